Context: an optimization exercise on an open-source flow, tuned for small area. The choices shown serve that exercise and are no tape-out recipe.
RTL that was checked went through simulation tests only; none was proved equivalent to the original.
Order is by start time. A run may have started before the one above it ended, and the first run may already hold edits.
Not every run is shown, and edits may drop behaviour that the tests do not exercise.
Only the layout flow was run in runs 1 to 5; the RTL was not checked for function there.
The clock port is modelled as an ideal driver; clocking choices that lean on that would not hold on a real chip.
Power is estimated from default activity; no workload was simulated.

## design/flow/run.sh

```bash
#!/bin/bash
# synth_recipe.tcl (not shown) runs the flow's synth.tcl, then flattens the netlist and writes it again
# the make line also repeats each setting of config.mk as NAME=value (left out here)
make -C /OpenROAD-flow-scripts/flow DESIGN_CONFIG=/design/flow/config.mk WORK_HOME=/design/flow/orfs CLKGATE_MAP_FILE= SYNTH_SCRIPT=/design/flow/synth_recipe.tcl finish
```

## design/flow/config.mk

```make
export PLATFORM = sky130hd
export DESIGN_NAME = Top_PWM_Light
export DESIGN_NICKNAME = Top_PWM_Light
export VERILOG_FILES = /design/flow/design.v
export SDC_FILE = /design/flow/constraint.sdc
export NUM_CORES = 4
export LEC_CHECK = 0
export CAP_MARGIN = 20
export CORE_MARGIN = 2
export CORE_UTILIZATION = 40
export SLEW_MARGIN = 20
```

## design/flow/constraint.sdc

```tcl
create_clock -name core_clock -period 10.0 [get_ports {i_clk}]
set_input_delay 2.0000 -clock core_clock [delete_from_list [all_inputs] [get_ports {i_clk}]]
set_output_delay 2.0000 -clock core_clock [all_outputs]
set_load 0.01 [all_outputs]
```

## design/flow/design.v

```verilog
`timescale 1ns / 1ps
module Clock_Divider(
    input i_clk,
    input i_reset,
    output o_tick
    );
    reg [6:0] r_phase;
    wire w_fb = ~(r_phase[6] ^ r_phase[0]);
    wire w_wrap = (r_phase == 7'd7);
    assign o_tick = (r_phase == 7'd73);
    always @(posedge i_clk) begin
        r_phase <= (i_reset | w_wrap) ? 7'd0 : {r_phase[5:0], w_fb};
    end
endmodule
`timescale 1ns / 1ps
module Counter(
    input i_clk,
    input i_en,
    input i_reset,
    output [9:0] o_counter
    );
    reg [9:0] r_counter;
    assign o_counter = r_counter;
    always @(posedge i_clk) begin
        if (i_reset)
            r_counter <= 10'd0;
        else if (i_en)
            r_counter <= (r_counter == 10'd999) ? 10'd0 : r_counter + 10'd1;
    end
endmodule
`timescale 1ns / 1ps
module comparater(
    input [9:0] i_counter,
    output o_light_0, o_light_1, o_light_2, o_light_3
    );
    assign o_light_0 = (i_counter == 0);
    assign o_light_1 = (i_counter < 300);
    assign o_light_2 = (i_counter < 400);
    assign o_light_3 = (i_counter < 600);
endmodule
`timescale 1ns / 1ps
module Button_Controller(
    input i_clk,
    input i_button,
    input i_reset,
    output o_button
    );
    reg r_state;             
    reg r_event;             
    reg [18:0] r_count;
    wire w_diff = i_button ^ r_state;
    wire w_term = (r_count == 19'd207217);
    wire w_en   = w_diff & ~w_term & ~i_reset;
    wire w_fb   = ~(r_count[18] ^ r_count[5]);
    assign o_button = r_event;
    always @(posedge i_clk) begin
        r_count <= w_en ? {r_count[17:0], w_fb} : 19'd0;
        r_state <= ~i_reset & (r_state ^ (w_diff & w_term));
        r_event <= ~i_reset & w_diff & w_term & r_state;
    end
endmodule
`timescale 1ns / 1ps
module FSM(
    input i_clk,
    input i_reset,
    input [2:0] i_button,
    output [2:0] o_lightState
    );
    reg [2:0] r_level;
    reg [2:0] w_next;
    assign o_lightState = r_level;
    always @(*) begin
        w_next = r_level;
        if (i_button[0]) begin
            if (r_level != 3'd4) w_next = r_level + 3'd1;
        end else if (r_level != 3'd0) begin
            if (i_button[1])      w_next = r_level - 3'd1;
            else if (i_button[2]) w_next = 3'd0;
        end
    end
    always @(posedge i_clk) begin
        r_level <= i_reset ? 3'd0 : w_next;
    end
endmodule
`timescale 1ns / 1ps
module MUX(
    input [3:0] i_x,
    input [2:0] sel,
    input i_reset,
    output o_y
    );
    reg r_y;
    always @(*) begin
        case (sel)
            3'd1: r_y = i_x[0];
            3'd2: r_y = i_x[1];
            3'd3: r_y = i_x[2];
            3'd4: r_y = i_x[3];
            default: r_y = 1'b0;
        endcase
    end
    assign o_y = r_y & ~i_reset;
endmodule
`timescale 1ns / 1ps
module Top_PWM_Light(
    input i_clk,
    input i_reset,
    input [2:0] i_button,
    output o_y
    );
    wire w_tick;
    Clock_Divider Clock_divider(.i_clk(i_clk), .i_reset(i_reset), .o_tick(w_tick));
    wire [9:0] w_counter;
    Counter counter(.i_clk(i_clk), .i_en(w_tick), .i_reset(i_reset), .o_counter(w_counter));
    wire [3:0] w_light;
    comparater comp(.i_counter(w_counter), .o_light_0(w_light[0]), .o_light_1(w_light[1]),
                    .o_light_2(w_light[2]), .o_light_3(w_light[3]));
    wire [2:0] w_button;
    Button_Controller Bt0(.i_clk(i_clk), .i_button(i_button[0]), .i_reset(i_reset), .o_button(w_button[0]));
    Button_Controller Bt1(.i_clk(i_clk), .i_button(i_button[1]), .i_reset(i_reset), .o_button(w_button[1]));
    Button_Controller Bt2(.i_clk(i_clk), .i_button(i_button[2]), .i_reset(i_reset), .o_button(w_button[2]));
    wire [2:0] w_lightState;
    FSM fsm(.i_clk(i_clk), .i_reset(i_reset), .i_button(w_button), .o_lightState(w_lightState));
    MUX mux(.i_x(w_light), .sel(w_lightState), .i_reset(i_reset), .o_y(o_y));
endmodule
```

==> run_results.csv, run 1 <==
group,metric,value,unit
run_status,status,"timing/DRC/antenna clean",
clock_network,numCtsBuffers,9,
clock_network,cts.sinks,83,
clock_network,post_cts_resized,0,
final_layout,diodes,0,
power_and_ir_drop,p_leak,0.00134,uW
yosys,synth-seq-cells,83,
yosys,ys.flop_type,"dfxtp_1",
global_route,grt_pass1_wl,9.28,mm
yosys,synthArstFlopShare,0,%
placed_design,dpl.hpwl,3.45,mm
drt,ant_nets,0,
yosys,syn_avg_cell_area,10.4,um^2
worst_setup_path,crit_fanout,23,
yosys,synth-seq-area-share,52.3,%
power_and_ir_drop,pwr_density_cell,169,nW/um^2
timing,fin_hold_ws,448,ps
power_and_ir_drop,sw_frac_of_total,22.8,%
drt,viasPerCell,4.89,
yosys,synth_top_cell_area_share,52.3,%
flow_run,drv_cap,0,
timing,drv_slew,0,
clock_network,cts.reportedPaths.clkPinSlew,80,ps
global_route,overflow,0,
clock_network,postCtsHoldBufs,0,
floorplan,die_x,93.1,um
timing,finalCritPeriodShare,55.9,%
power_and_ir_drop,power.share.sequential,56.3,%
power_and_ir_drop,p_switching,135,uW
timing,worstMarginPinSlew,786,ps
global_route,antenna_found_initial,0,
floorplan,core_region_area,7730,um^2
final_layout,stdcell_count,420,
timing,setup_viol,0,
yosys,synth_edf_count,0,
floorplan,dieArea,8660,um^2
yosys,yosysTopAreaCell,"dfxtp_1",
final_layout,layout_commonest_cell,"dfxtp_1",
global_route,grt_max_degree,24,
timing,hold_violations,0,
final_layout,fillers,769,
clock_network,worst_skew_pair.late_latency,350,ps
placed_design,placedCellCount,404,
placed_design,port_buffers,5,
timing,post-route-min-period,5590,ps
final_layout,layout_common_cells,"dfxtp_1 (83), and2_1 (60), nor2_1 (19), inv_1 (12), a21oi_1 (12)",
worst_setup_path,critical_path_class,"input port to primary output",
clock_network,cts-htree-levels,3,
final_layout,syn_to_final_growth,10.1,%
final_layout,fin_nets,326,
power_and_ir_drop,fin_total_pwr,592,uW
drt,dr_wl_met3,148,um
drt,met2_length,2.21,mm
power_and_ir_drop,combPwrFrac,2.0,%
timing,max_freq,179,MHz
placed_design,place.gp.congestion,0.790,
floorplan,initial_core_util,41.1,%
timing,rsz0062_at_grt,"no",
floorplan,die_y,93.1,um
yosys,synthTopCellsByArea,"dfxtp_1 (52%), and2_1 (12%), ha_1 (3.2%), nor4bb_1 (3.2%), nor2_1 (2.2%)",
drt,drt-met1-wl,2.65,mm
drt,top_layer_used,"met4",
timing,relSlewSlack,47.5,%
worst_setup_path,crit_path_start_kind,"input port",
floorplan,pin_count,6,
drt,routed_wirelength,5.10,mm
power_and_ir_drop,internal-power,457,uW
yosys,syn-num-nets,319,
clock_network,cts_tree,"done",
clock_network,cts_setup_buffers,0,
worst_setup_path,cp_data_arrival_time,3590,ps
timing,clock_skew,15.0,ps
power_and_ir_drop,clkPwrFrac,41.7,%
worst_setup_path,critical_path_required,8000,ps
global_route,grt_pass1_vias,1997,
floorplan,num_rows,32,
hold_path,hold_path_class,"flop to flop",
worst_setup_path,critPathCaptureType,"primary output",
yosys,syn_area,3170,um^2
final_layout,drive_gt1_share,8.81,%
drt,drt_iter0_drc,75,
drt,vias,2053,
yosys,yosys_warnings,5,
drt,wl_per_cell,12.1,um
clock_network,cts_buffer_depth,2,
drt,first_pass_iters,4,
drt,drc,0,
yosys,ys_types,47,
clock_network,root_buffer,"clkbuf_8",
power_and_ir_drop,ir_drop,0.108,mV
yosys,synth_cells,306,
global_route,grt_util_all_layers,13.6,%
timing,tns,0,ps
final_layout,fin_util,45.2,%
==> cells by family after synthesis <==
| group | Yosys count | share of synthesized area (%) |
|---|---|---|
| AOI/OAI and AO/OA | 36 | 7.84 |
| xor gates and xnor gates | 14 | 3.86 |
| buffers and inverters | 22 | 3.67 |
| DFF | 83 | 52.3 |
| and+or+nand+nor | 143 | 29.1 |
| adders and majority gates | 8 | 3.15 |
==> path summary, 6_finish.rpt <==
check,depth (start not counted),slack (ps),end,startpoint
setup / recovery,5,4410,o_y,i_reset
hold / removal,1,450,Bt1.r_count[9]$_SDFF_PN0_,Bt1.r_count[8]$_SDFF_PN0_
setup reg to reg,4,8320,Bt2.r_count[5]$_SDFF_PN0_,Bt2.r_state$_DFF_P_
hold reg to reg,1,450,Bt1.r_count[9]$_SDFF_PN0_,Bt1.r_count[8]$_SDFF_PN0_
==> final cells by class <==
type / instances / area, um^2 / share of cell area, %
Clock inverter: 7 / 83.8 / 2.40
Timing Repair Buffer: 6 / 57.6 / 1.65
Inverter: 12 / 45.0 / 1.29
Multi-Input combinational cell: 201 / 1400 / 39.9
Clock buffer: 9 / 124 / 3.54
Tap cell: 102 / 128 / 3.65
Sequential cell: 83 / 1660 / 47.5
==> stage by stage <==
| step | area (um^2) | setup slack [ps] |
|---|---|---|
| 6_report | 3500 | 4410 |
| 5_1_grt | 3500 | 4240 |
| 4_1_cts | 3500 | 4410 |
| 3_5_place_dp | 3290 | 4430 |
| 3_3_place_gp | 3290 | 4420 |
| 2_1_floorplan | 3170 | 5280 |
==> synth_stat cells (4+ instances only) <==
cell type and count:
a21oi_1 12, and2_1 60, and4_1 6, clkbuf_1 4, dfxtp_1 83, ha_1 8
inv_1 12, nand2_1 7, nand3_1 6, nand4_1 6, nor2_1 19, nor2b_1 4
nor4b_1 6, nor4bb_1 10, o21ai_0 6, xnor2_1 7, xor2_1 7
==> sequential cells by signal (all words and copies together) (netlist names) <==
| register | count |
|---|---|
| Bt0.r_count | 19 |
| Bt0.r_event | 1 |
| Bt0.r_state | 1 |
| Bt1.r_count | 19 |
| Bt1.r_event | 1 |
| Bt1.r_state | 1 |
| Bt2.r_count | 19 |
| Bt2.r_event | 1 |
| Bt2.r_state | 1 |
| Clock_divider.r_phase | 7 |
| counter.r_counter | 10 |
| fsm.r_level | 3 |
==> layer usage <==
| metal | global-route usage (%) | vias to the layer above |
|---|---|---|
| met2 | 20.5 | 26 |
| li1 | - | 1062 |
| met5 | 0 | - |
| met4 | 5.51 | 0 |
| met1 | 17.9 | 957 |
| met3 | 4.35 | 8 |
==> critical path, cell delays in order <==
cell and delay, ps:
clkdlybuf4s50_1 410, buf_4 220, a21oi_1 130, nor4b_1 240, clkdlybuf4s50_1 580
==> power by group through the flow <==
stage                     clock [uW]  sequential [uW]  combinational, uW
final                            247              333               12.0
after global routing             271              334               13.8
after CTS                        257              333               12.4
after detailed placement           0              341               12.3
after global placement             0              341               12.3
after floorplan                    0              341               8.24
==> run 2, diff against run 1 <==
--- a/design/flow/design.v
+++ b/design/flow/design.v
@@ -6,8 +6,13 @@
     );
+    localparam [6:0] POL  = 7'h2a;
+    localparam [6:0] SEED = 7'h72;
+    localparam [6:0] TICK = 7'h46;
+    localparam [6:0] TERM = 7'h2a;
     reg [6:0] r_phase;
-    wire w_fb = ~(r_phase[6] ^ r_phase[0]);
-    wire w_wrap = (r_phase == 7'd7);
-    assign o_tick = (r_phase == 7'd73);
+    wire [6:0] w_phase = r_phase ^ POL;
+    wire w_fb = ~(w_phase[6] ^ w_phase[0]);
+    wire w_wrap = (w_phase == TERM);
+    assign o_tick = (w_phase == TICK);
     always @(posedge i_clk) begin
-        r_phase <= (i_reset | w_wrap) ? 7'd0 : {r_phase[5:0], w_fb};
+        r_phase <= ((i_reset | w_wrap) ? SEED : {w_phase[5:0], w_fb}) ^ POL;
     end
@@ -47,2 +52,5 @@
     );
+    localparam [18:0] POL  = 19'h2aaaa;
+    localparam [18:0] SEED = 19'h71c3e;
+    localparam [18:0] TERM = 19'h2aaaa;
     reg r_state;             
@@ -50,9 +58,11 @@
     reg [18:0] r_count;
+    wire [18:0] w_count = r_count ^ POL;
     wire w_diff = i_button ^ r_state;
-    wire w_term = (r_count == 19'd207217);
+    wire w_term = (w_count == TERM);
     wire w_en   = w_diff & ~w_term & ~i_reset;
-    wire w_fb   = ~(r_count[18] ^ r_count[5]);
+    wire w_fb   = ~(w_count[18] ^ w_count[5]);
+    wire [18:0] w_next = w_en ? {w_count[17:0], w_fb} : SEED;
     assign o_button = r_event;
     always @(posedge i_clk) begin
-        r_count <= w_en ? {r_count[17:0], w_fb} : 19'd0;
+        r_count <= w_next ^ POL;
         r_state <= ~i_reset & (r_state ^ (w_diff & w_term));
==> run 2 against run 1 <==
Against the previous run: still clean on timing, DRC and antenna; synthesized cell count increased by 2.9%; total power increased by 1.3%; sequential power increased by 3%; sequential share of layout area increased by 2.4 points; global-route usage increased by 0.62 points; via count increased by 3.5%; maximum frequency decreased by 3.2%; largest power group unchanged.
==> run_results.csv, run 2 <==
group,metric,value,unit
run_status,status,"timing/DRC/antenna clean",
final_layout,fin_nets,339,
worst_setup_path,critical_path_class,"input port to primary output",
worst_setup_path,crit_path_frequent_cell,"clkdlybuf4s50_1",
power_and_ir_drop,combPwrFrac,2.9,%
worst_setup_path,cpPeakStageDelay,870,ps
drt,first_pass_iters,4,
hold_path,hold-path-endpoint,"Bt2.r_count[12]$_SDFF_PN1_",
global_route,grt_pass1_vias,2065,
floorplan,die_x,90.4,um
drt,vias,2124,
floorplan,initial_core_util,41.2,%
placed_design,dpl.hpwl,3.70,mm
drt,drt_iter0_drc,103,
final_layout,fin_util,45.9,%
placed_design,place_ws,4190,ps
yosys,synthAdderAreaFrac,3.35,%
worst_setup_path,reg2reg_to,"counter.r_counter[0]$_SDFFE_PP0N_",
timing,finalCritPeriodShare,57.7,%
timing,hold_violations,0,
yosys,synth-seq-cells,83,
flow_run,drv_cap,0,
yosys,netlist_top_cells_count,"dfxtp_1 (83), nand2_1 (45), nor2_1 (45)",
worst_setup_path,critical_path_required,8000,ps
yosys,synthTopCellsByArea,"dfxtp_1 (56%), nand2_1 (5.7%), nor2_1 (5.7%), ha_1 (3.4%), xnor2_1 (3.2%)",
global_route,grt_pass1_wl,9.38,mm
floorplan,core_region_area,7250,um^2
final_layout,largest_registers,"Bt0.r_count (19), Bt1.r_count (19), Bt2.r_count (19)",
final_layout,drive_gt1_share,8.16,%
placed_design,placedCellCount,414,
timing,tns,0,ps
yosys,synth-xor-area-share,3.81,%
yosys,syn_avg_cell_area,9.48,um^2
final_layout,fillers,744,
drt,viasPerCell,4.94,
timing,max_freq,173,MHz
yosys,synthMuxAreaShare,0,%
worst_setup_path,timing.rr.start,"Clock_divider.r_phase[0]$_SDFF_PP0_",
yosys,synth_top_family_by_area,"simple AND/OR/NAND/NOR gates",
yosys,synth-seq-area-share,55.7,%
yosys,synth_simple_gate_area_share,25.1,%
power_and_ir_drop,pwr_density_cell,180,nW/um^2
drt,ant_nets,0,
global_route,overflow,0,
clock_network,cts.sinks,83,
worst_setup_path,worst-r2r-setup-slack,8390,ps
timing,setup_ws,4230,ps
worst_setup_path,critPathCaptureType,"primary output",
yosys,ys_types,47,
timing,clock_skew,10.5,ps
timing,rsz0062_at_grt,"no",
final_layout,stdcell_count,430,
hold_path,min_path_cells,1,
power_and_ir_drop,clkPwrFrac,39.9,%
floorplan,die_y,90.4,um
floorplan,dieArea,8170,um^2
worst_setup_path,worstPathCellList,"clkdlybuf4s50_1 -> inv_1 -> o211a_1 -> clkdlybuf4s50_1",
timing,worstMarginPinSlew,632,ps
drt,routed_wirelength,5.26,mm
yosys,yosys_warnings,5,
clock_network,cts-htree-levels,3,
power_and_ir_drop,ir_drop,0.106,mV
hold_path,min_from,"Bt2.r_count[11]$_DFF_P_",
worst_setup_path,cp_data_arrival_time,3770,ps
placed_design,port_buffers,5,
worst_setup_path,r2r_cells,4,
yosys,ys.flop_type,"dfxtp_1",
power_and_ir_drop,p_leak,0.00125,uW
worst_setup_path,crit_path_start_kind,"input port",
global_route,grt_util_all_layers,14.2,%
yosys,yosysMostFrequentCell,"dfxtp_1",
power_and_ir_drop,sw_frac_of_total,23.0,%
yosys,syn-num-nets,328,
clock_network,worst_skew_pair.late_latency,340,ps
drt,wl_per_cell,12.2,um
final_layout,syn_to_final_growth,11.5,%
yosys,syn_area,2990,um^2
yosys,synth_compound_area_share,9.72,%
global_route,antenna_found_initial,0,
floorplan,num_rows,31,
timing,relSlewSlack,57.7,%
yosys,synth_edf_count,0,
clock_network,cts_buffer_depth,2,
power_and_ir_drop,p_switching,138,uW
floorplan,pin_count,6,
timing,setup_viol,0,
worst_setup_path,critPathSlowestCell,"clkdlybuf4s50_1",
clock_network,cts_tree,"done",
clock_network,post_cts_resized,0,
yosys,synthArstFlopShare,0,%
clock_network,cts_setup_buffers,0,
placed_design,place.gp.congestion,0.848,
worst_setup_path,crit_fanout,17,
clock_network,postCtsHoldBufs,0,
yosys,synth_cells,315,
yosys,yosysTopAreaCell,"dfxtp_1",
power_and_ir_drop,power.share.sequential,57.2,%
clock_network,root_buffer,"clkbuf_8",
clock_network,cts.reportedPaths.clkPinSlew,80,ps
final_layout,layout_common_cells,"dfxtp_1 (83), nand2_1 (45), nor2_1 (45), a21oi_1 (13), nor4_1 (12)",
clock_network,numCtsBuffers,9,
power_and_ir_drop,internal-power,462,uW
final_layout,diodes,0,
timing,drv_slew,0,
yosys,synth_top_cell_area_share,55.7,%
final_layout,layout_commonest_cell,"dfxtp_1",
drt,drc,0,
hold_path,hold_path_class,"flop to flop",
global_route,grt_max_degree,18,
timing,post-route-min-period,5770,ps
## run 2: cell types whose count changed after synthesis, moves of 4 or more
cell      before  now
nor4bb_1      10    0
xnor2_1        7   11
nor4_1         1   12
and2_1        60    3
nor4b_1        6    0
nor3_1         1    9
nand2_1        7   45
xor2_1         7    2
o21ai_0        6   10
and4_1         6    2
nor2_1        19   45
## run 2: worst max path at each step
stage / start / endpoint / slack [ps] / cells after the start
after floorplan: i_reset / o_y / 5480 / 3
after detailed placement: i_reset / o_y / 4190 / 4
after CTS: i_reset / o_y / 4180 / 4
after global routing: i_reset / o_y / 4060 / 4
final: i_reset / o_y / 4230 / 4
after global placement: i_reset / o_y / 4240 / 4
## run 2: logic make-up (layout without fill, tap and decap cells)
group           Yosys count  count (layout)
compound gates           44              44
fa+ha+maj                 8               8
xor+xnor                 13              13
simple gates            151             151
buf+inv                  16              32
flops                    83              83
## run 2: power groups by stage
stage | sequential, uW | clock, uW | combinational [uW]
finish | 343 | 239 | 17.3
global route | 345 | 263 | 19.7
CTS | 343 | 245 | 17.5
detailed placement | 351 | 0 | 17.3
global placement | 351 | 0 | 17.2
floorplan | 350 | 0 | 12.7
## run 2: area by class of cell
| type | count | area [um^2] | share of cell area, % |
|---|---|---|---|
| clock buffer | 9 | 124 | 3.72 |
| clock inverter | 7 | 75.1 | 2.25 |
| inverter | 11 | 41.3 | 1.24 |
| multi-input combinational | 216 | 1250 | 37.7 |
| sequential | 83 | 1660 | 49.9 |
| tap | 99 | 124 | 3.72 |
| timing repair buffer | 5 | 50.0 | 1.50 |
## run 2: metrics by stage
| stage | area, um^2 | total power, uW | hold WS [ps] |
|---|---|---|---|
| finish | 3330 | 600 | 376 |
| CTS | 3330 | 606 | 382 |
| floorplan | 2990 | 363 | 358 |
| global route | 3330 | 627 | 402 |
| global placement | 3130 | 368 | 364 |
| detailed placement | 3130 | 368 | 366 |
## run 2: metal layers
| layer | global-route usage [%] | up-vias | wire length (um) |
|---|---|---|---|
| met5 | 0 | - | 0 |
| li1 | - | 1104 | - |
| met3 | 4.34 | 4 | 217 |
| met1 | 20.2 | 983 | 2720 |
| met4 | 4.74 | 0 | 36 |
| met2 | 20.4 | 33 | 2280 |
## run 2: worst max-delay path, delay by kind of cell
family,cells,cell delay [ps]
AOI/OAI and AO/OA,1,170
buffers and inverters,3,1590
==> run 3, diff against run 2 <==
--- a/design/flow/design.v
+++ b/design/flow/design.v
@@ -53,18 +53,16 @@
     localparam [18:0] POL  = 19'h2aaaa;
-    localparam [18:0] SEED = 19'h71c3e;
-    localparam [18:0] TERM = 19'h2aaaa;
+    localparam [18:0] SEED = 19'h2b0b7;
+    localparam [18:0] PEND = 19'h6b0b7;
     reg r_state;             
-    reg r_event;             
     reg [18:0] r_count;
     wire [18:0] w_count = r_count ^ POL;
-    wire w_diff = i_button ^ r_state;
-    wire w_term = (w_count == TERM);
-    wire w_en   = w_diff & ~w_term & ~i_reset;
-    wire w_fb   = ~(w_count[18] ^ w_count[5]);
+    wire w_pend  = (w_count == PEND);
+    wire w_state = r_state ^ w_pend;
+    wire w_en    = (i_button ^ w_state) & ~i_reset;
+    wire w_fb    = ~(w_count[18] ^ w_count[5]) ^ w_pend;
     wire [18:0] w_next = w_en ? {w_count[17:0], w_fb} : SEED;
-    assign o_button = r_event;
+    assign o_button = w_pend & r_state;
     always @(posedge i_clk) begin
         r_count <= w_next ^ POL;
-        r_state <= ~i_reset & (r_state ^ (w_diff & w_term));
-        r_event <= ~i_reset & w_diff & w_term & r_state;
+        r_state <= ~i_reset & w_state;
     end
--- a/design/flow/config.mk
+++ b/design/flow/config.mk
@@ -10,2 +10,5 @@
 export CORE_UTILIZATION = 40
+export CTS_BUF_LIST = sky130_fd_sc_hd__clkbuf_4
+export CTS_CLUSTER_DIAMETER = 200
+export CTS_CLUSTER_SIZE = 40
 export SLEW_MARGIN = 20
==> run 3 against run 2 <==
Against the previous run: largest power group unchanged; total power shrank 4.8%; clock-buffer cell count is the same; final cell count shrank 3.0%; design area shrank 2.1%; core utilization shrank 1.2 points; worst hold slack gained 11 ps.
==> run_results.csv, run 3 <==
group,metric,value,unit
global_route,grt_max_degree,27,
drt,first_pass_iters,4,
timing,drv_slew,0,
timing,max_freq,176,MHz
clock_network,cts.reportedPaths.clkPinSlew,130,ps
floorplan,dieArea,8250,um^2
floorplan,pin_count,6,
run_status,status,"timing/DRC/antenna clean",
power_and_ir_drop,p_leak,0.00126,uW
power_and_ir_drop,ir_drop,0.0892,mV
worst_setup_path,r2r_cells,10,
power_and_ir_drop,pwr_density_cell,175,nW/um^2
yosys,synth-seq-area-share,53.1,%
power_and_ir_drop,p_switching,144,uW
clock_network,root_buffer,"clkbuf_4",
floorplan,initial_core_util,41.3,%
power_and_ir_drop,combPwrFrac,7.1,%
placed_design,dpl.hpwl,3.49,mm
clock_network,cts_buffer_depth,2,
worst_setup_path,critPathSlowestCell,"clkdlybuf4s50_1",
final_layout,layout_common_cells,"dfxtp_1 (80), nor2_1 (56), nand2_1 (28), inv_1 (11), ha_1 (10)",
yosys,synthTopCellsByArea,"dfxtp_1 (53%), nor2_1 (7.0%), ha_1 (4.2%), nand2_1 (3.5%), xor2_1 (2.6%)",
worst_setup_path,crit_path_frequent_cell,"clkdlybuf4s50_1",
clock_network,numCtsBuffers,9,
clock_network,postCtsHoldBufs,0,
yosys,yosysMostFrequentCell,"dfxtp_1",
clock_network,worst_skew_pair.late_latency,420,ps
yosys,yosys_warnings,5,
hold_path,hold_path_class,"flop to flop",
clock_network,cts_tree,"done",
floorplan,die_x,90.8,um
final_layout,fin_util,44.7,%
global_route,antenna_found_initial,0,
worst_setup_path,cp_data_arrival_time,3680,ps
global_route,grt_util_all_layers,13.7,%
drt,routed_wirelength,5.00,mm
yosys,synth_top_cell_area_share,53.1,%
yosys,synth_edf_count,0,
yosys,syn_area,3010,um^2
drt,vias,2038,
yosys,netlist_top_cells_count,"dfxtp_1 (80), nor2_1 (56), nand2_1 (28)",
timing,relSlewSlack,50.3,%
worst_setup_path,endpoint,"o_y",
final_layout,drive_gt1_share,8.49,%
worst_setup_path,timing.rr.start,"Bt0.r_count[5]$_DFF_P_",
yosys,ys_types,60,
timing,tns,0,ps
worst_setup_path,reg2reg_to,"fsm.r_level[2]$_SDFFE_PP0P_",
timing,setup_viol,0,
yosys,ys.flop_type,"dfxtp_1",
clock_network,cts-htree-levels,3,
worst_setup_path,worstPathCellList,"clkdlybuf4s50_1 -> buf_4 -> a2111oi_0 -> clkdlybuf4s50_1",
yosys,yosysTopAreaCell,"dfxtp_1",
timing,rsz0062_at_grt,"no",
clock_network,post_cts_resized,0,
final_layout,layout_commonest_cell,"dfxtp_1",
worst_setup_path,critical_path_required,8000,ps
worst_setup_path,worst-r2r-setup-slack,7560,ps
global_route,grt_pass1_wl,9.05,mm
drt,viasPerCell,4.89,
final_layout,largest_registers,"Bt0.r_count (19), Bt1.r_count (19), Bt2.r_count (19)",
drt,wl_per_cell,12.0,um
timing,finalCritPeriodShare,56.8,%
clock_network,cts_setup_buffers,0,
global_route,overflow,0,
yosys,synth-seq-cells,80,
final_layout,fin_nets,328,
timing,post-route-min-period,5680,ps
drt,ant_nets,0,
floorplan,die_y,90.8,um
timing,worstMarginPinSlew,742,ps
timing,hold_violations,0,
floorplan,num_rows,31,
timing,clock_skew,10.2,ps
global_route,grt_pass1_vias,2048,
flow_run,drv_cap,0,
placed_design,place.gp.congestion,0.788,
worst_setup_path,crit_path_start,"i_reset",
clock_network,cts.sinks,80,
drt,drc,0,
worst_setup_path,critical_path_class,"input port to primary output",
floorplan,core_region_area,7290,um^2
power_and_ir_drop,internal-power,427,uW
worst_setup_path,critPathCaptureType,"primary output",
final_layout,diodes,0,
yosys,syn_avg_cell_area,9.82,um^2
power_and_ir_drop,sw_frac_of_total,25.2,%
power_and_ir_drop,clkPwrFrac,32.9,%
yosys,syn-num-nets,322,
worst_setup_path,cpPeakStageDelay,630,ps
yosys,synthArstFlopShare,0,%
power_and_ir_drop,power.share.sequential,60.1,%
worst_setup_path,crit_path_start_kind,"input port",
worst_setup_path,crit_fanout,26,
final_layout,syn_to_final_growth,8.14,%
drt,drt_iter0_drc,73,
yosys,synth_cells,307,
placed_design,port_buffers,5,
-- run 3: cell count changes after synthesis, moves of 5 or more --
cell	before	now
nor4_1	12	4
xnor2_1	11	5
o21ai_0	10	5
nor4b_1	0	5
nor2_1	45	56
a21oi_1	13	7
nand2_1	45	28
xor2_1	2	9
-- run 3: area by class of cell --
class,count,area (um^2)
sequential,80,1600
fill,737,4030
timing repair buffer,6,57.6
inverter,11,41.3
clock inverter,7,71.3
multi-input combinational,205,1300
tap,99,124
clock buffer,9,67.6
-- run 3: worst max-delay path, delay by kind of cell --
| family | cells | cell delay, ps |
|---|---|---|
| buffers and inverters | 3 | 1240 |
| AOI/OAI and AO/OA | 1 | 430 |
-- run 3: worst min path at each step --
stage / start / endpoint / depth (start not counted)
2_1_floorplan: Bt2.r_count[11]$_DFF_P_ / Bt2.r_count[12]$_SDFF_PN1_ / 1
3_3_place_gp: Bt0.r_count[2]$_SDFF_PN1_ / Bt0.r_count[3]$_DFF_P_ / 1
3_5_place_dp: Bt1.r_count[3]$_DFF_P_ / Bt1.r_count[4]$_SDFF_PN1_ / 1
4_1_cts: Bt1.r_count[3]$_DFF_P_ / Bt1.r_count[4]$_SDFF_PN1_ / 1
5_1_grt: Bt2.r_count[11]$_DFF_P_ / Bt2.r_count[12]$_SDFF_PN1_ / 1
6_report: Bt1.r_count[3]$_DFF_P_ / Bt1.r_count[4]$_SDFF_PN1_ / 1
-- run 3: logic make-up after synthesis --
kind of cell             Yosys count  share of synthesized area, %
buffers and inverters             22                          3.86
XOR/XNOR                          14                          4.07
adder cells (fa/ha/maj)           10                          4.15
AO/OA/AOI/OAI                     33                          8.47
multiplexers                       1                         0.332
flip-flops                        80                          53.1
AND/OR/NAND/NOR                  147                          26.0
-- run 3: metrics by stage --
step	worst slack, ps	area, um^2	hold WS [ps]	cells	power [uW]
6_report	4320	3260	387	417	571
5_1_grt	4210	3260	390	417	600
4_1_cts	4320	3260	384	417	580
3_5_place_dp	4320	3120	364	401	391
3_3_place_gp	4380	3120	359	401	390
2_1_floorplan	4970	3010	353	307	381
-- run 3: power groups by stage --
stage | clock, uW | sequential (uW) | combinational, uW
after floorplan | 0 | 348 | 33.2
final | 188 | 343 | 40.3
after global routing | 208 | 345 | 46.4
after CTS | 195 | 343 | 41.1
after global placement | 0 | 350 | 39.9
after detailed placement | 0 | 350 | 40.7
-- run 3: metal layers --
| layer | routed length [um] | share of wire, % | GRT usage (%) | vias to the layer above |
|---|---|---|---|---|
| li1 | - | - | - | 1060 |
| met1 | 2500 | 50 | 16.5 | 950 |
| met2 | 2250 | 45 | 21.9 | 21 |
| met3 | 173 | 3.5 | 5.51 | 7 |
| met4 | 78 | 1.6 | 5.30 | 0 |
| met5 | 0 | 0 | 0 | - |
==> run 4, diff against run 3 <==
==> design/flow/design.v (replaced) <==
`timescale 1ns / 1ps
module Clock_Divider(
    input i_clk,
    input i_reset,
    output o_tick,
    output o_first
    );
    localparam [13:0] POL  = 14'h2aaa;
    localparam [13:0] SEED = 14'h0;
    localparam [13:0] R99  = 14'h225a;
    localparam [13:0] R9999 = 14'h3933;
    localparam [13:0] R49  = 14'h354f;
    reg [13:0] r_r;
    reg r_first;
    wire [13:0] w_r = r_r ^ POL;
    wire w_fb = ~(w_r[13] ^ w_r[0]);
    wire w_wrap = (w_r == R49);
    assign o_tick = (w_r == R9999);
    assign o_first = r_first;
    always @(posedge i_clk) begin
        r_r <= ((i_reset | w_wrap) ? SEED : {w_r[12:0], w_fb}) ^ POL;
        r_first <= i_reset | o_tick | (r_first & ~(w_r == R99));
    end
endmodule
`timescale 1ns / 1ps
module Counter(
    input i_clk,
    input i_en,
    input i_reset,
    output [3:0] o_counter
    );
    reg [3:0] r_counter;
    assign o_counter = r_counter;
    wire w_wrap = i_en & r_counter[3] & r_counter[0];
    always @(posedge i_clk) begin
        if (i_reset | w_wrap)
            r_counter <= 4'd0;
        else
            r_counter <= r_counter + {3'd0, i_en};
    end
endmodule
`timescale 1ns / 1ps
module comparater(
    input [3:0] i_counter,
    input i_first,
    output o_light_0, o_light_1, o_light_2, o_light_3
    );
    assign o_light_0 = i_first & (i_counter == 4'd0);
    assign o_light_1 = (i_counter < 4'd3);
    assign o_light_2 = (i_counter < 4'd4);
    assign o_light_3 = (i_counter < 4'd6);
endmodule
`timescale 1ns / 1ps
module Button_Controller(
    input i_clk,
    input i_button,
    input i_reset,
    output o_button
    );
    localparam [18:0] POL  = 19'h2aaaa;
    localparam [18:0] SEED = 19'h2b0b7;
    localparam [18:0] PEND = 19'h6b0b7;
    reg r_state;             
    reg [18:0] r_count;
    wire [18:0] w_count = r_count ^ POL;
    wire w_pend  = (w_count == PEND);
    wire w_state = r_state ^ w_pend;
    wire w_en    = (i_button ^ w_state) & ~i_reset;
    wire w_fb    = w_pend ? 1'b0 : ~(w_count[18] ^ w_count[5]);
    wire [18:0] w_next = w_en ? {w_count[17:0], w_fb} : SEED;
    assign o_button = w_pend & r_state;
    always @(posedge i_clk) begin
        r_count <= w_next ^ POL;
        r_state <= ~i_reset & w_state;
    end
endmodule
`timescale 1ns / 1ps
module FSM(
    input i_clk,
    input i_reset,
    input [2:0] i_button,
    output [3:0] o_lightState
    );
    reg [3:0] r_level;
    assign o_lightState = r_level;
    always @(posedge i_clk) begin
        if (i_reset)          r_level <= 4'b0000;
        else if (i_button[0] & ~r_level[3]) r_level <= {r_level[2:0], 1'b1};   
        else if (i_button[1]) r_level <= {1'b0, r_level[3:1]};
        else if (i_button[2]) r_level <= 4'b0000;
    end
endmodule
`timescale 1ns / 1ps
module MUX(
    input [3:0] i_x,
    input [3:0] sel,
    input i_reset,
    output o_y
    );
    assign o_y = ~i_reset & |(i_x & sel);
endmodule
`timescale 1ns / 1ps
module Top_PWM_Light(
    input i_clk,
    input i_reset,
    input [2:0] i_button,
    output o_y
    );
    wire w_tick, w_first;
    Clock_Divider Clock_divider(.i_clk(i_clk), .i_reset(i_reset), .o_tick(w_tick), .o_first(w_first));
    wire [3:0] w_counter;
    Counter counter(.i_clk(i_clk), .i_en(w_tick), .i_reset(i_reset), .o_counter(w_counter));
    wire [3:0] w_light;
    comparater comp(.i_counter(w_counter), .i_first(w_first), .o_light_0(w_light[0]), .o_light_1(w_light[1]),
                    .o_light_2(w_light[2]), .o_light_3(w_light[3]));
    wire [2:0] w_button;
    Button_Controller Bt0(.i_clk(i_clk), .i_button(i_button[0]), .i_reset(i_reset), .o_button(w_button[0]));
    Button_Controller Bt1(.i_clk(i_clk), .i_button(i_button[1]), .i_reset(i_reset), .o_button(w_button[1]));
    Button_Controller Bt2(.i_clk(i_clk), .i_button(i_button[2]), .i_reset(i_reset), .o_button(w_button[2]));
    wire [3:0] w_lightState;
    FSM fsm(.i_clk(i_clk), .i_reset(i_reset), .i_button(w_button), .o_lightState(w_lightState));
    MUX mux(.i_x(w_light), .sel(w_lightState), .i_reset(i_reset), .o_y(o_y));
endmodule
==> design/flow/flow/run.sh (new file) <==
#!/bin/bash
# Own flow: the standard layout (standard.sh), with three changes:
#  - synthesis maps with an area-oriented ABC script (flow/area.abc) instead of
#    ORFS's speed script; everything else in synthesis is the standard flow's synth_recipe.tcl
#    and ORFS's synth.tcl unchanged (same registers and names);
#  - ports are buffered with buf_1 cells;
#  - CTS uses clkbuf_8 and inserts no dummy loads.
set -euo pipefail
W=$(pwd)
F=$W/flow
sed 's#^\( *\)log_cmd abc {\*}\$abc_args#\1log_cmd abc -script '"$F"'/area.abc {*}$lib_args {*}$lib_dont_use_args#' \
  "$FLOW_HOME/scripts/synth.tcl" > "$W/synth_core.tcl"
grep -q "$F/area.abc" "$W/synth_core.tcl"
sed "s#\$::env(SCRIPTS_DIR)/synth.tcl#$W/synth_core.tcl#" synth_recipe.tcl > "$W/synth_area.tcl"
grep -q synth_core.tcl "$W/synth_area.tcl"
export BUFFER_PORTS_ARGS="-buffer_cell sky130_fd_sc_hd__buf_1"
export CTS_ARGS="-sink_clustering_enable -repair_clock_nets -dont_use_dummy_load -buf_list sky130_fd_sc_hd__clkbuf_8"
bash standard.sh SYNTH_SCRIPT="$W/synth_area.tcl" finish > "$W/standard.log" 2>&1
==> design/flow/flow/area.abc (new file) <==
strash
&get -n
&st
&syn2
&dch -f
&nf -R 1000
&put
topo
==> design/flow/standard.sh (new file) <==
#!/bin/bash
# synth_recipe.tcl (not shown) runs the flow's synth.tcl, then flattens the netlist and writes it again
# the make line also repeats each setting of config.mk as NAME=value (left out here)
make -C /OpenROAD-flow-scripts/flow DESIGN_CONFIG=/design/flow/config.mk WORK_HOME=/design/flow/orfs CLKGATE_MAP_FILE= SYNTH_SCRIPT=/design/flow/synth_recipe.tcl "${@:-finish}"
--- a/design/flow/config.mk
+++ b/design/flow/config.mk
@@ -10,5 +10,2 @@
 export CORE_UTILIZATION = 40
-export CTS_BUF_LIST = sky130_fd_sc_hd__clkbuf_4
-export CTS_CLUSTER_DIAMETER = 200
-export CTS_CLUSTER_SIZE = 40
 export SLEW_MARGIN = 20
removed: design/flow/run.sh
==> run 4 against run 3 <==
Against the previous run: sequential cell count rose by 3; via count fell by 20%; design area fell by 14%; worst hold slack got worse by 12 ps; critical endpoint unchanged; worst setup slack improved by 1000 ps; clock power fell by 6%; die area fell by 15%; critical path depth did not move; final cell count fell by 19%; still clean on timing, DRC and antenna; wire length fell by 25%; combinational power fell by 43%; sequential power rose by 3%.
==> run_results.csv, run 4 <==
group,metric,value,unit
run_status,status,"timing/DRC/antenna clean",
yosys,syn-num-nets,256,
global_route,grt_pass1_wl,6.71,mm
timing,clock_skew,15.1,ps
yosys,synth_top_cell_area_share,65.3,%
flow_run,drv_cap,0,
hold_path,hold_path_class,"flop to flop",
placed_design,place_ws,5350,ps
yosys,synth-seq-cells,83,
timing,setup_viol,0,
placed_design,place.gp.congestion,0.697,
floorplan,die_y,83.8,um
drt,wl_per_cell,11.1,um
worst_setup_path,crit_fanout,21,
worst_setup_path,crit_path_start_kind,"input port",
final_layout,stdcell_count,338,
timing,fin_hold_ws,375,ps
final_layout,fin_nets,273,
worst_setup_path,worstPathCellList,"buf_1 -> buf_4 -> nor3_1 -> buf_1",
floorplan,die_x,83.8,um
worst_setup_path,crit_path_frequent_cell,"buf_1",
yosys,synth-seq-area-share,65.3,%
worst_setup_path,critPathSlowestCell,"nor3_1",
clock_network,cts.reportedPaths.clkPinSlew,70,ps
drt,routed_wirelength,3.75,mm
yosys,ys_types,32,
global_route,grt_util_all_layers,12.1,%
worst_setup_path,worst-r2r-setup-slack,7700,ps
floorplan,dieArea,7020,um^2
clock_network,postCtsHoldBufs,0,
yosys,syn_area,2550,um^2
final_layout,largest_registers,"Bt0.r_count (19), Bt1.r_count (19), Bt2.r_count (19)",
worst_setup_path,critical_path_required,8000,ps
final_layout,drive_gt1_share,3.83,%
final_layout,diodes,0,
power_and_ir_drop,ir_drop,0.0882,mV
timing,rsz0062_at_grt,"no",
drt,drc,0,
global_route,antenna_found_initial,0,
yosys,synthArstFlopShare,0,%
worst_setup_path,cp_data_arrival_time,2640,ps
final_layout,fin_area,2790,um^2
yosys,yosysTopAreaCell,"dfxtp_1",
floorplan,pin_count,6,
clock_network,post_cts_resized,0,
worst_setup_path,critPathBufInv,3,
floorplan,num_rows,29,
timing,post-route-min-period,4640,ps
final_layout,layout_common_cells,"dfxtp_1 (83), nor2_1 (57), nand2_1 (30), clkbuf_8 (9), nor2b_1 (8)",
clock_network,cts-htree-levels,3,
drt,first_pass_iters,4,
worst_setup_path,critical_path_class,"input port to primary output",
power_and_ir_drop,p_leak,0.00112,uW
yosys,synth_edf_count,0,
clock_network,numCtsBuffers,9,
global_route,overflow,0,
global_route,grt_pass1_vias,1579,
placed_design,port_buffers,5,
placed_design,placedCellCount,329,
clock_network,cts_setup_buffers,0,
timing,finalCritPeriodShare,46.4,%
final_layout,layout_commonest_cell,"dfxtp_1",
yosys,ys.flop_type,"dfxtp_1",
drt,vias,1634,
timing,max_freq,216,MHz
yosys,syn_avg_cell_area,10.4,um^2
clock_network,cts_tree,"done",
timing,setup_ws,5360,ps
floorplan,core_region_area,6240,um^2
placed_design,dpl.hpwl,2.59,mm
yosys,yosys_warnings,4,
worst_setup_path,critPathCaptureType,"primary output",
clock_network,cts_buffer_depth,2,
drt,drt_iter0_drc,52,
yosys,synth_cells,246,
final_layout,syn_to_final_growth,9.68,%
floorplan,initial_core_util,40.8,%
clock_network,root_buffer,"clkbuf_8",
worst_setup_path,cpPeakStageDelay,200,ps
drt,viasPerCell,4.83,
yosys,synthTopCellsByArea,"dfxtp_1 (65%), nor2_1 (8.4%), nand2_1 (4.4%), ha_1 (2.5%), nor2b_1 (2.0%)",
placed_design,placed_cell_area,2670,um^2
drt,ant_nets,0,
timing,drv_slew,0,
timing,worstMarginPinSlew,636,ps
power_and_ir_drop,pwr_density_cell,197,nW/um^2
clock_network,cts.sinks,83,
timing,tns,0,ps
yosys,yosysMostFrequentCell,"dfxtp_1",
clock_network,worst_skew_pair.late_latency,340,ps
global_route,grt_max_degree,22,
worst_setup_path,critical-path-top-delay-family,"buffers and inverters",
timing,hold_violations,0,
yosys,netlist_top_cells_count,"dfxtp_1 (83), nor2_1 (57), nand2_1 (30)",
timing,relSlewSlack,57.2,%
## run 4: cell type report
cell class / count / area [um^2]
clock buffers: 9 / 124
fillers: 630 / 3450
inverters: 2 / 7.51
multi-input cells: 161 / 877
flip-flops and latches: 83 / 1660
well taps: 77 / 96.3
repair buffers: 6 / 26.3
## run 4: worst paths after layout
check | start | end | depth (start not counted)
max reg2reg | Bt0.r_count[5]$_DFF_P_ | Bt0.r_count[0]$_SDFF_PN1_ | 6
max | i_reset | o_y | 4
min | Bt1.r_count[11]$_DFF_P_ | Bt1.r_count[12]$_SDFF_PN1_ | 1
min reg2reg | Bt1.r_count[11]$_DFF_P_ | Bt1.r_count[12]$_SDFF_PN1_ | 1
## run 4: kinds of logic (layout without fill, tap and decap cells)
logic type,after synthesis,count (layout),synth area share [%]
buffers and inverters,2,17,0.295
AND/OR/NAND/NOR,130,130,24.5
adder cells (fa/ha/maj),5,5,2.46
flip-flops,83,83,65.3
XOR/XNOR,9,9,3.10
AO/OA/AOI/OAI,17,17,4.42
## run 4: worst reg2reg max path, delay by kind of cell, from the launching register on
kind / cells / cell delay, ps
compound gates: 1 / 160
fa+ha+maj: 1 / 300
flops: 1 / 330
xor+xnor: 1 / 190
simple gates: 3 / 1210
## run 4: where the power goes
| group | leakage, uW | switching [uW] | internal [uW] | total (uW) |
|---|---|---|---|---|
| Combinational | 0.000372 | 13.1 | 9.76 | 22.9 |
| Clock | 0.0000647 | 95.2 | 80.4 | 176 |
| Sequential | 0.000680 | 7.44 | 345 | 352 |
## run 4: per-layer routing
metal / vias up / GRT usage, % / part of all wire, %
met5: - / 0 / 0
met2: 21 / 17.8 / 43
li1: 856 / - / -
met1: 753 / 14.9 / 51
met4: 0 / 5.28 / 0.96
met3: 4 / 5.84 / 4.7
## run 4: through the flow
step	util, %	power, uW
final	44.7	551
after global routing	44.7	579
after floorplan	-	375
after CTS	44.7	561
after global placement	42.8	383
after detailed placement	42.8	383
==> run 5, diff against run 4 <==
--- a/design/flow/design.v
+++ b/design/flow/design.v
@@ -4,20 +4,15 @@
     input i_reset,
-    output o_tick,
-    output o_first
+    output o_tick
     );
-    localparam [13:0] POL  = 14'h2aaa;
-    localparam [13:0] SEED = 14'h0;
-    localparam [13:0] R99  = 14'h225a;
-    localparam [13:0] R9999 = 14'h3933;
-    localparam [13:0] R49  = 14'h354f;
-    reg [13:0] r_r;
-    reg r_first;
-    wire [13:0] w_r = r_r ^ POL;
-    wire w_fb = ~(w_r[13] ^ w_r[0]);
-    wire w_wrap = (w_r == R49);
-    assign o_tick = (w_r == R9999);
-    assign o_first = r_first;
+    localparam [6:0] POL  = 7'h2a;
+    localparam [6:0] SEED = 7'h0;
+    localparam [6:0] TICK = 7'h49;
+    localparam [6:0] TERM = 7'h7;
+    reg [6:0] r_phase;
+    wire [6:0] w_phase = r_phase ^ POL;
+    wire w_fb = ~(w_phase[6] ^ w_phase[0]);
+    wire w_wrap = (w_phase == TERM);
+    assign o_tick = (w_phase == TICK);
     always @(posedge i_clk) begin
-        r_r <= ((i_reset | w_wrap) ? SEED : {w_r[12:0], w_fb}) ^ POL;
-        r_first <= i_reset | o_tick | (r_first & ~(w_r == R99));
+        r_phase <= ((i_reset | w_wrap) ? SEED : {w_phase[5:0], w_fb}) ^ POL;
     end
@@ -29,12 +24,12 @@
     input i_reset,
-    output [3:0] o_counter
+    output [9:0] o_counter
     );
-    reg [3:0] r_counter;
+    reg [9:0] r_counter;
     assign o_counter = r_counter;
-    wire w_wrap = i_en & r_counter[3] & r_counter[0];
+    wire w_wrap = i_en & (r_counter[9:5] == 5'b11111) & (r_counter[2:0] == 3'b111);
     always @(posedge i_clk) begin
         if (i_reset | w_wrap)
-            r_counter <= 4'd0;
+            r_counter <= 10'd0;
         else
-            r_counter <= r_counter + {3'd0, i_en};
+            r_counter <= r_counter + {9'd0, i_en};
     end
@@ -43,10 +38,9 @@
 module comparater(
-    input [3:0] i_counter,
-    input i_first,
+    input [9:0] i_counter,
     output o_light_0, o_light_1, o_light_2, o_light_3
     );
-    assign o_light_0 = i_first & (i_counter == 4'd0);
-    assign o_light_1 = (i_counter < 4'd3);
-    assign o_light_2 = (i_counter < 4'd4);
-    assign o_light_3 = (i_counter < 4'd6);
+    assign o_light_0 = (i_counter == 10'd0);
+    assign o_light_1 = (i_counter < 10'd300);
+    assign o_light_2 = (i_counter < 10'd400);
+    assign o_light_3 = (i_counter < 10'd600);
 endmodule
@@ -108,8 +102,8 @@
     );
-    wire w_tick, w_first;
-    Clock_Divider Clock_divider(.i_clk(i_clk), .i_reset(i_reset), .o_tick(w_tick), .o_first(w_first));
-    wire [3:0] w_counter;
+    wire w_tick;
+    Clock_Divider Clock_divider(.i_clk(i_clk), .i_reset(i_reset), .o_tick(w_tick));
+    wire [9:0] w_counter;
     Counter counter(.i_clk(i_clk), .i_en(w_tick), .i_reset(i_reset), .o_counter(w_counter));
     wire [3:0] w_light;
-    comparater comp(.i_counter(w_counter), .i_first(w_first), .o_light_0(w_light[0]), .o_light_1(w_light[1]),
+    comparater comp(.i_counter(w_counter), .o_light_0(w_light[0]), .o_light_1(w_light[1]),
                     .o_light_2(w_light[2]), .o_light_3(w_light[3]));
==> run 5 against run 4 <==
Against the previous run: still clean on timing, DRC and antenna; maximum frequency is 0.83% higher; register-to-register slack hardly changed; clock-buffer cell count stayed put; first-iteration DRC count is 3.8% lower; largest power group unchanged.
==> run_results.csv, run 5 <==
group,metric,value,unit
clock_network,post_cts_resized,0,
drt,first_pass_iters,4,
timing,hold_violations,0,
worst_setup_path,cp_data_arrival_time,2600,ps
worst_setup_path,reg2reg_to,"Bt2.r_count[0]$_SDFF_PN1_",
clock_network,root_buffer,"clkbuf_8",
power_and_ir_drop,p_leak,0.00113,uW
drt,routed_wirelength,3.94,mm
clock_network,cts_buffer_depth,2,
global_route,grt_pass1_wl,6.97,mm
clock_network,cts.reportedPaths.clkPinSlew,70,ps
power_and_ir_drop,ir_drop,0.0816,mV
drt,drc,0,
worst_setup_path,worst-r2r-setup-slack,7710,ps
worst_setup_path,endpoint,"o_y",
yosys,synth_cells,260,
timing,post-route-min-period,4600,ps
worst_setup_path,cpPeakStageDelay,180,ps
global_route,overflow,0,
floorplan,dieArea,7140,um^2
yosys,yosysTopAreaCell,"dfxtp_1",
final_layout,stdcell_count,352,
final_layout,syn_to_final_growth,9.51,%
run_status,status,"timing/DRC/antenna clean",
timing,rsz0062_at_grt,"no",
worst_setup_path,crit_path_frequent_cell,"buf_1",
floorplan,pin_count,6,
yosys,synthArstFlopShare,0,%
placed_design,dpl.hpwl,2.83,mm
drt,drt_iter0_drc,50,
final_layout,multiInputGateArea,960,um^2
floorplan,die_y,84.5,um
timing,relSlewSlack,70.1,%
worst_setup_path,critical_path_class,"input port to primary output",
clock_network,cts_setup_buffers,0,
placed_design,port_buffers,5,
yosys,syn_area,2590,um^2
clock_network,cts.sinks,81,
timing,finalCritPeriodShare,46.0,%
final_layout,diodes,0,
drt,drt-met1-wl,2.02,mm
power_and_ir_drop,pwr_density_cell,191,nW/um^2
worst_setup_path,critPathCaptureType,"primary output",
yosys,synth_top_cell_area_share,62.5,%
final_layout,layout_commonest_cell,"dfxtp_1",
final_layout,final-seq-area,1620,um^2
global_route,grt_util_all_layers,12.2,%
drt,ant_nets,0,
timing,setup_viol,0,
drt,viasPerCell,4.84,
yosys,synth_edf_count,0,
final_layout,largest_registers,"Bt0.r_count (19), Bt1.r_count (19), Bt2.r_count (19)",
clock_network,numCtsBuffers,9,
worst_setup_path,timing.rr.start,"Bt2.r_count[5]$_DFF_P_",
floorplan,initial_core_util,41.1,%
timing,drv_slew,0,
timing,worstMarginPinSlew,448,ps
yosys,synthTopCellsByArea,"dfxtp_1 (63%), nor2_1 (9.7%), nand2_1 (3.9%), xor2_1 (2.7%), ha_1 (2.4%)",
worst_setup_path,crit_path_start,"i_reset",
timing,tns,0,ps
yosys,synth-seq-area-share,62.5,%
drt,top_layer_used,"met4",
yosys,yosysMostFrequentCell,"dfxtp_1",
worst_setup_path,critical_path_required,8000,ps
clock_network,cts_tree,"done",
floorplan,core_region_area,6310,um^2
worst_setup_path,crit_fanout,19,
final_layout,drive_gt1_share,3.64,%
worst_setup_path,critPathSlowestCell,"buf_4",
global_route,grt_max_degree,20,
yosys,synth-seq-cells,81,
yosys,ys.flop_type,"dfxtp_1",
drt,wl_per_cell,11.2,um
yosys,ys_types,31,
drt,vias,1704,
worst_setup_path,crit_path_start_kind,"input port",
worst_setup_path,worstPathCellList,"buf_1 -> buf_4 -> a31oi_1 -> buf_1",
worst_setup_path,r2r_cells,8,
floorplan,die_x,84.5,um
clock_network,cts-htree-levels,3,
global_route,grt_pass1_vias,1648,
drt,met2_length,1.72,mm
placed_design,place.gp.congestion,0.745,
global_route,antenna_found_initial,0,
drt,dr_wl_met3,107,um
clock_network,worst_skew_pair.late_latency,340,ps
final_layout,fillers,623,
flow_run,drv_cap,0,
yosys,syn-num-nets,270,
clock_network,postCtsHoldBufs,0,
placed_design,placedCellCount,343,
timing,max_freq,217,MHz
yosys,netlist_top_cells_count,"dfxtp_1 (81), nor2_1 (67), nand2_1 (27)",
yosys,yosys_warnings,4,
timing,clock_skew,20.6,ps
hold_path,hold_path_class,"flop to flop",
yosys,syn_avg_cell_area,9.97,um^2
floorplan,num_rows,29,
final_layout,layout_common_cells,"dfxtp_1 (81), nor2_1 (67), nand2_1 (27), nor2b_1 (10), clkbuf_8 (9)",
final_layout,fin_nets,287,
==> run 5: cells by family after synthesis <==
family          synth area share [%]
simple gates                    24.8
fa+ha+maj                       2.41
compound gates                  4.73
xor+xnor                        5.07
buf+inv                        0.434
flops                           62.5
==> run 5: layout make-up <==
cell class                 count  area share (%)
tap                           77            3.39
clock buffer                   9            4.36
timing repair buffer           6           0.926
inverter                       3           0.397
sequential                    81            57.1
multi-input combinational    176            33.8
==> run 5: critical path: cells and delay by family <==
kind,cells,cell delay (ps)
compound gates,1,170
buf+inv,3,420
==> run 5: layer usage <==
metal,vias up,track usage (%)
met5,-,0
met4,0,7.36
met3,8,3.24
met2,16,19.3
met1,778,14.9
li1,902,-
==> run 5: worst min path at each step <==
stage,start,to,slack (ps),depth (start not counted)
2_1_floorplan,Bt0.r_count[3]$_DFF_P_,Bt0.r_count[4]$_SDFF_PN1_,350,1
3_3_place_gp,Bt1.r_count[3]$_DFF_P_,Bt1.r_count[4]$_SDFF_PN1_,370,1
3_5_place_dp,Bt0.r_count[3]$_DFF_P_,Bt0.r_count[4]$_SDFF_PN1_,370,1
4_1_cts,Bt0.r_count[2]$_SDFF_PN1_,Bt0.r_count[3]$_DFF_P_,370,1
5_1_grt,Bt0.r_count[2]$_SDFF_PN1_,Bt0.r_count[3]$_DFF_P_,390,1
6_report,Bt0.r_count[2]$_SDFF_PN1_,Bt0.r_count[3]$_DFF_P_,370,1
==> run 5: through the flow <==
| stage | hold slack [ps] | utilization [%] | power [uW] | area [um^2] | worst slack [ps] |
|---|---|---|---|---|---|
| detailed placement | 368 | 43.0 | 376 | 2720 | 5370 |
| CTS | 373 | 45.0 | 551 | 2840 | 5370 |
| global route | 388 | 45.0 | 568 | 2840 | 5330 |
| floorplan | 353 | - | 368 | 2590 | 5770 |
| global placement | 365 | 43.0 | 376 | 2720 | 5370 |
| finish | 368 | 45.0 | 541 | 2840 | 5400 |
==> run 5: power breakdown <==
group          internal, uW  leakage, uW  total, uW  switching (uW)
logic                  10.4     0.000406       24.0            13.6
registers               337     0.000664        344            7.59
clock network          80.4    0.0000647        173            92.2
total                   427      0.00113        541             113
==> run 6, diff against run 5 <==
--- a/design/flow/design.v
+++ b/design/flow/design.v
@@ -4,15 +4,17 @@
     input i_reset,
-    output o_tick
+    output o_tick,
+    output o_r99
     );
-    localparam [6:0] POL  = 7'h2a;
-    localparam [6:0] SEED = 7'h0;
-    localparam [6:0] TICK = 7'h49;
-    localparam [6:0] TERM = 7'h7;
-    reg [6:0] r_phase;
-    wire [6:0] w_phase = r_phase ^ POL;
-    wire w_fb = ~(w_phase[6] ^ w_phase[0]);
-    wire w_wrap = (w_phase == TERM);
-    assign o_tick = (w_phase == TICK);
+    localparam [13:0] POL   = 14'h2aaa;
+    localparam [13:0] R0    = 14'h0;
+    localparam [13:0] R50   = 14'h4b4;
+    localparam [13:0] R99   = 14'h3435;
+    localparam [13:0] R9999 = 14'h354f;
+    reg [13:0] r_r;
+    wire [13:0] w_r = r_r ^ POL;
+    wire w_fb = ~(w_r[13] ^ w_r[0]);
+    assign o_tick = (w_r == R9999);
+    assign o_r99 = (w_r == R99);
     always @(posedge i_clk) begin
-        r_phase <= ((i_reset | w_wrap) ? SEED : {w_phase[5:0], w_fb}) ^ POL;
+        r_r <= (i_reset ? R50 : o_tick ? R0 : {w_r[12:0], w_fb}) ^ POL;
     end
@@ -23,13 +25,16 @@
     input i_en,
+    input i_r99,
     input i_reset,
-    output [9:0] o_counter
+    output [3:0] o_counter
     );
-    reg [9:0] r_counter;
+    reg [3:0] r_counter;
     assign o_counter = r_counter;
-    wire w_wrap = i_en & (r_counter[9:5] == 5'b11111) & (r_counter[2:0] == 3'b111);
+    wire w_zero = (r_counter == 4'd0);
+    wire w_inc = i_en | (i_r99 & w_zero);
+    wire w_wrap = i_en & r_counter[3] & r_counter[1];
     always @(posedge i_clk) begin
         if (i_reset | w_wrap)
-            r_counter <= 10'd0;
+            r_counter <= 4'd0;
         else
-            r_counter <= r_counter + {9'd0, i_en};
+            r_counter <= r_counter + {3'd0, w_inc};
     end
@@ -38,9 +43,9 @@
 module comparater(
-    input [9:0] i_counter,
+    input [3:0] i_counter,
     output o_light_0, o_light_1, o_light_2, o_light_3
     );
-    assign o_light_0 = (i_counter == 10'd0);
-    assign o_light_1 = (i_counter < 10'd300);
-    assign o_light_2 = (i_counter < 10'd400);
-    assign o_light_3 = (i_counter < 10'd600);
+    assign o_light_0 = (i_counter == 4'd0);    
+    assign o_light_1 = (i_counter < 4'd4);     
+    assign o_light_2 = (i_counter < 4'd5);     
+    assign o_light_3 = (i_counter < 4'd7);     
 endmodule
@@ -102,6 +107,6 @@
     );
-    wire w_tick;
-    Clock_Divider Clock_divider(.i_clk(i_clk), .i_reset(i_reset), .o_tick(w_tick));
-    wire [9:0] w_counter;
-    Counter counter(.i_clk(i_clk), .i_en(w_tick), .i_reset(i_reset), .o_counter(w_counter));
+    wire w_tick, w_r99;
+    Clock_Divider Clock_divider(.i_clk(i_clk), .i_reset(i_reset), .o_tick(w_tick), .o_r99(w_r99));
+    wire [3:0] w_counter;
+    Counter counter(.i_clk(i_clk), .i_en(w_tick), .i_r99(w_r99), .i_reset(i_reset), .o_counter(w_counter));
     wire [3:0] w_light;
==> design/flow/flow/area.abc (replaced) <==
strash
&get -n
&st
&deepsyn -T 60
&synch2
&nf -R 1000
&put
topo
==> run 6 against run 5 <==
Against the previous run: clock skew grew 0.70 ps; clock power about the same; synthesized cell count fell by 10%; synthesized area decreased by 4.1%; largest power group unchanged; via count is 7.3% lower; combinational power about the same; register-to-register slack got worse by 40 ps; sequential share of layout area rose by 2.7 points; critical path depth stayed put; total power increased by 1.5%; worst hold slack got worse by 0.57 ps; sequential power grew 2%.
==> run_results.csv, run 6 <==
group,metric,value,unit
floorplan,initial_core_util,41.8,%
drt,met2_length,1.59,mm
power_and_ir_drop,ir_drop,0.0832,mV
clock_network,cts.reportedPaths.clkPinSlew,70,ps
yosys,syn-num-nets,243,
placed_design,place.gp.congestion,0.777,
final_layout,multiInputGateArea,838,um^2
drt,wl_per_cell,11.6,um
worst_setup_path,r2r_cells,8,
timing,hold_violations,0,
placed_design,placedCellCount,316,
yosys,ys.flop_type,"dfxtp_1",
floorplan,die_x,82.9,um
yosys,yosys_warnings,4,
timing,clock_skew,21.3,ps
yosys,synthArstFlopShare,0,%
timing,drv_slew,0,
final_layout,diodes,0,
clock_network,cts-htree-levels,3,
drt,top_layer_used,"met4",
floorplan,core_region_area,5960,um^2
drt,first_pass_iters,4,
global_route,antenna_found_initial,0,
final_layout,fin_util,46.1,%
hold_path,min_from,"Bt1.r_count[2]$_SDFF_PN1_",
yosys,synthTopCellsByArea,"dfxtp_1 (66%), nor2_1 (7.4%), nand2_1 (4.1%), nor4bb_1 (2.8%), ha_1 (2.5%)",
worst_setup_path,crit_fanout,20,
timing,fin_hold_ws,367,ps
timing,worstMarginPinSlew,802,ps
timing,finalCritPeriodShare,49.5,%
worst_setup_path,critPathCaptureType,"primary output",
drt,ant_nets,0,
clock_network,numCtsBuffers,9,
final_layout,layout_common_cells,"dfxtp_1 (82), nor2_1 (49), nand2_1 (27), clkbuf_8 (9)",
timing,setup_viol,0,
floorplan,dieArea,6860,um^2
timing,post-route-min-period,4950,ps
power_and_ir_drop,fin_total_pwr,549,uW
worst_setup_path,crit_path_start_kind,"input port",
power_and_ir_drop,clkPwrFrac,31.8,%
power_and_ir_drop,power.share.sequential,63.9,%
final_layout,stdcell_count,325,
timing,max_freq,202,MHz
final_layout,final-seq-area,1640,um^2
worst_setup_path,critical_path_required,8000,ps
global_route,grt_pass1_wl,6.60,mm
yosys,synth_top_cell_area_share,66.0,%
timing,tns,0,ps
drt,dr_wl_met3,139,um
global_route,grt_pass1_vias,1536,
power_and_ir_drop,pwr_density_cell,200,nW/um^2
yosys,synth-seq-area-share,66.0,%
worst_setup_path,timing.rr.start,"Clock_divider.r_r[13]$_DFF_P_",
worst_setup_path,critical_path_class,"input port to primary output",
run_status,status,"timing/DRC/antenna clean",
timing,relSlewSlack,46.6,%
yosys,netlist_top_cells_count,"dfxtp_1 (82), nor2_1 (49), nand2_1 (27)",
clock_network,post_cts_resized,0,
worst_setup_path,worst-r2r-setup-slack,7670,ps
clock_network,cts_buffer_depth,2,
drt,drt_iter0_drc,45,
placed_design,dpl.hpwl,2.65,mm
final_layout,fin_nets,262,
floorplan,pin_count,6,
hold_path,min_path_cells,1,
power_and_ir_drop,p_switching,116,uW
power_and_ir_drop,internal-power,433,uW
final_layout,fillers,574,
clock_network,cts_tree,"done",
clock_network,postCtsHoldBufs,0,
global_route,grt_util_all_layers,12.2,%
final_layout,layout_commonest_cell,"dfxtp_1",
yosys,yosysTopAreaCell,"dfxtp_1",
placed_design,port_buffers,5,
power_and_ir_drop,sw_frac_of_total,21.1,%
yosys,ys_types,30,
yosys,yosysMostFrequentCell,"dfxtp_1",
power_and_ir_drop,p_leak,0.00111,uW
global_route,grt_max_degree,21,
worst_setup_path,cp_data_arrival_time,2950,ps
yosys,synth_cells,233,
global_route,overflow,0,
drt,drc,0,
worst_setup_path,reg2reg_to,"counter.r_counter[1]$_SDFF_PP0_",
power_and_ir_drop,combPwrFrac,4.3,%
clock_network,cts_setup_buffers,0,
final_layout,drive_gt1_share,4.80,%
clock_network,cts.sinks,82,
floorplan,die_y,82.9,um
timing,rsz0062_at_grt,"no",
final_layout,syn_to_final_growth,10.4,%
yosys,synth_edf_count,0,
yosys,syn_area,2490,um^2
hold_path,hold_path_class,"flop to flop",
drt,viasPerCell,4.86,
drt,drt-met1-wl,1.93,mm
yosys,syn_avg_cell_area,10.7,um^2
clock_network,root_buffer,"clkbuf_8",
flow_run,drv_cap,0,
clock_network,worst_skew_pair.late_latency,350,ps
floorplan,num_rows,28,
drt,vias,1580,
drt,routed_wirelength,3.77,mm
hold_path,hold-path-endpoint,"Bt1.r_count[3]$_DFF_P_",
yosys,synth-seq-cells,82,
final_layout,largest_registers,"Bt0.r_count (19), Bt1.r_count (19), Bt2.r_count (19)",
==> run 6: cell types whose count changed in the layout (fill, tap and decap cells not counted), sizes merged, moves of 3 or more <==
cell / before / now
nor2: 67 / 49
nor4bb: 0 / 7
xor2: 8 / 1
a21oi: 3 / 7
nor2b: 10 / 6
o21a: 0 / 4
nand3: 6 / 3
o21ai: 3 / 6
==> run 6: logic make-up (layout without fill, tap and decap cells) <==
logic type               Yosys count  after routing  share of synthesized area (%)
AO/OA/AOI/OAI                     27             27                           7.19
XOR/XNOR                           6              6                           2.11
adder cells (fa/ha/maj)            5              5                           2.52
buffers and inverters              2             19                          0.302
flip-flops                        82             82                           66.0
AND/OR/NAND/NOR                  111            111                           21.9
==> run 6: worst max-delay path, cell delays in order <==
cell,delay (ps)
buf_1,330
a311oi_1,310
o21a_1,160
buf_1,140
==> run 6: final cells by class <==
class | count | area share, %
Clock buffer | 9 | 4.51
Tap cell | 75 | 3.42
Multi-Input combinational cell | 149 | 30.5
Timing Repair Buffer | 8 | 1.50
Inverter | 2 | 0.273
Sequential cell | 82 | 59.8
==> run 6: routing by layer <==
metal | global-route usage, % | vias up
met4 | 7.15 | 0
li1 | - | 827
met1 | 14.8 | 728
met3 | 5.37 | 12
met5 | 0 | -
met2 | 17.7 | 13
==> run 6: stage by stage <==
stage          worst slack, ps  cell area [um^2]
2_1_floorplan             5630              2490
3_3_place_gp              5040              2620
3_5_place_dp              5020              2620
4_1_cts                   5020              2750
5_1_grt                   4890              2750
6_report                  5050              2750
==> run 6: power groups by stage <==
stage	registers, uW	logic, uW	clock network [uW]
2_1_floorplan	356	17.4	0
3_3_place_gp	358	23.8	0
3_5_place_dp	358	24.3	0
4_1_cts	351	24.3	183
5_1_grt	353	27.5	196
6_report	351	23.7	174
==> run 6: worst max-delay path by stage <==
| stage | end | startpoint |
|---|---|---|
| floorplan | o_y | i_reset |
| global placement | o_y | i_reset |
| detailed placement | o_y | i_reset |
| CTS | o_y | i_reset |
| global route | o_y | i_reset |
| finish | o_y | i_reset |
==> run 7, diff against run 6 <==
--- a/design/flow/flow/run.sh
+++ b/design/flow/flow/run.sh
@@ -6,3 +6,5 @@
 #  - ports are buffered with buf_1 cells;
-#  - CTS uses clkbuf_8 and inserts no dummy loads.
+#  - the clock is buffered by flow/clock_buffers.tcl (run before CTS): the
+#    clock sinks are split into three groups by position, each driven by one
+#    clkbuf_16 at its centroid; CTS then finds no net left to buffer.
 set -euo pipefail
@@ -16,3 +18,4 @@
 export BUFFER_PORTS_ARGS="-buffer_cell sky130_fd_sc_hd__buf_1"
-export CTS_ARGS="-sink_clustering_enable -repair_clock_nets -dont_use_dummy_load -buf_list sky130_fd_sc_hd__clkbuf_8"
+export PRE_CTS_TCL="$F/clock_buffers.tcl"
+export CTS_ARGS="-sink_clustering_enable -repair_clock_nets -dont_use_dummy_load -buf_list sky130_fd_sc_hd__clkbuf_16"
 bash standard.sh SYNTH_SCRIPT="$W/synth_area.tcl" finish > "$W/standard.log" 2>&1
==> design/flow/flow/clock_buffers.tcl (new file) <==
# manual clock buffering: split the clock sinks into K groups by position (k-means)
# and drive each group with one buffer of type CELL placed at the group's centroid
proc my_clock_buffers {K CELL} {
  set block [ord::get_db_block]
  set dbu [$block getDbUnitsPerMicron]
  set net [$block findNet i_clk]
  set pins {}
  foreach it [$net getITerms] {
    set inst [$it getInst]
    set bb [$inst getBBox]
    lappend pins [list [$inst getName]/[[$it getMTerm] getName] [expr ([$bb xMin]+[$bb xMax])/2.0/$dbu] [expr ([$bb yMin]+[$bb yMax])/2.0/$dbu]]
  }
  set n [llength $pins]
  # init centroids: spread along sorted x
  set sorted [lsort -real -index 1 $pins]
  set cs {}
  for {set k 0} {$k < $K} {incr k} {
    set p [lindex $sorted [expr int(($k + 0.5) * $n / $K)]]
    lappend cs [list [lindex $p 1] [lindex $p 2]]
  }
  for {set iter 0} {$iter < 50} {incr iter} {
    set groups {}
    for {set k 0} {$k < $K} {incr k} { lappend groups {} }
    foreach p $pins {
      set best 0; set bd 1e18
      for {set k 0} {$k < $K} {incr k} {
        set c [lindex $cs $k]
        set d [expr abs([lindex $p 1]-[lindex $c 0]) + abs([lindex $p 2]-[lindex $c 1])]
        if {$d < $bd} { set bd $d; set best $k }
      }
      lset groups $best [concat [lindex $groups $best] [list $p]]
    }
    set cs {}
    foreach g $groups {
      set sx 0; set sy 0
      foreach p $g { set sx [expr $sx + [lindex $p 1]]; set sy [expr $sy + [lindex $p 2]] }
      set m [llength $g]; if {$m == 0} { set m 1 }
      lappend cs [list [expr $sx / $m] [expr $sy / $m]]
    }
  }
  set k 0
  foreach g $groups c $cs {
    if {[llength $g] == 0} continue
    set loads {}
    foreach p $g { lappend loads [get_pins [lindex $p 0]] }
    puts "clock group $k: [llength $g] sinks at $c"
    insert_buffer -buffer_cell $CELL -net i_clk -load_pins $loads -location $c -buffer_name clkbuf_my_$k -net_name clknet_my_$k
    incr k
  }
}

# PRE_CTS hook: drive the clock sinks from three clkbuf_16, one per group;
# the clock port drives only these three buffers.
my_clock_buffers 3 sky130_fd_sc_hd__clkbuf_16
==> run 7 against run 6 <==
Against the previous run: still clean; clock power decreased by 25%; wire length shrank 2.4%; sequential cell count stayed put; critical endpoint unchanged.
==> run_results.csv, run 7 <==
group,metric,value,unit
run_status,status,"timing/DRC/antenna clean",
timing,setup_viol,0,
timing,post-route-min-period,4960,ps
worst_setup_path,critical_path_class,"input port to primary output",
floorplan,dieArea,6860,um^2
timing,worstMarginPinSlew,817,ps
yosys,synth_cells,233,
power_and_ir_drop,ir_drop,0.142,mV
drt,viasPerCell,4.88,
worst_setup_path,crit_path_start_kind,"input port",
global_route,overflow,0,
yosys,syn-num-nets,243,
power_and_ir_drop,power.share.sequential,69.4,%
final_layout,multiInputGateArea,838,um^2
timing,clock_skew,14.1,ps
placed_design,place_ws,5020,ps
timing,hold_violations,0,
floorplan,core_region_area,5960,um^2
floorplan,pin_count,6,
power_and_ir_drop,p_leak,0.00108,uW
final_layout,drive_gt1_share,2.46,%
yosys,yosysTopAreaCell,"dfxtp_1",
global_route,grt_util_all_layers,10.4,%
hold_path,hold_path_class,"flop to flop",
placed_design,port_buffers,5,
floorplan,die_x,82.9,um
timing,rsz0062_at_grt,"no",
final_layout,layout_commonest_cell,"dfxtp_1",
drt,wl_per_cell,11.5,um
worst_setup_path,cp_data_arrival_time,2960,ps
final_layout,largest_registers,"Bt0.r_count (19), Bt1.r_count (19), Bt2.r_count (19)",
yosys,ys.flop_type,"dfxtp_1",
drt,vias,1557,
global_route,grt_pass1_wl,6.38,mm
yosys,synth_top_cell_area_share,66.0,%
timing,finalCritPeriodShare,49.6,%
timing,setup_ws,5040,ps
yosys,synthArstFlopShare,0,%
yosys,synth-seq-area-share,66.0,%
final_layout,fillers,580,
drt,drc,0,
power_and_ir_drop,internal-power,408,uW
power_and_ir_drop,p_switching,97.4,uW
drt,routed_wirelength,3.68,mm
timing,relSlewSlack,45.5,%
floorplan,die_y,82.9,um
final_layout,fin_nets,256,
drt,first_pass_iters,4,
worst_setup_path,critical_path_required,8000,ps
yosys,synthTopCellsByArea,"dfxtp_1 (66%), nor2_1 (7.4%), nand2_1 (4.1%), nor4bb_1 (2.8%), ha_1 (2.5%)",
worst_setup_path,critPathCaptureType,"primary output",
final_layout,syn_to_final_growth,8.45,%
power_and_ir_drop,combPwrFrac,4.7,%
final_layout,diodes,0,
clock_network,cts_setup_buffers,0,
power_and_ir_drop,pwr_density_cell,187,nW/um^2
placed_design,dpl.hpwl,2.65,mm
yosys,yosysMostFrequentCell,"dfxtp_1",
worst_setup_path,crit_fanout,20,
global_route,grt_pass1_vias,1477,
power_and_ir_drop,sw_frac_of_total,19.3,%
yosys,netlist_top_cells_count,"dfxtp_1 (82), nor2_1 (49), nand2_1 (27)",
clock_network,worst_skew_pair.late_latency,160,ps
drt,ant_nets,0,
yosys,syn_area,2490,um^2
yosys,synth_edf_count,0,
global_route,grt_max_degree,31,
flow_run,drv_cap,0,
placed_design,place.gp.congestion,0.777,
yosys,syn_avg_cell_area,10.7,um^2
yosys,yosys_warnings,4,
clock_network,postCtsHoldBufs,0,
power_and_ir_drop,clkPwrFrac,25.9,%
final_layout,layout_common_cells,"dfxtp_1 (82), nor2_1 (49), nand2_1 (27), a21oi_1 (7), nor4bb_1 (7)",
global_route,antenna_found_initial,0,
final_layout,final-seq-area,1640,um^2
clock_network,cts.reportedPaths.clkPinSlew,100,ps
drt,drt_iter0_drc,52,
floorplan,num_rows,28,
yosys,synth-seq-cells,82,
floorplan,initial_core_util,41.8,%
timing,drv_slew,0,
clock_network,post_cts_resized,0,
timing,tns,0,ps
timing,max_freq,202,MHz
yosys,ys_types,30,
run 7: cell counts after synthesis:
Identical to the previous run, type by type.
run 7: per-layer routing:
layer | wire length, um | vias up | global-route usage [%] | share of wire, %
li1 | - | 817 | - | -
met1 | 1950 | 729 | 15.0 | 53
met2 | 1590 | 6 | 17.3 | 43
met3 | 77 | 5 | 0.895 | 2.1
met4 | 62 | 0 | 1.49 | 1.7
met5 | 0 | - | 0 | 0
run 7: final cells by class, without the clock buffers:
type,instances,share of cell area [%]
Inverter,2,0.278
Multi-Input combinational cell,149,31.1
Sequential cell,82,60.9
Tap cell,75,3.48
Timing Repair Buffer,8,1.53
run 7: critical path, cell delays in order:
cell and delay, ps:
buf_1 330, a311oi_1 320, o21a_1 160, buf_1 140
run 7: cell families after synthesis:
logic type               after synthesis  share of synthesized area, %
AND/OR/NAND/NOR                      111                          21.9
flip-flops                            82                          66.0
AO/OA/AOI/OAI                         27                          7.19
XOR/XNOR                               6                          2.11
adder cells (fa/ha/maj)                5                          2.52
buffers and inverters                  2                         0.302
run 7: power groups by stage:
stage	Clock (uW)	Sequential, uW	Combinational (uW)
3_3_place_gp	0	358	23.8
5_1_grt	146	353	27.5
4_1_cts	104	359	24.3
6_report	131	351	23.8
3_5_place_dp	0	358	24.3
2_1_floorplan	0	356	17.4
run 7: per-stage QoR:
step / cells / utilization, % / hold WS (ps) / area, um^2 / power [uW]
global route: 319 / 45.3 / 397 / 2700 / 527
detailed placement: 316 / 44.0 / 366 / 2620 / 383
global placement: 316 / 44.0 / 363 / 2620 / 382
floorplan: 233 / - / 353 / 2490 / 373
finish: 319 / 45.3 / 389 / 2700 / 506
CTS: 319 / 45.3 / 366 / 2700 / 487
run 7: worst paths after layout:
path | startpoint | end | slack (ps) | depth (start not counted)
max | i_reset | o_y | 5040 | 4
min | Bt2.r_count[11]$_DFF_P_ | Bt2.r_count[12]$_SDFF_PN1_ | 390 | 1
max reg2reg | Clock_divider.r_r[13]$_DFF_P_ | counter.r_counter[1]$_SDFF_PP0_ | 7680 | 8
min reg2reg | Bt2.r_count[11]$_DFF_P_ | Bt2.r_count[12]$_SDFF_PN1_ | 390 | 1
==> run 8, diff against run 7 <==
==> design/flow/flow/area.abc (replaced) <==
strash
&get -n
&st
&deepsyn -T 120
&synch2
&nf -R 1000
&put
topo
--- a/design/flow/config.mk
+++ b/design/flow/config.mk
@@ -10,2 +10,3 @@
 export CORE_UTILIZATION = 40
+export GPL_TIMING_DRIVEN = 0
 export SLEW_MARGIN = 20
==> run 8 against run 7 <==
Against the previous run: sequential share of layout area increased by 0.51 points; clock power about the same; first-iteration DRC count increased by 12%; worst setup slack got worse by 28 ps; critical path depth unchanged; die area unchanged; sequential cell count unchanged; wire length decreased by 3.0%; worst hold slack got worse by 5.3 ps; still clean; total power decreased by 0.25%; critical path type unchanged; design area decreased by 0.83%.
==> run_results.csv, run 8 <==
group,metric,value,unit
timing,hold_violations,0,
floorplan,dieArea,6860,um^2
worst_setup_path,r2r_cells,8,
worst_setup_path,path_depth,4,
timing,relSlewSlack,43.1,%
timing,finalCritPeriodShare,49.9,%
global_route,grt_util_all_layers,10.3,%
placed_design,place_ws,4980,ps
yosys,syn-num-nets,243,
drt,drt_iter0_drc,58,
yosys,synth-seq-cells,82,
worst_setup_path,reg2reg_to,"counter.r_counter[1]$_SDFF_PP0_",
power_and_ir_drop,pwr_density_cell,189,nW/um^2
yosys,yosys_warnings,4,
drt,wl_per_cell,11.3,um
global_route,grt_pass1_wl,6.33,mm
yosys,yosysTopAreaCell,"dfxtp_1",
timing,post-route-min-period,4990,ps
yosys,synthArstFlopShare,0,%
power_and_ir_drop,fin_total_pwr,504,uW
power_and_ir_drop,ir_drop,0.156,mV
clock_network,worst_skew_pair.late_latency,170,ps
worst_setup_path,crit_fanout,20,
final_layout,fin_nets,253,
yosys,synth-seq-area-share,66.0,%
worst_setup_path,critical_path_class,"input port to primary output",
timing,setup_viol,0,
timing,setup_ws,5010,ps
drt,vias,1521,
floorplan,die_x,82.9,um
floorplan,die_y,82.9,um
global_route,antenna_found_initial,0,
worst_setup_path,worstPathCellList,"buf_1 -> a311oi_1 -> o21a_1 -> buf_1",
floorplan,core_region_area,5960,um^2
clock_network,postCtsHoldBufs,0,
drt,viasPerCell,4.81,
final_layout,diodes,0,
final_layout,syn_to_final_growth,7.55,%
hold_path,hold_path_class,"flop to flop",
yosys,ys.flop_type,"dfxtp_1",
yosys,ys_types,30,
timing,max_freq,201,MHz
worst_setup_path,endpoint,"o_y",
yosys,synth_cells,233,
global_route,grt_pass1_vias,1465,
worst_setup_path,critical_path_required,8000,ps
yosys,synthTopCellsByArea,"dfxtp_1 (66%), nor2_1 (7.4%), nand2_1 (4.1%), nor4bb_1 (2.8%), ha_1 (2.5%)",
worst_setup_path,worst-r2r-setup-slack,7620,ps
clock_network,cts_setup_buffers,0,
final_layout,layout_common_cells,"dfxtp_1 (82), nor2_1 (49), nand2_1 (27), a21oi_1 (7), nor4bb_1 (7)",
timing,fin_hold_ws,383,ps
timing,clock_skew,22.0,ps
drt,routed_wirelength,3.57,mm
worst_setup_path,crit_path_frequent_cell,"buf_1",
yosys,syn_area,2490,um^2
drt,ant_nets,0,
clock_network,post_cts_resized,0,
worst_setup_path,cpPeakStageDelay,330,ps
final_layout,layout_commonest_cell,"dfxtp_1",
power_and_ir_drop,p_leak,0.00107,uW
timing,rsz0062_at_grt,"no",
worst_setup_path,timing.rr.start,"Clock_divider.r_r[13]$_DFF_P_",
clock_network,cts.reportedPaths.clkPinSlew,90,ps
yosys,syn_avg_cell_area,10.7,um^2
drt,drc,0,
global_route,grt_max_degree,34,
worst_setup_path,crit_path_start,"i_reset",
worst_setup_path,crit_path_start_kind,"input port",
timing,tns,0,ps
timing,worstMarginPinSlew,848,ps
worst_setup_path,critPathBufInv,2,
final_layout,largest_registers,"Bt0.r_count (19), Bt1.r_count (19), Bt2.r_count (19)",
placed_design,place.gp.congestion,0.720,
worst_setup_path,cp_data_arrival_time,2990,ps
floorplan,initial_core_util,41.8,%
worst_setup_path,critPathSlowestCell,"buf_1",
floorplan,pin_count,6,
yosys,netlist_top_cells_count,"dfxtp_1 (82), nor2_1 (49), nand2_1 (27)",
worst_setup_path,critPathCaptureType,"primary output",
placed_design,port_buffers,5,
floorplan,num_rows,28,
drt,first_pass_iters,4,
timing,drv_slew,0,
run_status,status,"timing/DRC/antenna clean",
global_route,overflow,0,
worst_setup_path,critical-path-top-delay-family,"compound AO/OA/AOI/OAI gates",
flow_run,drv_cap,0,
yosys,synth_edf_count,0,
placed_design,dpl.hpwl,2.55,mm
yosys,synth_top_cell_area_share,66.0,%
final_layout,drive_gt1_share,1.24,%
yosys,yosysMostFrequentCell,"dfxtp_1",
==> run 8: cell counts after synthesis <==
Identical to the previous run, type by type.
==> run 8: power by group <==
part	internal, uW	switching (uW)
clock	55.2	75.7
sequential	342	8.34
combinational	10.1	12.8
==> run 8: logic make-up (layout without fill, tap and decap cells) <==
group / Yosys count / in the layout / synth area share (%)
buf+inv: 2 / 10 / 0.302
simple gates: 111 / 111 / 21.9
fa+ha+maj: 5 / 5 / 2.52
compound gates: 27 / 27 / 7.19
xor+xnor: 6 / 6 / 2.11
flops: 82 / 82 / 66.0
==> run 8: per-layer routing <==
| metal | vias up | wire [um] | GRT usage (%) |
|---|---|---|---|
| li1 | 816 | - | - |
| met1 | 695 | 1920 | 14.6 |
| met5 | - | 0 | 0 |
| met2 | 6 | 1530 | 17.7 |
| met4 | 0 | 46 | 1.04 |
| met3 | 4 | 83 | 0.994 |
==> run 8: metrics by stage <==
stage	instances	utilization, %	area (um^2)
after floorplan	233	-	2490
after global placement	313	43.7	2600
after detailed placement	313	43.7	2600
after CTS	316	44.9	2680
after global routing	316	44.9	2680
final	316	44.9	2680
==> run 8: how the worst min path moves through the flow <==
stage / startpoint / end / cells past startpoint
after floorplan: Bt0.r_count[11]$_DFF_P_ / Bt0.r_count[12]$_SDFF_PN1_ / 1
after global placement: Bt0.r_count[3]$_DFF_P_ / Bt0.r_count[4]$_SDFF_PN1_ / 1
after detailed placement: Bt0.r_count[3]$_DFF_P_ / Bt0.r_count[4]$_SDFF_PN1_ / 1
after CTS: Bt0.r_count[3]$_DFF_P_ / Bt0.r_count[4]$_SDFF_PN1_ / 1
after global routing: Bt2.r_count[3]$_DFF_P_ / Bt2.r_count[4]$_SDFF_PN1_ / 1
final: Bt2.r_count[10]$_SDFF_PN0_ / Bt2.r_count[11]$_DFF_P_ / 1
==> run 8: area by class of cell, without the clock buffers <==
class / count / area [um^2]
fill: 566 / 3280
sequential: 82 / 1640
multi-input combinational: 149 / 838
tap: 75 / 93.8
timing repair buffer: 5 / 18.8
inverter: 2 / 7.51
==> run 8: worst reg2reg max path: stages (launching register included) <==
cell and delay [ps]:
dfxtp_1 340, nand4b_1 170, nor2_1 180, nor4b_1 650, clkinv_1 210, o41ai_1 120
ha_1 240, ha_1 220, nor2b_1 130
==> run 9, diff against run 8 <==
--- a/design/flow/config.mk
+++ b/design/flow/config.mk
@@ -9,3 +9,3 @@
 export CORE_MARGIN = 2
-export CORE_UTILIZATION = 40
+export CORE_UTILIZATION = 55
 export GPL_TIMING_DRIVEN = 0
==> run 9 against run 8 <==
Against the previous run: combinational power about the same; register-to-register slack got worse by 30 ps; design area fell by 1.1%; worst hold slack improved by 4.3 ps; maximum frequency decreased by 0.27%; first-iteration DRC count rose by 22%; critical path depth did not move; sequential power about the same.
==> run_results.csv, run 9 <==
group,metric,value,unit
run_status,status,"timing/DRC/antenna clean",
yosys,ys_types,30,
global_route,grt_pass1_vias,1487,
power_and_ir_drop,p_leak,0.00107,uW
yosys,synth_compound_area_share,7.19,%
timing,rsz0062_at_grt,"no",
worst_setup_path,reg2reg_to,"counter.r_counter[2]$_SDFF_PP0_",
floorplan,pin_count,6,
floorplan,die_y,71.3,um
global_route,grt_use_met2,27.6,%
timing,worstMarginPinSlew,833,ps
final_layout,layout_common_cells,"dfxtp_1 (82), nor2_1 (49), nand2_1 (27), a21oi_1 (7), nor4bb_1 (7)",
timing,relSlewSlack,44.4,%
worst_setup_path,critical_path_class,"input port to primary output",
yosys,synth-xor-area-share,2.11,%
final_layout,fin_nets,253,
drt,ant_nets,0,
drt,vias,1566,
global_route,grt_max_degree,32,
worst_setup_path,critPathCaptureType,"primary output",
yosys,synth_edf_count,0,
final_layout,layout_commonest_cell,"dfxtp_1",
yosys,netlist_top_cells_count,"dfxtp_1 (82), nor2_1 (49), nand2_1 (27)",
timing,finalCritPeriodShare,50.0,%
yosys,syn_avg_cell_area,10.7,um^2
yosys,synth-seq-cells,82,
yosys,yosysMostFrequentCell,"dfxtp_1",
yosys,synth_top_family_by_area,"simple AND/OR/NAND/NOR gates",
floorplan,dieArea,5080,um^2
yosys,syn-num-nets,243,
clock_network,cts_setup_buffers,0,
clock_network,postCtsHoldBufs,0,
yosys,synth_cells,233,
global_route,grt_util_all_layers,15.2,%
yosys,synthArstFlopShare,0,%
drt,drc,0,
worst_setup_path,worst-r2r-setup-slack,7590,ps
yosys,synthMuxAreaShare,0,%
worst_setup_path,crit_path_start_kind,"input port",
floorplan,core_region_area,4350,um^2
yosys,synth_simple_gate_area_share,21.9,%
final_layout,largest_registers,"Bt0.r_count (19), Bt1.r_count (19), Bt2.r_count (19)",
floorplan,num_rows,24,
placed_design,place_ws,5000,ps
final_layout,syn_to_final_growth,6.39,%
yosys,yosys_warnings,4,
flow_run,drv_cap,0,
yosys,yosysTopAreaCell,"dfxtp_1",
drt,wl_per_cell,12.7,um
timing,clock_skew,21.1,ps
final_layout,drive_gt1_share,1.24,%
hold_path,hold_path_class,"flop to flop",
placed_design,port_buffers,5,
global_route,grt_pass1_wl,6.56,mm
floorplan,initial_core_util,57.1,%
hold_path,min_from,"Bt1.r_count[11]$_DFF_P_",
power_and_ir_drop,ir_drop,0.105,mV
floorplan,die_x,71.3,um
global_route,met3_usage,0.985,%
global_route,overflow,0,
clock_network,cts.reportedPaths.clkPinSlew,80,ps
yosys,synth-seq-area-share,66.0,%
clock_network,post_cts_resized,0,
placed_design,place.gp.congestion,0.786,
worst_setup_path,timing.rr.start,"Clock_divider.r_r[13]$_DFF_P_",
timing,drv_slew,0,
drt,drt_iter0_drc,71,
yosys,synthTopCellsByArea,"dfxtp_1 (66%), nor2_1 (7.4%), nand2_1 (4.1%), nor4bb_1 (2.8%), ha_1 (2.5%)",
global_route,antenna_found_initial,0,
drt,routed_wirelength,3.72,mm
timing,tns,0,ps
worst_setup_path,cp_data_arrival_time,3000,ps
yosys,syn_area,2490,um^2
power_and_ir_drop,pwr_density_cell,190,nW/um^2
worst_setup_path,critical_path_required,8000,ps
yosys,ys.flop_type,"dfxtp_1",
placed_design,dpl.hpwl,2.77,mm
hold_path,hold-path-endpoint,"Bt1.r_count[12]$_SDFF_PN1_",
timing,setup_viol,0,
final_layout,diodes,0,
yosys,synthAdderAreaFrac,2.52,%
drt,viasPerCell,5.34,
worst_setup_path,r2r_cells,9,
global_route,grtUsageMet1,21.0,%
global_route,busiest_layer,"met2",
timing,max_freq,200,MHz
timing,setup_ws,5000,ps
timing,post-route-min-period,5000,ps
hold_path,min_path_cells,1,
clock_network,worst_skew_pair.late_latency,160,ps
drt,first_pass_iters,4,
worst_setup_path,crit_fanout,20,
yosys,synth_top_cell_area_share,66.0,%
timing,hold_violations,0,
-- run 9: cell counts after synthesis --
No cell type changed its count.
-- run 9: worst max-delay path by stage --
stage,startpoint,to,slack (ps),cells past startpoint
global route,i_reset,o_y,4880,4
finish,i_reset,o_y,5000,4
global placement,i_reset,o_y,5000,4
CTS,i_reset,o_y,4990,4
detailed placement,i_reset,o_y,5000,4
floorplan,i_reset,o_y,5630,2
-- run 9: report_power, final --
part	switching [uW]	internal, uW
Clock	73.1	55.1
Combinational	12.8	10.1
Sequential	8.90	342
Total	94.8	407
-- run 9: cell type report, without the clock buffers --
cell class	count	area, um^2
Fill cell	360	1710
Inverter	2	7.51
Multi-Input combinational cell	149	838
Sequential cell	82	1640
Tap cell	52	65.1
Timing Repair Buffer	5	18.8
-- run 9: kinds of logic after synthesis --
group / count (synthesis)
flip-flops: 82
AO/OA/AOI/OAI: 27
AND/OR/NAND/NOR: 111
buffers and inverters: 2
adder cells (fa/ha/maj): 5
XOR/XNOR: 6
-- run 9: stage by stage --
stage | cell area, um^2 | utilization (%) | instances | hold slack [ps] | total power (uW)
after floorplan | 2490 | - | 233 | 353 | 373
after global placement | 2570 | 59.1 | 290 | 360 | 380
after detailed placement | 2570 | 59.1 | 290 | 369 | 382
after CTS | 2650 | 60.8 | 293 | 369 | 486
after global routing | 2650 | 60.8 | 293 | 401 | 524
final | 2650 | 60.8 | 293 | 388 | 502
-- run 9: metal layers --
layer	up-vias	share of wire, %	wire length (um)
met3	2	2.8	103
met5	-	0	0
met2	18	50	1860
met4	0	0.67	25
met1	732	46	1730
li1	814	-	-
-- run 9: worst max-delay path: stages --
cell and delay, ps:
buf_1 340, a311oi_1 340, o21a_1 170, buf_1 150
==> run 10, diff against run 9 <==
--- a/design/flow/design.v
+++ b/design/flow/design.v
@@ -8,11 +8,13 @@
     localparam [13:0] POL   = 14'h2aaa;
-    localparam [13:0] R0    = 14'h0;
-    localparam [13:0] R50   = 14'h4b4;
-    localparam [13:0] R99   = 14'h3435;
-    localparam [13:0] R9999 = 14'h354f;
+    localparam [13:0] R0    = 14'h3781;
+    localparam [13:0] R50   = 14'h37c1;
+    localparam [13:0] R99   = 14'h1be8;
+    localparam [13:0] R9999 = 14'h2f5;
     reg [13:0] r_r;
     wire [13:0] w_r = r_r ^ POL;
-    wire w_fb = ~(w_r[13] ^ w_r[0]);
-    assign o_tick = (w_r == R9999);
-    assign o_r99 = (w_r == R99);
+    wire w_fb = ~(w_r[13] ^ w_r[12]);
+    localparam [13:0] M9999 = 14'h16ff;
+    localparam [13:0] M99   = 14'h17fb;
+    assign o_tick = ((w_r & M9999) == (R9999 & M9999));
+    assign o_r99 = ((w_r & M99) == (R99 & M99));
     always @(posedge i_clk) begin
@@ -59,4 +61,4 @@
     localparam [18:0] POL  = 19'h2aaaa;
-    localparam [18:0] SEED = 19'h2b0b7;
-    localparam [18:0] PEND = 19'h6b0b7;
+    localparam [18:0] SEED = 19'h3d7d5;
+    localparam [18:0] PEND = 19'h7d7d5;
     reg r_state;             
@@ -64,6 +66,7 @@
     wire [18:0] w_count = r_count ^ POL;
-    wire w_pend  = (w_count == PEND);
+    localparam [18:0] MASK = 19'h7fff7;
+    wire w_pend  = ((w_count & MASK) == (PEND & MASK));    
     wire w_state = r_state ^ w_pend;
     wire w_en    = (i_button ^ w_state) & ~i_reset;
-    wire w_fb    = w_pend ? 1'b0 : ~(w_count[18] ^ w_count[5]);
+    wire w_fb    = w_pend ? 1'b1 : ~(w_count[18] ^ w_count[11]);
     wire [18:0] w_next = w_en ? {w_count[17:0], w_fb} : SEED;
==> design/flow/flow/area.abc (replaced) <==
strash
&get -n
&st
&deepsyn -T 120
&synch2
&nf -R 1000
&put
mfs3 -ae
mfs3 -am
topo
==> run 10 against run 9 <==
Against the previous run: still clean; sequential power increased by 2%; maximum frequency hardly changed; first-iteration DRC count down 49%; highest routed layer unchanged.
==> run_results.csv, run 10 <==
group,metric,value,unit
run_status,status,"timing/DRC/antenna clean",
final_layout,diodes,0,
final_layout,largest_registers,"Bt0.r_count (19), Bt1.r_count (19), Bt2.r_count (19)",
final_layout,fin_nets,254,
yosys,syn_avg_cell_area,10.5,um^2
yosys,synth_top_cell_area_share,66.7,%
timing,finalCritPeriodShare,50.0,%
power_and_ir_drop,p_leak,0.00104,uW
yosys,synth_cells,234,
drt,wl_per_cell,12.6,um
yosys,yosysMostFrequentCell,"dfxtp_1",
global_route,grt_max_degree,34,
final_layout,syn_to_final_growth,6.46,%
timing,post-route-min-period,5000,ps
yosys,synthArstFlopShare,0,%
floorplan,die_x,70.9,um
power_and_ir_drop,pwr_density_cell,198,nW/um^2
final_layout,fin_area,2620,um^2
global_route,grt_pass1_vias,1571,
yosys,syn_area,2460,um^2
timing,tns,0,ps
drt,drc,0,
final_layout,layout_commonest_cell,"dfxtp_1",
worst_setup_path,critical_path_required,8000,ps
worst_setup_path,critical_path_class,"input port to primary output",
clock_network,postCtsHoldBufs,0,
yosys,yosys_warnings,4,
timing,rsz0062_at_grt,"no",
yosys,ys.flop_type,"dfxtp_1",
final_layout,drive_gt1_share,1.24,%
placed_design,placed_cell_area,2540,um^2
hold_path,hold_path_class,"flop to flop",
drt,ant_nets,0,
yosys,yosysTopAreaCell,"dfxtp_1",
placed_design,place.gp.congestion,0.745,
clock_network,cts.reportedPaths.clkPinSlew,100,ps
global_route,overflow,0,
yosys,synthTopCellsByArea,"dfxtp_1 (67%), nand2_1 (7.6%), nor2_1 (4.7%), ha_1 (2.5%), nand4b_1 (2.1%)",
timing,hold_violations,0,
worst_setup_path,reg2reg_to,"Bt1.r_count[12]$_SDFF_PN1_",
worst_setup_path,critPathCaptureType,"primary output",
clock_network,worst_skew_pair.late_latency,170,ps
floorplan,core_region_area,4320,um^2
global_route,grt_pass1_wl,6.71,mm
global_route,grt_util_all_layers,15.7,%
worst_setup_path,critical-path-top-delay-family,"buffers and inverters",
timing,max_freq,200,MHz
timing,relSlewSlack,37.7,%
final_layout,layout_common_cells,"dfxtp_1 (82), nand2_1 (50), nor2_1 (31), nand4_1 (6), nand4b_1 (6)",
floorplan,pin_count,6,
worst_setup_path,crit_path_start_kind,"input port",
drt,drt_iter0_drc,36,
final_layout,fillers,382,
yosys,ys_types,27,
yosys,syn-num-nets,244,
worst_setup_path,worst-r2r-setup-slack,7410,ps
worst_setup_path,r2r_cells,7,
floorplan,dieArea,5020,um^2
floorplan,die_y,70.9,um
drt,first_pass_iters,4,
floorplan,num_rows,24,
yosys,synth_edf_count,0,
clock_network,cts_setup_buffers,0,
timing,setup_ws,5000,ps
timing,setup_viol,0,
floorplan,initial_core_util,56.9,%
clock_network,post_cts_resized,0,
worst_setup_path,crit_path_frequent_cell,"buf_1",
power_and_ir_drop,ir_drop,0.182,mV
timing,drv_slew,0,
drt,viasPerCell,5.26,
timing,clock_skew,23.7,ps
timing,worstMarginPinSlew,934,ps
hold_path,min_path_cells,1,
worst_setup_path,worstPathCellList,"buf_1 -> nor4_1 -> buf_1",
worst_setup_path,cpPeakStageDelay,680,ps
hold_path,hold-path-endpoint,"Bt0.r_count[4]$_SDFF_PN1_",
yosys,synth-seq-cells,82,
worst_setup_path,crit_fanout,23,
worst_setup_path,timing.rr.start,"Bt1.r_count[12]$_SDFF_PN1_",
worst_setup_path,critPathBufInv,2,
placed_design,dpl.hpwl,2.71,mm
global_route,antenna_found_initial,0,
drt,vias,1546,
final_layout,fin_util,60.6,%
worst_setup_path,cp_data_arrival_time,3000,ps
placed_design,port_buffers,5,
drt,routed_wirelength,3.71,mm
yosys,synth-seq-area-share,66.7,%
yosys,netlist_top_cells_count,"dfxtp_1 (82), nand2_1 (50), nor2_1 (31)",
hold_path,min_from,"Bt0.r_count[3]$_DFF_P_",
worst_setup_path,critPathSlowestCell,"buf_1",
placed_design,place_ws,5000,ps
flow_run,drv_cap,0,
## run 10: kinds of logic (layout without fill, tap and decap cells)
| logic type | Yosys count | after routing | synth area share (%) |
|---|---|---|---|
| buf+inv | 0 | 8 | 0 |
| compound gates | 13 | 13 | 3.51 |
| xor+xnor | 9 | 9 | 3.20 |
| fa+ha+maj | 5 | 5 | 2.54 |
| simple gates | 125 | 125 | 24.0 |
| flops | 82 | 82 | 66.7 |
## run 10: metrics by stage
stage | instances | hold slack (ps) | total power, uW
after floorplan | 234 | 343 | 386
after global placement | 291 | 350 | 395
after detailed placement | 291 | 357 | 397
after CTS | 294 | 357 | 501
after global routing | 294 | 397 | 542
final | 294 | 375 | 519
## run 10: metal layers
layer | global-route usage (%) | wire [um] | vias to the layer above
li1 | - | - | 801
met1 | 20.4 | 1770 | 727
met2 | 29.2 | 1800 | 11
met3 | 0.997 | 73 | 7
met4 | 2.52 | 74 | 0
met5 | 0 | 0 | -
## run 10: how the worst max path moves through the flow
stage               depth (start not counted)    start   to  slack, ps
global route                                3  i_reset  o_y       4840
CTS                                         3  i_reset  o_y       5000
global placement                            3  i_reset  o_y       5030
detailed placement                          3  i_reset  o_y       5000
finish                                      3  i_reset  o_y       5000
floorplan                                   1  i_reset  o_y       5570
## run 10: cell type report, without the clock buffers
cell class	instances	area (um^2)	share of cell area, %
Multi-Input combinational cell	152	818	31.2
Timing Repair Buffer	5	18.8	0.717
Sequential cell	82	1640	62.7
Tap cell	52	65.1	2.48
## run 10: where the power goes
part / total (uW) / switching (uW) / internal, uW
registers: 357 / 10.9 / 346
logic: 31.4 / 17.8 / 13.6
clock network: 130 / 74.6 / 55.2
## run 10: worst register-to-register path, stage by stage (launching register included)
cell and delay (ps):
dfxtp_1 360, nand4_1 100, or3_1 380, nor4_1 410, ha_1 330, xnor2_1 140
nor2_1 590, nand2_1 140
==> run 11, diff against run 10 <==
--- a/design/flow/flow/run.sh
+++ b/design/flow/flow/run.sh
@@ -3,4 +3,5 @@
 #  - synthesis maps with an area-oriented ABC script (flow/area.abc) instead of
-#    ORFS's speed script; everything else in synthesis is the standard flow's synth_recipe.tcl
-#    and ORFS's synth.tcl unchanged (same registers and names);
+#    ORFS's speed script, and leaves adders to ABC (no half/full-adder cell
+#    mapping); everything else in synthesis is the standard flow's synth_recipe.tcl and
+#    ORFS's synth.tcl unchanged (same registers and names);
 #  - ports are buffered with buf_1 cells;
@@ -20,2 +21,2 @@
 export CTS_ARGS="-sink_clustering_enable -repair_clock_nets -dont_use_dummy_load -buf_list sky130_fd_sc_hd__clkbuf_16"
-bash standard.sh SYNTH_SCRIPT="$W/synth_area.tcl" finish > "$W/standard.log" 2>&1
+bash standard.sh SYNTH_SCRIPT="$W/synth_area.tcl" ADDER_MAP_FILE= finish > "$W/standard.log" 2>&1
==> run 11 against run 10 <==
Against the previous run: synthesized area down 1.0%; wire length up 0.65%; maximum frequency down 2.9%; core utilization about the same; sequential cell count unchanged; still clean on timing, DRC and antenna; die area down 0.96%; sequential power up 1%; final cell count up 1.7%; critical endpoint unchanged.
==> run_results.csv, run 11 <==
group,metric,value,unit
run_status,status,"timing/DRC/antenna clean",
yosys,synth_top_cell_area_share,67.4,%
timing,max_freq,194,MHz
final_layout,largest_registers,"Bt0.r_count (19), Bt1.r_count (19), Bt2.r_count (19)",
timing,post-route-min-period,5150,ps
placed_design,place.gp.congestion,0.727,
global_route,grtUsageMet1,20.7,%
drt,first_pass_iters,4,
yosys,synth-seq-area-share,67.4,%
drt,wl_per_cell,12.5,um
timing,rsz0062_at_grt,"no",
timing,relSlewSlack,37.1,%
global_route,grt_util_all_layers,15.5,%
worst_setup_path,critical-path-top-delay-family,"buffers and inverters",
final_layout,fin_area,2600,um^2
global_route,grt_pass1_wl,6.70,mm
yosys,syn_area,2430,um^2
final_layout,final-seq-area,1640,um^2
flow_run,drv_cap,0,
timing,clock_skew,23.2,ps
global_route,busiest_layer,"met2",
placed_design,port_buffers,5,
drt,ant_nets,0,
drt,vias,1558,
yosys,synth-seq-cells,82,
placed_design,placed_cell_area,2520,um^2
clock_network,postCtsHoldBufs,0,
hold_path,hold_path_class,"flop to flop",
global_route,grt_pass1_vias,1581,
worst_setup_path,cp_data_arrival_time,3150,ps
floorplan,dieArea,4980,um^2
global_route,met3_usage,1.28,%
worst_setup_path,critPathBufInv,2,
yosys,syn_avg_cell_area,10.2,um^2
yosys,ys_types,26,
worst_setup_path,worstPathCellList,"buf_1 -> a311oi_1 -> and2_0 -> buf_1",
final_layout,drive_gt1_share,1.62,%
worst_setup_path,critPathSlowestCell,"buf_1",
timing,drv_slew,0,
clock_network,worst_skew_pair.late_latency,170,ps
floorplan,core_region_area,4290,um^2
floorplan,initial_core_util,56.7,%
final_layout,multiInputGateArea,796,um^2
global_route,antenna_found_initial,0,
drt,viasPerCell,5.21,
global_route,overflow,0,
final_layout,syn_to_final_growth,6.78,%
drt,routed_wirelength,3.74,mm
yosys,synthArstFlopShare,0,%
timing,setup_viol,0,
final_layout,layout_common_cells,"dfxtp_1 (82), nand2_1 (57), nor2_1 (34), nor3_1 (7), nand3_1 (7)",
yosys,syn-num-nets,244,
final_layout,diodes,0,
final_layout,fillers,359,
final_layout,fin_nets,254,
yosys,synthTopCellsByArea,"dfxtp_1 (67%), nand2_1 (8.8%), nor2_1 (5.2%), nand4b_1 (2.2%), xor2_1 (2.2%)",
clock_network,cts_setup_buffers,0,
yosys,yosysMostFrequentCell,"dfxtp_1",
floorplan,pin_count,6,
floorplan,num_rows,24,
yosys,synth_cells,239,
clock_network,post_cts_resized,0,
worst_setup_path,crit_fanout,23,
final_layout,fin_util,60.5,%
global_route,grt_use_met2,28.8,%
worst_setup_path,crit_path_start_kind,"input port",
yosys,synth_edf_count,0,
yosys,yosys_warnings,4,
yosys,ys.flop_type,"dfxtp_1",
floorplan,die_x,70.5,um
worst_setup_path,critical_path_required,8000,ps
clock_network,cts.reportedPaths.clkPinSlew,90,ps
timing,finalCritPeriodShare,51.5,%
power_and_ir_drop,pwr_density_cell,203,nW/um^2
yosys,netlist_top_cells_count,"dfxtp_1 (82), nand2_1 (57), nor2_1 (34)",
timing,hold_violations,0,
worst_setup_path,critical_path_class,"input port to primary output",
floorplan,die_y,70.5,um
worst_setup_path,critPathCaptureType,"primary output",
worst_setup_path,crit_path_frequent_cell,"buf_1",
yosys,yosysTopAreaCell,"dfxtp_1",
worst_setup_path,cpPeakStageDelay,680,ps
timing,tns,0,ps
drt,drc,0,
global_route,grt_max_degree,33,
placed_design,dpl.hpwl,2.74,mm
timing,worstMarginPinSlew,944,ps
power_and_ir_drop,p_leak,0.000993,uW
final_layout,layout_commonest_cell,"dfxtp_1",
power_and_ir_drop,ir_drop,0.129,mV
drt,drt_iter0_drc,65,
-- run 11: cells by family after synthesis --
kind of cell    synth area share, %
simple gates                   24.5
flops                          67.4
compound gates                 4.32
xor+xnor                       3.60
buf+inv                       0.154
-- run 11: worst reg2reg max path: stages, from the launching register on --
cell and delay [ps]:
dfxtp_1 320, nor4b_1 480, nand2_1 140, nor4b_2 660
a31oi_1 210, nand2_1 130, o21a_1 150, nor2b_1 180
o21a_1 120
-- run 11: final cells by class, without the clock buffers --
type | count | area share, %
timing repair buffer | 5 | 0.722
multi-input combinational | 156 | 30.6
tap | 52 | 2.50
sequential | 82 | 63.1
inverter | 1 | 0.144
-- run 11: metal layers --
| layer | part of all wire (%) | vias up |
|---|---|---|
| met1 | 47 | 736 |
| met3 | 2.5 | 4 |
| met4 | 0.99 | 0 |
| met2 | 49 | 10 |
| met5 | 0 | - |
| li1 | - | 808 |
-- run 11: worst paths after layout --
path              depth (start not counted)  slack, ps                           from                                to
setup / recovery                          4       4850                        i_reset                               o_y
hold / removal                            1        370  Clock_divider.r_r[11]$_DFF_P_  Clock_divider.r_r[12]$_SDFF_PP1_
setup reg to reg                          8       7580   Clock_divider.r_r[7]$_DFF_P_   counter.r_counter[3]$_SDFF_PP0_
hold reg to reg                           1        370  Clock_divider.r_r[11]$_DFF_P_  Clock_divider.r_r[12]$_SDFF_PP1_
-- run 11: power by group --
group / internal, uW / total [uW] / switching [uW]
registers: 349 / 361 / 12.5
clock network: 55.2 / 130 / 75.1
logic: 15.3 / 35.1 / 19.8
total: 419 / 527 / 107
-- run 11: per-stage QoR --
step	hold WS, ps	setup WS, ps	power (uW)	cells
after floorplan	343	5550	393	239
after global placement	344	4870	402	296
after detailed placement	349	4840	404	296
after CTS	349	4830	509	299
after global routing	395	4720	548	299
final	369	4850	527	299
==> run 12, diff against run 11 <==
--- a/design/flow/config.mk
+++ b/design/flow/config.mk
@@ -11,2 +11,3 @@
 export GPL_TIMING_DRIVEN = 0
+export PLACE_DENSITY = 0.75
 export SLEW_MARGIN = 20
==> run 12 against run 11 <==
Against the previous run: total power down 0.15%; global-route usage down 1.1 points; synthesized area unchanged; sequential power about the same; register-to-register slack about the same; worst setup slack better by 40 ps; design area unchanged; critical endpoint unchanged; largest power group unchanged; critical path depth unchanged; clock skew down 10 ps; wire length down 7.0%; combinational power about the same; largest cell class unchanged; still clean.
==> run_results.csv, run 12 <==
group,metric,value,unit
drt,drt_iter0_drc,85,
worst_setup_path,crit_fanout,23,
yosys,syn_avg_cell_area,10.2,um^2
flow_run,drv_cap,0,
worst_setup_path,r2r_cells,8,
placed_design,place.gp.congestion,0.759,
drt,drc,0,
drt,wl_per_cell,11.6,um
yosys,ys_types,26,
timing,finalCritPeriodShare,51.1,%
floorplan,core_region_area,4290,um^2
yosys,synth_top_cell_area_share,67.4,%
worst_setup_path,timing.rr.start,"Clock_divider.r_r[7]$_DFF_P_",
final_layout,stdcell_count,299,
timing,setup_viol,0,
clock_network,cts_setup_buffers,0,
drt,routed_wirelength,3.48,mm
floorplan,die_x,70.5,um
placed_design,port_buffers,5,
final_layout,largest_registers,"Bt0.r_count (19), Bt1.r_count (19), Bt2.r_count (19)",
floorplan,die_y,70.5,um
timing,post-route-min-period,5110,ps
worst_setup_path,crit_path_start,"i_reset",
worst_setup_path,critPathCaptureType,"primary output",
worst_setup_path,reg2reg_to,"counter.r_counter[3]$_SDFF_PP0_",
worst_setup_path,crit_path_start_kind,"input port",
yosys,netlist_top_cells_count,"dfxtp_1 (82), nand2_1 (57), nor2_1 (34)",
global_route,grt_pass1_wl,6.25,mm
final_layout,fin_nets,254,
timing,worstMarginPinSlew,897,ps
yosys,syn_area,2430,um^2
final_layout,layout_common_cells,"dfxtp_1 (82), nand2_1 (57), nor2_1 (34), nor3_1 (7), nand3_1 (7)",
drt,vias,1527,
floorplan,pin_count,6,
timing,clock_skew,12.8,ps
timing,hold_violations,0,
yosys,yosysTopAreaCell,"dfxtp_1",
timing,relSlewSlack,40.2,%
yosys,synthArstFlopShare,0,%
worst_setup_path,cp_data_arrival_time,3110,ps
final_layout,fillers,381,
yosys,synth_edf_count,0,
yosys,yosysMostFrequentCell,"dfxtp_1",
worst_setup_path,worst-r2r-setup-slack,7590,ps
drt,viasPerCell,5.11,
power_and_ir_drop,pwr_density_cell,202,nW/um^2
clock_network,cts.reportedPaths.clkPinSlew,100,ps
final_layout,syn_to_final_growth,6.78,%
global_route,grt_max_degree,30,
placed_design,placedCellCount,296,
final_layout,diodes,0,
clock_network,post_cts_resized,0,
worst_setup_path,endpoint,"o_y",
timing,tns,0,ps
timing,max_freq,196,MHz
timing,fin_hold_ws,371,ps
clock_network,postCtsHoldBufs,0,
hold_path,hold_path_class,"flop to flop",
final_layout,drive_gt1_share,1.62,%
placed_design,dpl.hpwl,2.52,mm
timing,drv_slew,0,
worst_setup_path,critical_path_required,8000,ps
timing,rsz0062_at_grt,"no",
global_route,grt_pass1_vias,1477,
yosys,synth_cells,239,
power_and_ir_drop,ir_drop,0.165,mV
final_layout,fin_util,60.5,%
clock_network,worst_skew_pair.late_latency,160,ps
yosys,synthTopCellsByArea,"dfxtp_1 (67%), nand2_1 (8.8%), nor2_1 (5.2%), nand4b_1 (2.2%), xor2_1 (2.2%)",
final_layout,layout_commonest_cell,"dfxtp_1",
yosys,synth-seq-area-share,67.4,%
power_and_ir_drop,p_leak,0.000993,uW
global_route,overflow,0,
run_status,status,"timing/DRC/antenna clean",
floorplan,dieArea,4980,um^2
drt,ant_nets,0,
global_route,grt_util_all_layers,14.4,%
worst_setup_path,critical_path_class,"input port to primary output",
yosys,syn-num-nets,244,
floorplan,initial_core_util,56.7,%
yosys,synth-seq-cells,82,
drt,first_pass_iters,3,
global_route,antenna_found_initial,0,
yosys,yosys_warnings,4,
floorplan,num_rows,24,
yosys,ys.flop_type,"dfxtp_1",
run 12: cell counts in the layout (fill, tap and decap cells not counted):
Identical to the previous run, type by type.
run 12: worst min path at each step:
stage | endpoint | start | cells after the start | slack, ps
after floorplan | Bt0.r_count[4]$_SDFF_PN1_ | Bt0.r_count[3]$_DFF_P_ | 1 | 340
after global placement | Bt1.r_count[4]$_SDFF_PN1_ | Bt1.r_count[3]$_DFF_P_ | 1 | 340
after detailed placement | Clock_divider.r_r[12]$_SDFF_PP1_ | Clock_divider.r_r[11]$_DFF_P_ | 1 | 350
after CTS | Clock_divider.r_r[12]$_SDFF_PP1_ | Clock_divider.r_r[11]$_DFF_P_ | 1 | 350
after global routing | Bt0.r_count[4]$_SDFF_PN1_ | Bt0.r_count[3]$_DFF_P_ | 1 | 380
final | Clock_divider.r_r[12]$_SDFF_PP1_ | Clock_divider.r_r[11]$_DFF_P_ | 1 | 370
run 12: final cells by class, without the clock buffers:
cell class / count / area [um^2] / share of cell area [%]
inverter: 1 / 3.75 / 0.144
multi-input combinational: 156 / 796 / 30.6
sequential: 82 / 1640 / 63.1
tap: 52 / 65.1 / 2.50
timing repair buffer: 5 / 18.8 / 0.722
run 12: logic make-up (layout without fill, tap and decap cells):
kind of cell / after synthesis / count (layout) / synth area share (%)
DFF: 82 / 82 / 67.4
buffers and inverters: 1 / 9 / 0.154
xor gates and xnor gates: 10 / 10 / 3.60
and+or+nand+nor: 130 / 130 / 24.5
AOI/OAI and AO/OA: 16 / 16 / 4.32
run 12: layer usage:
layer | global-route usage (%) | wire (um) | part of all wire, %
met5 | 0 | 0 | 0
met4 | 1.89 | 48 | 1.4
met3 | 1.14 | 57 | 1.6
met2 | 25.3 | 1600 | 46
met1 | 20.3 | 1770 | 51
run 12: report_power, final:
group | leakage (uW) | switching [uW] | internal, uW
Sequential | 0.000674 | 12.2 | 349
Combinational | 0.000281 | 20.1 | 15.3
Clock | 0.0000370 | 74.5 | 55.2
run 12: worst max-delay path, stage by stage:
cell and delay [ps]:
buf_1 650, a311oi_1 130, and2_0 200, buf_1 120
run 12: through the flow:
| stage | power (uW) | cell area [um^2] | setup WS, ps |
|---|---|---|---|
| 2_1_floorplan | 393 | 2430 | 5550 |
| 3_3_place_gp | 402 | 2520 | 4890 |
| 3_5_place_dp | 404 | 2520 | 4870 |
| 4_1_cts | 509 | 2600 | 4870 |
| 5_1_grt | 551 | 2600 | 4730 |
| 6_report | 526 | 2600 | 4890 |
==> run 13, diff against run 12 <==
--- a/design/flow/flow/run.sh
+++ b/design/flow/flow/run.sh
@@ -2,4 +2,5 @@
 # Own flow: the standard layout (standard.sh), with three changes:
-#  - synthesis maps with an area-oriented ABC script (flow/area.abc) instead of
-#    ORFS's speed script, and leaves adders to ABC (no half/full-adder cell
+#  - synthesis maps with area-oriented ABC scripts (flow/area*.abc, the same
+#    script with four random seeds; flow/abc_best.tcl keeps the smallest
+#    result) instead of ORFS's speed script, and leaves adders to ABC (no half/full-adder cell
 #    mapping); everything else in synthesis is the standard flow's synth_recipe.tcl and
@@ -13,5 +14,6 @@
 F=$W/flow
-sed 's#^\( *\)log_cmd abc {\*}\$abc_args#\1log_cmd abc -script '"$F"'/area.abc {*}$lib_args {*}$lib_dont_use_args#' \
-  "$FLOW_HOME/scripts/synth.tcl" > "$W/synth_core.tcl"
-grep -q "$F/area.abc" "$W/synth_core.tcl"
+{ echo "source $F/abc_best.tcl"
+  sed 's#^\( *\)log_cmd abc {\*}\$abc_args#\1abc_best [list '"$F/area1.abc $F/area2.abc $F/area3.abc $F/area4.abc"']#' \
+    "$FLOW_HOME/scripts/synth.tcl"; } > "$W/synth_core.tcl"
+grep -q "abc_best \[list" "$W/synth_core.tcl"
 sed "s#\$::env(SCRIPTS_DIR)/synth.tcl#$W/synth_core.tcl#" synth_recipe.tcl > "$W/synth_area.tcl"
==> design/flow/flow/abc_best.tcl (new file) <==
# Map the design with each ABC script given and keep the smallest result.
proc abc_best {scripts} {
  global lib_args lib_dont_use_args
  set dir $::env(OBJECTS_DIR)
  yosys design -save abc_pre
  set best 1e18
  set i 0
  foreach s $scripts {
    yosys design -load abc_pre
    yosys abc -script $s {*}$lib_args {*}$lib_dont_use_args
    yosys tee -q -o $dir/abc_area_$i.txt stat {*}$lib_args
    set fh [open $dir/abc_area_$i.txt]
    set txt [read $fh]
    close $fh
    regexp {Chip area for module [^:]*: ([0-9.]+)} $txt -> a
    puts "abc_best: $s area $a"
    if {$a < $best} {
      set best $a
      yosys design -save abc_best
    }
    incr i
  }
  yosys design -load abc_best
  puts "abc_best: kept area $best"
}
==> design/flow/flow/area1.abc (new file) <==
strash
&get -n
&st
&deepsyn -T 90 -S 1
&synch2
&nf -R 1000
&put
mfs3 -ae
mfs3 -am
topo
==> design/flow/flow/area2.abc (new file) <==
strash
&get -n
&st
&deepsyn -T 90 -S 2
&synch2
&nf -R 1000
&put
mfs3 -ae
mfs3 -am
topo
==> design/flow/flow/area3.abc (new file) <==
strash
&get -n
&st
&deepsyn -T 90 -S 3
&synch2
&nf -R 1000
&put
mfs3 -ae
mfs3 -am
topo
==> design/flow/flow/area4.abc (new file) <==
strash
&get -n
&st
&deepsyn -T 90 -S 4
&synch2
&nf -R 1000
&put
mfs3 -ae
mfs3 -am
topo
removed: design/flow/flow/area.abc
==> run 13 against run 12 <==
Against the previous run: worst setup slack worse by 39 ps; synthesized area fell by 0.57%; still clean; first-iteration DRC count is 18% lower; register-to-register slack got worse by 150 ps; sequential cell count stayed put; maximum frequency fell by 0.76%; die area decreased by 0.54%; final cell count is 0.33% lower; via count shrank 1.2%; design area down 0.77%.
==> run_results.csv, run 13 <==
group,metric,value,unit
run_status,status,"timing/DRC/antenna clean",
floorplan,core_region_area,4290,um^2
worst_setup_path,worst-r2r-setup-slack,7440,ps
clock_network,cts_setup_buffers,0,
placed_design,place.gp.congestion,0.792,
drt,drc,0,
timing,clock_skew,20.4,ps
yosys,synthArstFlopShare,0,%
yosys,yosys_warnings,4,
yosys,synth-seq-area-share,67.8,%
worst_setup_path,critical_path_required,8000,ps
drt,drt_iter0_drc,70,
yosys,ys.flop_type,"dfxtp_1",
final_layout,syn_to_final_growth,6.56,%
final_layout,fin_nets,253,
final_layout,layout_common_cells,"dfxtp_1 (82), nand2_1 (52), nor2_1 (38), nand3_1 (10), nor3_1 (7)",
timing,worstMarginPinSlew,933,ps
floorplan,initial_core_util,56.4,%
global_route,grt_pass1_wl,6.13,mm
final_layout,layout_commonest_cell,"dfxtp_1",
yosys,netlist_top_cells_count,"dfxtp_1 (82), nand2_1 (52), nor2_1 (38)",
timing,rsz0062_at_grt,"no",
yosys,synth_cells,238,
final_layout,largest_registers,"Bt0.r_count (19), Bt1.r_count (19), Bt2.r_count (19)",
worst_setup_path,crit_path_start,"i_reset",
drt,first_pass_iters,4,
timing,max_freq,194,MHz
yosys,synthTopCellsByArea,"dfxtp_1 (68%), nand2_1 (8.1%), nor2_1 (5.9%), nand4b_1 (2.2%), xor2_1 (2.2%)",
global_route,grt_max_degree,32,
floorplan,die_x,70.3,um
floorplan,num_rows,24,
placed_design,dpl.hpwl,2.40,mm
power_and_ir_drop,p_leak,0.000999,uW
yosys,syn-num-nets,243,
timing,hold_violations,0,
power_and_ir_drop,pwr_density_cell,204,nW/um^2
yosys,syn_area,2420,um^2
final_layout,fillers,368,
worst_setup_path,critical_path_class,"input port to primary output",
hold_path,hold_path_class,"flop to flop",
drt,wl_per_cell,11.7,um
placed_design,port_buffers,5,
worst_setup_path,cp_data_arrival_time,3150,ps
timing,setup_viol,0,
yosys,synth_edf_count,0,
clock_network,cts.reportedPaths.clkPinSlew,110,ps
drt,routed_wirelength,3.48,mm
yosys,yosysTopAreaCell,"dfxtp_1",
yosys,ys_types,29,
hold_path,min_from,"Clock_divider.r_r[11]$_DFF_P_",
worst_setup_path,crit_fanout,23,
global_route,grt_pass1_vias,1457,
worst_setup_path,timing.rr.start,"Clock_divider.r_r[5]$_DFF_P_",
clock_network,post_cts_resized,0,
timing,post-route-min-period,5150,ps
clock_network,worst_skew_pair.late_latency,170,ps
global_route,antenna_found_initial,0,
timing,setup_ws,4850,ps
drt,vias,1509,
timing,tns,0,ps
yosys,synth-seq-cells,82,
timing,drv_slew,0,
drt,ant_nets,0,
final_layout,drive_gt1_share,1.22,%
worst_setup_path,critPathCaptureType,"primary output",
placed_design,place_ws,4850,ps
global_route,grt_util_all_layers,14.2,%
yosys,syn_avg_cell_area,10.2,um^2
timing,finalCritPeriodShare,51.5,%
floorplan,pin_count,6,
floorplan,dieArea,4950,um^2
yosys,synth_top_cell_area_share,67.8,%
timing,relSlewSlack,37.8,%
floorplan,die_y,70.3,um
power_and_ir_drop,fin_total_pwr,527,uW
final_layout,diodes,0,
power_and_ir_drop,ir_drop,0.171,mV
worst_setup_path,crit_path_start_kind,"input port",
yosys,yosysMostFrequentCell,"dfxtp_1",
drt,viasPerCell,5.06,
clock_network,postCtsHoldBufs,0,
global_route,overflow,0,
flow_run,drv_cap,0,
-- run 13: cell types whose count changed after synthesis, sizes merged, moves of 2 or more --
cell / delta
nor2: +4
nor2b: -2
nor4b: -2
nand3: +3
o21ai: -2
nand2: -5
clkinv: +2
-- run 13: cell families after synthesis --
family	synth area share [%]
buf+inv	0.465
simple gates	23.7
xor+xnor	3.62
compound gates	4.39
flops	67.8
-- run 13: power by group --
group          total, uW  switching, uW  internal [uW]  leakage, uW
Combinational       35.4           20.4           15.0     0.000287
Sequential           362           12.7            349     0.000675
Clock                130           74.7           55.2    0.0000370
Total                527            108            419     0.000999
-- run 13: cell type report, without the clock buffers --
class / count / area [um^2] / area share (%)
inverters: 3 / 11.3 / 0.436
multi-input cells: 153 / 768 / 29.8
flip-flops and latches: 82 / 1640 / 63.6
well taps: 52 / 65.1 / 2.52
repair buffers: 5 / 18.8 / 0.727
-- run 13: critical path, stage by stage --
cell	delay (ps)
buf_1	370
a311oi_1	420
o31a_1	200
buf_1	150
-- run 13: per-layer routing --
layer | GRT usage, % | routed length, um | share of wire, %
met5 | 0 | 0 | 0
met4 | 1.50 | 40 | 1.1
met3 | 1.73 | 107 | 3.1
met2 | 24.2 | 1500 | 43
met1 | 20.1 | 1830 | 53
-- run 13: through the flow --
stage | std cells | hold slack (ps) | cell area [um^2] | utilization [%]
after global placement | 295 | 344 | 2500 | 58.3
after floorplan | 238 | 343 | 2420 | -
after CTS | 298 | 349 | 2580 | 60.1
after detailed placement | 295 | 355 | 2500 | 58.3
final | 298 | 356 | 2580 | 60.1
after global routing | 298 | 378 | 2580 | 60.1
-- run 13: path summary, 6_finish.rpt --
check	endpoint	cells past startpoint
max	o_y	4
max reg2reg	counter.r_counter[3]$_SDFF_PP0_	9
min	Clock_divider.r_r[12]$_SDFF_PP1_	1
min reg2reg	Clock_divider.r_r[12]$_SDFF_PP1_	1
==> run 14, diff against run 13 <==
--- a/design/flow/flow/run.sh
+++ b/design/flow/flow/run.sh
@@ -9,4 +9,4 @@
 #  - the clock is buffered by flow/clock_buffers.tcl (run before CTS): the
-#    clock sinks are split into three groups by position, each driven by one
-#    clkbuf_16 at its centroid; CTS then finds no net left to buffer.
+#    clock sinks are split into four groups by position, each driven by one
+#    clkbuf_8 at its centroid; CTS then finds no net left to buffer.
 set -euo pipefail
--- a/design/flow/flow/clock_buffers.tcl
+++ b/design/flow/flow/clock_buffers.tcl
@@ -51,4 +51,4 @@
 
-# PRE_CTS hook: drive the clock sinks from three clkbuf_16, one per group;
-# the clock port drives only these three buffers.
-my_clock_buffers 3 sky130_fd_sc_hd__clkbuf_16
+# PRE_CTS hook: drive the clock sinks from four clkbuf_8, one per group;
+# the clock port drives only these four buffers.
+my_clock_buffers 4 sky130_fd_sc_hd__clkbuf_8
==> run 14 against run 13 <==
Against the previous run: critical path type unchanged; worst setup slack got worse by 7.8 ps; largest power group is now the clock network; synthesized cell count unchanged; sequential share of layout area is 7.7 points lower; critical endpoint unchanged; final cell count is 5.4% higher; largest cell class unchanged.
==> run_results.csv, run 14 <==
group,metric,value,unit
final_layout,final-seq-area,1640,um^2
worst_setup_path,critPathSlowestCell,"a311oi_1",
worst_setup_path,critical-path-top-delay-family,"compound AO/OA/AOI/OAI gates",
floorplan,die_x,70.3,um
floorplan,initial_core_util,56.4,%
clock_network,cts.reportedPaths.clkPinSlew,50,ps
worst_setup_path,critPathCaptureType,"primary output",
final_layout,layout_common_cells,"dfxtp_1 (82), nand2_1 (52), nor2_1 (38), clkbuf_16 (15), nand3_1 (10)",
drt,routed_wirelength,3.92,mm
timing,tns,0,ps
final_layout,layout_commonest_cell,"dfxtp_1",
final_layout,fin_nets,269,
global_route,grt_max_degree,24,
timing,rsz0062_at_grt,"no",
clock_network,postCtsHoldBufs,0,
worst_setup_path,crit_path_start_kind,"input port",
power_and_ir_drop,power.share.sequential,43.8,%
timing,drv_slew,0,
final_layout,fin_util,68.4,%
yosys,synth_edf_count,0,
power_and_ir_drop,pwr_density_cell,282,nW/um^2
worst_setup_path,critical_path_required,8000,ps
worst_setup_path,path_depth,4,
clock_network,post_cts_resized,0,
global_route,overflow,0,
timing,clock_skew,15.0,ps
yosys,synth_compound_area_share,4.39,%
timing,setup_viol,0,
timing,fin_hold_ws,352,ps
run_status,status,"timing/DRC/antenna clean",
hold_path,min_path_cells,1,
yosys,synthTopCellsByArea,"dfxtp_1 (68%), nand2_1 (8.1%), nor2_1 (5.9%), nand4b_1 (2.2%), xor2_1 (2.2%)",
drt,viasPerCell,5.17,
timing,finalCritPeriodShare,51.6,%
worst_setup_path,cp_data_arrival_time,3160,ps
timing,max_freq,194,MHz
hold_path,hold_path_class,"flop to flop",
yosys,syn_area,2420,um^2
power_and_ir_drop,p_switching,168,uW
worst_setup_path,critPathBufInv,2,
floorplan,core_region_area,4290,um^2
yosys,synthMuxAreaShare,0,%
placed_design,placedCellCount,295,
clock_network,cts_tree,"done",
yosys,synth_top_cell_area_share,67.8,%
final_layout,fillers,323,
timing,post-route-min-period,5160,ps
worst_setup_path,r2r_cells,9,
worst_setup_path,critical_path_class,"input port to primary output",
yosys,syn_avg_cell_area,10.2,um^2
power_and_ir_drop,clkPwrFrac,51.9,%
power_and_ir_drop,sw_frac_of_total,20.2,%
drt,drt_iter0_drc,96,
timing,relSlewSlack,36.8,%
yosys,synth-seq-cells,82,
timing,worstMarginPinSlew,947,ps
power_and_ir_drop,fin_total_pwr,828,uW
global_route,grt_pass1_vias,1638,
yosys,syn-num-nets,243,
yosys,synth_top_family_by_area,"simple AND/OR/NAND/NOR gates",
yosys,netlist_top_cells_count,"dfxtp_1 (82), nand2_1 (52), nor2_1 (38)",
final_layout,syn_to_final_growth,21.2,%
placed_design,dpl.hpwl,2.40,mm
floorplan,dieArea,4950,um^2
final_layout,largest_registers,"Bt0.r_count (19), Bt1.r_count (19), Bt2.r_count (19)",
yosys,yosys_warnings,4,
placed_design,port_buffers,5,
clock_network,cts_setup_buffers,0,
power_and_ir_drop,combPwrFrac,4.3,%
final_layout,diodes,0,
yosys,yosysMostFrequentCell,"dfxtp_1",
floorplan,num_rows,24,
yosys,yosysTopAreaCell,"dfxtp_1",
power_and_ir_drop,p_leak,0.00118,uW
final_layout,multiInputGateArea,768,um^2
clock_network,worst_skew_pair.late_latency,610,ps
drt,first_pass_iters,4,
floorplan,pin_count,6,
worst_setup_path,cpPeakStageDelay,430,ps
drt,vias,1623,
timing,hold_violations,0,
worst_setup_path,worstPathCellList,"buf_1 -> a311oi_1 -> o31a_1 -> buf_1",
global_route,antenna_found_initial,0,
yosys,synth-seq-area-share,67.8,%
placed_design,place.gp.congestion,0.792,
yosys,synthAdderAreaFrac,0,%
drt,ant_nets,0,
yosys,ys.flop_type,"dfxtp_1",
global_route,grt_pass1_wl,6.84,mm
drt,drc,0,
drt,wl_per_cell,12.5,um
floorplan,die_y,70.3,um
flow_run,drv_cap,0,
yosys,synth_simple_gate_area_share,23.7,%
final_layout,drive_gt1_share,7.25,%
yosys,synth-xor-area-share,3.62,%
yosys,ys_types,29,
power_and_ir_drop,internal-power,660,uW
yosys,synth_cells,238,
global_route,grt_util_all_layers,17.8,%
worst_setup_path,crit_path_frequent_cell,"buf_1",
worst_setup_path,crit_fanout,23,
final_layout,stdcell_count,314,
power_and_ir_drop,ir_drop,0.157,mV
yosys,synthArstFlopShare,0,%
-- run 14: final cells by class, without the clock buffers --
class,instances,area share [%]
flip-flops and latches,82,55.9
multi-input cells,153,26.2
well taps,52,2.22
repair buffers,5,0.639
inverters,3,0.384
-- run 14: path summary, 6_finish.rpt --
path | startpoint | endpoint | slack (ps)
worst max register to register | Clock_divider.r_r[5]$_DFF_P_ | counter.r_counter[3]$_SDFF_PP0_ | 7380
worst min-delay path | Bt2.r_count[3]$_DFF_P_ | Bt2.r_count[4]$_SDFF_PN1_ | 350
worst min register to register | Bt2.r_count[3]$_DFF_P_ | Bt2.r_count[4]$_SDFF_PN1_ | 350
worst max-delay path | i_reset | o_y | 4840
-- run 14: worst reg2reg max path, cell delays in order, from the launching register on --
cell and delay (ps):
dfxtp_1 310, nor4_1 330, nand3_1 140, nor4b_1 730, nor2_1 330, nor2b_1 290
a21oi_1 140, nor2_1 150, nor2_1 50, nor2_1 80
-- run 14: metal layers --
layer  global-route usage, %  share of wire [%]
met3                    8.66                4.8
met5                       0                  0
met2                    25.7                 45
met4                    10.7                2.4
met1                    21.3                 48
-- run 14: power by group through the flow --
stage,clock network [uW],registers (uW),logic [uW]
floorplan,0,366,28.2
CTS,440,363,36.2
global placement,0,369,34.7
global route,453,366,41.3
detailed placement,0,369,35.9
finish,430,363,35.6
-- run 14: metrics by stage --
stage	instance area, um^2	setup WS, ps
2_1_floorplan	2420	5530
3_3_place_gp	2500	4870
3_5_place_dp	2500	4850
4_1_cts	2940	4840
5_1_grt	2940	4740
6_report	2940	4840
-- run 14: logic make-up (layout without fill, tap and decap cells) --
kind of cell / Yosys count / after routing
flops: 82 / 82
compound gates: 15 / 15
buf+inv: 3 / 27
simple gates: 128 / 128
xor+xnor: 10 / 10
==> run 15, diff against run 14 <==
--- a/design/flow/flow/run.sh
+++ b/design/flow/flow/run.sh
@@ -22,3 +22,3 @@
 export PRE_CTS_TCL="$F/clock_buffers.tcl"
-export CTS_ARGS="-sink_clustering_enable -repair_clock_nets -dont_use_dummy_load -buf_list sky130_fd_sc_hd__clkbuf_16"
+export CTS_ARGS="-sink_clustering_enable -repair_clock_nets -dont_use_dummy_load -buf_list sky130_fd_sc_hd__clkbuf_8"
 bash standard.sh SYNTH_SCRIPT="$W/synth_area.tcl" ADDER_MAP_FILE= finish > "$W/standard.log" 2>&1
==> run 15 against run 14 <==
Against the previous run: worst setup slack gained 14 ps; largest cell class unchanged; design area shrank 13%; sequential share of layout area grew 8.2 points; sequential power is essentially flat; still clean; via count shrank 7.3%; maximum frequency grew 0.27%; register-to-register slack gained 50 ps; clock skew grew 11 ps.
==> run_results.csv, run 15 <==
group,metric,value,unit
clock_network,worst_skew_pair.late_latency,170,ps
worst_setup_path,timing.rr.start,"Clock_divider.r_r[5]$_DFF_P_",
global_route,antenna_found_initial,0,
final_layout,fin_area,2560,um^2
yosys,ys.flop_type,"dfxtp_1",
final_layout,largest_registers,"Bt0.r_count (19), Bt1.r_count (19), Bt2.r_count (19)",
timing,relSlewSlack,38.6,%
power_and_ir_drop,sw_frac_of_total,21.2,%
drt,ant_nets,0,
yosys,synth_edf_count,0,
final_layout,syn_to_final_growth,5.74,%
floorplan,core_region_area,4290,um^2
hold_path,min_from,"Bt1.r_count[15]$_DFF_P_",
drt,wl_per_cell,11.6,um
worst_setup_path,crit_fanout,23,
yosys,ys_types,29,
yosys,netlist_top_cells_count,"dfxtp_1 (82), nand2_1 (52), nor2_1 (38)",
final_layout,fin_nets,254,
drt,drc,0,
final_layout,drive_gt1_share,1.62,%
global_route,grt_util_all_layers,14.1,%
power_and_ir_drop,combPwrFrac,6.9,%
placed_design,place.gp.congestion,0.792,
power_and_ir_drop,pwr_density_cell,199,nW/um^2
yosys,yosysTopAreaCell,"dfxtp_1",
yosys,syn_area,2420,um^2
global_route,grt_pass1_wl,6.09,mm
power_and_ir_drop,power.share.sequential,71.0,%
placed_design,dpl.hpwl,2.40,mm
hold_path,min_path_cells,1,
yosys,synth-seq-cells,82,
timing,post-route-min-period,5140,ps
yosys,synth_cells,238,
placed_design,port_buffers,5,
final_layout,layout_common_cells,"dfxtp_1 (82), nand2_1 (52), nor2_1 (38), nand3_1 (10), nor3_1 (7)",
timing,drv_slew,0,
run_status,status,"timing/DRC/antenna clean",
worst_setup_path,critPathCaptureType,"primary output",
timing,finalCritPeriodShare,51.4,%
global_route,grt_max_degree,24,
clock_network,post_cts_resized,0,
global_route,grt_pass1_vias,1450,
hold_path,hold_path_class,"flop to flop",
drt,vias,1504,
power_and_ir_drop,clkPwrFrac,22.1,%
yosys,synth-seq-area-share,67.8,%
worst_setup_path,r2r_cells,9,
drt,drt_iter0_drc,94,
worst_setup_path,critical_path_required,8000,ps
timing,max_freq,194,MHz
worst_setup_path,worst-r2r-setup-slack,7430,ps
power_and_ir_drop,p_switching,108,uW
drt,first_pass_iters,4,
yosys,syn_avg_cell_area,10.2,um^2
drt,viasPerCell,5.03,
yosys,yosysMostFrequentCell,"dfxtp_1",
power_and_ir_drop,internal-power,401,uW
yosys,synthArstFlopShare,0,%
timing,rsz0062_at_grt,"no",
timing,hold_violations,0,
yosys,synth_top_cell_area_share,67.8,%
flow_run,drv_cap,0,
worst_setup_path,crit_path_start_kind,"input port",
yosys,syn-num-nets,243,
floorplan,initial_core_util,56.4,%
worst_setup_path,critical_path_class,"input port to primary output",
clock_network,cts_setup_buffers,0,
final_layout,diodes,0,
hold_path,hold-path-endpoint,"Bt1.r_count[16]$_SDFF_PN1_",
placed_design,placed_cell_area,2500,um^2
global_route,overflow,0,
worst_setup_path,cp_data_arrival_time,3140,ps
yosys,yosys_warnings,4,
yosys,synthTopCellsByArea,"dfxtp_1 (68%), nand2_1 (8.1%), nor2_1 (5.9%), nand4b_1 (2.2%), xor2_1 (2.2%)",
final_layout,layout_commonest_cell,"dfxtp_1",
timing,worstMarginPinSlew,921,ps
power_and_ir_drop,p_leak,0.000990,uW
power_and_ir_drop,ir_drop,0.142,mV
clock_network,postCtsHoldBufs,0,
floorplan,die_y,70.3,um
floorplan,pin_count,6,
floorplan,die_x,70.3,um
timing,clock_skew,25.7,ps
worst_setup_path,reg2reg_to,"counter.r_counter[3]$_SDFF_PP0_",
timing,tns,0,ps
floorplan,dieArea,4950,um^2
timing,setup_viol,0,
drt,routed_wirelength,3.48,mm
clock_network,cts.reportedPaths.clkPinSlew,120,ps
floorplan,num_rows,24,
[run 15: changes by cell type in the layout (fill, tap and decap cells not counted)]
cell / change
clkbuf_16: -15
[run 15: layout make-up, without the clock buffers]
type / instances / area [um^2]
fill: 370 / 1730
inverter: 3 / 11.3
multi-input combinational: 153 / 768
sequential: 82 / 1640
tap: 52 / 65.1
timing repair buffer: 5 / 18.8
[run 15: metal layers]
| layer | track usage [%] | part of all wire (%) |
|---|---|---|
| met5 | 0 | 0 |
| met2 | 23.8 | 43 |
| met4 | 2.14 | 1.7 |
| met3 | 1.59 | 2.6 |
| met1 | 20.0 | 53 |
[run 15: power by group through the flow]
stage | clock network, uW | logic (uW) | registers, uW
2_1_floorplan | 0 | 28.2 | 366
3_3_place_gp | 0 | 34.7 | 369
3_5_place_dp | 0 | 35.9 | 369
4_1_cts | 86.6 | 35.9 | 370
5_1_grt | 125 | 41.0 | 365
6_report | 113 | 35.4 | 362
[run 15: logic make-up after synthesis]
logic type / after synthesis / synth area share, %
DFF: 82 / 67.8
xor gates and xnor gates: 10 / 3.62
AOI/OAI and AO/OA: 15 / 4.39
and+or+nand+nor: 128 / 23.7
buffers and inverters: 3 / 0.465
[run 15: how the worst max path moves through the flow]
stage            start  end  slack (ps)  depth (start not counted)
2_1_floorplan  i_reset  o_y        5530                          2
3_3_place_gp   i_reset  o_y        4870                          4
3_5_place_dp   i_reset  o_y        4850                          4
4_1_cts        i_reset  o_y        4850                          4
5_1_grt        i_reset  o_y        4740                          4
6_report       i_reset  o_y        4860                          4
[run 15: stage by stage]
step | utilization, % | power, uW | std cells | hold slack [ps] | setup slack [ps]
floorplan | - | 394 | 238 | 343 | 5530
global placement | 58.3 | 404 | 295 | 344 | 4870
detailed placement | 58.3 | 405 | 295 | 355 | 4850
CTS | 59.6 | 492 | 299 | 349 | 4850
global route | 59.6 | 531 | 299 | 370 | 4740
finish | 59.6 | 510 | 299 | 351 | 4860
[run 15: worst max-delay path, stage by stage]
cell      delay (ps)
buf_1            370
a311oi_1         420
o31a_1           200
buf_1            150
==> run 16, diff against run 15 <==
==> design/flow/flow/run.sh (replaced) <==
#!/bin/bash
# Own flow: the standard layout (standard.sh), with three changes:
#  - synthesis maps with area-oriented ABC scripts (flow/area*.abc, the same
#    script with eight random seeds; flow/abc_best.tcl keeps the smallest
#    result) instead of ORFS's speed script, and leaves adders to ABC (no half/full-adder cell
#    mapping); everything else in synthesis is the standard flow's synth_recipe.tcl and
#    ORFS's synth.tcl unchanged (same registers and names);
#  - ports are buffered with buf_1 cells;
#  - the clock is buffered by flow/clock_buffers.tcl (run before CTS): the
#    clock sinks are split into three groups by position, each driven by one
#    clkbuf_16 at its centroid; CTS then finds no net left to buffer.
set -euo pipefail
W=$(pwd)
F=$W/flow
{ echo "source $F/abc_best.tcl"
  sed 's#^\( *\)log_cmd abc {\*}\$abc_args#\1abc_best [list '"$F/area1.abc $F/area2.abc $F/area3.abc $F/area4.abc $F/area5.abc $F/area6.abc $F/area7.abc $F/area8.abc"']#' \
    "$FLOW_HOME/scripts/synth.tcl"; } > "$W/synth_core.tcl"
grep -q "abc_best \[list" "$W/synth_core.tcl"
sed "s#\$::env(SCRIPTS_DIR)/synth.tcl#$W/synth_core.tcl#" synth_recipe.tcl > "$W/synth_area.tcl"
grep -q synth_core.tcl "$W/synth_area.tcl"
export BUFFER_PORTS_ARGS="-buffer_cell sky130_fd_sc_hd__buf_1"
export PRE_CTS_TCL="$F/clock_buffers.tcl"
export CTS_ARGS="-sink_clustering_enable -repair_clock_nets -dont_use_dummy_load -buf_list sky130_fd_sc_hd__clkbuf_16"
bash standard.sh SYNTH_SCRIPT="$W/synth_area.tcl" ADDER_MAP_FILE= finish > "$W/standard.log" 2>&1
==> design/flow/flow/area5.abc (new file) <==
strash
&get -n
&st
&deepsyn -T 90 -S 5
&synch2
&nf -R 1000
&put
mfs3 -ae
mfs3 -am
topo
==> design/flow/flow/area6.abc (new file) <==
strash
&get -n
&st
&deepsyn -T 90 -S 6
&synch2
&nf -R 1000
&put
mfs3 -ae
mfs3 -am
topo
==> design/flow/flow/area7.abc (new file) <==
strash
&get -n
&st
&deepsyn -T 90 -S 7
&synch2
&nf -R 1000
&put
mfs3 -ae
mfs3 -am
topo
==> design/flow/flow/area8.abc (new file) <==
strash
&get -n
&st
&deepsyn -T 90 -S 8
&synch2
&nf -R 1000
&put
mfs3 -ae
mfs3 -am
topo
--- a/design/flow/flow/clock_buffers.tcl
+++ b/design/flow/flow/clock_buffers.tcl
@@ -51,4 +51,4 @@
 
-# PRE_CTS hook: drive the clock sinks from four clkbuf_8, one per group;
-# the clock port drives only these four buffers.
-my_clock_buffers 4 sky130_fd_sc_hd__clkbuf_8
+# PRE_CTS hook: drive the clock sinks from three clkbuf_16, one per group;
+# the clock port drives only these three buffers.
+my_clock_buffers 3 sky130_fd_sc_hd__clkbuf_16
==> run 16 against run 15 <==
Against the previous run: synthesized cell count did not move; largest cell class unchanged; clock power is 15% higher; highest routed layer unchanged; combinational power about the same; clock skew down 5.3 ps; design area rose by 0.78%; synthesized area stayed put; still clean; critical endpoint unchanged.
==> run_results.csv, run 16 <==
group,metric,value,unit
placed_design,placedCellCount,295,
worst_setup_path,cp_data_arrival_time,3150,ps
timing,rsz0062_at_grt,"no",
yosys,synthArstFlopShare,0,%
final_layout,fin_nets,253,
yosys,ys_types,29,
clock_network,cts.reportedPaths.clkPinSlew,110,ps
final_layout,drive_gt1_share,1.22,%
worst_setup_path,critical_path_required,8000,ps
final_layout,largest_registers,"Bt0.r_count (19), Bt1.r_count (19), Bt2.r_count (19)",
global_route,grt_pass1_vias,1457,
timing,post-route-min-period,5150,ps
yosys,yosysTopAreaCell,"dfxtp_1",
timing,setup_viol,0,
power_and_ir_drop,clkPwrFrac,24.7,%
flow_run,drv_cap,0,
timing,fin_hold_ws,356,ps
floorplan,dieArea,4950,um^2
global_route,grt_pass1_wl,6.13,mm
yosys,synth_edf_count,0,
timing,tns,0,ps
worst_setup_path,crit_fanout,23,
drt,ant_nets,0,
floorplan,core_region_area,4290,um^2
timing,finalCritPeriodShare,51.5,%
clock_network,post_cts_resized,0,
final_layout,layout_commonest_cell,"dfxtp_1",
hold_path,min_from,"Clock_divider.r_r[11]$_DFF_P_",
worst_setup_path,critical_path_class,"input port to primary output",
global_route,overflow,0,
yosys,yosys_warnings,4,
yosys,netlist_top_cells_count,"dfxtp_1 (82), nand2_1 (52), nor2_1 (38)",
timing,worstMarginPinSlew,933,ps
power_and_ir_drop,fin_total_pwr,527,uW
power_and_ir_drop,power.share.sequential,68.6,%
floorplan,initial_core_util,56.4,%
drt,routed_wirelength,3.48,mm
placed_design,port_buffers,5,
global_route,antenna_found_initial,0,
yosys,syn_avg_cell_area,10.2,um^2
floorplan,die_y,70.3,um
power_and_ir_drop,combPwrFrac,6.7,%
worst_setup_path,worstPathCellList,"buf_1 -> a311oi_1 -> o31a_1 -> buf_1",
timing,max_freq,194,MHz
clock_network,postCtsHoldBufs,0,
worst_setup_path,critPathSlowestCell,"a311oi_1",
floorplan,pin_count,6,
worst_setup_path,timing.rr.start,"Clock_divider.r_r[5]$_DFF_P_",
worst_setup_path,crit_path_start,"i_reset",
power_and_ir_drop,p_leak,0.000999,uW
final_layout,diodes,0,
clock_network,worst_skew_pair.late_latency,170,ps
final_layout,stdcell_count,298,
power_and_ir_drop,internal-power,419,uW
yosys,synthTopCellsByArea,"dfxtp_1 (68%), nand2_1 (8.1%), nor2_1 (5.9%), nand4b_1 (2.2%), xor2_1 (2.2%)",
global_route,grt_max_degree,32,
worst_setup_path,critPathCaptureType,"primary output",
drt,drc,0,
timing,drv_slew,0,
yosys,yosysMostFrequentCell,"dfxtp_1",
drt,first_pass_iters,4,
yosys,syn_area,2420,um^2
placed_design,place.gp.congestion,0.792,
final_layout,syn_to_final_growth,6.56,%
yosys,synth_cells,238,
worst_setup_path,critPathBufInv,2,
drt,vias,1509,
worst_setup_path,cpPeakStageDelay,420,ps
worst_setup_path,crit_path_start_kind,"input port",
yosys,syn-num-nets,243,
timing,hold_violations,0,
power_and_ir_drop,ir_drop,0.171,mV
placed_design,dpl.hpwl,2.40,mm
power_and_ir_drop,pwr_density_cell,204,nW/um^2
yosys,synth_top_cell_area_share,67.8,%
worst_setup_path,critical-path-top-delay-family,"compound AO/OA/AOI/OAI gates",
drt,viasPerCell,5.06,
hold_path,hold_path_class,"flop to flop",
yosys,synth-seq-cells,82,
global_route,grt_util_all_layers,14.2,%
yosys,ys.flop_type,"dfxtp_1",
drt,drt_iter0_drc,70,
worst_setup_path,crit_path_frequent_cell,"buf_1",
floorplan,die_x,70.3,um
timing,clock_skew,20.4,ps
drt,wl_per_cell,11.7,um
final_layout,layout_common_cells,"dfxtp_1 (82), nand2_1 (52), nor2_1 (38), nand3_1 (10), nor3_1 (7)",
floorplan,num_rows,24,
power_and_ir_drop,sw_frac_of_total,20.5,%
run_status,status,"timing/DRC/antenna clean",
clock_network,cts_setup_buffers,0,
power_and_ir_drop,p_switching,108,uW
final_layout,fin_util,60.1,%
yosys,synth-seq-area-share,67.8,%
timing,relSlewSlack,37.8,%
==> run 16: cell counts after synthesis <==
Identical to the previous run, type by type.
==> run 16: cell families (layout without fill, tap and decap cells) <==
| family | Yosys count | after routing | share of synthesized area [%] |
|---|---|---|---|
| and+or+nand+nor | 128 | 128 | 23.7 |
| DFF | 82 | 82 | 67.8 |
| AOI/OAI and AO/OA | 15 | 15 | 4.39 |
| xor gates and xnor gates | 10 | 10 | 3.62 |
| buffers and inverters | 3 | 11 | 0.465 |
==> run 16: path summary, 6_finish.rpt <==
kind                                      endpoint  slack (ps)  depth (start not counted)
setup / recovery                               o_y        4850                          4
hold reg to reg   Clock_divider.r_r[12]$_SDFF_PP1_         360                          1
setup reg to reg   counter.r_counter[3]$_SDFF_PP0_        7440                          9
hold / removal    Clock_divider.r_r[12]$_SDFF_PP1_         360                          1
==> run 16: power by group through the flow <==
| stage | clock, uW | combinational [uW] | sequential (uW) |
|---|---|---|---|
| after floorplan | 0 | 28.2 | 366 |
| final | 130 | 35.4 | 362 |
| after detailed placement | 0 | 35.9 | 369 |
| after global placement | 0 | 34.7 | 369 |
| after CTS | 104 | 35.9 | 370 |
| after global routing | 144 | 41.1 | 365 |
==> run 16: layer usage <==
metal / GRT usage, % / part of all wire (%) / vias to the layer above
li1: - / - / 806
met1: 20.1 / 53 / 690
met2: 24.2 / 43 / 10
met3: 1.73 / 3.1 / 3
met4: 1.50 / 1.1 / 0
met5: 0 / 0 / -
==> run 16: layout make-up, without the clock buffers <==
| cell class | count | area [um^2] |
|---|---|---|
| Fill cell | 368 | 1710 |
| Inverter | 3 | 11.3 |
| Multi-Input combinational cell | 153 | 768 |
| Sequential cell | 82 | 1640 |
| Tap cell | 52 | 65.1 |
| Timing Repair Buffer | 5 | 18.8 |
==> run 16: stage by stage <==
| step | instance area (um^2) | setup WS, ps |
|---|---|---|
| after floorplan | 2420 | 5530 |
| after global placement | 2500 | 4870 |
| after detailed placement | 2500 | 4850 |
| after CTS | 2580 | 4860 |
| after global routing | 2580 | 4740 |
| final | 2580 | 4850 |

## re-timing with driven ports
Ports are ideal in the flow. The routed layouts listed here were re-timed in OpenROAD. Step 1, drivers: a clkbuf_16 drives i_clk and a buf_2 each remaining input, both assumed. Step 2, shift: input delay + t, output delay - t, t = (earliest + latest rising clock arrival at the registers) / 2. This alone moves slack from input paths to output paths. a / b / c = ideal / step 1 / step 2; a / b = the first two.
| run | t (ns) | setup WS [ns] | worst hold slack (ns) | worst data-port slew with drivers (ns) |
|---|---|---|---|---|
| run 1 | 0.376 | 4.412 / 4.391 / 4.391 | 0.448 / 0.448 / 0.448 | 0.03 |
| run 2 | 0.362 | 4.228 / 4.203 / 4.203 | 0.376 / 0.376 / 0.376 | 0.03 |
| run 3 | 0.443 | 4.316 / 4.294 / 4.294 | 0.387 / 0.387 / 0.387 | 0.03 |
| run 4 | 0.356 | 5.362 / 5.340 / 5.340 | 0.375 / 0.375 / 0.375 | 0.03 |
| run 5 | 0.355 | 5.400 / 5.379 / 5.379 | 0.368 / 0.368 / 0.368 | 0.03 |
| run 6 | 0.367 | 5.050 / 5.029 / 5.029 | 0.367 / 0.367 / 0.367 | 0.03 |
| run 7 | 0.217 | 5.042 / 5.020 / 5.020 | 0.389 / 0.389 / 0.389 | 0.03 |
| run 8 | 0.216 | 5.014 / 4.992 / 4.992 | 0.383 / 0.383 / 0.383 | 0.03 |
| run 9 | 0.208 | 5.000 / 4.979 / 4.979 | 0.388 / 0.388 / 0.388 | 0.03 |
| run 10 | 0.215 | 4.998 / 4.970 / 4.970 | 0.375 / 0.375 / 0.375 | 0.03 |
| run 11 | 0.216 | 4.849 / 4.822 / 4.822 | 0.369 / 0.369 / 0.369 | 0.03 |
| run 12 | 0.215 | 4.889 / 4.864 / 4.864 | 0.371 / 0.371 / 0.371 | 0.03 |
| run 13 | 0.215 | 4.850 / 4.831 / 4.831 | 0.356 / 0.356 / 0.356 | 0.04 |
| run 14 | 0.635 | 4.842 / 4.823 / 4.823 | 0.352 / 0.352 / 0.352 | 0.03 |
| run 15 | 0.217 | 4.856 / 4.837 / 4.837 | 0.351 / 0.351 / 0.351 | 0.03 |
| run 16 | 0.215 | 4.850 / 4.831 / 4.831 | 0.356 / 0.356 / 0.356 | 0.04 |
After both steps every run listed still meets setup and hold. For run 10, which loses most, drivers alone change the setup slack by -0.028 ns; drivers and shift together by -0.028 ns.
